Source: an optimization exercise on an open RTL-to-GDS flow (aim: small area). Production flows keep margins and buffers that such runs may drop. Where RTL was checked, it was by simulation tests only, not by an equivalence proof against the original. Order is by start time. A run may have started before the one above it ended, and the first run may already hold edits. Some runs may be left out. An edit can pass the tests and still lose a function that they never use. The RTL of runs 3 to 6 and 12 was laid out without a check of its function. The clock cells of runs 14, 15, 17 and 18 come from the design's own scripts or RTL, not from TritonCTS. The clock port is modelled as an ideal driver, which makes a skipped or thinned clock tree look cheaper than it is; a real chip needs a root buffer or a tree. No activity file was given, so power comes from the tool's default toggle rates.

`design/flow/config.mk`:
```
export PLATFORM = sky130hd
export DESIGN_NAME = UART
export DESIGN_NICKNAME = UART
export VERILOG_FILES = /design/flow/design.v
export SDC_FILE = /design/flow/constraint.sdc
export NUM_CORES = 4
export LEC_CHECK = 0
export CAP_MARGIN = 20
export CORE_MARGIN = 2
export CORE_UTILIZATION = 40
export SLEW_MARGIN = 20
```
`design/flow/run.sh`:
```
#!/bin/bash
# synth_recipe.tcl (not shown) runs the flow's synth.tcl, then flattens the netlist and writes it again
# the make line also repeats each setting of config.mk as NAME=value (left out here)
make -C /OpenROAD-flow-scripts/flow DESIGN_CONFIG=/design/flow/config.mk WORK_HOME=/design/flow/orfs CLKGATE_MAP_FILE= SYNTH_SCRIPT=/design/flow/synth_recipe.tcl finish
```
`design/flow/constraint.sdc`:
```
create_clock -name core_clock -period 10.0 [get_ports {clk}]
set_input_delay 2.0000 -clock core_clock [delete_from_list [all_inputs] [get_ports {clk}]]
set_output_delay 2.0000 -clock core_clock [all_outputs]
set_load 0.01 [all_outputs]
```
`design/flow/design.v`:
```
`timescale 1ns / 1ps
module baud_decode(clk, rst, baud_control, baud_rate);
    input           clk, rst;
    input    [3:0]  baud_control; 
    output  [18:0]  baud_rate;
    reg     [18:0]  baud_rate;
    always @(*)
        case(baud_control)
            4'b0000: baud_rate = 19'd333_333;
            4'b0001: baud_rate = 19'd83_333;
            4'b0010: baud_rate = 19'd41_667;
            4'b0011: baud_rate = 19'd20_833;
            4'b0100: baud_rate = 19'd10_417;
            4'b0101: baud_rate = 19'd5_208;
            4'b0110: baud_rate = 19'd2_604;
            4'b0111: baud_rate = 19'd1_736;
            4'b1000: baud_rate = 19'd868;
            4'b1001: baud_rate = 19'd434;
            4'b1010: baud_rate = 19'd217;
            4'b1011: baud_rate = 19'd109;
            default: baud_rate = 19'd10_417;
        endcase
endmodule
`timescale 1ns / 1ps
module PED(reset, clk, in, ped);
input           clk, reset, in;
output          ped;
reg             q1, q2;
reg             nq1, nq2;
assign ped = q1 & ~q2;
always @(*)
    begin 
    nq1 = in;
    nq2 = q1;
    end 
always @(posedge clk, posedge reset)
    if (reset) {q1,q2} <= 2'b0;
    else     {q1,q2} <= {nq1,nq2};
endmodule
`timescale 1ns / 1ps
module Rx_engine(clk, rst, BAUD_DECODE, EIGHT, PEN, OHEL, RX, 
                 READS, UART_RDATA, PERR, FERR, OVF, RX_RDY);
    input           clk, rst;
    input  [18:0]   BAUD_DECODE;
    input           EIGHT, PEN, OHEL;
    input           RX; 
    input           READS;
    output  [7:0]   UART_RDATA; 
    output          RX_RDY;
    output          PERR, FERR, OVF;
    wire   [18:0]   K;
    wire            BTU, DONE; 
    wire            Gen_Parity1, Gen_Parity2, Re_Parity;
    wire            Parity_Error;
    reg     [3:0]   Q;
    reg     [1:0]   state, n_state; 
    reg             START, DOIT;
    reg    [18:0]   count, n_count;
    reg     [3:0]   bit_count, bit_count_n;
    reg     [9:0]   shift_reg, RJ_out;
    reg             PERR, FERR, OVF, RX_RDY;
    reg             Stop_Bit;
    always @(posedge clk, posedge rst) 
        if (rst) 
            state <= 2'b0;
        else
            state <= n_state;
    always @*
        case(state)
            2'b00: begin 
                   n_state = RX?  2'b00 : 2'b01;
                   {START,DOIT} = 2'b00;
                   end
            2'b01: begin
                   n_state = RX?  2'b00 : (BTU? 2'b10 : 2'b01);
                   {START,DOIT} = 2'b11; 
                   end
            2'b10: begin
                   n_state = DONE? 2'b00 : 2'b10;
                   {START,DOIT} = 2'b01;
                   end
            default: {n_state,START,DOIT} = 4'b0;
        endcase
    assign K = START? BAUD_DECODE>>1 : BAUD_DECODE; 
    always @(posedge rst, posedge clk) 
        if (rst)
            count <= 19'b0; 
        else   
            count <= n_count; 
    always @(*) 
        casex({DOIT,BTU})
            2'b0?: n_count = 19'b0;
            2'b10: n_count = count + 19'b1;
            2'b11: n_count = 19'b0;
            default: n_count = 19'b0; 
        endcase
    assign BTU = (count == K);
    always @(*) 
        case({EIGHT,PEN})
            2'b00: Q = 4'd9;
            2'b01: Q = 4'd10; 
            2'b10: Q = 4'd10;
            2'b11: Q = 4'd11;
            default: Q = 4'd9;
        endcase
    always @(posedge clk, posedge rst) 
        if (rst)
            bit_count <= 4'b0; 
        else 
            bit_count <= bit_count_n;
    always @(*)
        casex({DOIT,BTU})
            2'b0?: bit_count_n = 4'd0;
            2'b10: bit_count_n = bit_count;
            2'b11: bit_count_n = bit_count + 4'b1; 
            default: bit_count_n = 4'd0;
        endcase
    assign DONE = (bit_count == Q); 
    always @(posedge clk, posedge rst) 
        if (rst) 
            shift_reg <= 10'b0; 
        else if (BTU & ~START)
            shift_reg <= {RX,shift_reg[9:1]};
        else
            shift_reg <= shift_reg;      
    always @(*)
        case({PEN,EIGHT}) 
            2'b00: RJ_out = {2'b0,shift_reg[9:2]}; 
            2'b01: RJ_out = {1'b0,shift_reg[9:1]}; 
            2'b10: RJ_out = {1'b0,shift_reg[9:1]};
            2'b11: RJ_out = shift_reg; 
            default: RJ_out  = 10'b0; 
        endcase   
    assign UART_RDATA =  RJ_out[7:0]; 
    assign Gen_Parity1 = EIGHT? ^RJ_out[7:0] : ^{1'b0,RJ_out[6:0]}; 
    assign Gen_Parity2 = OHEL? ~Gen_Parity1 : Gen_Parity1;
    assign Re_Parity = EIGHT? RJ_out[8] : RJ_out[7]; 
    assign Parity_Error  = PEN & DONE & (Gen_Parity2 ^ Re_Parity);
    always @(posedge clk, posedge rst)
        if (rst) 
            PERR <= 1'b0;
        else if (Parity_Error)
            PERR <= 1'b1;
        else if(READS) 
            PERR <= 1'b0;
        else 
            PERR <= PERR; 
    always @(*)
        case({EIGHT,PEN}) 
            2'b00: Stop_Bit = RJ_out[7];
            2'b01: Stop_Bit = RJ_out[8];
            2'b10: Stop_Bit = RJ_out[8];
            2'b11: Stop_Bit = RJ_out[9];
            default: Stop_Bit = 1'b0;
        endcase
    always @(posedge clk, posedge rst)
        if (rst) 
            FERR <= 1'b0; 
        else if (~Stop_Bit&DONE)
            FERR <= 1'b1;
        else if (READS)
            FERR <= 1'b0;
        else 
            FERR <= FERR; 
    reg         DONE_reg;     
    always @(posedge clk, posedge rst) 
        if (rst)
            DONE_reg <= 1'b0;
        else
            DONE_reg <= DONE;
    always @(posedge clk, posedge rst)
        if (rst) 
            OVF <= 1'b0;
        else if (DONE & ~DONE_reg & RX_RDY)
            OVF <= 1'b1; 
        else if (READS)
            OVF <= 1'b0;
        else
            OVF <= OVF;
    always @(posedge clk, posedge rst) 
        if (rst) 
            RX_RDY <= 1'b0;
        else if (DONE)
            RX_RDY <= 1'b1;
        else if (READS)
            RX_RDY <= 1'b0;
        else 
            RX_RDY <= RX_RDY;
endmodule
`timescale 1ns / 1ps
module transmit_engine(clk, rst, write, out_port, eight, pen, ohel, 
		       baud_decode, TxRdy, Tx);
    input           clk, rst; 
    input           write, eight, pen, ohel;
    input  [18:0]   baud_decode;
    input   [7:0]   out_port; 
    output          TxRdy, Tx;
    reg             TxRdy, doit;
    reg    [18:0]   count, n_count;
    reg     [3:0]   bit_count, n_bit_count;
    reg     [7:0]   out_port_reg;
    reg             write_reg;
    reg             b9, b10;
    reg    [10:0]   shift_reg;
    wire            done, btu;
    wire            EP, OP;
    always @(posedge rst, posedge clk)
        if (rst) 
            TxRdy <= 1'b1;
        else if (done == 1'b1)
            TxRdy <= 1'b1;
        else if (write == 1'b1) 
            TxRdy <= 1'b0;
        else    
            TxRdy <= TxRdy;
    always @(posedge rst, posedge clk)
        if (rst) 
            doit <= 1'b0;
        else if (write == 1'b1)
            doit <= 1'b1;
        else if (done == 1'b1) 
            doit <= 1'b0;
        else    
            doit <= doit;
    always @(posedge rst, posedge clk)
        if(rst)             
            count <= 19'b0;
        else    
            count <= n_count; 
    always @(*)
        casex ({doit,btu})
            2'b0?:      n_count = 19'b0;
            2'b10:      n_count = count + 1;
            2'b11:      n_count = 19'b0;
            default:    n_count = 19'b0;
        endcase
    assign btu = (count == baud_decode)? 1'b1 : 1'b0;
    always @(posedge rst, posedge clk)
        if(rst)             
            bit_count <= 4'b0;
        else    
            bit_count <= n_bit_count; 
    always @(*)
        casex ({doit,btu})
            2'b0?:      n_bit_count = 4'b0;
            2'b10:      n_bit_count = bit_count;
            2'b11:      n_bit_count = bit_count + 1;
            default:    n_bit_count = 4'b0;
        endcase
    assign done = (bit_count == 4'd11)? 1'b1 : 1'b0;  
    always @(posedge clk, posedge rst) 
        if(rst)
            out_port_reg <= 8'b0;
        else if (write)
            out_port_reg <= out_port; 
        else 
            out_port_reg <= out_port_reg; 
    always @(posedge clk, posedge rst)
        if(rst)
            write_reg <= 1'b0;
        else
            write_reg <= write;
    always @(*)
        casex({eight,pen,ohel})
            3'b00?:  {b10,b9} = 2'b11;
            3'b010:  {b10,b9} = {1'b1,EP};
            3'b011:  {b10,b9} = {1'b1,OP};
            3'b10?:  {b10,b9} = {1'b1, out_port_reg[7]};
            3'b110:  {b10,b9} = {EP, out_port_reg[7]};
            3'b111:  {b10,b9} = {OP, out_port_reg[7]};
            default: {b10,b9} = 2'b11;
        endcase
    assign EP = eight? ^out_port_reg : ^out_port_reg[6:0];
    assign OP = eight? !(^out_port_reg) : !(^out_port_reg[6:0]);
    always @(posedge clk, posedge rst) 
        if(rst)
            shift_reg <= 11'h7FF;
        else if (write_reg) 
            shift_reg <= {b10,b9,out_port_reg[6:0],1'b0,1'b1};
        else if (btu)
            shift_reg <= {1'b1,shift_reg[10:1]};
        else 
            shift_reg <= shift_reg; 
    assign Tx = shift_reg[0];
endmodule
`timescale 1ns / 1ps
module UART(clk, rst, WRITES, READS, UDI, RX, UART_INT, TX, UDO);
    input               clk, rst, RX;
    input       [7:0]   READS, WRITES;
    input       [7:0]   UDI;
    output              TX, UART_INT;
    output      [7:0]   UDO; 
    reg         [7:0]   UART_config, UDO;
    wire       [18:0]   baud_decode; 
    wire        [7:0]   UART_RDATA;
    wire                TX_RDY, RX_RDY, TX_PED, RX_PED;
    wire                PERR, FERR, OVF;
    always @(posedge clk, posedge rst) 
        if (rst) 
            UART_config <= 8'b0;
        else if (WRITES[6])
            UART_config <= UDI; 
        else 
            UART_config <= UART_config;
    baud_decode 
        BAUD_DECODE(.clk(clk), 
                    .rst(rst), 
                    .baud_control(UART_config[7:4]), 
                    .baud_rate(baud_decode)); 
    Rx_engine
        RX_engine   (.clk(clk), 
                     .rst(rst), 
                     .BAUD_DECODE(baud_decode), 
                     .EIGHT(UART_config[3]), 
                     .PEN(UART_config[2]),
                     .OHEL(UART_config[1]), 
                     .RX(RX), 
                     .READS(READS[0]), 
                     .UART_RDATA(UART_RDATA), 
                     .PERR(PERR), 
                     .FERR(FERR), 
                     .OVF(OVF), 
                     .RX_RDY(RX_RDY));    
    transmit_engine
        TX_engine   (.clk(clk), 
                     .rst(rst), 
                     .write(WRITES[0]), 
                     .out_port(UDI), 
                     .eight(UART_config[3]), 
                     .pen(UART_config[2]), 
                     .ohel(UART_config[1]), 
		             .baud_decode(baud_decode), 
		             .TxRdy(TX_RDY), 
		             .Tx(TX));    
	always @(*)
	   begin
	   UDO = 8'b0;
	   if (READS[0])
	       UDO = UART_RDATA;
	   else if (READS[1])
	       UDO = {3'b0,OVF,FERR,PERR,TX_RDY,RX_RDY};
	   end 
    PED 
        RxPED (.reset(rst), .clk(clk), .in(RX_RDY), .ped(RX_PED));
    PED    
        TxPED (.reset(rst), .clk(clk), .in(TX_RDY), .ped(TX_PED));
    assign UART_INT = RX_PED | TX_PED;
endmodule
```
==> results of run 1 <==
==> routing by layer <==
metal / vias to the layer above / GRT usage / wire (µm)
met4: 0 / 0.0491 / 158
li1: 2374 / - / -
met3: 13 / 0.0349 / 436
met5: - / 0 / 0
met1: 2332 / 0.245 / 6780
met2: 58 / 0.276 / 6420
==> where the power goes <==
group	switching (mW)	leakage (nW)	internal [mW]
clock	0.166	0.144	0.177
combinational	0.153	1.41	0.116
sequential	0.0379	1.24	0.420
==> kinds of logic after synthesis <==
kind of cell / Yosys count / synth area share
muxes: 34 / 0.0594
AOI/OAI and AO/OA: 137 / 0.161
DFF: 96 / 0.390
and+or+nand+nor: 242 / 0.207
adders and majority gates: 17 / 0.0343
buffers and inverters: 69 / 0.0457
xor gates and xnor gates: 72 / 0.102
==> worst paths after layout <==
check / endpoint / slack (ns)
hold reg to reg: RxPED.q2$_DFF_PP0_ / 0.39
setup / recovery: UDO[1] / 4.48
min in group asynchronous: RX_engine.shift_reg[4]$_DFFE_PP0P_ / 1.99
hold / removal: RxPED.q2$_DFF_PP0_ / 0.39
max in group asynchronous: TX_engine.count[17]$_DFF_PP0_ / 6.87
setup reg to reg: RX_engine.shift_reg[8]$_DFFE_PP0P_ / 5.66
==> cells in the mapped netlist (all sizes together), types with 5 or more instances <==
master | instances | area (µm²)
nor3b | 6 | 45.0
xor2 | 25 | 219
mux2i | 12 | 120
o21ai | 33 | 169
nand3 | 25 | 125
o22ai | 5 | 31.3
dfrtp | 84 | 2100
a22oi | 6 | 45.0
ha | 17 | 213
nor2b | 15 | 93.8
a221o | 8 | 80.1
a21o | 6 | 45.0
inv | 28 | 105
nor4 | 6 | 52.6
xnor2 | 47 | 412
and3 | 9 | 56.3
nor3 | 7 | 35.0
dfstp | 12 | 315
nand4 | 11 | 75.1
nand3b | 6 | 45.0
nand2b | 12 | 75.1
clkbuf | 21 | 78.8
or2 | 6 | 40.0
a21oi | 21 | 105
nand2 | 55 | 206
mux2 | 22 | 248
a211oi | 12 | 90.1
nor2 | 58 | 218
buf | 19 | 95.1
==> layout make-up <==
class	instances	area, µm²
clock buffer	9	225
clock inverter	7	75.1
fill	1421	8300
inverter	29	111
multi-input combinational	502	3500
sequential	96	2420
tap	188	235
timing repair buffer	30	285
==> stage by stage <==
step | instances | setup slack, ns
after floorplan | 667 | 5.51
after global placement | 845 | 4.50
after detailed placement | 845 | 4.48
after CTS | 861 | 4.48
after global routing | 861 | 4.38
final | 861 | 4.48
==> impl_results.md, run 1 <==
* Final critical path time including I/O delays and setup at 5.52 ns
* Kind of start point of the critical path: input pin
* Die ar. at 0.0165 mm²
* Number of unique standard cell types used by synthesis at 69
* Clock-pin slew reported for the worst setup and hold paths after clock tree synthesis at 0.08 ns
* R2r worst-path depth at 9
* Total wirelength of the detailed-routed design at 13800 µm
* Core Area at 0.0151 mm²
* Period Utilization, post-route at 0.552
* Final Skew at 0.00886 ns
* Number of buffers inserted to repair setup after CTS at 0
* Crit path cell chain: clkdlybuf4s50_1, nor2b_1, a22o_1, clkdlybuf4s50_1
* Clock latency reported for the late side of the worst-skew pair at 0.35 ns
* Post-layout net count at 712
* Pin slew with the least headroom to its limit at 0.807 ns
* Number of synthesized register bits at 96
* CP bufs+invs at 2
* Final hold violation count at 0
* Ant diodes at 0
* Number of synthesized flops with an enable pin at 0
* Synth Net Count at 711
* Master cell of the clock root buffer: clkbuf_16
* CP Data Arrival Time at 3.52 ns
* Count of pins over their slew limit at 0
* Total of buffers placed on input and output ports at 24
* Post-route cell area at 0.00685 mm²
* Maximum number of pins on one net before global-route repair at 66
* Placed instance area at 0.00655 mm²
* Number of antenna violations at the first check in global routing at 0
* Htree depth at 3
* Cell depth of the worst hold path at 0
* Via Count at 4777
* Cell with the biggest individual delay on the critical path: clkdlybuf4s50_1
* DRC violation count after routing at 0
* Area of the mapped netlist at 0.00619 mm²
* R2r startpoint: UART_config[5]$_DFFE_PP0P_
* Share of cells above drive strength 1 at 0.110
* Startpoint of the tightest hold check path: RxPED.q1$_DFF_PP0_
* Element type at the critical path end: output port
* Critical Setup Path Class: input pin to output port
* TNS Setup at 0 ns
* Most common library cell in the layout ignoring fill and taps: dfrtp_1
* Initial cell density of the core at 0.409
* Fraction of synthesis flops using an asynchronous set or reset pin at 1.00
* Setup repair after global routing missed its margin: false
* Highest achievable clock rate at 181 MHz
* Final setup violation count at 0
* Relative slew slack at 0.462
* Remaining global-route overflow at 0
* Post-Synthesis Mean Instance Area at 9.28 µm²
* Buffer depth of the longest clock path at 2
* Clock sink count at 96
* Syn. warnings at 5
* Clock tree from TritonCTS: done
* Cell Rows at 45
* Depth of the critical timing path with buffers and inverters included at 4
* Inserted Clock Buffers at 9
* Dominant register cell in the synthesized netlist: dfrtp_1
* Commonest cells after routing, fill and taps aside: dfrtp_1 (84), nor2_1 (58), nand2_1 (55), xnor2_1 (47), o21ai_0 (32)
* Gate family responsible for the most delay along the worst path: buffers and inverters
* DRT iter0 DRCs at 260
* Vias per cell at 5.55
* Beginning of the critical path: READS[0]
* Count of max-cap constraint violations at 0
* Maximum fanout encountered on the critical timing path at 12
* Dpl hpwl at 9940 µm
* Ratio of total power to cell area at 156 mW/mm²
* Layout overhead on the synthesized area at 10.6%
* Y dimension of the die at 128 µm
* Stage delay of the slowest cell on the critical path at 0.58 ns
* Die width at 128 µm
* Last weighted congestion value of the routability-driven placer at 0.838
* Number of instances in the synthesized netlist at 667
* Static Leakage at 2.80 nW
* Number of global-route vias before repair at 4613
* Post-CTS sizing at 0
* Run status: finished clean
* Total I/O pin count at 37
* Crit-path most repeated cell: clkdlybuf4s50_1
* Finished Core Util at 0.452
* Hold-fix buffers, CTS at 0
* Total power at 1.07 mW
* Hold WS at 0.387 ns
* Worst EP required at 8.00 ns
* Post-synthesis sequential area ratio at 0.390
* Worst vdd rail ir drop at 0.0973 mV
* Wire length of the first global-routing pass at 23300 µm
* Drt first pass iters at 5
* Residual antenna-violating net count after detailed routing at 0
* Total GRT Usage at 0.175
* Final routed wire length divided by cell count at 16.0 µm
* Type of the tightest min-delay check: register to register
==> inputs of run 2 (changes only) <==
==> design/flow/design.v (replaced) <==
`timescale 1ns / 1ps
module baud_decode(baud_control, baud_rate);
    input    [3:0]  baud_control;
    output  [18:0]  baud_rate;
    assign baud_rate =
        (baud_control == 4'd0)  ? 19'd333_333 :
        (baud_control == 4'd1)  ? 19'd83_333  :
        (baud_control == 4'd2)  ? 19'd41_667  :
        (baud_control == 4'd3)  ? 19'd20_833  :
        (baud_control == 4'd5)  ? 19'd5_208   :
        (baud_control == 4'd6)  ? 19'd2_604   :
        (baud_control == 4'd7)  ? 19'd1_736   :
        (baud_control == 4'd8)  ? 19'd868     :
        (baud_control == 4'd9)  ? 19'd434     :
        (baud_control == 4'd10) ? 19'd217     :
        (baud_control == 4'd11) ? 19'd109     :
                                  19'd10_417;
endmodule
`timescale 1ns / 1ps
module PED(reset, clk, rise, ped);
    input       clk, reset, rise;
    output      ped;
    reg         p1, ped;
    always @(posedge clk)
        if (reset) begin
            p1  <= 1'b1;
            ped <= 1'b0;
        end else begin
            p1  <= rise;
            ped <= p1;
        end
endmodule
`timescale 1ns / 1ps
module Rx_engine(clk, rst, BAUD_DECODE, EIGHT, PEN, OHEL, RX,
                 READS, UART_RDATA, PERR, FERR, OVF, RX_RDY, rise);
    input           clk, rst;
    input  [18:0]   BAUD_DECODE;
    input           EIGHT, PEN, OHEL;
    input           RX;
    input           READS;
    output  [7:0]   UART_RDATA;
    output          PERR, FERR, OVF, RX_RDY, rise;
    reg             active;           
    reg    [18:0]   count;
    reg     [3:0]   bit_count;
    reg     [9:0]   shift_reg;        
    reg             PERR, FERR, OVF, RX_RDY;
    wire            bc0   = (bit_count == 4'd0);
    wire            START = active & bc0;
    wire            BTU   = &({count[18:1], count[0] | START} | ~BAUD_DECODE);
    wire            DONE  = bit_count[3] & (bit_count[0] | (EIGHT ^ PEN))
                                         & (bit_count[1] | ~(EIGHT | PEN));
    assign          rise  = DONE & ~RX_RDY;
    always @(posedge clk, posedge rst)
        if (rst)
            active <= 1'b0;
        else
            active <= (~active | bc0) ? ~RX : ~DONE;
    always @(posedge clk) begin
        count     <= (active & ~BTU) ?
                     {count[18:1] + {17'b0, count[0] | START}, ~count[0] & ~START} : 19'd0;
        bit_count <= active ? bit_count + {3'b0, BTU} : 4'd0;
    end
    wire            shift = BTU & active & ~bc0;
    always @(posedge clk)
        if (rst)
            shift_reg <= 10'b0;
        else if (shift)
            shift_reg <= {RX, (EIGHT & PEN) ? shift_reg[9] : RX,
                          (EIGHT | PEN) ? shift_reg[8] : RX, shift_reg[7:1]};
    assign UART_RDATA = shift_reg[7:0];
    wire Stop_Bit = (EIGHT & PEN) ? shift_reg[9] : (EIGHT | PEN) ? shift_reg[8] : shift_reg[7];
    wire Parity_Error = PEN & DONE & (^shift_reg[7:0] ^ (EIGHT & shift_reg[8]) ^ OHEL);
    always @(posedge clk)
        if (rst) begin
            PERR   <= 1'b0;
            FERR   <= 1'b0;
            OVF    <= 1'b0;
            RX_RDY <= 1'b0;
        end else begin
            if (Parity_Error)             PERR <= 1'b1;
            else if (READS)               PERR <= 1'b0;
            if (~Stop_Bit & DONE)         FERR <= 1'b1;
            else if (READS)               FERR <= 1'b0;
            if (DONE & active & RX_RDY)   OVF  <= 1'b1;
            else if (READS)               OVF  <= 1'b0;
            if (DONE)                     RX_RDY <= 1'b1;
            else if (READS)               RX_RDY <= 1'b0;
        end
endmodule
`timescale 1ns / 1ps
module transmit_engine(clk, rst, write, out_port, eight, pen, ohel,
                       baud_decode, TxRdy, Tx, rise);
    input           clk, rst;
    input           write, eight, pen, ohel;
    input  [18:0]   baud_decode;
    input   [7:0]   out_port;
    output          TxRdy, Tx, rise;
    reg             TxRdy, doit;
    reg    [18:0]   count;
    reg     [3:0]   bit_count;
    reg             write_reg;
    reg    [10:0]   shift_reg;
    wire            done = (bit_count == 4'd11);
    wire            btu  = &(count | ~baud_decode);
    assign          rise = done & ~TxRdy;
    assign          Tx   = shift_reg[0];
    always @(posedge clk, posedge rst)
        if (rst) begin
            TxRdy <= 1'b1;
            doit  <= 1'b0;
        end else begin
            if (done)       TxRdy <= 1'b1;
            else if (write) TxRdy <= 1'b0;
            if (write)      doit  <= 1'b1;
            else if (done)  doit  <= 1'b0;
        end
    always @(posedge clk) begin
        count     <= (doit & ~btu) ? count + 19'd1 : 19'd0;
        bit_count <= doit ? bit_count + {3'b0, btu} : 4'd0;
        write_reg <= write;
    end
    wire            par = ^out_port[6:0] ^ (eight & out_port[7]) ^ ohel;
    wire            b9  = eight ? out_port[7] : (pen ? par : 1'b1);
    wire            b10 = (eight & pen) ? par : 1'b1;
    always @(posedge clk)
        if (rst)
            shift_reg[0] <= 1'b1;
        else if (write_reg)
            shift_reg[0] <= 1'b1;
        else if (btu)
            shift_reg[0] <= shift_reg[1];
    always @(posedge clk)
        if (write_reg)
            shift_reg[1] <= 1'b0;
        else if (btu)
            shift_reg[1] <= shift_reg[2];
    always @(posedge clk)
        if (write)
            shift_reg[10:2] <= {b10, b9, out_port[6:0]};
        else if (btu & ~write_reg)
            shift_reg[10:2] <= {1'b1, shift_reg[10:3]};
endmodule
`timescale 1ns / 1ps
module UART(clk, rst, WRITES, READS, UDI, RX, UART_INT, TX, UDO);
    input               clk, rst, RX;
    input       [7:0]   READS, WRITES;
    input       [7:0]   UDI;
    output              TX, UART_INT;
    output      [7:0]   UDO;
    reg         [7:1]   UART_config;
    reg         [7:0]   UDO;
    wire       [18:0]   baud_decode;
    wire        [7:0]   UART_RDATA;
    wire                TX_RDY, RX_RDY, TX_RISE, RX_RISE;
    wire                PERR, FERR, OVF;
    always @(posedge clk)
        if (rst)
            UART_config <= 7'b0;
        else if (WRITES[6])
            UART_config <= UDI[7:1];
    baud_decode
        BAUD_DECODE(.baud_control(UART_config[7:4]),
                    .baud_rate(baud_decode));
    Rx_engine
        RX_engine   (.clk(clk),
                     .rst(rst),
                     .BAUD_DECODE(baud_decode),
                     .EIGHT(UART_config[3]),
                     .PEN(UART_config[2]),
                     .OHEL(UART_config[1]),
                     .RX(RX),
                     .READS(READS[0]),
                     .UART_RDATA(UART_RDATA),
                     .PERR(PERR),
                     .FERR(FERR),
                     .OVF(OVF),
                     .RX_RDY(RX_RDY),
                     .rise(RX_RISE));
    transmit_engine
        TX_engine   (.clk(clk),
                     .rst(rst),
                     .write(WRITES[0]),
                     .out_port(UDI),
                     .eight(UART_config[3]),
                     .pen(UART_config[2]),
                     .ohel(UART_config[1]),
                     .baud_decode(baud_decode),
                     .TxRdy(TX_RDY),
                     .Tx(TX),
                     .rise(TX_RISE));
    always @(*)
        if (READS[0])
            UDO = UART_RDATA;
        else if (READS[1])
            UDO = {3'b0, OVF, FERR, PERR, TX_RDY, RX_RDY};
        else
            UDO = 8'b0;
    PED
        IntPED (.reset(rst), .clk(clk), .rise(RX_RISE | TX_RISE), .ped(UART_INT));
endmodule
==> run 2 against run 1 <==
  * Power decreased by 28%
  * Flip-flop and latch count decreased by 12
  * Register-to-register slack improved by 1.1 ns
  * Non-clock buffer count decreased by 2
  * Worst hold slack improved by 0.071 ns
  * Critical path depth increased by 1
  * Largest cell class unchanged
==> impl_results.md, run 2 <==
* Run status: finished clean
* Hold-fix buffers, CTS at 0 (unchanged)
* Total GRT Usage at 0.163 (-0.0118)
* Maximum fanout encountered on the critical timing path at 11 (-1)
* Total I/O pin count at 37 (unchanged)
* Synth Net Count at 534 (-25%)
* Share of power burned in combinational logic at 0.167 (-0.084)
* Final routed wire length divided by cell count at 14.0 µm (-12%)
* Count of max-cap constraint violations at 0 (unchanged)
* Most numerous cell types in the synthesized netlist: dfxtp_1 (72), nor2_1 (69), nand2_1 (38)
* Stage delay of the slowest cell on the critical path at 0.59 ns (about the same)
* Post-Synthesis Mean Instance Area at 8.91 µm² (-4.0%)
* Vias per cell at 5.28 (-4.9%)
* Fraction of post-synthesis cell area in the top cell type by area at 0.325 (-0.0148)
* CP Data Arrival Time at 3.60 ns (+0.08 ns)
* Dpl hpwl at 6500 µm (-35%)
* Switch Pwr at 0.242 mW (-32%)
* Wire length of the first global-routing pass at 15600 µm (-33%)
* DRC violation count after routing at 0 (unchanged)
* Area of the mapped netlist at 0.00444 mm² (-28%)
* Layout overhead on the synthesized area at 10.1%
* Maximum number of pins on one net before global-route repair at 33 (-50%)
* Number of buffers inserted to repair setup after CTS at 0 (unchanged)
* Clock tree from TritonCTS: done
* TNS Setup at 0 ns (unchanged)
* Final WS setup at 4.40 ns (-0.0729 ns)
* Commonest cells after routing, fill and taps aside: dfxtp_1 (72), nor2_1 (69), nand2_1 (38), xnor2_1 (31)
* CP bufs+invs at 3 (+1)
* Last weighted congestion value of the routability-driven placer at 0.838 (about the same)
* Clock share of power at 0.301 (-0.020)
* Most common library cell in the layout ignoring fill and taps: dfxtp_1
* Finished Core Util at 0.451 (-0.00118)
* Period Utilization, post-route at 0.560 (+0.00729)
* Clock latency reported for the late side of the worst-skew pair at 0.36 ns (about the same)
* Drt first pass iters at 4 (-1)
* Leading cell types by total area after synthesis: dfxtp_1 (32%), xnor2_1 (6.1%), edfxtp_1 (6.1%)
* Type of the tightest min-delay check: register to register
* Total wirelength of the detailed-routed design at 9170 µm (-34%)
* Ratio of total power to cell area at 158 mW/mm² (+1.1%)
* Number of instances in the synthesized netlist at 498 (-25%)
* Die width at 109 µm (-15%)
* Setup slack after placement at 4.40 ns (-0.0757 ns)
* Fraction of power consumed by sequential logic at 0.533 (+0.105)
* Most area-hungry cell type in the Yosys netlist: dfxtp_1
* Initial cell density of the core at 0.410 (+0.000671)
* Pin slew with the least headroom to its limit at 0.771 ns (-0.0362 ns)
* Crit-path most repeated cell: clkdlybuf4s50_1
* Final setup violation count at 0 (unchanged)
* Critical Setup Path Class: input pin to output port
* Number of synthesized register bits at 84 (-13%)
* Number of global-route vias before repair at 3309 (-28%)
* Kind of start point of the critical path: input pin
* Dominant register cell in the synthesized netlist: dfxtp_1
* Clock sink count at 84 (-13%)
* Inserted Clock Buffers at 9 (unchanged)
* Fraction of synthesis flops using an asynchronous set or reset pin at 0.0357 (-0.964)
* Most common cell in the netlist: dfxtp_1
* Buffer depth of the longest clock path at 2 (unchanged)
* Share of cells above drive strength 1 at 0.0799 (-0.0300)
* Post-synthesis sequential area ratio at 0.403 (+0.0124)
* Crit path cell chain: clkdlybuf4s50_1, inv_1, nand2_1, o21ai_0, clkdlybuf4s50_1
* Cell with the biggest individual delay on the critical path: clkdlybuf4s50_1
* Htree depth at 3 (unchanged)
* Static Leakage at 1.84 nW (-34%)
* Worst vdd rail ir drop at 0.124 mV (+28%)
* Total of buffers placed on input and output ports at 24 (unchanged)
* Gate family responsible for the most delay along the worst path: buffers and inverters
* DRT iter0 DRCs at 212 (-18%)
* Residual antenna-violating net count after detailed routing at 0 (unchanged)
* Post-layout net count at 544 (-24%)
* Number of synthesized flops with an enable pin at 9 (+9)
* Remaining global-route overflow at 0 (unchanged)
* Post-CTS sizing at 0 (unchanged)
* Total power at 0.772 mW (-28%)
* Count of pins over their slew limit at 0 (unchanged)
* Cell Rows at 38 (-16%)
* Via Count at 3445 (-28%)
* Ant diodes at 0 (unchanged)
* Y dimension of the die at 109 µm (-15%)
* Final hold violation count at 0 (unchanged)
* Highest achievable clock rate at 179 MHz (-1.3%)
* Setup repair after global routing missed its margin: false
* Syn. warnings at 4 (-1)
* Final critical path time including I/O delays and setup at 5.60 ns (+0.0729 ns)
* Post-route cell area at 0.00489 mm² (-29%)
* Placed instance area at 0.00470 mm² (-28%)
* Clock-pin slew reported for the worst setup and hold paths after clock tree synthesis at 0.10 ns (+0.02 ns)
* Sw frac at 0.313 (-0.0208)
* Core Area at 0.0108 mm² (-28%)
* Internal power contribution at 0.531 mW (-26%)
* Relative slew slack at 0.486 (+0.0241)
* Element type at the critical path end: output port
* Master cell of the clock root buffer: clkbuf_8
* Number of unique standard cell types used by synthesis at 64 (-7.2%)
* Final Skew at 0.0109 ns (+0.00206 ns)
* Number of antenna violations at the first check in global routing at 0 (unchanged)
* Worst EP required at 8.00 ns (about the same)
* Die ar. at 0.0120 mm² (-28%)
## run 2: final cells by class
class | instances | area (µm²)
fill | 1042 | 5950
multi-input combinational | 364 | 2390
sequential | 84 | 1790
timing repair buffer | 28 | 270
tap | 140 | 175
clock buffer | 10 | 128
inverter | 21 | 78.8
clock inverter | 6 | 56.3
## run 2: logic make-up after synthesis
family	Yosys count	synth area share
compound gates	75	0.123
simple gates	196	0.214
buf+inv	50	0.0583
xor+xnor	55	0.109
mux	29	0.0676
fa+ha+maj	9	0.0254
flops	84	0.403
## run 2: path summary, 6_finish.rpt
check	to	cells after the start	slack (ns)	from
max in group asynchronous	TX_engine.TxRdy$_DFFE_PP1P_	3	7.49	rst
setup reg to reg	RX_engine.count[11]$_SDFF_PN0_	6	6.79	UART_config[7]$_SDFFE_PP0P_
hold / removal	IntPED.ped$_SDFF_PP0_	1	0.46	IntPED.p1$_SDFF_PP1_
min in group asynchronous	TX_engine.doit$_DFFE_PP0P_	3	2.19	rst
hold reg to reg	IntPED.ped$_SDFF_PP0_	1	0.46	IntPED.p1$_SDFF_PP1_
setup / recovery	UDO[3]	5	4.40	READS[0]
## run 2: power by group through the flow
stage / logic [mW] / clock network [mW] / registers, mW
2_1_floorplan: 0.114 / 0 / 0.400
3_3_place_gp: 0.124 / 0 / 0.418
3_5_place_dp: 0.128 / 0 / 0.419
4_1_cts: 0.130 / 0.238 / 0.411
5_1_grt: 0.147 / 0.249 / 0.417
6_report: 0.129 / 0.232 / 0.411
## run 2: per-layer routing
layer	track usage	part of all wire	vias to the layer above
met5	0	0	-
met4	0.0470	0.0089	0
met3	0.0332	0.045	9
met2	0.254	0.45	61
met1	0.230	0.50	1633
li1	-	-	1742
## run 2: metrics by stage
| stage | instances | hold WS [ns] |
|---|---|---|
| 2_1_floorplan | 498 | 0.414 |
| 3_3_place_gp | 637 | 0.427 |
| 3_5_place_dp | 637 | 0.447 |
| 4_1_cts | 653 | 0.461 |
| 5_1_grt | 653 | 0.474 |
| 6_report | 653 | 0.457 |
==> inputs of run 3 (changes only) <==
--- a/design/flow/design.v
+++ b/design/flow/design.v
@@ -1,20 +1,28 @@
 `timescale 1ns / 1ps
-module baud_decode(baud_control, baud_rate);
+module baud_decode(baud_control, tx_count, rx_count, rx_half, tx_btu, rx_btu);
     input    [3:0]  baud_control;
-    output  [18:0]  baud_rate;
-    assign baud_rate =
-        (baud_control == 4'd0)  ? 19'd333_333 :
-        (baud_control == 4'd1)  ? 19'd83_333  :
-        (baud_control == 4'd2)  ? 19'd41_667  :
-        (baud_control == 4'd3)  ? 19'd20_833  :
-        (baud_control == 4'd5)  ? 19'd5_208   :
-        (baud_control == 4'd6)  ? 19'd2_604   :
-        (baud_control == 4'd7)  ? 19'd1_736   :
-        (baud_control == 4'd8)  ? 19'd868     :
-        (baud_control == 4'd9)  ? 19'd434     :
-        (baud_control == 4'd10) ? 19'd217     :
-        (baud_control == 4'd11) ? 19'd109     :
-                                  19'd10_417;
+    input   [18:0]  tx_count, rx_count;
+    input           rx_half;           
+    output          tx_btu, rx_btu;
+    wire    [18:0]  rx_c = {rx_count[18:1], rx_count[0] | rx_half};
+    function automatic covers(input [18:0] c, input [3:0] code);
+        case (code)
+            4'd0:    covers = &(c | ~19'd333_333);
+            4'd1:    covers = &(c | ~19'd83_333);
+            4'd2:    covers = &(c | ~19'd41_667);
+            4'd3:    covers = &(c | ~19'd20_833);
+            4'd5:    covers = &(c | ~19'd5_208);
+            4'd6:    covers = &(c | ~19'd2_604);
+            4'd7:    covers = &(c | ~19'd1_736);
+            4'd8:    covers = &(c | ~19'd868);
+            4'd9:    covers = &(c | ~19'd434);
+            4'd10:   covers = &(c | ~19'd217);
+            4'd11:   covers = &(c | ~19'd109);
+            default: covers = &(c | ~19'd10_417);
+        endcase
+    endfunction
+    assign tx_btu = covers(tx_count, baud_control);
+    assign rx_btu = covers(rx_c, baud_control);
 endmodule
 `timescale 1ns / 1ps
 module PED(reset, clk, rise, ped);
@@ -31,10 +39,12 @@
         end
 endmodule
 `timescale 1ns / 1ps
-module Rx_engine(clk, rst, BAUD_DECODE, EIGHT, PEN, OHEL, RX,
+module Rx_engine(clk, rst, BTU, count, START, EIGHT, PEN, OHEL, RX,
                  READS, UART_RDATA, PERR, FERR, OVF, RX_RDY, rise);
     input           clk, rst;
-    input  [18:0]   BAUD_DECODE;
+    input           BTU;
+    output [18:0]   count;
+    output          START;
     input           EIGHT, PEN, OHEL;
     input           RX;
     input           READS;
@@ -46,8 +56,7 @@
     reg     [9:0]   shift_reg;        
     reg             PERR, FERR, OVF, RX_RDY;
     wire            bc0   = (bit_count == 4'd0);
-    wire            START = active & bc0;
-    wire            BTU   = &({count[18:1], count[0] | START} | ~BAUD_DECODE);
+    assign          START = active & bc0;    
     wire            DONE  = bit_count[3] & (bit_count[0] | (EIGHT ^ PEN))
                                          & (bit_count[1] | ~(EIGHT | PEN));
     assign          rise  = DONE & ~RX_RDY;
@@ -90,10 +99,11 @@
 endmodule
 `timescale 1ns / 1ps
 module transmit_engine(clk, rst, write, out_port, eight, pen, ohel,
-                       baud_decode, TxRdy, Tx, rise);
+                       btu, count, TxRdy, Tx, rise);
     input           clk, rst;
     input           write, eight, pen, ohel;
-    input  [18:0]   baud_decode;
+    input           btu;
+    output [18:0]   count;
     input   [7:0]   out_port;
     output          TxRdy, Tx, rise;
     reg             TxRdy, doit;
@@ -102,7 +112,6 @@
     reg             write_reg;
     reg    [10:0]   shift_reg;
     wire            done = (bit_count == 4'd11);
-    wire            btu  = &(count | ~baud_decode);
     assign          rise = done & ~TxRdy;
     assign          Tx   = shift_reg[0];
     always @(posedge clk, posedge rst)
@@ -150,7 +159,8 @@
     output      [7:0]   UDO;
     reg         [7:1]   UART_config;
     reg         [7:0]   UDO;
-    wire       [18:0]   baud_decode;
+    wire       [18:0]   tx_count, rx_count;
+    wire                tx_btu, rx_btu, rx_half;
     wire        [7:0]   UART_RDATA;
     wire                TX_RDY, RX_RDY, TX_RISE, RX_RISE;
     wire                PERR, FERR, OVF;
@@ -161,11 +171,17 @@
             UART_config <= UDI[7:1];
     baud_decode
         BAUD_DECODE(.baud_control(UART_config[7:4]),
-                    .baud_rate(baud_decode));
+                    .tx_count(tx_count),
+                    .rx_count(rx_count),
+                    .rx_half(rx_half),
+                    .tx_btu(tx_btu),
+                    .rx_btu(rx_btu));
     Rx_engine
         RX_engine   (.clk(clk),
                      .rst(rst),
-                     .BAUD_DECODE(baud_decode),
+                     .BTU(rx_btu),
+                     .count(rx_count),
+                     .START(rx_half),
                      .EIGHT(UART_config[3]),
                      .PEN(UART_config[2]),
                      .OHEL(UART_config[1]),
@@ -185,7 +201,8 @@
                      .eight(UART_config[3]),
                      .pen(UART_config[2]),
                      .ohel(UART_config[1]),
-                     .baud_decode(baud_decode),
+                     .btu(tx_btu),
+                     .count(tx_count),
                      .TxRdy(TX_RDY),
                      .Tx(TX),
                      .rise(TX_RISE));
==> run 3 against run 2 <==
  * Clock skew down 0.0028 ns
  * Non-clock buffer count decreased by 3
  * Core utilization grew 0.68 points
  * Fmax grew 0.52%
  * Worst hold slack improved by 0.016 ns
  * Via count decreased by 6.7%
  * Flip-flop and latch count stayed put
  * Global-route usage grew 0.086 points
  * Die area fell by 3.7%
  * Wire length down 4.8%
  * Worst setup slack improved by 0.029 ns
  * Register-to-register slack better by 0.34 ns
  * Critical path type unchanged
  * Largest cell class unchanged
  * Largest power group unchanged
==> impl_results.md, run 3 <==
* Htree depth at 3 (unchanged)
* Total wirelength of the detailed-routed design at 8720 µm (-4.8%)
* Gate family responsible for the most delay along the worst path: buffers and inverters
* Via Count at 3213 (-6.7%)
* Clock tree from TritonCTS: done
* Fraction of post-synthesis cell area in the top cell type by area at 0.338 (+0.0129)
* Cell with the biggest individual delay on the critical path: clkdlybuf4s50_1
* Relative slew slack at 0.421 (-0.0653)
* Synth Net Count at 496 (-7.1%)
* Area of the mapped netlist at 0.00427 mm² (-3.8%)
* Core Area at 0.0103 mm² (-4.8%)
* GR met3 Demand/Resource at 0.0363 (+0.00312)
* Total I/O pin count at 37 (unchanged)
* Reg-to-reg setup timing slack at 7.13 ns (+0.34 ns)
* Vias per cell at 5.27 (-0.16%)
* Hold-fix buffers, CTS at 0 (unchanged)
* Residual antenna-violating net count after detailed routing at 0 (unchanged)
* Remaining global-route overflow at 0 (unchanged)
* Pin slew with the least headroom to its limit at 0.869 ns (+0.0980 ns)
* Final hold violation count at 0 (unchanged)
* Dpl hpwl at 6150 µm (-5.4%)
* Most common cell in the netlist: dfxtp_1
* Ratio of total power to cell area at 154 mW/mm² (-2.7%)
* Maximum fanout encountered on the critical timing path at 11 (unchanged)
* Post-layout net count at 505 (-7.2%)
* Clock sink count at 84 (unchanged)
* Cell Rows at 37 (-2.6%)
* Post-Synthesis Mean Instance Area at 9.28 µm² (+4.1%)
* Highest achievable clock rate at 180 MHz (+0.52%)
* Dominant register cell in the synthesized netlist: dfxtp_1
* Combinational family with the most area after synthesis: simple AND/OR/NAND/NOR gates
* Die ar. at 0.0115 mm² (-3.7%)
* Clock-pin slew reported for the worst setup and hold paths after clock tree synthesis at 0.09 ns (about the same)
* Leading cell types by total area after synthesis: dfxtp_1 (34%), xnor2_1 (6.8%), edfxtp_1 (6.3%)
* Most Used Layer, Global Route: met2
* Last weighted congestion value of the routability-driven placer at 0.933 (+11%)
* Area of all sequential standard cells at 0.00179 mm² (unchanged)
* Post-route cell area at 0.00473 mm² (-3.3%)
* Final setup violation count at 0 (unchanged)
* Wire length of the first global-routing pass at 15000 µm (-3.9%)
* Stage delay of the slowest cell on the critical path at 0.57 ns (-0.02 ns)
* Run status: finished clean
* Y dimension of the die at 107 µm (-1.9%)
* Most area-hungry cell type in the Yosys netlist: dfxtp_1
* Setup repair after global routing missed its margin: false
* Hold WS at 0.473 ns (+0.0156 ns)
* TNS Setup at 0 ns (unchanged)
* Master cell of the clock root buffer: clkbuf_8
* Count of max-cap constraint violations at 0 (unchanged)
* Number of buffers inserted to repair setup after CTS at 0 (unchanged)
* Number of filler instances in the final layout at 1018 (-2.3%)
* Post-CTS sizing at 0 (unchanged)
* Initial cell density of the core at 0.414 (+0.00401)
* Worst vdd rail ir drop at 0.106 mV (-15%)
* Number of antenna violations at the first check in global routing at 0 (unchanged)
* Area of the multi-input gates at 0.00230 mm² (-3.8%)
* Post-synthesis sequential area ratio at 0.419 (+0.0161)
* Beginning of the critical path: READS[0]
* Simple-gate share of the synthesized area at 0.271 (+0.0572)
* DRT iter0 DRCs at 116 (-45%)
* Clock latency reported for the late side of the worst-skew pair at 0.36 ns (about the same)
* Most common library cell in the layout ignoring fill and taps: dfxtp_1
* Static Leakage at 1.61 nW (-13%)
* Crit-path most repeated cell: clkdlybuf4s50_1
* CP bufs+invs at 3 (unchanged)
* Crit path cell chain: clkdlybuf4s50_1, inv_1, nand2_1, o21ai_0, clkdlybuf4s50_1
* Number of synthesized register bits at 84 (unchanged)
* R2r startpoint: RX_engine.active$_DFF_PP0_
* Total GRT Usage at 0.164 (+0.000855)
* Syn. warnings at 5 (+1)
* Post-synthesis adder-cell area fraction at 0.0264 (+0.00101)
* Number of global-route vias before repair at 3130 (-5.4%)
* DRC violation count after routing at 0 (unchanged)
* Layout overhead on the synthesized area at 10.7%
* Period Utilization, post-route at 0.557 (-0.00291)
* Inserted Clock Buffers at 9 (unchanged)
* Critical Setup Path Class: input pin to output port
* Element type at the critical path end: output port
* Number of unique standard cell types used by synthesis at 50 (-22%)
* Ant diodes at 0 (unchanged)
* Total of buffers placed on input and output ports at 24 (unchanged)
* Global routing usage on met2 at 0.264 (+0.00959)
* Die width at 107 µm (-1.9%)
* Portion of netlist area occupied by mux cells at 0.0706 (+0.00299)
* Maximum number of pins on one net before global-route repair at 27 (-18%)
* Number of instances in the synthesized netlist at 460 (-7.6%)
* Final routed wire length divided by cell count at 14.3 µm (+1.9%)
* Number of synthesized flops with an enable pin at 9 (unchanged)
* Most numerous cell types in the synthesized netlist: dfxtp_1 (72), nand2_1 (47), nor3b_1 (36)
* Startpoint of the tightest hold check path: IntPED.p1$_SDFF_PP1_
* Final critical path time including I/O delays and setup at 5.57 ns (-0.0291 ns)
* Fraction of synthesis flops using an asynchronous set or reset pin at 0.0357 (unchanged)
* Buffer depth of the longest clock path at 2 (unchanged)
* Placed instance area at 0.00455 mm² (-3.2%)
* Count of pins over their slew limit at 0 (unchanged)
* Xor and xnor fraction of the mapped netlist area at 0.111 (+0.00227)
* Type of the tightest min-delay check: register to register
* Worst EP required at 8.00 ns (about the same)
* Final Skew at 0.00817 ns (-0.00275 ns)
* Commonest cells after routing, fill and taps aside: dfxtp_1 (72), nand2_1 (47), nor3b_1 (36), xnor2_1 (33)
* Share of cells above drive strength 1 at 0.0675 (-0.0124)
* Kind of start point of the critical path: input pin
* CP Data Arrival Time at 3.57 ns (-0.03 ns)
* Post-synthesis compound-gate area fraction at 0.0601 (-0.0634)
* Drt first pass iters at 4 (unchanged)
* Met1 track utilization from global routing at 0.214 (-0.0157)
## run 3: changes by cell type in the layout (fill, tap and decap cells not counted), moves of 4 or more
cell     before  now
o22ai_1       6    1
nor3_1       11   15
nor3b_1       3   36
inv_1        21   12
a21oi_1      11    7
o21ai_0      21   10
a31oi_1       4    0
nand4_1       5   16
nand2_1      38   47
nor2_1       69   23
## run 3: power by group
| group | switching, mW | leakage [nW] | internal [mW] |
|---|---|---|---|
| logic | 0.0438 | 0.821 | 0.0521 |
| clock network | 0.132 | 0.0837 | 0.0911 |
| registers | 0.0362 | 0.702 | 0.372 |
## run 3: path summary, 6_finish.rpt
kind	end	depth (start not counted)
max reg2reg	RX_engine.count[17]$_SDFF_PN0_	9
max in group asynchronous	TX_engine.TxRdy$_DFFE_PP1P_	2
min reg2reg	IntPED.ped$_SDFF_PP0_	1
min in group asynchronous	RX_engine.active$_DFF_PP0_	2
min	IntPED.ped$_SDFF_PP0_	1
max	UDO[3]	5
## run 3: logic make-up after synthesis
group	Yosys count
XOR/XNOR	54
AO/OA/AOI/OAI	38
buffers and inverters	39
multiplexers	29
AND/OR/NAND/NOR	207
flip-flops	84
adder cells (fa/ha/maj)	9
## run 3: area by class of cell
type / count / share of cell area
multi-input cells: 337 / 0.487
flip-flops and latches: 84 / 0.378
repair buffers: 25 / 0.0524
well taps: 136 / 0.0360
clock buffers: 9 / 0.0262
clock inverters: 7 / 0.0106
inverters: 12 / 0.00953
## run 3: worst reg2reg max path: stages, from the launching register on
cell	delay [ns]
dfrtp_1	0.76
a21o_1	0.27
ha_1	0.22
ha_1	0.19
nand3_1	0.15
or3_1	0.41
nor3_1	0.29
nand4_1	0.16
xor2_1	0.17
nor3b_1	0.17
## run 3: layer usage
metal / vias to the layer above / wire length [µm]
li1: 1634 / -
met1: 1506 / 4330
met2: 55 / 3940
met3: 18 / 281
met4: 0 / 178
met5: - / 0
## run 3: stage by stage
step	instances	util	power [mW]	worst slack [ns]
2_1_floorplan	460	-	0.484	5.46
3_3_place_gp	594	0.441	0.510	4.44
3_5_place_dp	594	0.441	0.512	4.44
4_1_cts	610	0.458	0.736	4.42
5_1_grt	610	0.458	0.768	4.29
6_report	610	0.458	0.727	4.43
==> inputs of run 4 (changes only) <==
==> design/flow/flow/run.sh (new file) <==
#!/bin/bash
# Standard layout, with the port buffers made from the smallest buffer cell.
set -euo pipefail
bash standard.sh "BUFFER_PORTS_ARGS=-buffer_cell sky130_fd_sc_hd__buf_1" finish > standard_flow.log 2>&1
==> design/flow/standard.sh (new file) <==
#!/bin/bash
# synth_recipe.tcl (not shown) runs the flow's synth.tcl, then flattens the netlist and writes it again
# the make line also repeats each setting of config.mk as NAME=value (left out here)
make -C /OpenROAD-flow-scripts/flow DESIGN_CONFIG=/design/flow/config.mk WORK_HOME=/design/flow/orfs CLKGATE_MAP_FILE= SYNTH_SCRIPT=/design/flow/synth_recipe.tcl "${@:-finish}"
removed: design/flow/run.sh
==> run 4 against run 3 <==
  * Synthesized cell count is the same
  * Flip-flop and latch count stayed put
  * Final cell count did not move
  * Worst setup slack improved by 0.76 ns
  * Clock skew is 0.0046 ns higher
  * Clock power is 15% higher
  * Area after synthesis is the same
  * Sequential power is essentially flat
  * Critical path type unchanged
  * Highest routed layer unchanged
==> impl_results.md, run 4 <==
* Run status: finished clean
* Dominant register cell in the synthesized netlist: dfxtp_1
* Most numerous cell types in the synthesized netlist: dfxtp_1 (72), nand2_1 (47), nor3b_1 (36)
* Static Leakage at 1.57 nW (-2.4%)
* Post-layout net count at 505 (unchanged)
* Maximum number of pins on one net before global-route repair at 27 (unchanged)
* Clock sink count at 84 (unchanged)
* Post-synthesis compound-gate area fraction at 0.0601 (unchanged)
* Dpl hpwl at 6120 µm (-0.52%)
* Depth of the critical timing path with buffers and inverters included at 5 (unchanged)
* Y dimension of the die at 107 µm (unchanged)
* Residual antenna-violating net count after detailed routing at 0 (unchanged)
* Crit-path most repeated cell: buf_1
* Final Skew at 0.0127 ns (+0.00456 ns)
* Xor and xnor fraction of the mapped netlist area at 0.111 (unchanged)
* Post-synthesis sequential area ratio at 0.419 (unchanged)
* Stage delay of the slowest cell on the critical path at 0.19 ns (-0.38 ns)
* Number of antenna violations at the first check in global routing at 0 (unchanged)
* Buffer depth of the longest clock path at 2 (unchanged)
* CP bufs+invs at 3 (unchanged)
* Post-Synthesis Mean Instance Area at 9.28 µm² (unchanged)
* Count of pins over their slew limit at 0 (unchanged)
* R2r startpoint: RX_engine.active$_DFF_PP0_
* Ratio of total power to cell area at 164 mW/mm² (+6.9%)
* DRT iter0 DRCs at 133 (+15%)
* Leading cell types by total area after synthesis: dfxtp_1 (34%), xnor2_1 (6.8%), edfxtp_1 (6.3%)
* Gate family responsible for the most delay along the worst path: buffers and inverters
* Final routed wire length divided by cell count at 14.5 µm (+1.1%)
* Total GRT Usage at 0.165 (+0.000580)
* Kind of start point of the critical path: input pin
* Vias per cell at 5.29 (+0.47%)
* Simple-gate share of the synthesized area at 0.271 (unchanged)
* Synth Net Count at 496 (unchanged)
* Number of instances in the synthesized netlist at 460 (unchanged)
* Cell Rows at 37 (unchanged)
* Reg-to-reg setup timing slack at 7.01 ns (-0.12 ns)
* Share of cells above drive strength 1 at 0.0696 (+0.00211)
* Portion of netlist area occupied by mux cells at 0.0706 (unchanged)
* Core Area at 0.0103 mm² (unchanged)
* Number of unique standard cell types used by synthesis at 50 (unchanged)
* Worst vdd rail ir drop at 0.0880 mV (-17%)
* Htree depth at 3 (unchanged)
* Ant diodes at 0 (unchanged)
* Pin slew with the least headroom to its limit at 0.880 ns (+0.0111 ns)
* Combinational family with the most area after synthesis: simple AND/OR/NAND/NOR gates
* Commonest cells after routing, fill and taps aside: dfxtp_1 (72), nand2_1 (47), nor3b_1 (36), xnor2_1 (33)
* Placed Cells at 594 (unchanged)
* Capture point of the critical path: UDO[3]
* Die ar. at 0.0115 mm² (unchanged)
* Highest achievable clock rate at 208 MHz (+16%)
* Most area-hungry cell type in the Yosys netlist: dfxtp_1
* Final setup violation count at 0 (unchanged)
* Total wirelength of the detailed-routed design at 8820 µm (+1.1%)
* Element type at the critical path end: output port
* Number of synthesized flops with an enable pin at 9 (unchanged)
* Last weighted congestion value of the routability-driven placer at 0.896 (-4.0%)
* Layout overhead on the synthesized area at 7.91%
* Area of the mapped netlist at 0.00427 mm² (unchanged)
* Critical register-to-register path endpoint: RX_engine.bit_count[3]$_SDFF_PN0_
* Count of max-cap constraint violations at 0 (unchanged)
* Clock latency reported for the late side of the worst-skew pair at 0.36 ns (about the same)
* Syn. warnings at 5 (unchanged)
* Number of synthesized register bits at 84 (unchanged)
* CP Data Arrival Time at 2.81 ns (-0.76 ns)
* Critical Setup Path Class: input pin to output port
* Most common cell in the netlist: dfxtp_1
* Fraction of synthesis flops using an asynchronous set or reset pin at 0.0357 (unchanged)
* Most common library cell in the layout ignoring fill and taps: dfxtp_1
* Fraction of post-synthesis cell area in the top cell type by area at 0.338 (unchanged)
* Initial cell density of the core at 0.414 (unchanged)
* Drt first pass iters at 5 (+1)
* Setup repair after global routing missed its margin: false
* Master cell of the clock root buffer: clkbuf_8
* Inserted Clock Buffers at 9 (unchanged)
* Remaining global-route overflow at 0 (unchanged)
* Via Count at 3228 (+0.47%)
* Period Utilization, post-route at 0.481 (-0.0759)
* Type of the tightest min-delay check: register to register
* Crit path cell chain: buf_1, inv_1, nand2_1, o21ai_0, buf_1
* Hold-fix buffers, CTS at 0 (unchanged)
* Beginning of the critical path: READS[0]
* Worst EP required at 8.00 ns (about the same)
* Relative slew slack at 0.413 (-0.00737)
* Cell with the biggest individual delay on the critical path: o21ai_0
* Maximum fanout encountered on the critical timing path at 11 (unchanged)
* Final hold violation count at 0 (unchanged)
* Clock-pin slew reported for the worst setup and hold paths after clock tree synthesis at 0.10 ns (about the same)
* Final standard cell count with taps included and fillers excluded at 610 (unchanged)
* DRC violation count after routing at 0 (unchanged)
* Total of buffers placed on input and output ports at 24 (unchanged)
* Post-synthesis adder-cell area fraction at 0.0264 (unchanged)
* Number of buffers inserted to repair setup after CTS at 0 (unchanged)
* Post-CTS sizing at 0 (unchanged)
* Clock tree from TritonCTS: done
* Total I/O pin count at 37 (unchanged)
* R2r worst-path depth at 12 (+3)
* Final critical path time including I/O delays and setup at 4.81 ns (-0.759 ns)
* Number of global-route vias before repair at 3165 (+1.1%)
* Wire length of the first global-routing pass at 15300 µm (+2.0%)
* Die width at 107 µm (unchanged)
* TNS Setup at 0 ns (unchanged)
[run 4: tightest hold or removal path, delay by kind of cell (launching register included)]
kind,cells,cell delay [ns]
compound gates,1,0.06
simple gates,1,0.06
flops,1,0.31
[run 4: power breakdown]
part	internal (mW)	switching (mW)	total, mW
registers	0.372	0.0368	0.408
clock network	0.120	0.137	0.257
logic	0.0479	0.0437	0.0916
[run 4: routing by layer]
| metal | up-vias | part of all wire | wire (µm) | track usage |
|---|---|---|---|---|
| met3 | 11 | 0.044 | 389 | 0.0381 |
| li1 | 1629 | - | - | - |
| met1 | 1513 | 0.48 | 4230 | 0.220 |
| met5 | - | 0 | 0 | 0 |
| met4 | 0 | 0.010 | 89 | 0.0427 |
| met2 | 75 | 0.47 | 4110 | 0.269 |
[run 4: cell type report]
type / count / area, µm²
Fill cell: 1013 / 5720
Clock inverter: 7 / 81.3
Tap cell: 136 / 170
Multi-Input combinational cell: 337 / 2300
Inverter: 12 / 45.0
Sequential cell: 84 / 1790
Clock buffer: 9 / 124
Timing Repair Buffer: 25 / 97.6
[run 4: per-stage QoR]
stage               worst slack, ns  hold slack, ns  power [mW]  utilization  cell area, µm²
floorplan                      5.46           0.414       0.484            -            4270
global placement               5.25           0.444       0.505        0.426            4400
detailed placement             5.20           0.460       0.508        0.426            4400
CTS                            5.19           0.475       0.766        0.446            4610
global route                   5.04           0.484       0.795        0.446            4610
finish                         5.19           0.471       0.757        0.446            4610
[run 4: worst min-delay path by stage]
stage / depth (start not counted) / end / startpoint
after floorplan: 1 / IntPED.ped$_SDFF_PP0_ / IntPED.p1$_SDFF_PP1_
after global placement: 2 / TX_engine.shift_reg[1]$_SDFFE_PP0N_ / TX_engine.shift_reg[1]$_SDFFE_PP0N_
after detailed placement: 2 / RX_engine.PERR$_SDFFE_PP0P_ / RX_engine.PERR$_SDFFE_PP0P_
after CTS: 2 / RX_engine.PERR$_SDFFE_PP0P_ / RX_engine.PERR$_SDFFE_PP0P_
after global routing: 1 / IntPED.ped$_SDFF_PP0_ / IntPED.p1$_SDFF_PP1_
final: 2 / RX_engine.PERR$_SDFFE_PP0P_ / RX_engine.PERR$_SDFFE_PP0P_
[run 4: kinds of logic after synthesis]
| logic type | count (synthesis) |
|---|---|
| and+or+nand+nor | 207 |
| muxes | 29 |
| buffers and inverters | 39 |
| adders and majority gates | 9 |
| AOI/OAI and AO/OA | 38 |
| xor gates and xnor gates | 54 |
| DFF | 84 |
==> inputs of run 5 (changes only) <==
==> design/flow/config.mk (replaced) <==
export PLATFORM = sky130hd
export DESIGN_NAME = UART
export DESIGN_NICKNAME = UART
export VERILOG_FILES = /design/flow/design.v
export SDC_FILE = /design/flow/constraint.sdc
export NUM_CORES = 4
export LEC_CHECK = 0
export CAP_MARGIN = 0
export CORE_MARGIN = 2
export CORE_UTILIZATION = 60
export SLEW_MARGIN = 0
==> run 5 against run 4 <==
  * Clock skew fell by 0.0064 ns
  * Synthesized cell count did not move
  * Worst hold slack got worse by 0.022 ns
  * Final cell count fell by 6.6%
  * Critical endpoint is now UDO[2]
  * Largest cell class unchanged
==> impl_results.md, run 5 <==
* Number of buffers inserted to repair setup after CTS at 0 (unchanged)
* Finished Core Util at 0.669 (+0.223)
* Ant diodes at 0 (unchanged)
* Sw frac at 0.271 (-0.0164)
* Most numerous cell types in the synthesized netlist: dfxtp_1 (72), nand2_1 (47), nor3b_1 (36)
* Total power at 0.771 mW (+1.8%)
* Final standard cell count with taps included and fillers excluded at 570 (-6.6%)
* Share of cells above drive strength 1 at 0.0675 (-0.00211)
* Initial cell density of the core at 0.625 (+0.211)
* Final hold violation count at 0 (unchanged)
* Number of global-route vias before repair at 2988 (-5.6%)
* Critical Setup Path Class: input pin to output port
* Drt first pass iters at 4 (-1)
* Clock sink count at 84 (unchanged)
* Number of unique standard cell types used by synthesis at 50 (unchanged)
* Ratio of total power to cell area at 169 mW/mm² (+2.5%)
* Core Area at 0.00683 mm² (-34%)
* Leading cell types by total area after synthesis: dfxtp_1 (34%), xnor2_1 (6.8%), edfxtp_1 (6.3%)
* Vias per cell at 5.66 (+7.0%)
* Number of antenna violations at the first check in global routing at 0 (unchanged)
* Final Skew at 0.00629 ns (-0.00644 ns)
* Type of the tightest min-delay check: register to register
* Total GRT Usage at 0.225 (+0.0603)
* Worst vdd rail ir drop at 0.121 mV (+38%)
* Syn. warnings at 5 (unchanged)
* Pin slew with the least headroom to its limit at 0.847 ns (-0.0334 ns)
* Area of the mapped netlist at 0.00427 mm² (unchanged)
* Die width at 88.4 µm (-18%)
* Worst EP required at 8.00 ns (about the same)
* Total wirelength of the detailed-routed design at 8120 µm (-7.9%)
* Total of buffers placed on input and output ports at 24 (unchanged)
* Final WS setup at 5.20 ns (+0.0106 ns)
* Final critical path time including I/O delays and setup at 4.80 ns (-0.0106 ns)
* Portion of netlist area occupied by mux cells at 0.0706 (unchanged)
* Period Utilization, post-route at 0.480 (-0.00106)
* Fraction of post-synthesis cell area in the top cell type by area at 0.338 (unchanged)
* Htree depth at 3 (unchanged)
* Internal power contribution at 0.562 mW (+4.1%)
* Post-CTS sizing at 0 (unchanged)
* Y dimension of the die at 88.4 µm (-18%)
* Maximum number of pins on one net before global-route repair at 27 (unchanged)
* Switch Pwr at 0.209 mW (-4.0%)
* Share of power burned in combinational logic at 0.116 (-0.005)
* Kind of start point of the critical path: input pin
* Highest achievable clock rate at 208 MHz (+0.22%)
* Fraction of synthesis flops using an asynchronous set or reset pin at 0.0357 (unchanged)
* Wire length of the first global-routing pass at 13800 µm (-9.8%)
* Post-synthesis sequential area ratio at 0.419 (unchanged)
* Final setup violation count at 0 (unchanged)
* Dpl hpwl at 5700 µm (-6.8%)
* Post-layout net count at 505 (unchanged)
* Hold WS at 0.449 ns (-0.0218 ns)
* Hold-fix buffers, CTS at 0 (unchanged)
* Placed Cells at 554 (-6.7%)
* Residual antenna-violating net count after detailed routing at 0 (unchanged)
* Static Leakage at 1.57 nW (+0.11%)
* Clock tree from TritonCTS: done
* Most common library cell in the layout ignoring fill and taps: dfxtp_1
* Clock-pin slew reported for the worst setup and hold paths after clock tree synthesis at 0.08 ns (-0.02 ns)
* Count of max-cap constraint violations at 0 (unchanged)
* Fraction of power consumed by sequential logic at 0.530 (-0.009)
* Buffer depth of the longest clock path at 2 (unchanged)
* Clock latency reported for the late side of the worst-skew pair at 0.36 ns (about the same)
* Run status: finished clean
* Number of filler instances in the final layout at 581 (-43%)
* Most area-hungry cell type in the Yosys netlist: dfxtp_1
* Number of synthesized flops with an enable pin at 9 (unchanged)
* Commonest cells after routing, fill and taps aside: dfxtp_1 (72), nand2_1 (47), nor3b_1 (36), xnor2_1 (33)
* Combinational family with the most area after synthesis: simple AND/OR/NAND/NOR gates
* Post-synthesis adder-cell area fraction at 0.0264 (unchanged)
* Simple-gate share of the synthesized area at 0.271 (unchanged)
* Placed instance area at 0.00435 mm² (-1.1%)
* Cell Rows at 30 (-19%)
* Setup repair after global routing missed its margin: false
* Last weighted congestion value of the routability-driven placer at 0.980 (+9.4%)
* DRT iter0 DRCs at 132 (-0.75%)
* Post-Synthesis Mean Instance Area at 9.28 µm² (unchanged)
* Total I/O pin count at 37 (unchanged)
* CP Data Arrival Time at 2.80 ns (about the same)
* Maximum fanout encountered on the critical timing path at 11 (unchanged)
* Number of synthesized register bits at 84 (unchanged)
* Element type at the critical path end: output port
* Inserted Clock Buffers at 9 (unchanged)
* Post-synthesis compound-gate area fraction at 0.0601 (unchanged)
* TNS Setup at 0 ns (unchanged)
* Remaining global-route overflow at 0 (unchanged)
* Clock share of power at 0.354 (+0.014)
* Post-route cell area at 0.00457 mm² (-0.73%)
* Synth Net Count at 496 (unchanged)
* Xor and xnor fraction of the mapped netlist area at 0.111 (unchanged)
* Setup slack after placement at 5.21 ns (+0.0117 ns)
* Layout overhead on the synthesized area at 7.12%
* Most common cell in the netlist: dfxtp_1
* Area of all sequential standard cells at 0.00179 mm² (unchanged)
* Via Count at 3226 (-0.062%)
* Master cell of the clock root buffer: clkbuf_8
* Count of pins over their slew limit at 0 (unchanged)
* Die ar. at 0.00781 mm² (-32%)
* Number of instances in the synthesized netlist at 460 (unchanged)
* DRC violation count after routing at 0 (unchanged)
* Dominant register cell in the synthesized netlist: dfxtp_1
* Final routed wire length divided by cell count at 14.2 µm (-1.5%)
* Area of the multi-input gates at 0.00230 mm² (unchanged)
* Relative slew slack at 0.436 (+0.0223)
[run 5: cell count changes in the layout (fill, tap and decap cells not counted), sizes merged]
cell / before / now
clkinvlp: 0 / 1
clkinv: 2 / 1
inv: 16 / 15
bufinv: 1 / 2
[run 5: final timing paths]
kind	startpoint	endpoint	slack (ns)	cells after the start
max in group asynchronous	rst	TX_engine.TxRdy$_DFFE_PP1P_	7.67	2
setup / recovery	READS[0]	UDO[2]	5.20	5
hold / removal	IntPED.p1$_SDFF_PP1_	IntPED.ped$_SDFF_PP0_	0.45	1
setup reg to reg	TX_engine.count[0]$_SDFF_PN0_	TX_engine.bit_count[1]$_SDFF_PN0_	7.15	9
hold reg to reg	IntPED.p1$_SDFF_PP1_	IntPED.ped$_SDFF_PP0_	0.45	1
min in group asynchronous	rst	RX_engine.active$_DFF_PP0_	1.98	2
[run 5: cell type report]
type | count | area share
timing repair buffer | 25 | 0.0213
tap | 96 | 0.0263
clock buffer | 9 | 0.0271
clock inverter | 7 | 0.0213
multi-input combinational | 337 | 0.503
sequential | 84 | 0.391
inverter | 12 | 0.00985
[run 5: routing by layer]
layer  wire length, µm  track usage  up-vias
met5                 0            0        -
met4                98       0.0730        0
met3               399       0.0550       10
met2              3710        0.362       75
met1              3910        0.300     1509
li1                  -            -     1632
[run 5: critical path, stage by stage]
cell,delay (ns)
buf_1,0.32
inv_1,0.15
nand2_1,0.12
o21ai_0,0.08
buf_1,0.13
[run 5: power by group through the flow]
| stage | Sequential [mW] | Clock, mW | Combinational [mW] |
|---|---|---|---|
| 4_1_cts | 0.408 | 0.281 | 0.0908 |
| 2_1_floorplan | 0.398 | 0 | 0.0854 |
| 6_report | 0.408 | 0.273 | 0.0897 |
| 3_5_place_dp | 0.415 | 0 | 0.0902 |
| 5_1_grt | 0.413 | 0.291 | 0.100 |
| 3_3_place_gp | 0.415 | 0 | 0.0886 |
[run 5: kinds of logic (layout without fill, tap and decap cells)]
family,Yosys count,after routing
DFF,84,84
and+or+nand+nor,207,207
buffers and inverters,39,53
adders and majority gates,9,9
AOI/OAI and AO/OA,38,38
muxes,29,29
xor gates and xnor gates,54,54
==> inputs of run 6 (changes only) <==
==> design/flow/flow/run.sh (replaced) <==
#!/bin/bash
# Standard layout, with the port buffers made from the smallest buffer cell
# and a clock tree without dummy loads.
set -euo pipefail
bash standard.sh "BUFFER_PORTS_ARGS=-buffer_cell sky130_fd_sc_hd__buf_1" \
  "CTS_ARGS=-sink_clustering_enable -repair_clock_nets -dont_use_dummy_load -sink_clustering_size 30 -sink_clustering_max_diameter 60" \
  finish > standard_flow.log 2>&1
==> design/flow/config.mk (replaced) <==
export PLATFORM = sky130hd
export DESIGN_NAME = UART
export DESIGN_NICKNAME = UART
export VERILOG_FILES = /design/flow/design.v
export SDC_FILE = /design/flow/constraint.sdc
export NUM_CORES = 4
export LEC_CHECK = 0
export CAP_MARGIN = 20
export CORE_MARGIN = 2
export CORE_UTILIZATION = 40
export SLEW_MARGIN = 20
==> run 6 against run 5 <==
  * Still clean on timing, DRC and antenna
  * Register-to-register slack got worse by 0.16 ns
  * Sequential share of layout area is 0.41 points higher
  * Worst setup slack lost 0.0085 ns
  * Sequential power barely moved
  * Critical endpoint is now UDO[3]
  * Largest power group unchanged
==> impl_results.md, run 6 <==
* Run status: finished clean
* Number of synthesized register bits at 84 (unchanged)
* Hold-fix buffers, CTS at 0 (unchanged)
* Vias per cell at 5.29 (-6.6%)
* Residual antenna-violating net count after detailed routing at 0 (unchanged)
* Relative slew slack at 0.413 (-0.0222)
* Final critical path time including I/O delays and setup at 4.81 ns (+0.00853 ns)
* Htree depth at 3 (unchanged)
* Maximum fanout encountered on the critical timing path at 11 (unchanged)
* Master cell of the clock root buffer: clkbuf_8
* Total I/O pin count at 37 (unchanged)
* Post-layout net count at 505 (unchanged)
* Final Skew at 0.0259 ns (+0.0196 ns)
* Wire length of the first global-routing pass at 15300 µm (+11%)
* Post-Synthesis Mean Instance Area at 9.28 µm² (unchanged)
* Fraction of post-synthesis cell area in the top cell type by area at 0.338 (unchanged)
* Die ar. at 0.0115 mm² (+48%)
* Area of the mapped netlist at 0.00427 mm² (unchanged)
* Period Utilization, post-route at 0.481 (+0.000853)
* Most common cell in the netlist: dfxtp_1
* Pin slew with the least headroom to its limit at 0.880 ns (+0.0333 ns)
* Gate family responsible for the most delay along the worst path: buffers and inverters
* Via Count at 3188 (-1.2%)
* Ant diodes at 0 (unchanged)
* Cell with the biggest individual delay on the critical path: o21ai_0
* Most common library cell in the layout ignoring fill and taps: dfxtp_1
* Most numerous cell types in the synthesized netlist: dfxtp_1 (72), nand2_1 (47), nor3b_1 (36)
* Clock-pin slew reported for the worst setup and hold paths after clock tree synthesis at 0.09 ns (about the same)
* Commonest cells after routing, fill and taps aside: dfxtp_1 (72), nand2_1 (47), nor3b_1 (36), xnor2_1 (33)
* Critical Setup Path Class: input pin to output port
* Share of cells above drive strength 1 at 0.0557 (-0.0118)
* Ratio of total power to cell area at 153 mW/mm² (-9.5%)
* Inserted Clock Buffers at 9 (unchanged)
* Die width at 107 µm (+21%)
* Static Leakage at 1.53 nW (-2.8%)
* Area of all sequential standard cells at 0.00179 mm² (unchanged)
* Number of filler instances in the final layout at 1018 (+75%)
* Setup slack after placement at 5.20 ns (-0.0117 ns)
* Layout overhead on the synthesized area at 6.01%
* CP Data Arrival Time at 2.81 ns (about the same)
* Buffer depth of the longest clock path at 2 (unchanged)
* Final hold violation count at 0 (unchanged)
* Number of unique standard cell types used by synthesis at 50 (unchanged)
* Dpl hpwl at 6120 µm (+7.3%)
* Worst EP required at 8.00 ns (about the same)
* Final setup violation count at 0 (unchanged)
* Post-synthesis sequential area ratio at 0.419 (unchanged)
* Element type at the critical path end: output port
* Highest achievable clock rate at 208 MHz (-0.18%)
* Number of synthesized flops with an enable pin at 9 (unchanged)
* Last weighted congestion value of the routability-driven placer at 0.896 (-8.6%)
* Final routed wire length divided by cell count at 14.5 µm (+1.7%)
* Clock tree from TritonCTS: done
* Count of pins over their slew limit at 0 (unchanged)
* TNS Setup at 0 ns (unchanged)
* Number of buffers inserted to repair setup after CTS at 0 (unchanged)
* Leading cell types by total area after synthesis: dfxtp_1 (34%), xnor2_1 (6.8%), edfxtp_1 (6.3%)
* Post-CTS sizing at 0 (unchanged)
* Number of antenna violations at the first check in global routing at 0 (unchanged)
* CP bufs+invs at 3 (unchanged)
* Count of max-cap constraint violations at 0 (unchanged)
* Cell Rows at 37 (+23%)
* Type of the tightest min-delay check: register to register
* Total GRT Usage at 0.166 (-0.0592)
* Core Area at 0.0103 mm² (+51%)
* Stage delay of the slowest cell on the critical path at 0.19 ns (-0.13 ns)
* Total wirelength of the detailed-routed design at 8740 µm (+7.6%)
* Most area-hungry cell type in the Yosys netlist: dfxtp_1
* Kind of start point of the critical path: input pin
* DRT iter0 DRCs at 126 (-4.5%)
* DRC violation count after routing at 0 (unchanged)
* Maximum number of pins on one net before global-route repair at 27 (unchanged)
* Y dimension of the die at 107 µm (+21%)
* Setup repair after global routing missed its margin: false
* Synth Net Count at 496 (unchanged)
* Crit path cell chain: buf_1, inv_1, nand2_1, o21ai_0, buf_1
* Number of instances in the synthesized netlist at 460 (unchanged)
* Worst vdd rail ir drop at 0.0847 mV (-30%)
* Syn. warnings at 5 (unchanged)
* Total of buffers placed on input and output ports at 24 (unchanged)
* Area of the multi-input gates at 0.00230 mm² (unchanged)
* Fraction of synthesis flops using an asynchronous set or reset pin at 0.0357 (unchanged)
* Clock latency reported for the late side of the worst-skew pair at 0.37 ns (about the same)
* Initial cell density of the core at 0.414 (-0.211)
* Dominant register cell in the synthesized netlist: dfxtp_1
* Number of global-route vias before repair at 3143 (+5.2%)
* Remaining global-route overflow at 0 (unchanged)
* Final WS setup at 5.19 ns (-0.00853 ns)
* Drt first pass iters at 8 (+4)
* Clock sink count at 84 (unchanged)
* Crit-path most repeated cell: buf_1
[run 6: area by class of cell]
class | count | area share
Tap cell | 136 | 0.0376
Inverter | 12 | 0.00995
Clock buffer | 9 | 0.0274
Multi-Input combinational cell | 337 | 0.508
Sequential cell | 84 | 0.395
Timing Repair Buffer | 25 | 0.0216
[run 6: path summary, 6_finish.rpt]
| kind | startpoint | end | slack, ns | depth (start not counted) |
|---|---|---|---|---|
| max in group asynchronous | rst | RX_engine.active$_DFF_PP0_ | 7.64 | 2 |
| max | READS[0] | UDO[3] | 5.19 | 5 |
| min | RX_engine.PERR$_SDFFE_PP0P_ | RX_engine.PERR$_SDFFE_PP0P_ | 0.47 | 2 |
| min reg2reg | RX_engine.PERR$_SDFFE_PP0P_ | RX_engine.PERR$_SDFFE_PP0P_ | 0.47 | 2 |
| min in group asynchronous | rst | TX_engine.doit$_DFFE_PP0P_ | 2.01 | 2 |
| max reg2reg | RX_engine.active$_DFF_PP0_ | RX_engine.bit_count[3]$_SDFF_PN0_ | 6.99 | 12 |
[run 6: metrics by stage]
stage,cells,hold slack [ns],utilization,power [mW],area (µm²)
3_3_place_gp,594,0.444,0.426,0.505,4400
3_5_place_dp,594,0.460,0.426,0.508,4400
4_1_cts,603,0.474,0.438,0.699,4530
6_report,603,0.469,0.438,0.690,4530
5_1_grt,603,0.480,0.438,0.729,4530
2_1_floorplan,460,0.414,-,0.484,4270
[run 6: power by group]
part / internal (mW) / switching (mW) / total [mW]
clock: 0.0806 / 0.109 / 0.190
sequential: 0.372 / 0.0370 / 0.409
combinational: 0.0479 / 0.0437 / 0.0915
[run 6: tightest hold or removal path, cell delays in order (launching register included)]
cell	delay [ns]
dfxtp_1	0.30
nand2_1	0.06
a21oi_1	0.06
[run 6: cell families after synthesis]
| group | share of synthesized area |
|---|---|
| and+or+nand+nor | 0.271 |
| DFF | 0.419 |
| xor gates and xnor gates | 0.111 |
| buffers and inverters | 0.0422 |
| AOI/OAI and AO/OA | 0.0601 |
| muxes | 0.0706 |
| adders and majority gates | 0.0264 |
[run 6: per-layer routing]
layer / GRT usage / wire [µm]
met2: 0.266 / 4020
met4: 0.0371 / 97
met1: 0.222 / 4180
met3: 0.0472 / 442
met5: 0 / 0
==> inputs of run 7 (changes only) <==
--- a/design/flow/design.v
+++ b/design/flow/design.v
@@ -79,8 +79,12 @@
                           (EIGHT | PEN) ? shift_reg[8] : RX, shift_reg[7:1]};
     assign UART_RDATA = shift_reg[7:0];
     wire Stop_Bit = (EIGHT & PEN) ? shift_reg[9] : (EIGHT | PEN) ? shift_reg[8] : shift_reg[7];
-    wire Parity_Error = PEN & DONE & (^shift_reg[7:0] ^ (EIGHT & shift_reg[8]) ^ OHEL);
-    always @(posedge clk)
+    reg             par;
+    always @(posedge clk)
+        if (BTU)
+            par <= ~START & (par ^ RX);
+    wire Parity_Error = PEN & DONE & (par ^ Stop_Bit ^ OHEL);
+    always @(posedge clk, posedge rst)
         if (rst) begin
             PERR   <= 1'b0;
             FERR   <= 1'b0;
==> design/flow/flow/run.sh (replaced) <==
#!/bin/bash
# The standard layout (standard.sh), with three changes:
#  - synthesis maps the logic with an area-oriented ABC script (flow/area.abc);
#    everything else in synthesis is ORFS's and the standard flow's own script;
#  - the port buffers are the smallest buffer cell;
#  - the clock tree is built without dummy loads.
set -euo pipefail
here=$(pwd)
export AREA_SYNTH_DIR=$here
sed 's#^source $::env(SCRIPTS_DIR)/synth_preamble.tcl$#source $::env(SCRIPTS_DIR)/synth_preamble.tcl\nlset abc_args 1 '"$here"'/flow/area.abc#' \
  "$FLOW_HOME/scripts/synth.tcl" > my_synth.tcl
grep -q "flow/area.abc" my_synth.tcl
bash standard.sh "SYNTH_SCRIPT=$here/flow/area_synth.tcl" \
  "BUFFER_PORTS_ARGS=-buffer_cell sky130_fd_sc_hd__buf_1" \
  "CTS_ARGS=-sink_clustering_enable -repair_clock_nets -dont_use_dummy_load" \
  finish > standard_flow.log 2>&1
==> design/flow/flow/area.abc (new file) <==
&get -n
&st
&syn2
&dch
&nf -p -R 1000
&st
&syn2
&dch
&nf -p -R 1000
&st
&syn2
&dch
&nf -p -R 1000
&st
&syn2
&dch
&nf -p -R 1000
&put
==> design/flow/flow/area_synth.tcl (new file) <==
# synth_recipe.tcl's synthesis (ORFS synth.tcl, without the fsm and share
# passes, flattened, function nets renamed), with ABC mapping for area:
# my_synth.tcl is ORFS's synth.tcl with the ABC script set to area.abc.
proc synth {args} { yosys synth -nofsm -noshare {*}$args }
source $::env(AREA_SYNTH_DIR)/my_synth.tcl
# left out here: clear keep_hierarchy, flatten, clean up, hide names made inside functions, write 1_2_yosys.v
==> run 7 against run 6 <==
  * Sequential share of layout area up 4.0 points
  * Clock power about the same
  * Sequential power about the same
  * Core utilization up 1.6 points
  * Register-to-register slack worse by 0.14 ns
  * Synthesized cell count down 7.0%
  * Via count down 3.4%
  * Worst setup slack worse by 0.0091 ns
  * Critical endpoint unchanged
  * Fmax down 0.19%
  * Power down 0.83%
  * Still clean
  * Highest routed layer unchanged
  * Combinational power down 5.4%
==> impl_results.md, run 7 <==
* Static Leakage at 1.46 nW (-4.3%)
* Number of synthesized register bits at 85 (+1.2%)
* Relative slew slack at 0.521 (+0.108)
* Syn. warnings at 5 (unchanged)
* Total I/O pin count at 37 (unchanged)
* Remaining global-route overflow at 0 (unchanged)
* Final hold violation count at 0 (unchanged)
* Wire length on met2 at 3480 µm (-13%)
* Capture point of the critical path: UDO[3]
* Most common library cell in the layout ignoring fill and taps: dfxtp_1
* Number of instances in the synthesized netlist at 428 (-7.0%)
* Post-synthesis compound-gate area fraction at 0.0974 (+0.0373)
* Synth Net Count at 464 (-6.5%)
* Placed instance area at 0.00409 mm² (-7.0%)
* Worst EP required at 8.00 ns (about the same)
* Via Count at 3079 (-3.4%)
* Final critical path time including I/O delays and setup at 4.82 ns (+0.00905 ns)
* Final setup violation count at 0 (unchanged)
* Type of the tightest min-delay check: register to register
* Wire length of the first global-routing pass at 14100 µm (-7.9%)
* Drt first pass iters at 4 (-4)
* Worst vdd rail ir drop at 0.0643 mV (-24%)
* Count of max-cap constraint violations at 0 (unchanged)
* Post-route cell area at 0.00422 mm² (-6.7%)
* TNS Setup at 0 ns (unchanged)
* Most numerous cell types in the synthesized netlist: dfxtp_1 (68), nor2_1 (56), nand2_1 (42)
* Layout overhead on the synthesized area at 9.83%
* Post-layout net count at 499 (-1.2%)
* Final Skew at 0.0340 ns (+0.00810 ns)
* Combinational family with the most area after synthesis: simple AND/OR/NAND/NOR gates
* R2r startpoint: RX_engine.bit_count[0]$_SDFF_PN0_
* DRC violation count after routing at 0 (unchanged)
* Element type at the critical path end: output port
* Ant diodes at 0 (unchanged)
* Total wirelength of the detailed-routed design at 8130 µm (-6.9%)
* Total length of routed met3 wires at 262 µm (-41%)
* Period Utilization, post-route at 0.482 (+0.000905)
* Core Area at 0.00928 mm² (-10%)
* Portion of netlist area occupied by mux cells at 0.0414 (-0.0293)
* Total GRT Usage at 0.171 (+0.00547)
* Setup repair after global routing missed its margin: false
* Htree depth at 3 (unchanged)
* Kind of start point of the critical path: input pin
* Run status: finished clean
* Final standard cell count with taps included and fillers excluded at 590 (-2.2%)
* Count of pins over their slew limit at 0 (unchanged)
* Dpl hpwl at 5930 µm (-3.0%)
* Finished Core Util at 0.455 (+0.0162)
* Number of buffers inserted to repair setup after CTS at 0 (unchanged)
* Y dimension of the die at 102 µm (-4.9%)
* Clock-pin slew reported for the worst setup and hold paths after clock tree synthesis at 0.10 ns (about the same)
* Master cell of the clock root buffer: clkbuf_8
* R2r worst-path depth at 12 (unchanged)
* Share of cells above drive strength 1 at 0.0239 (-0.0318)
* Total power at 0.685 mW (-0.83%)
* Reg-to-reg setup timing slack at 6.85 ns (-0.14 ns)
* Total of buffers placed on input and output ports at 24 (unchanged)
* Number of antenna violations at the first check in global routing at 0 (unchanged)
* DRT iter0 DRCs at 162 (+29%)
* Post-CTS sizing at 0 (unchanged)
* Critical register-to-register path endpoint: RX_engine.shift_reg[6]$_SDFFE_PP0P_
* Initial cell density of the core at 0.414 (about the same)
* Ratio of total power to cell area at 162 mW/mm² (+6.3%)
* Final routed wire length divided by cell count at 13.8 µm (-4.9%)
* Critical Setup Path Class: input pin to output port
* Met1 layer wirelength in the final routing at 4250 µm (+1.8%)
* Die width at 102 µm (-4.9%)
* Leading cell types by total area after synthesis: dfxtp_1 (35%), edfxtp_1 (7.8%), nor2_1 (5.5%)
* Maximum number of pins on one net before global-route repair at 21 (-22%)
* Last weighted congestion value of the routability-driven placer at 0.895 (-0.11%)
* Beginning of the critical path: READS[0]
* Fraction of synthesis flops using an asynchronous set or reset pin at 0.0824 (+0.0466)
* Post-synthesis sequential area ratio at 0.478 (+0.0595)
* Clock tree from TritonCTS: done
* Dominant register cell in the synthesized netlist: dfxtp_1
* Clock latency reported for the late side of the worst-skew pair at 0.37 ns (about the same)
* Post-synthesis adder-cell area fraction at 0.0293 (+0.00293)
* Post-Synthesis Mean Instance Area at 8.98 µm² (-3.3%)
* Setup slack after placement at 5.20 ns (-0.00365 ns)
* Cell Rows at 35 (-5.4%)
* Final WS setup at 5.18 ns (-0.00905 ns)
* Commonest cells after routing, fill and taps aside: dfxtp_1 (68), nor2_1 (55), nand2_1 (42), nand3_1 (28), buf_1 (24)
* Inserted Clock Buffers at 9 (unchanged)
* Most common cell in the netlist: dfxtp_1
* Hold-fix buffers, CTS at 0 (unchanged)
* Number of global-route vias before repair at 2889 (-8.1%)
* Placed Cells at 581 (-2.2%)
* Residual antenna-violating net count after detailed routing at 0 (unchanged)
* Fraction of post-synthesis cell area in the top cell type by area at 0.354 (+0.0167)
* Hold WS at 0.444 ns (-0.0245 ns)
* Number of unique standard cell types used by synthesis at 36 (-28%)
* Clock sink count at 85 (+1.2%)
* Highest achievable clock rate at 208 MHz (-0.19%)
* Maximum fanout encountered on the critical timing path at 17 (+6)
* Buffer depth of the longest clock path at 2 (unchanged)
* Area of the mapped netlist at 0.00384 mm² (-10%)
* Simple-gate share of the synthesized area at 0.247 (-0.0236)
* Top routing layer in use: met4
* CP Data Arrival Time at 2.82 ns (about the same)
* Number of synthesized flops with an enable pin at 10 (+1)
* Vias per cell at 5.22 (-1.3%)
* Die ar. at 0.0104 mm² (-9.6%)
* Pin slew with the least headroom to its limit at 0.719 ns (-0.161 ns)
* Xor and xnor fraction of the mapped netlist area at 0.0866 (-0.0242)
* Most area-hungry cell type in the Yosys netlist: dfxtp_1
==> run 7: layout make-up <==
type	instances	area, µm²
clock buffers	9	124
fillers	950	5060
inverters	20	75.1
multi-input cells	323	1930
flip-flops and latches	85	1840
well taps	129	161
repair buffers	24	90.1
==> run 7: logic make-up after synthesis <==
| logic type | after synthesis |
|---|---|
| compound gates | 64 |
| fa+ha+maj | 9 |
| buf+inv | 20 |
| mux | 15 |
| flops | 85 |
| xor+xnor | 38 |
| simple gates | 197 |
==> run 7: where the power goes <==
part           internal (mW)  switching, mW  total, mW  leakage [nW]
registers              0.375         0.0354      0.411         0.735
logic                 0.0374         0.0492     0.0866         0.660
clock network         0.0806          0.107      0.188        0.0647
==> run 7: worst min path at each step <==
stage / slack [ns] / end / cells past startpoint / startpoint
2_1_floorplan: 0.41 / IntPED.ped$_SDFF_PP0_ / 1 / IntPED.p1$_SDFF_PP1_
3_3_place_gp: 0.42 / IntPED.ped$_SDFF_PP0_ / 1 / IntPED.p1$_SDFF_PP1_
5_1_grt: 0.46 / IntPED.ped$_SDFF_PP0_ / 1 / IntPED.p1$_SDFF_PP1_
3_5_place_dp: 0.44 / IntPED.ped$_SDFF_PP0_ / 1 / IntPED.p1$_SDFF_PP1_
4_1_cts: 0.44 / RX_engine.shift_reg[3]$_SDFFE_PP0P_ / 2 / RX_engine.shift_reg[4]$_SDFFE_PP0P_
6_report: 0.44 / RX_engine.shift_reg[3]$_SDFFE_PP0P_ / 2 / RX_engine.shift_reg[4]$_SDFFE_PP0P_
==> run 7: layer usage <==
layer	GRT usage	vias to the layer above
met2	0.256	49
met5	0	-
met1	0.245	1442
met3	0.0363	13
met4	0.0615	0
li1	-	1575
==> run 7: critical path: stages <==
cell and delay [ns]:
buf_1 0.43, nand2_1 0.11, o21ai_0 0.10, buf_1 0.17
==> inputs of run 8 (changes only) <==
--- a/design/flow/flow/run.sh
+++ b/design/flow/flow/run.sh
@@ -12,5 +12,5 @@
 grep -q "flow/area.abc" my_synth.tcl
 bash standard.sh "SYNTH_SCRIPT=$here/flow/area_synth.tcl" \
   "BUFFER_PORTS_ARGS=-buffer_cell sky130_fd_sc_hd__buf_1" \
-  "CTS_ARGS=-sink_clustering_enable -repair_clock_nets -dont_use_dummy_load" \
+  "CTS_ARGS=-sink_clustering_enable -dont_use_dummy_load -sink_clustering_size 42 -sink_clustering_max_diameter 300 -buf_list sky130_fd_sc_hd__clkbuf_16" \
   finish > standard_flow.log 2>&1
--- a/design/flow/config.mk
+++ b/design/flow/config.mk
@@ -7,5 +7,6 @@
 export LEC_CHECK = 0
 export CAP_MARGIN = 20
 export CORE_MARGIN = 2
-export CORE_UTILIZATION = 40
+export CORE_UTILIZATION = 70
+export PLACE_DENSITY = 0.75
 export SLEW_MARGIN = 20
==> run 8 against run 7 <==
  * Still clean
  * First-iteration DRC count rose by 64%
  * Cell area rose by 0.65%
  * Area after synthesis is the same
  * Fmax rose by 1.0%
  * Highest routed layer unchanged
==> impl_results.md, run 8 <==
* Maximum number of pins on one net before global-route repair at 21 (unchanged)
* Maximum fanout encountered on the critical timing path at 17 (unchanged)
* Highest achievable clock rate at 210 MHz (+1.0%)
* Static Leakage at 1.51 nW (+3.2%)
* CP Data Arrival Time at 2.77 ns (-0.05 ns)
* Buffer depth of the longest clock path at 2 (unchanged)
* Leading cell types by total area after synthesis: dfxtp_1 (35%), edfxtp_1 (7.8%), nor2_1 (5.5%)
* Post-synthesis sequential area ratio at 0.478 (unchanged)
* Share of cells above drive strength 1 at 0.0239 (unchanged)
* Fraction of post-synthesis cell area in the top cell type by area at 0.354 (unchanged)
* Pin slew with the least headroom to its limit at 0.705 ns (-0.0137 ns)
* Final Skew at 0.0110 ns (-0.0230 ns)
* R2r worst-path depth at 12 (unchanged)
* Total I/O pin count at 37 (unchanged)
* Fraction of synthesis flops using an asynchronous set or reset pin at 0.0824 (unchanged)
* Number of synthesized flops with an enable pin at 10 (unchanged)
* DRT iter0 DRCs at 266 (+64%)
* Drt first pass iters at 5 (+1)
* Number of unique standard cell types used by synthesis at 36 (unchanged)
* Clock-pin slew reported for the worst setup and hold paths after clock tree synthesis at 0.05 ns (-0.05 ns)
* Type of the tightest min-delay check: register to register
* Most common library cell in the layout ignoring fill and taps: dfxtp_1
* Syn. warnings at 5 (unchanged)
* CP bufs+invs at 2 (unchanged)
* Cell depth of the worst hold path at 1 (-1)
* Final standard cell count with taps included and fillers excluded at 531 (-10%)
* Dpl hpwl at 5720 µm (-3.5%)
* Last weighted congestion value of the routability-driven placer at 0.981 (+9.6%)
* Residual antenna-violating net count after detailed routing at 0 (unchanged)
* Crit-path most repeated cell: buf_1
* Remaining global-route overflow at 0 (unchanged)
* Core Area at 0.00520 mm² (-44%)
* DRC violation count after routing at 0 (unchanged)
* Hold worst-path end: IntPED.ped$_SDFF_PP0_
* Layout overhead on the synthesized area at 10.6%
* Setup repair after global routing missed its margin: false
* Count of pins over their slew limit at 0 (unchanged)
* Worst vdd rail ir drop at 0.141 mV (+120%)
* Number of filler instances in the final layout at 353 (-63%)
* R2r startpoint: RX_engine.active$_DFF_PP0_
* Most area-hungry cell type in the Yosys netlist: dfxtp_1
* Y dimension of the die at 78.1 µm (-23%)
* Final hold violation count at 0 (unchanged)
* Number of antenna violations at the first check in global routing at 0 (unchanged)
* Ratio of total power to cell area at 184 mW/mm² (+13%)
* Final critical path time including I/O delays and setup at 4.77 ns (-0.0478 ns)
* Most numerous cell types in the synthesized netlist: dfxtp_1 (68), nor2_1 (56), nand2_1 (42)
* Gate family responsible for the most delay along the worst path: buffers and inverters
* Master cell of the clock root buffer: clkbuf_16
* Number of global-route vias before repair at 3006 (+4.0%)
* Wire length of the first global-routing pass at 13900 µm (-1.4%)
* Total wirelength of the detailed-routed design at 8220 µm (+1.1%)
* Element type at the critical path end: output port
* Reg-to-reg setup timing slack at 6.83 ns (-0.02 ns)
* Post-CTS sizing at 0 (unchanged)
* Number of instances in the synthesized netlist at 428 (unchanged)
* Critical Setup Path Class: input pin to output port
* Die ar. at 0.00610 mm² (-41%)
* Area of the mapped netlist at 0.00384 mm² (unchanged)
* Htree depth at 3 (unchanged)
* Ant diodes at 0 (unchanged)
* Count of max-cap constraint violations at 0 (unchanged)
* Crit path cell chain: buf_1, and2_0, buf_1
* Via Count at 3214 (+4.4%)
* Initial cell density of the core at 0.738 (+0.324)
* Run status: finished clean
* Final setup violation count at 0 (unchanged)
* Inserted Clock Buffers at 9 (unchanged)
* Commonest cells after routing, fill and taps aside: dfxtp_1 (68), nor2_1 (55), nand2_1 (42), nand3_1 (28), buf_1 (24)
* Critical register-to-register path endpoint: RX_engine.bit_count[1]$_SDFF_PN0_
* Startpoint of the tightest hold check path: IntPED.p1$_SDFF_PP1_
* Stage delay of the slowest cell on the critical path at 0.41 ns (-0.02 ns)
* Kind of start point of the critical path: input pin
* TNS Setup at 0 ns (unchanged)
* Die width at 78.1 µm (-23%)
* Post-layout net count at 499 (unchanged)
* Number of synthesized register bits at 85 (unchanged)
* Hold-fix buffers, CTS at 0 (unchanged)
* Most common cell in the netlist: dfxtp_1
* Placed instance area at 0.00402 mm² (-1.8%)
* Placed Cells at 522 (-10%)
* Clock sink count at 85 (unchanged)
* Clock latency reported for the late side of the worst-skew pair at 0.33 ns (-0.04 ns)
* Clock tree from TritonCTS: done
* Final routed wire length divided by cell count at 15.5 µm (+12%)
* Cell Rows at 26 (-26%)
* Total GRT Usage at 0.287 (+0.115)
* Post-Synthesis Mean Instance Area at 8.98 µm² (unchanged)
* Number of buffers inserted to repair setup after CTS at 0 (unchanged)
* Cell with the biggest individual delay on the critical path: buf_1
* Total of buffers placed on input and output ports at 24 (unchanged)
* Dominant register cell in the synthesized netlist: dfxtp_1
* Post-route cell area at 0.00425 mm² (+0.65%)
* Period Utilization, post-route at 0.477 (-0.00478)
* Vias per cell at 6.05 (+16%)
* Relative slew slack at 0.530 (+0.00911)
* Worst EP required at 8.00 ns (about the same)
* Synth Net Count at 464 (unchanged)
[run 8: kinds of logic (layout without fill, tap and decap cells)]
group | after synthesis | after routing | share of synthesized area
xor+xnor | 38 | 38 | 0.0866
mux | 15 | 15 | 0.0414
flops | 85 | 85 | 0.478
buf+inv | 20 | 53 | 0.0195
fa+ha+maj | 9 | 9 | 0.0293
compound gates | 64 | 64 | 0.0974
simple gates | 197 | 197 | 0.247
[run 8: how the worst max path moves through the flow]
| stage | startpoint | to | slack [ns] | depth (start not counted) |
|---|---|---|---|---|
| after detailed placement | READS[0] | UDO[7] | 5.22 | 3 |
| after floorplan | READS[1] | UDO[0] | 5.69 | 2 |
| final | READS[0] | UDO[7] | 5.23 | 3 |
| after CTS | READS[0] | UDO[7] | 5.23 | 3 |
| after global routing | READS[0] | UDO[3] | 5.08 | 4 |
| after global placement | READS[0] | UDO[6] | 5.23 | 3 |
[run 8: final cells by class]
cell class	count	area [µm²]	area share
Inverter	20	75.1	0.0177
Clock buffer	9	225	0.0530
Multi-Input combinational cell	323	1930	0.455
Tap cell	70	87.6	0.0206
Sequential cell	85	1840	0.433
Timing Repair Buffer	24	90.1	0.0212
[run 8: routing by layer]
| layer | up-vias | global-route usage | part of all wire |
|---|---|---|---|
| li1 | 1573 | - | - |
| met5 | - | 0 | 0 |
| met1 | 1516 | 0.376 | 0.45 |
| met2 | 110 | 0.463 | 0.47 |
| met3 | 15 | 0.0828 | 0.061 |
| met4 | 0 | 0.0860 | 0.014 |
[run 8: worst register-to-register path, delay by kind of cell (launching register included)]
family / cells / cell delay (ns)
compound gates: 2 / 0.60
fa+ha+maj: 3 / 0.78
buf+inv: 2 / 0.42
flops: 1 / 0.48
simple gates: 5 / 0.79
[run 8: stage by stage]
step / hold WS [ns] / setup slack, ns / utilization / power (mW)
finish: 0.441 / 5.23 / 0.816 / 0.780
CTS: 0.443 / 5.23 / 0.816 / 0.778
detailed placement: 0.436 / 5.22 / 0.772 / 0.505
floorplan: 0.414 / 5.69 / - / 0.474
global route: 0.469 / 5.08 / 0.816 / 0.810
global placement: 0.422 / 5.23 / 0.772 / 0.499
[run 8: power breakdown]
part	switching [mW]	internal, mW	leakage, nW
Clock	0.119	0.158	0.111
Combinational	0.0534	0.0377	0.660
Sequential	0.0359	0.376	0.735
Total	0.208	0.572	1.51
==> inputs of run 9 (changes only) <==
--- a/design/flow/flow/run.sh
+++ b/design/flow/flow/run.sh
@@ -12,5 +12,5 @@
 grep -q "flow/area.abc" my_synth.tcl
 bash standard.sh "SYNTH_SCRIPT=$here/flow/area_synth.tcl" \
   "BUFFER_PORTS_ARGS=-buffer_cell sky130_fd_sc_hd__buf_1" \
-  "CTS_ARGS=-sink_clustering_enable -dont_use_dummy_load -sink_clustering_size 42 -sink_clustering_max_diameter 300 -buf_list sky130_fd_sc_hd__clkbuf_16" \
+  "CTS_ARGS=-sink_clustering_enable -repair_clock_nets -dont_use_dummy_load -sink_clustering_size 30 -sink_clustering_max_diameter 300 -buf_list sky130_fd_sc_hd__clkbuf_8" \
   finish > standard_flow.log 2>&1
==> run 9 against run 8 <==
  * Non-clock buffer count did not move
  * Final cell count did not move
  * Power fell by 12%
  * Worst hold slack improved by 0.0019 ns
  * Die area did not move
  * Critical path depth rose by 1
  * Combinational power fell by 0.5%
  * Via count fell by 0.90%
  * Sequential power barely moved
  * Global-route usage fell by 0.58 points
  * Clock power fell by 32%
  * Synthesized cell count did not move
  * Largest power group unchanged
  * Highest routed layer unchanged
==> impl_results.md, run 9 <==
* Run status: finished clean
* Period Utilization, post-route at 0.477 (about the same)
* Master cell of the clock root buffer: clkbuf_8
* Post-Synthesis Mean Instance Area at 8.98 µm² (unchanged)
* Final WS setup at 5.23 ns (+0.000900 ns)
* Setup repair after global routing missed its margin: false
* Last weighted congestion value of the routability-driven placer at 0.981 (unchanged)
* Post-route cell area at 0.00415 mm² (-2.4%)
* Dpl hpwl at 5720 µm (unchanged)
* Y dimension of the die at 78.1 µm (unchanged)
* Highest achievable clock rate at 210 MHz (about the same)
* Fraction of synthesis flops using an asynchronous set or reset pin at 0.0824 (unchanged)
* Relative slew slack at 0.512 (-0.0179)
* Residual antenna-violating net count after detailed routing at 0 (unchanged)
* TNS Setup at 0 ns (unchanged)
* Critical Setup Path Class: input pin to output port
* Final critical path time including I/O delays and setup at 4.77 ns (-0.000900 ns)
* Wire length of the first global-routing pass at 13600 µm (-2.0%)
* Placed instance area at 0.00402 mm² (unchanged)
* Core Area at 0.00520 mm² (unchanged)
* Layout overhead on the synthesized area at 7.91%
* Clock latency reported for the late side of the worst-skew pair at 0.36 ns (+0.03 ns)
* Most common cell in the netlist: dfxtp_1
* Startpoint of the tightest hold check path: IntPED.p1$_SDFF_PP1_
* Drt first pass iters at 5 (unchanged)
* Cell with the biggest individual delay on the critical path: buf_1
* Hold WS at 0.442 ns (+0.00189 ns)
* DRC violation count after routing at 0 (unchanged)
* Kind of start point of the critical path: input pin
* Synth Net Count at 464 (unchanged)
* Number of unique standard cell types used by synthesis at 36 (unchanged)
* Count of pins over their slew limit at 0 (unchanged)
* Reg-to-reg setup timing slack at 6.90 ns (+0.07 ns)
* Number of global-route vias before repair at 2910 (-3.2%)
* Critical register-to-register path endpoint: RX_engine.bit_count[1]$_SDFF_PN0_
* Vias per cell at 6.00 (-0.90%)
* Via Count at 3185 (-0.90%)
* Total wirelength of the detailed-routed design at 8000 µm (-2.6%)
* Dominant register cell in the synthesized netlist: dfxtp_1
* Share of cells above drive strength 1 at 0.0239 (unchanged)
* Setup slack after placement at 5.22 ns (unchanged)
* Inserted Clock Buffers at 9 (unchanged)
* Most numerous cell types in the synthesized netlist: dfxtp_1 (68), nor2_1 (56), nand2_1 (42)
* Fraction of post-synthesis cell area in the top cell type by area at 0.354 (unchanged)
* Remaining global-route overflow at 0 (unchanged)
* Cell depth of the worst hold path at 1 (unchanged)
* Clock tree from TritonCTS: done
* Number of antenna violations at the first check in global routing at 0 (unchanged)
* Total power at 0.689 mW (-12%)
* Most common library cell in the layout ignoring fill and taps: dfxtp_1
* Count of max-cap constraint violations at 0 (unchanged)
* Stage delay of the slowest cell on the critical path at 0.41 ns (about the same)
* Final standard cell count with taps included and fillers excluded at 531 (unchanged)
* Static Leakage at 1.46 nW (-3.1%)
* Die width at 78.1 µm (unchanged)
* Crit path cell chain: buf_1, nand2_1, o21ai_0, buf_1
* Final setup violation count at 0 (unchanged)
* Hold-fix buffers, CTS at 0 (unchanged)
* Ratio of total power to cell area at 166 mW/mm² (-9.5%)
* Pin slew with the least headroom to its limit at 0.732 ns (+0.0268 ns)
* Initial cell density of the core at 0.738 (unchanged)
* Type of the tightest min-delay check: register to register
* Clock-pin slew reported for the worst setup and hold paths after clock tree synthesis at 0.07 ns (+0.02 ns)
* DRT iter0 DRCs at 243 (-8.6%)
* Post-CTS sizing at 0 (unchanged)
* Htree depth at 3 (unchanged)
* Most area-hungry cell type in the Yosys netlist: dfxtp_1
* Hold worst-path end: IntPED.ped$_SDFF_PP0_
* Number of synthesized flops with an enable pin at 10 (unchanged)
* Number of filler instances in the final layout at 374 (+5.9%)
* R2r startpoint: RX_engine.active$_DFF_PP0_
* Cell Rows at 26 (unchanged)
* Syn. warnings at 5 (unchanged)
* Number of instances in the synthesized netlist at 428 (unchanged)
* Maximum number of pins on one net before global-route repair at 21 (unchanged)
* Ant diodes at 0 (unchanged)
* Finished Core Util at 0.797 (-0.0195)
* Final routed wire length divided by cell count at 15.1 µm (-2.6%)
* R2r worst-path depth at 12 (unchanged)
* Total I/O pin count at 37 (unchanged)
* Leading cell types by total area after synthesis: dfxtp_1 (35%), edfxtp_1 (7.8%), nor2_1 (5.5%)
* Total of buffers placed on input and output ports at 24 (unchanged)
* Maximum fanout encountered on the critical timing path at 17 (unchanged)
* Worst vdd rail ir drop at 0.136 mV (-3.9%)
* Number of buffers inserted to repair setup after CTS at 0 (unchanged)
* Post-layout net count at 499 (unchanged)
* Total GRT Usage at 0.281 (-0.00580)
* Post-synthesis sequential area ratio at 0.478 (unchanged)
* Die ar. at 0.00610 mm² (unchanged)
* Number of synthesized register bits at 85 (unchanged)
* Beginning of the critical path: READS[0]
* Final hold violation count at 0 (unchanged)
* Element type at the critical path end: output port
* Commonest cells after routing, fill and taps aside: dfxtp_1 (68), nor2_1 (55), nand2_1 (42), nand3_1 (28), buf_1 (24)
* Clock sink count at 85 (unchanged)
* Placed Cells at 522 (unchanged)
* Final Skew at 0.0178 ns (+0.00679 ns)
* Buffer depth of the longest clock path at 2 (unchanged)
* Worst EP required at 8.00 ns (about the same)
* Area of the mapped netlist at 0.00384 mm² (unchanged)
* CP Data Arrival Time at 2.77 ns (about the same)
* Crit-path most repeated cell: buf_1
==> run 9: cell counts after synthesis <==
No cell type changed its count.
==> run 9: how the worst max path moves through the flow <==
stage,slack [ns],to
2_1_floorplan,5.69,UDO[0]
3_3_place_gp,5.23,UDO[6]
3_5_place_dp,5.22,UDO[7]
4_1_cts,5.22,UDO[7]
5_1_grt,5.07,UDO[3]
6_report,5.23,UDO[0]
==> run 9: final cells by class <==
class / instances / area, µm² / area share
timing repair buffer: 24 / 90.1 / 0.0217
clock buffer: 9 / 124 / 0.0299
multi-input combinational: 323 / 1930 / 0.466
inverter: 20 / 75.1 / 0.0181
tap: 70 / 87.6 / 0.0211
sequential: 85 / 1840 / 0.443
==> run 9: metal layers <==
metal	vias to the layer above	track usage	routed length, µm
met5	-	0	0
met4	0	0.0737	130
met3	16	0.0793	409
met2	102	0.443	3640
met1	1489	0.383	3820
li1	1578	-	-
==> run 9: report_power, final <==
group	switching [mW]	internal [mW]
Combinational	0.0529	0.0377
Sequential	0.0348	0.375
Clock	0.108	0.0806
==> run 9: cells by family (layout without fill, tap and decap cells) <==
logic type	count (synthesis)	after routing	share of synthesized area
AND/OR/NAND/NOR	197	197	0.247
flip-flops	85	85	0.478
AO/OA/AOI/OAI	64	64	0.0974
XOR/XNOR	38	38	0.0866
buffers and inverters	20	53	0.0195
multiplexers	15	15	0.0414
adder cells (fa/ha/maj)	9	9	0.0293
==> run 9: worst max-delay path: cells and delay by family <==
family / cells / cell delay (ns)
and+or+nand+nor: 1 / 0.10
AOI/OAI and AO/OA: 1 / 0.09
buffers and inverters: 2 / 0.58
==> inputs of run 10 (changes only) <==
--- a/design/flow/flow/run.sh
+++ b/design/flow/flow/run.sh
@@ -12,5 +12,5 @@
 grep -q "flow/area.abc" my_synth.tcl
 bash standard.sh "SYNTH_SCRIPT=$here/flow/area_synth.tcl" \
   "BUFFER_PORTS_ARGS=-buffer_cell sky130_fd_sc_hd__buf_1" \
-  "CTS_ARGS=-sink_clustering_enable -repair_clock_nets -dont_use_dummy_load -sink_clustering_size 30 -sink_clustering_max_diameter 300 -buf_list sky130_fd_sc_hd__clkbuf_8" \
+  "CTS_ARGS=-sink_clustering_enable -repair_clock_nets -dont_use_dummy_load -buf_list sky130_fd_sc_hd__clkbuf_4 -root_buf sky130_fd_sc_hd__clkbuf_8" \
   finish > standard_flow.log 2>&1
==> run 10 against run 9 <==
  * Still clean on timing, DRC and antenna
  * Power unchanged
  * Area after synthesis unchanged
  * Die area unchanged
  * Wire length unchanged
  * Final cell count unchanged
  * Sequential share of layout area unchanged
  * Fmax unchanged
  * Core utilization unchanged
  * Critical path depth unchanged
  * Non-clock buffer count unchanged
  * Critical endpoint unchanged
==> impl_results.md, run 10 <==
* TNS Setup at 0 ns (unchanged)
* Post-Synthesis Mean Instance Area at 8.98 µm² (unchanged)
* Crit path cell chain: buf_1, nand2_1, o21ai_0, buf_1
* DRC violation count after routing at 0 (unchanged)
* Area of the mapped netlist at 0.00384 mm² (unchanged)
* Clock latency reported for the late side of the worst-skew pair at 0.36 ns (about the same)
* Internal power contribution at 0.493 mW (unchanged)
* Worst EP required at 8.00 ns (about the same)
* Number of instances in the synthesized netlist at 428 (unchanged)
* Vias per cell at 6.00 (unchanged)
* Post-route cell area at 0.00415 mm² (unchanged)
* Fraction of synthesis flops using an asynchronous set or reset pin at 0.0824 (unchanged)
* DRT iter0 DRCs at 243 (unchanged)
* Switch Pwr at 0.196 mW (unchanged)
* Maximum number of pins on one net before global-route repair at 21 (unchanged)
* Clock tree from TritonCTS: done
* Dpl hpwl at 5720 µm (unchanged)
* Clock-pin slew reported for the worst setup and hold paths after clock tree synthesis at 0.07 ns (about the same)
* Period Utilization, post-route at 0.477 (unchanged)
* Leading cell types by total area after synthesis: dfxtp_1 (35%), edfxtp_1 (7.8%), nor2_1 (5.5%)
* Commonest cells after routing, fill and taps aside: dfxtp_1 (68), nor2_1 (55), nand2_1 (42), nand3_1 (28), buf_1 (24)
* Last weighted congestion value of the routability-driven placer at 0.981 (unchanged)
* CP bufs+invs at 2 (unchanged)
* Most area-hungry cell type in the Yosys netlist: dfxtp_1
* Hold-fix buffers, CTS at 0 (unchanged)
* Post-synthesis sequential area ratio at 0.478 (unchanged)
* Number of unique standard cell types used by synthesis at 36 (unchanged)
* Fraction of post-synthesis cell area in the top cell type by area at 0.354 (unchanged)
* Layout overhead on the synthesized area at 7.91% (unchanged)
* Number of global-route vias before repair at 2910 (unchanged)
* Worst vdd rail ir drop at 0.136 mV (unchanged)
* Total of buffers placed on input and output ports at 24 (unchanged)
* Final Skew at 0.0178 ns (unchanged)
* Initial cell density of the core at 0.738 (unchanged)
* Static Leakage at 1.46 nW (unchanged)
* Y dimension of the die at 78.1 µm (unchanged)
* Die width at 78.1 µm (unchanged)
* Setup repair after global routing missed its margin: false
* Fraction of power consumed by sequential logic at 0.595 (about the same)
* Relative slew slack at 0.512 (unchanged)
* Master cell of the clock root buffer: clkbuf_8
* Count of pins over their slew limit at 0 (unchanged)
* Gate family responsible for the most delay along the worst path: buffers and inverters
* Maximum fanout encountered on the critical timing path at 17 (unchanged)
* Critical Setup Path Class: input pin to output port
* Run status: finished clean
* Element type at the critical path end: output port
* Post-CTS sizing at 0 (unchanged)
* Share of power burned in combinational logic at 0.131 (about the same)
* Placed instance area at 0.00402 mm² (unchanged)
* CP Data Arrival Time at 2.77 ns (about the same)
* Number of filler instances in the final layout at 374 (unchanged)
* Remaining global-route overflow at 0 (unchanged)
* Drt first pass iters at 5 (unchanged)
* Highest achievable clock rate at 210 MHz (unchanged)
* Final critical path time including I/O delays and setup at 4.77 ns (unchanged)
* Ratio of total power to cell area at 166 mW/mm² (unchanged)
* Synth Net Count at 464 (unchanged)
* Cell Rows at 26 (unchanged)
* Syn. warnings at 5 (unchanged)
* Share of cells above drive strength 1 at 0.0239 (unchanged)
* Number of synthesized flops with an enable pin at 10 (unchanged)
* Most numerous cell types in the synthesized netlist: dfxtp_1 (68), nor2_1 (56), nand2_1 (42)
* Clock share of power at 0.274 (about the same)
* Type of the tightest min-delay check: register to register
* Crit-path most repeated cell: buf_1
* Most common library cell in the layout ignoring fill and taps: dfxtp_1
* Most common cell in the netlist: dfxtp_1
* Stage delay of the slowest cell on the critical path at 0.41 ns (about the same)
* Htree depth at 3 (unchanged)
* Wire length of the first global-routing pass at 13600 µm (unchanged)
* Inserted Clock Buffers at 9 (unchanged)
* Total GRT Usage at 0.281 (unchanged)
* Cell with the biggest individual delay on the critical path: buf_1
* Core Area at 0.00520 mm² (unchanged)
* Total I/O pin count at 37 (unchanged)
* Ant diodes at 0 (unchanged)
* Die ar. at 0.00610 mm² (unchanged)
* Clock sink count at 85 (unchanged)
* Pin slew with the least headroom to its limit at 0.732 ns (unchanged)
* Buffer depth of the longest clock path at 2 (unchanged)
* Count of max-cap constraint violations at 0 (unchanged)
* Via Count at 3185 (unchanged)
* Final hold violation count at 0 (unchanged)
* Dominant register cell in the synthesized netlist: dfxtp_1
* Total wirelength of the detailed-routed design at 8000 µm (unchanged)
* Residual antenna-violating net count after detailed routing at 0 (unchanged)
* Number of antenna violations at the first check in global routing at 0 (unchanged)
* Final routed wire length divided by cell count at 15.1 µm (unchanged)
* Final setup violation count at 0 (unchanged)
* Kind of start point of the critical path: input pin
* Sw frac at 0.284 (unchanged)
* Post-layout net count at 499 (unchanged)
* Number of buffers inserted to repair setup after CTS at 0 (unchanged)
* Number of synthesized register bits at 85 (unchanged)
## run 10: cell counts after synthesis
No cell type changed its count.
## run 10: metal layers
layer  part of all wire  track usage
met5                  0            0
met2               0.46        0.443
met4              0.016       0.0737
met3              0.051       0.0793
met1               0.48        0.383
## run 10: worst paths after layout
path | slack, ns | endpoint | depth (start not counted) | from
setup / recovery | 5.23 | UDO[0] | 4 | READS[0]
hold / removal | 0.44 | IntPED.ped$_SDFF_PP0_ | 1 | IntPED.p1$_SDFF_PP1_
setup reg to reg | 6.90 | RX_engine.bit_count[1]$_SDFF_PN0_ | 12 | RX_engine.active$_DFF_PP0_
hold reg to reg | 0.44 | IntPED.ped$_SDFF_PP0_ | 1 | IntPED.p1$_SDFF_PP1_
max in group asynchronous | 7.85 | TX_engine.TxRdy$_DFFE_PP1P_ | 2 | rst
min in group asynchronous | 1.82 | TX_engine.doit$_DFFE_PP0P_ | 2 | rst
## run 10: kinds of logic (layout without fill, tap and decap cells)
logic type | after synthesis | after routing | synth area share
fa+ha+maj | 9 | 9 | 0.0293
xor+xnor | 38 | 38 | 0.0866
buf+inv | 20 | 53 | 0.0195
compound gates | 64 | 64 | 0.0974
simple gates | 197 | 197 | 0.247
mux | 15 | 15 | 0.0414
flops | 85 | 85 | 0.478
## run 10: layout make-up
class | instances | area, µm² | share of cell area
Multi-Input combinational cell | 323 | 1930 | 0.466
Clock buffer | 9 | 124 | 0.0299
Tap cell | 70 | 87.6 | 0.0211
Inverter | 20 | 75.1 | 0.0181
Sequential cell | 85 | 1840 | 0.443
Timing Repair Buffer | 24 | 90.1 | 0.0217
## run 10: power by group through the flow
stage	clock, mW	combinational [mW]	sequential, mW
4_1_cts	0.191	0.0893	0.409
3_3_place_gp	0	0.0831	0.416
5_1_grt	0.204	0.100	0.415
3_5_place_dp	0	0.0887	0.417
6_report	0.189	0.0906	0.410
2_1_floorplan	0	0.0663	0.407
## run 10: metrics by stage
stage,hold slack [ns],total power [mW],cells,worst slack (ns),utilization
floorplan,0.414,0.474,428,5.69,-
global placement,0.422,0.499,522,5.23,0.772
detailed placement,0.436,0.505,522,5.22,0.772
CTS,0.447,0.689,531,5.22,0.796
global route,0.473,0.720,531,5.07,0.797
finish,0.442,0.689,531,5.23,0.797
==> inputs of run 11 (changes only) <==
--- a/design/flow/flow/run.sh
+++ b/design/flow/flow/run.sh
@@ -12,5 +12,5 @@
 grep -q "flow/area.abc" my_synth.tcl
 bash standard.sh "SYNTH_SCRIPT=$here/flow/area_synth.tcl" \
   "BUFFER_PORTS_ARGS=-buffer_cell sky130_fd_sc_hd__buf_1" \
-  "CTS_ARGS=-sink_clustering_enable -repair_clock_nets -dont_use_dummy_load -buf_list sky130_fd_sc_hd__clkbuf_4 -root_buf sky130_fd_sc_hd__clkbuf_8" \
+  "CTS_ARGS=-sink_clustering_enable -repair_clock_nets -dont_use_dummy_load -sink_clustering_size 42 -sink_clustering_max_diameter 300 -sink_buffer_max_cap_derate 1.0 -buf_list sky130_fd_sc_hd__clkbuf_8" \
   finish > standard_flow.log 2>&1
==> run 11 against run 10 <==
  * Synthesized cell count did not move
  * Register-to-register slack barely moved
  * Core utilization did not move
  * Highest routed layer unchanged
  * Critical path type unchanged
  * Sequential share of layout area did not move
  * Power did not move
==> impl_results.md, run 11 <==
* Gate family responsible for the most delay along the worst path: buffers and inverters
* Number of global-route vias before repair at 2910 (unchanged)
* Highest achievable clock rate at 210 MHz (unchanged)
* Area of the mapped netlist at 0.00384 mm² (unchanged)
* Static Leakage at 1.46 nW (unchanged)
* Master cell of the clock root buffer: clkbuf_8
* Number of synthesized flops with an enable pin at 10 (unchanged)
* Final routed wire length divided by cell count at 15.1 µm (unchanged)
* Clock latency reported for the late side of the worst-skew pair at 0.36 ns (about the same)
* Post-synthesis compound-gate area fraction at 0.0974 (unchanged)
* Remaining global-route overflow at 0 (unchanged)
* Run status: finished clean
* Pin slew with the least headroom to its limit at 0.732 ns (unchanged)
* Die ar. at 0.00610 mm² (unchanged)
* Vias per cell at 6.00 (unchanged)
* Total of buffers placed on input and output ports at 24 (unchanged)
* Initial cell density of the core at 0.738 (unchanged)
* Post-synthesis adder-cell area fraction at 0.0293 (unchanged)
* Worst vdd rail ir drop at 0.136 mV (unchanged)
* Fraction of synthesis flops using an asynchronous set or reset pin at 0.0824 (unchanged)
* Crit path cell chain: buf_1, nand2_1, o21ai_0, buf_1
* Final WS setup at 5.23 ns (unchanged)
* Stage delay of the slowest cell on the critical path at 0.41 ns (about the same)
* Maximum fanout encountered on the critical timing path at 17 (unchanged)
* Crit-path most repeated cell: buf_1
* Maximum number of pins on one net before global-route repair at 21 (unchanged)
* Cell Rows at 26 (unchanged)
* Inserted Clock Buffers at 9 (unchanged)
* Count of pins over their slew limit at 0 (unchanged)
* Number of buffers inserted to repair setup after CTS at 0 (unchanged)
* Cell with the biggest individual delay on the critical path: buf_1
* Number of antenna violations at the first check in global routing at 0 (unchanged)
* Portion of netlist area occupied by mux cells at 0.0414 (unchanged)
* Total I/O pin count at 37 (unchanged)
* Htree depth at 3 (unchanged)
* Last weighted congestion value of the routability-driven placer at 0.981 (unchanged)
* Syn. warnings at 5 (unchanged)
* Residual antenna-violating net count after detailed routing at 0 (unchanged)
* Relative slew slack at 0.512 (unchanged)
* Layout overhead on the synthesized area at 7.91% (unchanged)
* Drt first pass iters at 5 (unchanged)
* CP bufs+invs at 2 (unchanged)
* DRT iter0 DRCs at 243 (unchanged)
* Total wirelength of the detailed-routed design at 8000 µm (unchanged)
* CP Data Arrival Time at 2.77 ns (about the same)
* Synth Net Count at 464 (unchanged)
* Share of cells above drive strength 1 at 0.0239 (unchanged)
* Commonest cells after routing, fill and taps aside: dfxtp_1 (68), nor2_1 (55), nand2_1 (42), nand3_1 (28), buf_1 (24)
* Final hold violation count at 0 (unchanged)
* Period Utilization, post-route at 0.477 (unchanged)
* Most common library cell in the layout ignoring fill and taps: dfxtp_1
* Dominant register cell in the synthesized netlist: dfxtp_1
* Post-CTS sizing at 0 (unchanged)
* Setup repair after global routing missed its margin: false
* Final Skew at 0.0178 ns (unchanged)
* Total GRT Usage at 0.281 (unchanged)
* Clock-pin slew reported for the worst setup and hold paths after clock tree synthesis at 0.07 ns (about the same)
* Hold WS at 0.442 ns (unchanged)
* Number of synthesized register bits at 85 (unchanged)
* Ant diodes at 0 (unchanged)
* Xor and xnor fraction of the mapped netlist area at 0.0866 (unchanged)
* Clock sink count at 85 (unchanged)
* DRC violation count after routing at 0 (unchanged)
* Core Area at 0.00520 mm² (unchanged)
* Hold-fix buffers, CTS at 0 (unchanged)
* Fraction of post-synthesis cell area in the top cell type by area at 0.354 (unchanged)
* Dpl hpwl at 5720 µm (unchanged)
* Y dimension of the die at 78.1 µm (unchanged)
* Count of max-cap constraint violations at 0 (unchanged)
* Final critical path time including I/O delays and setup at 4.77 ns (unchanged)
* Element type at the critical path end: output port
* Leading cell types by total area after synthesis: dfxtp_1 (35%), edfxtp_1 (7.8%), nor2_1 (5.5%)
* Buffer depth of the longest clock path at 2 (unchanged)
* Post-layout net count at 499 (unchanged)
* Final setup violation count at 0 (unchanged)
* Via Count at 3185 (unchanged)
* Wire length of the first global-routing pass at 13600 µm (unchanged)
* Die width at 78.1 µm (unchanged)
* Critical Setup Path Class: input pin to output port
* Most area-hungry cell type in the Yosys netlist: dfxtp_1
* Number of instances in the synthesized netlist at 428 (unchanged)
* Post-synthesis sequential area ratio at 0.478 (unchanged)
* Type of the tightest min-delay check: register to register
* TNS Setup at 0 ns (unchanged)
* Combinational family with the most area after synthesis: simple AND/OR/NAND/NOR gates
* Post-Synthesis Mean Instance Area at 8.98 µm² (unchanged)
* Simple-gate share of the synthesized area at 0.247 (unchanged)
* Clock tree from TritonCTS: done
* Number of filler instances in the final layout at 374 (unchanged)
* Most numerous cell types in the synthesized netlist: dfxtp_1 (68), nor2_1 (56), nand2_1 (42)
* Finished Core Util at 0.797 (unchanged)
* Number of unique standard cell types used by synthesis at 36 (unchanged)
* Worst EP required at 8.00 ns (about the same)
* Most common cell in the netlist: dfxtp_1
* Ratio of total power to cell area at 166 mW/mm² (unchanged)
* Kind of start point of the critical path: input pin
* Setup slack after placement at 5.22 ns (unchanged)
==> run 11: cells by family (layout without fill, tap and decap cells) <==
| group | after synthesis | after routing |
|---|---|---|
| multiplexers | 15 | 15 |
| AO/OA/AOI/OAI | 64 | 64 |
| flip-flops | 85 | 85 |
| adder cells (fa/ha/maj) | 9 | 9 |
| XOR/XNOR | 38 | 38 |
| buffers and inverters | 20 | 53 |
| AND/OR/NAND/NOR | 197 | 197 |
==> run 11: layout make-up <==
type | count | area [µm²] | share of cell area
Tap cell | 70 | 87.6 | 0.0211
Multi-Input combinational cell | 323 | 1930 | 0.466
Inverter | 20 | 75.1 | 0.0181
Sequential cell | 85 | 1840 | 0.443
Clock buffer | 9 | 124 | 0.0299
Timing Repair Buffer | 24 | 90.1 | 0.0217
==> run 11: final timing paths <==
| check | start | to | slack [ns] | cells past startpoint |
|---|---|---|---|---|
| max in group asynchronous | rst | TX_engine.TxRdy$_DFFE_PP1P_ | 7.85 | 2 |
| hold / removal | IntPED.p1$_SDFF_PP1_ | IntPED.ped$_SDFF_PP0_ | 0.44 | 1 |
| min in group asynchronous | rst | TX_engine.doit$_DFFE_PP0P_ | 1.82 | 2 |
| hold reg to reg | IntPED.p1$_SDFF_PP1_ | IntPED.ped$_SDFF_PP0_ | 0.44 | 1 |
| setup reg to reg | RX_engine.active$_DFF_PP0_ | RX_engine.bit_count[1]$_SDFF_PN0_ | 6.90 | 12 |
| setup / recovery | READS[0] | UDO[0] | 5.23 | 4 |
==> run 11: per-stage QoR <==
step,total power [mW],cell area (µm²),std cells
finish,0.689,4150,531
global route,0.720,4150,531
CTS,0.689,4140,531
detailed placement,0.505,4020,522
global placement,0.499,4020,522
floorplan,0.474,3840,428
==> run 11: where the power goes <==
group / internal, mW / switching (mW) / leakage [nW]
registers: 0.375 / 0.0348 / 0.735
clock network: 0.0806 / 0.108 / 0.0647
logic: 0.0377 / 0.0529 / 0.660
total: 0.493 / 0.196 / 1.46
==> run 11: metal layers <==
layer  vias to the layer above  wire length [µm]  GRT usage
met5                         -                 0          0
met4                         0               130     0.0737
met3                        16               409     0.0793
met2                       102              3640      0.443
met1                      1489              3820      0.383
li1                       1578                 -          -
==> inputs of run 12 (changes only) <==
--- a/design/flow/design.v
+++ b/design/flow/design.v
@@ -4,6 +4,24 @@
     input   [18:0]  tx_count, rx_count;
     input           rx_half;           
     output          tx_btu, rx_btu;
+    reg             tx_end;
+    wire    [18:0]  c = tx_count;
+    always @(*)
+        case (baud_control)
+            4'd0    : tx_end = c[18] & c[17] & ~c[16] & ~c[15] & ~c[14] & c[13] & ~c[12] & c[11] & c[10] & ~c[8] & ~c[7] & c[6] & ~c[5] & ~c[4] & c[3] & ~c[1] & ~c[0];  
+            4'd1    : tx_end = c[18] & ~c[16] & ~c[15] & c[14] & ~c[13] & c[12] & c[11] & ~c[9] & ~c[8] & ~c[6] & ~c[5] & c[4] & ~c[1] & ~c[0];  
+            4'd2    : tx_end = c[17] & ~c[16] & ~c[15] & c[14] & c[13] & c[12] & c[11] & ~c[10] & c[9] & ~c[8] & ~c[7] & ~c[5] & ~c[3];  
+            4'd3    : tx_end = ~c[14] & c[13] & c[12] & ~c[10] & c[9] & c[8] & ~c[7] & c[5] & c[4] & ~c[3] & ~c[2] & ~c[1];  
+            4'd5    : tx_end = c[18] & c[17] & c[15] & ~c[14] & c[13] & ~c[12] & c[11] & ~c[9] & ~c[8] & c[5];  
+            4'd6    : tx_end = c[18] & ~c[17] & ~c[15] & c[14] & c[13] & c[12] & c[9] & ~c[8] & ~c[7];  
+            4'd7    : tx_end = ~c[11] & c[8] & c[6] & ~c[5] & c[4] & c[1] & ~c[0];  
+            4'd8    : tx_end = c[17] & c[16] & ~c[15] & c[14] & ~c[11] & ~c[6];  
+            4'd9    : tx_end = ~c[13] & c[4] & ~c[3] & c[1] & ~c[0];  
+            4'd10   : tx_end = ~c[16] & c[14] & ~c[10];  
+            4'd11   : tx_end = ~c[18] & c[17] & ~c[14];  
+            default : tx_end = ~c[17] & c[16] & ~c[15] & c[14] & ~c[12] & c[11] & ~c[9] & ~c[8] & c[7] & ~c[6] & ~c[2];  
+        endcase
+    assign tx_btu = tx_end;
     wire    [18:0]  rx_c = {rx_count[18:1], rx_count[0] | rx_half};
     function automatic covers(input [18:0] c, input [3:0] code);
         case (code)
@@ -21,7 +39,6 @@
             default: covers = &(c | ~19'd10_417);
         endcase
     endfunction
-    assign tx_btu = covers(tx_count, baud_control);
     assign rx_btu = covers(rx_c, baud_control);
 endmodule
 `timescale 1ns / 1ps
@@ -129,7 +146,7 @@
             else if (done)  doit  <= 1'b0;
         end
     always @(posedge clk) begin
-        count     <= (doit & ~btu) ? count + 19'd1 : 19'd0;
+        count     <= (doit & ~btu) ? {count[17:0], ~(count[18] ^ count[17])} : 19'd0;
         bit_count <= doit ? bit_count + {3'b0, btu} : 4'd0;
         write_reg <= write;
     end
--- a/design/flow/flow/run.sh
+++ b/design/flow/flow/run.sh
@@ -12,5 +12,5 @@
 grep -q "flow/area.abc" my_synth.tcl
 bash standard.sh "SYNTH_SCRIPT=$here/flow/area_synth.tcl" \
   "BUFFER_PORTS_ARGS=-buffer_cell sky130_fd_sc_hd__buf_1" \
-  "CTS_ARGS=-sink_clustering_enable -repair_clock_nets -dont_use_dummy_load -sink_clustering_size 42 -sink_clustering_max_diameter 300 -sink_buffer_max_cap_derate 1.0 -buf_list sky130_fd_sc_hd__clkbuf_8" \
+  "CTS_ARGS=-sink_clustering_enable -repair_clock_nets -dont_use_dummy_load" \
   finish > standard_flow.log 2>&1
==> design/flow/flow/area.abc (replaced) <==
&get -n
&st
&dc2
&dch -f
&nf -p -a -R 1000
&st
&dc2
&dch -f
&nf -p -a -R 1000
&st
&dc2
&dch -f
&nf -p -a -R 1000
&st
&dc2
&dch -f
&nf -p -a -R 1000
&st
&dc2
&dch -f
&nf -p -a -R 1000
&put
==> run 12 against run 11 <==
  * Worst hold slack worse by 0.014 ns
  * Clock power about the same
  * First-iteration DRC count stayed put
  * Area after synthesis is 3.1% lower
  * Sequential power shrank 8.3%
  * Critical path depth unchanged
  * Power fell by 12%
  * Critical path type unchanged
  * Final cell count is 7.2% lower
  * Via count is 2.6% lower
  * Wire length up 1.5%
  * Sequential share of layout area rose by 1.2 points
  * Cell area is 2.6% lower
  * Largest cell class is now registers
==> impl_results.md, run 12 <==
* Clock share of power at 0.312 (+0.038)
* Fraction of synthesis flops using an asynchronous set or reset pin at 0.0824 (unchanged)
* Static Leakage at 1.56 nW (+6.9%)
* Vias per cell at 6.29 (+4.9%)
* Count of max-cap constraint violations at 0 (unchanged)
* DRT iter0 DRCs at 243 (unchanged)
* Hold-fix buffers, CTS at 0 (unchanged)
* Inserted Clock Buffers at 9 (unchanged)
* Fraction of post-synthesis cell area in the top cell type by area at 0.366 (+0.0113)
* Internal power contribution at 0.460 mW (-6.7%)
* Final critical path time including I/O delays and setup at 4.79 ns (+0.0243 ns)
* Share of cells above drive strength 1 at 0.0284 (+0.00451)
* Most common library cell in the layout ignoring fill and taps: dfxtp_1
* Area of the mapped netlist at 0.00372 mm² (-3.1%)
* Ant diodes at 0 (unchanged)
* Reg-to-reg setup timing slack at 6.89 ns (about the same)
* Type of the tightest min-delay check: register to register
* Dpl hpwl at 5550 µm (-3.0%)
* Die ar. at 0.00592 mm² (-2.9%)
* Layout overhead on the synthesized area at 8.50%
* Final Skew at 0.0313 ns (+0.0135 ns)
* Leading cell types by total area after synthesis: dfxtp_1 (37%), edfxtp_1 (8.1%), and3_1 (5.2%)
* Setup repair after global routing missed its margin: false
* Relative slew slack at 0.390 (-0.122)
* Number of filler instances in the final layout at 356 (-4.8%)
* Most numerous cell types in the synthesized netlist: dfxtp_1 (68), nor2_1 (37), nand2_1 (34)
* Final setup violation count at 0 (unchanged)
* Fraction of power consumed by sequential logic at 0.618 (+0.023)
* Pin slew with the least headroom to its limit at 0.915 ns (+0.184 ns)
* Placed instance area at 0.00392 mm² (-2.6%)
* Area of all sequential standard cells at 0.00184 mm² (unchanged)
* Htree depth at 3 (unchanged)
* Post-CTS sizing at 0 (unchanged)
* Total of buffers placed on input and output ports at 24 (unchanged)
* Element type at the critical path end: output port
* Number of synthesized flops with an enable pin at 10 (unchanged)
* Via Count at 3103 (-2.6%)
* Total wirelength of the detailed-routed design at 8120 µm (+1.5%)
* Total I/O pin count at 37 (unchanged)
* Sw frac at 0.243 (-0.0409)
* Number of unique standard cell types used by synthesis at 47 (+31%)
* Master cell of the clock root buffer: clkbuf_8
* CP Data Arrival Time at 2.79 ns (+0.02 ns)
* Core Area at 0.00511 mm² (-1.9%)
* Final hold violation count at 0 (unchanged)
* Number of buffers inserted to repair setup after CTS at 0 (unchanged)
* Share of power burned in combinational logic at 0.070 (-0.061)
* Cell Rows at 26 (unchanged)
* Dominant register cell in the synthesized netlist: dfxtp_1
* Count of pins over their slew limit at 0 (unchanged)
* Worst vdd rail ir drop at 0.105 mV (-22%)
* R2r startpoint: RX_engine.bit_count[0]$_SDFF_PN0_
* Ratio of total power to cell area at 151 mW/mm² (-9.5%)
* R2r worst-path depth at 11 (-1)
* Commonest cells after routing, fill and taps aside: dfxtp_1 (68), nor2_1 (37), nand2_1 (34), and3_1 (31), buf_1 (24)
* Maximum fanout encountered on the critical timing path at 17 (unchanged)
* Final routed wire length divided by cell count at 16.5 µm (+9.3%)
* Hold worst-path end: TX_engine.shift_reg[1]$_SDFFE_PP0P_
* Wire length of the first global-routing pass at 13900 µm (+2.4%)
* DRC violation count after routing at 0 (unchanged)
* Post-route cell area at 0.00404 mm² (-2.6%)
* Critical Setup Path Class: input pin to output port
* Cell depth of the worst hold path at 1 (unchanged)
* Highest achievable clock rate at 209 MHz (-0.51%)
* Clock sink count at 85 (unchanged)
* Initial cell density of the core at 0.729 (-0.00917)
* Worst EP required at 8.00 ns (about the same)
* Startpoint of the tightest hold check path: TX_engine.write_reg$_DFF_P_
* Most area-hungry cell type in the Yosys netlist: dfxtp_1
* Total GRT Usage at 0.296 (+0.0150)
* Syn. warnings at 5 (unchanged)
* Switch Pwr at 0.148 mW (-24%)
* Kind of start point of the critical path: input pin
* TNS Setup at 0 ns (unchanged)
* Residual antenna-violating net count after detailed routing at 0 (unchanged)
* Y dimension of the die at 76.9 µm (-1.5%)
* Area of the multi-input gates at 0.00183 mm² (-5.5%)
* Most common cell in the netlist: dfxtp_1
* Number of instances in the synthesized netlist at 388 (-9.3%)
* Synth Net Count at 426 (-8.2%)
* Drt first pass iters at 5 (unchanged)
* Last weighted congestion value of the routability-driven placer at 0.877 (-11%)
* Die width at 76.9 µm (-1.5%)
* Number of synthesized register bits at 85 (unchanged)
* Period Utilization, post-route at 0.479 (+0.00243)
* Critical register-to-register path endpoint: RX_engine.count[18]$_SDFF_PN0_
* Maximum number of pins on one net before global-route repair at 26 (+24%)
* Buffer depth of the longest clock path at 2 (unchanged)
* Number of antenna violations at the first check in global routing at 0 (unchanged)
* Post-layout net count at 463 (-7.2%)
* Number of global-route vias before repair at 2963 (+1.8%)
* Run status: finished clean
* Post-synthesis sequential area ratio at 0.494 (+0.0153)
* Clock-pin slew reported for the worst setup and hold paths after clock tree synthesis at 0.09 ns (+0.02 ns)
* Remaining global-route overflow at 0 (unchanged)
* Clock tree from TritonCTS: done
* Clock latency reported for the late side of the worst-skew pair at 0.36 ns (about the same)
* Post-Synthesis Mean Instance Area at 9.60 µm² (+6.9%)
## run 12: per-stage QoR
stage / std cells / utilization / total power [mW] / hold slack (ns) / worst slack (ns)
global route: 493 / 0.791 / 0.627 / 0.444 / 5.09
floorplan: 388 / - / 0.406 / 0.414 / 5.75
CTS: 493 / 0.791 / 0.607 / 0.429 / 5.21
detailed placement: 484 / 0.767 / 0.424 / 0.422 / 5.21
global placement: 484 / 0.767 / 0.422 / 0.416 / 5.22
finish: 493 / 0.791 / 0.608 / 0.428 / 5.21
## run 12: worst max-delay path by stage
stage,start,to,slack [ns],cells after the start
finish,READS[0],UDO[1],5.21,4
global route,READS[0],UDO[1],5.09,4
CTS,READS[0],UDO[1],5.21,4
detailed placement,READS[0],UDO[1],5.21,4
global placement,READS[0],UDO[1],5.22,4
floorplan,READS[1],UDO[1],5.75,2
## run 12: area by class of cell
class	count	area share
tap	70	0.0217
timing repair buffer	26	0.0260
multi-input combinational	287	0.452
clock buffer	9	0.0307
sequential	85	0.455
inverter	16	0.0149
## run 12: critical path, cell delays in order
cell	delay (ns)
buf_1	0.42
a21oi_1	0.08
a21oi_1	0.13
buf_1	0.16
## run 12: kinds of logic (layout without fill, tap and decap cells)
group	Yosys count	count (layout)	synth area share
fa+ha+maj	11	11	0.0370
compound gates	61	61	0.102
buf+inv	16	51	0.0161
mux	22	22	0.0615
simple gates	180	180	0.259
xor+xnor	13	13	0.0306
flops	85	85	0.494
## run 12: per-layer routing
metal  routed length [µm]  up-vias  share of wire  track usage
li1                     -     1494              -            -
met1                 3450     1465           0.42        0.384
met3                  502       21          0.062       0.0482
met2                 3960      123           0.49        0.484
met4                  211        0          0.026        0.142
met5                    0        -              0            0
## run 12: power groups by stage
stage / clock network (mW) / logic, mW / registers (mW)
4_1_cts: 0.189 / 0.0422 / 0.375
6_report: 0.190 / 0.0425 / 0.376
2_1_floorplan: 0 / 0.0285 / 0.377
5_1_grt: 0.201 / 0.0469 / 0.378
3_5_place_dp: 0 / 0.0412 / 0.383
3_3_place_gp: 0 / 0.0396 / 0.383
==> inputs of run 13 (changes only) <==
--- a/design/flow/design.v
+++ b/design/flow/design.v
@@ -8,18 +8,18 @@
     wire    [18:0]  c = tx_count;
     always @(*)
         case (baud_control)
-            4'd0    : tx_end = c[18] & c[17] & ~c[16] & ~c[15] & ~c[14] & c[13] & ~c[12] & c[11] & c[10] & ~c[8] & ~c[7] & c[6] & ~c[5] & ~c[4] & c[3] & ~c[1] & ~c[0];  
-            4'd1    : tx_end = c[18] & ~c[16] & ~c[15] & c[14] & ~c[13] & c[12] & c[11] & ~c[9] & ~c[8] & ~c[6] & ~c[5] & c[4] & ~c[1] & ~c[0];  
-            4'd2    : tx_end = c[17] & ~c[16] & ~c[15] & c[14] & c[13] & c[12] & c[11] & ~c[10] & c[9] & ~c[8] & ~c[7] & ~c[5] & ~c[3];  
-            4'd3    : tx_end = ~c[14] & c[13] & c[12] & ~c[10] & c[9] & c[8] & ~c[7] & c[5] & c[4] & ~c[3] & ~c[2] & ~c[1];  
-            4'd5    : tx_end = c[18] & c[17] & c[15] & ~c[14] & c[13] & ~c[12] & c[11] & ~c[9] & ~c[8] & c[5];  
-            4'd6    : tx_end = c[18] & ~c[17] & ~c[15] & c[14] & c[13] & c[12] & c[9] & ~c[8] & ~c[7];  
-            4'd7    : tx_end = ~c[11] & c[8] & c[6] & ~c[5] & c[4] & c[1] & ~c[0];  
-            4'd8    : tx_end = c[17] & c[16] & ~c[15] & c[14] & ~c[11] & ~c[6];  
-            4'd9    : tx_end = ~c[13] & c[4] & ~c[3] & c[1] & ~c[0];  
-            4'd10   : tx_end = ~c[16] & c[14] & ~c[10];  
-            4'd11   : tx_end = ~c[18] & c[17] & ~c[14];  
-            default : tx_end = ~c[17] & c[16] & ~c[15] & c[14] & ~c[12] & c[11] & ~c[9] & ~c[8] & c[7] & ~c[6] & ~c[2];  
+            4'd0    : tx_end = ~c[18] & c[17] & c[16] & c[15] & c[14] & ~c[13] & ~c[12] & c[11] & ~c[10] & c[9] & c[8] & ~c[6] & c[3] & c[2] & c[1] & c[0];  
+            4'd1    : tx_end = c[18] & ~c[17] & ~c[15] & c[14] & c[13] & ~c[12] & c[11] & ~c[10] & ~c[9] & ~c[8] & ~c[7] & ~c[6] & c[4] & c[1];  
+            4'd2    : tx_end = ~c[18] & c[17] & c[16] & c[15] & ~c[14] & c[13] & c[11] & c[10] & ~c[9] & ~c[8] & ~c[7] & c[5] & c[3];  
+            4'd3    : tx_end = c[18] & c[17] & c[16] & c[15] & c[14] & ~c[13] & c[11] & c[10] & ~c[9] & c[8] & c[7] & ~c[4];  
+            4'd5    : tx_end = c[18] & ~c[17] & ~c[16] & c[14] & ~c[13] & c[11] & c[9] & c[8] & ~c[5] & c[3];  
+            4'd6    : tx_end = c[17] & ~c[13] & c[11] & ~c[9] & ~c[8] & ~c[6] & ~c[5] & c[1];  
+            4'd7    : tx_end = ~c[15] & ~c[13] & ~c[12] & c[8] & ~c[7] & c[6] & c[5] & ~c[1];  
+            4'd8    : tx_end = ~c[14] & c[10] & c[9] & ~c[8] & c[7] & c[6];  
+            4'd9    : tx_end = c[17] & ~c[14] & ~c[13] & c[1];  
+            4'd10   : tx_end = c[9] & ~c[1] & ~c[0];  
+            4'd11   : tx_end = c[15] & ~c[1] & ~c[0];  
+            default : tx_end = ~c[18] & c[16] & c[15] & ~c[14] & ~c[13] & ~c[12] & c[11] & ~c[9] & ~c[8] & c[6] & ~c[5];  
         endcase
     assign tx_btu = tx_end;
     wire    [18:0]  rx_c = {rx_count[18:1], rx_count[0] | rx_half};
@@ -146,7 +146,7 @@
             else if (done)  doit  <= 1'b0;
         end
     always @(posedge clk) begin
-        count     <= (doit & ~btu) ? {count[17:0], ~(count[18] ^ count[17])} : 19'd0;
+        count     <= (doit & ~btu) ? {~count[17:0], count[18] ^ count[17]} : 19'd0;
         bit_count <= doit ? bit_count + {3'b0, btu} : 4'd0;
         write_reg <= write;
     end
==> run 13 against run 12 <==
  * Still clean on timing, DRC and antenna
  * Clock-buffer cell count unchanged
  * Clock skew down 0.0099 ns
  * Synthesized cell count unchanged
  * Die area down 0.48%
  * Critical path depth unchanged
  * Wire length down 6.6%
  * Clock power about the same
  * Non-clock buffer count down 2
==> impl_results.md, run 13 <==
* Setup repair after global routing missed its margin: false
* Met1 layer wirelength in the final routing at 3300 µm (-4.2%)
* Area of the mapped netlist at 0.00370 mm² (-0.50%)
* Y dimension of the die at 76.8 µm (-0.24%)
* Most common library cell in the layout ignoring fill and taps: dfxtp_1
* Dpl hpwl at 5410 µm (-2.6%)
* Total GRT Usage at 0.267 (-0.0288)
* Die ar. at 0.00589 mm² (-0.48%)
* Number of antenna violations at the first check in global routing at 0 (unchanged)
* CP bufs+invs at 2 (unchanged)
* Post-synthesis sequential area ratio at 0.496 (+0.00250)
* Post-synthesis compound-gate area fraction at 0.0993 (-0.00252)
* Number of instances in the synthesized netlist at 388 (unchanged)
* Dominant register cell in the synthesized netlist: dfxtp_1
* Total length of routed met3 wires at 392 µm (-22%)
* Maximum fanout encountered on the critical timing path at 17 (unchanged)
* Total I/O pin count at 37 (unchanged)
* Critical Setup Path Class: input pin to output port
* Master cell of the clock root buffer: clkbuf_8
* Maximum number of pins on one net before global-route repair at 21 (-19%)
* Remaining global-route overflow at 0 (unchanged)
* Static Leakage at 1.54 nW (-1.5%)
* Total wirelength of the detailed-routed design at 7580 µm (-6.6%)
* Die width at 76.8 µm (-0.24%)
* Placed Cells at 482 (-0.41%)
* Layout overhead on the synthesized area at 8.14%
* Xor and xnor fraction of the mapped netlist area at 0.0449 (+0.0143)
* Number of unique standard cell types used by synthesis at 49 (+4.3%)
* R2r startpoint: RX_engine.active$_DFF_PP0_
* Total of buffers placed on input and output ports at 24 (unchanged)
* Reg-to-reg setup timing slack at 6.64 ns (-0.25 ns)
* Count of pins over their slew limit at 0 (unchanged)
* Inserted Clock Buffers at 9 (unchanged)
* Final routed wire length divided by cell count at 15.4 µm (-6.3%)
* Cell Rows at 26 (unchanged)
* TNS Setup at 0 ns (unchanged)
* Count of max-cap constraint violations at 0 (unchanged)
* Stage delay of the slowest cell on the critical path at 0.44 ns (+0.02 ns)
* Cell with the biggest individual delay on the critical path: buf_1
* Crit path cell chain: buf_1, a21oi_1, a21oi_1, buf_1
* Synth Net Count at 426 (unchanged)
* Top routing layer in use: met4
* Number of synthesized register bits at 85 (unchanged)
* Initial cell density of the core at 0.725 (-0.00367)
* Core Area at 0.00511 mm² (unchanged)
* Relative slew slack at 0.327 (-0.0627)
* Clock sink count at 85 (unchanged)
* Post-CTS sizing at 0 (unchanged)
* Final hold violation count at 0 (unchanged)
* Element type at the critical path end: output port
* Commonest cells after routing, fill and taps aside: dfxtp_1 (68), nor2_1 (56), nand2_1 (35), buf_1 (24), clkinv_1 (16)
* Drt first pass iters at 5 (unchanged)
* Via Count at 3025 (-2.5%)
* Gate family responsible for the most delay along the worst path: buffers and inverters
* Final standard cell count with taps included and fillers excluded at 491 (-0.41%)
* Hold-fix buffers, CTS at 0 (unchanged)
* DRC violation count after routing at 0 (unchanged)
* Fraction of post-synthesis cell area in the top cell type by area at 0.367 (+0.00185)
* Ant diodes at 0 (unchanged)
* Final critical path time including I/O delays and setup at 4.83 ns (+0.0386 ns)
* Final Skew at 0.0214 ns (-0.00993 ns)
* Portion of netlist area occupied by mux cells at 0.0618 (+0.000312)
* Worst vdd rail ir drop at 0.188 mV (+79%)
* Type of the tightest min-delay check: register to register
* Post-synthesis adder-cell area fraction at 0.0371 (+0.000187)
* CP Data Arrival Time at 2.83 ns (+0.04 ns)
* Clock latency reported for the late side of the worst-skew pair at 0.35 ns (about the same)
* Post-Synthesis Mean Instance Area at 9.55 µm² (-0.50%)
* Ratio of total power to cell area at 184 mW/mm² (+22%)
* Post-layout net count at 461 (-0.43%)
* Period Utilization, post-route at 0.483 (+0.00386)
* Simple-gate share of the synthesized area at 0.245 (-0.0149)
* Clock tree from TritonCTS: done
* Vias per cell at 6.16 (-2.1%)
* Share of cells above drive strength 1 at 0.0238 (-0.00462)
* Buffer depth of the longest clock path at 2 (unchanged)
* Most area-hungry cell type in the Yosys netlist: dfxtp_1
* Most common cell in the netlist: dfxtp_1
* Number of synthesized flops with an enable pin at 10 (unchanged)
* Clock-pin slew reported for the worst setup and hold paths after clock tree synthesis at 0.06 ns (-0.03 ns)
* Run status: finished clean
* Worst EP required at 8.00 ns (about the same)
* Last weighted congestion value of the routability-driven placer at 0.891 (+1.6%)
* Combinational family with the most area after synthesis: simple AND/OR/NAND/NOR gates
* Wire length on met2 at 3650 µm (-7.8%)
* Critical register-to-register path endpoint: RX_engine.shift_reg[7]$_SDFFE_PP0P_
* Startpoint of the tightest hold check path: TX_engine.count[2]$_SDFF_PN0_
* Leading cell types by total area after synthesis: dfxtp_1 (37%), edfxtp_1 (8.1%), nor2_1 (5.7%)
* Residual antenna-violating net count after detailed routing at 0 (unchanged)
* Pin slew with the least headroom to its limit at 1.01 ns (+0.0940 ns)
* Hold worst-path end: TX_engine.count[3]$_SDFF_PN0_
* Cell depth of the worst hold path at 1 (unchanged)
* Most numerous cell types in the synthesized netlist: dfxtp_1 (68), nor2_1 (56), nand2_1 (35)
* Wire length of the first global-routing pass at 12700 µm (-9.2%)
* Number of global-route vias before repair at 2780 (-6.2%)
* Number of buffers inserted to repair setup after CTS at 0 (unchanged)
* Fraction of synthesis flops using an asynchronous set or reset pin at 0.0824 (unchanged)
* Final setup violation count at 0 (unchanged)
* Highest achievable clock rate at 207 MHz (-0.80%)
* Depth of the critical timing path with buffers and inverters included at 4 (unchanged)
* Syn. warnings at 5 (unchanged)
* Kind of start point of the critical path: input pin
* R2r worst-path depth at 11 (unchanged)
* DRT iter0 DRCs at 238 (-2.1%)
* Htree depth at 3 (unchanged)
## run 13: metrics by stage
stage / hold slack (ns) / utilization / area [µm²] / power, mW / worst slack [ns]
2_1_floorplan: 0.393 / - / 3700 / 0.511 / 5.75
3_3_place_gp: 0.400 / 0.760 / 3880 / 0.547 / 5.19
3_5_place_dp: 0.407 / 0.760 / 3880 / 0.553 / 5.18
4_1_cts: 0.416 / 0.784 / 4010 / 0.734 / 5.18
5_1_grt: 0.429 / 0.784 / 4010 / 0.770 / 5.10
6_report: 0.413 / 0.784 / 4010 / 0.736 / 5.17
## run 13: logic make-up (layout without fill, tap and decap cells)
| logic type | after synthesis | count (layout) |
|---|---|---|
| flip-flops | 85 | 85 |
| AND/OR/NAND/NOR | 178 | 178 |
| XOR/XNOR | 19 | 19 |
| buffers and inverters | 16 | 49 |
| adder cells (fa/ha/maj) | 11 | 11 |
| AO/OA/AOI/OAI | 57 | 57 |
| multiplexers | 22 | 22 |
## run 13: worst max-delay path by stage
stage                         from      to  slack [ns]
final                     READS[0]  UDO[1]        5.17
after global placement    READS[0]  UDO[1]        5.19
after global routing      READS[0]  UDO[1]        5.10
after CTS                 READS[0]  UDO[1]        5.18
after floorplan           READS[1]  UDO[1]        5.75
after detailed placement  READS[0]  UDO[1]        5.18
## run 13: layer usage
layer  global-route usage  up-vias
met5                    0        -
met4                0.127        0
met3               0.0447       33
met2                0.436      108
met1                0.346     1422
li1                     -     1462
## run 13: cell type report
class                   count  area (µm²)
well taps                  70        87.6
clock buffers               9         124
multi-input cells         287        1810
inverters                  16        60.1
flip-flops and latches     85        1840
fillers                   371        1100
repair buffers             24        90.1
## run 13: where the power goes
part	total, mW	internal [mW]	leakage (nW)	switching, mW
Combinational	0.0899	0.0452	0.736	0.0448
Clock	0.187	0.0806	0.0647	0.106
Sequential	0.459	0.397	0.737	0.0618
Total	0.736	0.523	1.54	0.213
==> inputs of run 14 (changes only) <==
==> design/flow/flow/run.sh (replaced) <==
#!/bin/bash
# The standard layout (standard.sh), with three changes:
#  - synthesis maps the logic with an area-oriented ABC script (flow/area.abc);
#    everything else in synthesis is ORFS's and the standard flow's own script;
#  - the port buffers are the smallest buffer cell;
#  - the clock tree is built by flow/manual_cts.tcl: the clock port drives one
#    clock buffer, which drives six buffers, each for the flip-flops of one
#    region of the core.
set -euo pipefail
here=$(pwd)
export AREA_SYNTH_DIR=$here
sed 's#^source $::env(SCRIPTS_DIR)/synth_preamble.tcl$#source $::env(SCRIPTS_DIR)/synth_preamble.tcl\nlset abc_args 1 '"$here"'/flow/area.abc#' \
  "$FLOW_HOME/scripts/synth.tcl" > my_synth.tcl
grep -q "flow/area.abc" my_synth.tcl
export MCTS_N=6 MCTS_COLS=2 MCTS_MAXG=15 MCTS_CELL=sky130_fd_sc_hd__clkbuf_8 \
  MCTS_ROOT=sky130_fd_sc_hd__clkbuf_2 MCTS_SLEW_PS=105 MCTS_BIG_CELL=sky130_fd_sc_hd__clkbuf_16
bash standard.sh "SYNTH_SCRIPT=$here/flow/area_synth.tcl" \
  "BUFFER_PORTS_ARGS=-buffer_cell sky130_fd_sc_hd__buf_1" \
  "PRE_CTS_TCL=$here/flow/manual_cts.tcl" \
  finish > standard_flow.log 2>&1
==> design/flow/flow/manual_cts.tcl (new file) <==
# Clock tree built by hand, in place of clock_tree_synthesis (sourced before
# CTS as PRE_CTS_TCL; cts.tcl then calls the proc below instead of TritonCTS).
# The clock port drives MCTS_N clock buffers (MCTS_CELL) directly; each drives
# the flip-flops of one region of the core. The regions start as an even split
# by position (columns by x, then rows by y) and are then made compact by a few
# rounds of k-means. A buffer whose estimated clock-pin slew is over
# MCTS_SLEW_PS is swapped for MCTS_BIG_CELL.
proc clock_tree_synthesis { args } {
  set n $::env(MCTS_N)
  set cell $::env(MCTS_CELL)
  set db [ord::get_db]
  set block [ord::get_db_block]
  set master [$db findMaster $cell]
  set clk [$block findNet clk]
  set sinks {}
  foreach it [$clk getITerms] {
    set inst [$it getInst]
    set box [$inst getBBox]
    set x [expr {([$box xMin] + [$box xMax]) / 2}]
    set y [expr {([$box yMin] + [$box yMax]) / 2}]
    lappend sinks [list $x $y $it]
  }
  set total [llength $sinks]
  set cols $::env(MCTS_COLS)
  set rows [expr {$n / $cols}]
  set sinks [lsort -integer -index 0 $sinks]
  set groups {}
  for {set c 0} {$c < $cols} {incr c} {
    set a [expr {$c * $total / $cols}]
    set b [expr {($c + 1) * $total / $cols - 1}]
    set col [lsort -integer -index 1 [lrange $sinks $a $b]]
    set m [llength $col]
    for {set r 0} {$r < $rows} {incr r} {
      lappend groups [lrange $col [expr {$r * $m / $rows}] [expr {($r + 1) * $m / $rows - 1}]]
    }
  }
  # k-means, keeping each group within MCTS_MAXG sinks
  set maxg $::env(MCTS_MAXG)
  for {set round 0} {$round < 10} {incr round} {
    set cents {}
    foreach g $groups {
      set sx 0; set sy 0
      foreach s $g { incr sx [lindex $s 0]; incr sy [lindex $s 1] }
      lappend cents [list [expr {$sx / [llength $g]}] [expr {$sy / [llength $g]}]]
    }
    # assign sinks, nearest first, to the nearest centre with room
    set pairs {}
    foreach s $sinks {
      set k 0
      foreach c $cents {
        set d [expr {abs([lindex $s 0] - [lindex $c 0]) + abs([lindex $s 1] - [lindex $c 1])}]
        lappend pairs [list $d $k $s]
        incr k
      }
    }
    set pairs [lsort -integer -index 0 $pairs]
    set done [dict create]
    set new {}
    for {set k 0} {$k < $n} {incr k} { lappend new {} }
    foreach p $pairs {
      set s [lindex $p 2]
      set key [lindex $s 2]
      if {[dict exists $done $key]} { continue }
      set k [lindex $p 1]
      if {[llength [lindex $new $k]] >= $maxg} { continue }
      lset new $k [concat [lindex $new $k] [list $s]]
      dict set done $key 1
    }
    set groups $new
  }
  # optional root buffer between the clock port and the leaf buffers
  set src $clk
  if {[info exists ::env(MCTS_ROOT)] && $::env(MCTS_ROOT) ne ""} {
    set root [odb::dbInst_create $block [$db findMaster $::env(MCTS_ROOT)] "clkbuf_root"]
    set rnet [odb::dbNet_create $block "clknet_root"]
    $rnet setSigType CLOCK
    [$root findITerm A] connect $clk
    [$root findITerm X] connect $rnet
    set sx 0; set sy 0
    foreach s $sinks { incr sx [lindex $s 0]; incr sy [lindex $s 1] }
    $root setLocation [expr {$sx / $total}] [expr {$sy / $total}]
    $root setPlacementStatus PLACED
    puts "manual CTS: clkbuf_root ($::env(MCTS_ROOT)) drives the $n leaf buffers"
    set src $rnet
  }
  set i 0
  set bufs {}
  foreach g $groups {
    set sx 0; set sy 0
    foreach s $g { incr sx [lindex $s 0]; incr sy [lindex $s 1] }
    set cx [expr {$sx / [llength $g]}]
    set cy [expr {$sy / [llength $g]}]
    set buf [odb::dbInst_create $block $master "clkbuf_leaf_$i"]
    set net [odb::dbNet_create $block "clknet_leaf_$i"]
    $net setSigType CLOCK
    [$buf findITerm A] connect $src
    [$buf findITerm X] connect $net
    foreach s $g {
      set it [lindex $s 2]
      $it disconnect
      $it connect $net
    }
    $buf setLocation $cx $cy
    $buf setPlacementStatus PLACED
    puts "manual CTS: clkbuf_leaf_$i ($cell) drives [llength $g] flip-flops at ($cx, $cy)"
    lappend bufs $buf
    incr i
  }
  # upsize the buffers whose flip-flops would see too slow a clock edge
  set_propagated_clock [all_clocks]
  estimate_parasitics -placement
  foreach buf $bufs {
    set worst 0
    foreach it [[[$buf findITerm X] getNet] getITerms] {
      if {[$it isOutputSignal]} { continue }
      set pin [get_pins [[$it getInst] getName]/[[$it getMTerm] getName]]
      foreach a {slew_max_rise slew_max_fall} {
        set s [get_property $pin $a]
        if {$s > $worst} { set worst $s }
      }
    }
    set ps [expr {[sta::time_ui_sta $worst] * 1e12}]
    puts "manual CTS: [$buf getName] worst clock-pin slew [format %.1f $ps] ps"
    if {$ps > $::env(MCTS_SLEW_PS)} {
      replace_cell [$buf getName] $::env(MCTS_BIG_CELL)
      puts "manual CTS: [$buf getName] swapped for $::env(MCTS_BIG_CELL)"
    }
  }
}
==> run 14 against run 13 <==
  * Core utilization shrank 0.71 points
  * Critical path type unchanged
  * Worst setup slack better by 0.0025 ns
  * Critical endpoint unchanged
  * Fmax about the same
==> impl_results.md, run 14 <==
* R2r startpoint: RX_engine.active$_DFF_PP0_
* DRT iter0 DRCs at 229 (-3.8%)
* Final Skew at 0.00576 ns (-0.0156 ns)
* Number of global-route vias before repair at 2737 (-1.5%)
* Clock-pin slew reported for the worst setup and hold paths after clock tree synthesis at 0.09 ns (+0.03 ns)
* Wire length of the first global-routing pass at 12700 µm (unchanged)
* Kind of start point of the critical path: input pin
* Post-Synthesis Mean Instance Area at 9.55 µm² (unchanged)
* Syn. warnings at 5 (unchanged)
* Worst EP required at 8.00 ns (about the same)
* Most numerous cell types in the synthesized netlist: dfxtp_1 (68), nor2_1 (56), nand2_1 (35)
* Number of antenna violations at the first check in global routing at 0 (unchanged)
* Cell with the biggest individual delay on the critical path: buf_1
* Maximum number of pins on one net before global-route repair at 21 (unchanged)
* Via Count at 2949 (-2.5%)
* Static Leakage at 1.52 nW (-1.1%)
* Ratio of total power to cell area at 178 mW/mm² (-3.2%)
* Maximum fanout encountered on the critical timing path at 17 (unchanged)
* Placed instance area at 0.00388 mm² (unchanged)
* Fraction of post-synthesis cell area in the top cell type by area at 0.367 (unchanged)
* Count of max-cap constraint violations at 0 (unchanged)
* Cell Rows at 26 (unchanged)
* Dpl hpwl at 5410 µm (unchanged)
* Count of pins over their slew limit at 0 (unchanged)
* Post-layout net count at 459 (-0.43%)
* Most common cell in the netlist: dfxtp_1
* Last weighted congestion value of the routability-driven placer at 0.891 (unchanged)
* Hold WS at 0.420 ns (+0.00656 ns)
* Number of unique standard cell types used by synthesis at 49 (unchanged)
* Vias per cell at 6.03 (-2.1%)
* Post-route cell area at 0.00397 mm² (-0.91%)
* Dominant register cell in the synthesized netlist: dfxtp_1
* Clock latency reported for the late side of the worst-skew pair at 0.48 ns (+0.13 ns)
* Critical Setup Path Class: input pin to output port
* R2r worst-path depth at 11 (unchanged)
* Startpoint of the tightest hold check path: TX_engine.count[2]$_SDFF_PN0_
* Drt first pass iters at 4 (-1)
* Total I/O pin count at 37 (unchanged)
* Final hold violation count at 0 (unchanged)
* Type of the tightest min-delay check: register to register
* TNS Setup at 0 ns (unchanged)
* Period Utilization, post-route at 0.483 (about the same)
* Cell depth of the worst hold path at 1 (unchanged)
* Area of the mapped netlist at 0.00370 mm² (unchanged)
* Number of instances in the synthesized netlist at 388 (unchanged)
* Core Area at 0.00511 mm² (unchanged)
* Initial cell density of the core at 0.725 (unchanged)
* Total of buffers placed on input and output ports at 24 (unchanged)
* Run status: finished clean
* Reg-to-reg setup timing slack at 6.62 ns (-0.02 ns)
* Y dimension of the die at 76.8 µm (unchanged)
* Final routed wire length divided by cell count at 15.6 µm (+0.77%)
* Number of synthesized register bits at 85 (unchanged)
* Number of synthesized flops with an enable pin at 10 (unchanged)
* Hold-fix buffers, CTS at 0 (unchanged)
* Post-synthesis sequential area ratio at 0.496 (unchanged)
* Total wirelength of the detailed-routed design at 7610 µm (+0.36%)
* Commonest cells after routing, fill and taps aside: dfxtp_1 (68), nor2_1 (56), nand2_1 (35), buf_1 (24), clkinv_1 (16)
* Worst vdd rail ir drop at 0.183 mV (-2.6%)
* Most common library cell in the layout ignoring fill and taps: dfxtp_1
* Layout overhead on the synthesized area at 7.16%
* Post-CTS sizing at 0 (unchanged)
* Final setup violation count at 0 (unchanged)
* Pin slew with the least headroom to its limit at 1.01 ns (+0.0000107 ns)
* Relative slew slack at 0.327 (about the same)
* Fraction of synthesis flops using an asynchronous set or reset pin at 0.0824 (unchanged)
* Highest achievable clock rate at 207 MHz (about the same)
* Crit path cell chain: buf_1, a21oi_1, a21oi_1, buf_1
* Most area-hungry cell type in the Yosys netlist: dfxtp_1
* Synth Net Count at 426 (unchanged)
* Placed Cells at 482 (unchanged)
* Finished Core Util at 0.777 (-0.00710)
* Final WS setup at 5.17 ns (+0.00246 ns)
* Number of buffers inserted to repair setup after CTS at 0 (unchanged)
* Setup repair after global routing missed its margin: false
* Leading cell types by total area after synthesis: dfxtp_1 (37%), edfxtp_1 (8.1%), nor2_1 (5.7%)
* Element type at the critical path end: output port
* Die ar. at 0.00589 mm² (unchanged)
* Ant diodes at 0 (unchanged)
* Final standard cell count with taps included and fillers excluded at 489 (-0.41%)
* DRC violation count after routing at 0 (unchanged)
* Final critical path time including I/O delays and setup at 4.83 ns (-0.00246 ns)
* CP Data Arrival Time at 2.83 ns (about the same)
* Total GRT Usage at 0.253 (-0.0137)
* Hold worst-path end: TX_engine.count[3]$_SDFF_PN0_
* Setup slack after placement at 5.18 ns (unchanged)
* Share of cells above drive strength 1 at 0.0191 (-0.00466)
* Critical register-to-register path endpoint: RX_engine.shift_reg[7]$_SDFFE_PP0P_
* Residual antenna-violating net count after detailed routing at 0 (unchanged)
* Stage delay of the slowest cell on the critical path at 0.44 ns (about the same)
* Remaining global-route overflow at 0 (unchanged)
* Total power at 0.706 mW (-4.0%)
* Die width at 76.8 µm (unchanged)
==> run 14: cell counts after synthesis <==
Identical to the previous run, type by type.
==> run 14: routing by layer <==
layer  routed length, µm  part of all wire  vias up  GRT usage
met5                   0                 0        -          0
li1                    -                 -     1454          -
met3                 316             0.042       18     0.0129
met1                3420              0.45     1382      0.360
met4                 162             0.021        0     0.0618
met2                3710              0.49       95      0.429
==> run 14: worst max path at each step <==
stage               slack [ns]      to  startpoint
detailed placement        5.18  UDO[1]    READS[0]
CTS                       5.18  UDO[1]    READS[0]
finish                    5.17  UDO[1]    READS[0]
global route              5.10  UDO[1]    READS[0]
global placement          5.19  UDO[1]    READS[0]
floorplan                 5.75  UDO[1]    READS[1]
==> run 14: cell type report <==
| cell class | count | area, µm² |
|---|---|---|
| repair buffers | 24 | 90.1 |
| fillers | 380 | 1140 |
| inverters | 16 | 60.1 |
| flip-flops and latches | 85 | 1840 |
| well taps | 70 | 87.6 |
| plain buffers | 7 | 87.6 |
| multi-input cells | 287 | 1810 |
==> run 14: worst max-delay path, delay by kind of cell <==
family | cells | cell delay [ns]
buffers and inverters | 2 | 0.61
AO/OA/AOI/OAI | 2 | 0.22
==> run 14: logic make-up (layout without fill, tap and decap cells) <==
logic type / after synthesis / in the layout / share of synthesized area
simple gates: 178 / 178 / 0.245
flops: 85 / 85 / 0.496
compound gates: 57 / 57 / 0.0993
mux: 22 / 22 / 0.0618
xor+xnor: 19 / 19 / 0.0449
buf+inv: 16 / 47 / 0.0162
fa+ha+maj: 11 / 11 / 0.0371
==> run 14: where the power goes <==
group	total (mW)	leakage (nW)	switching [mW]	internal, mW
sequential	0.459	0.737	0.0613	0.397
combinational	0.0895	0.736	0.0444	0.0451
clock	0.158	0.0473	0.103	0.0557
==> inputs of run 15 (changes only) <==
==> design/flow/flow/area.abc (replaced) <==
&get -n
&st
&syn3
&dc2
&dch -f
&nf -p -a -R 1000
&st
&syn3
&dc2
&dch -f
&nf -p -a -R 1000
&st
&syn3
&dc2
&dch -f
&nf -p -a -R 1000
&put
==> run 15 against run 14 <==
  * Clock skew increased by 0.0076 ns
  * Core utilization shrank 0.15 points
  * Register-to-register slack gained 0.48 ns
  * Fmax shrank 0.76%
  * Sequential share of layout area up 0.088 points
  * Still clean
  * Global-route usage about the same
  * Synthesized cell count is 2.8% higher
==> impl_results.md, run 15 <==
* Remaining global-route overflow at 0 (unchanged)
* Run status: finished clean
* Number of antenna violations at the first check in global routing at 0 (unchanged)
* Type of the tightest min-delay check: register to register
* Die width at 76.7 µm (-0.13%)
* Total wirelength of the detailed-routed design at 7520 µm (-1.2%)
* Maximum number of pins on one net before global-route repair at 21 (unchanged)
* Dpl hpwl at 5320 µm (-1.5%)
* Most numerous cell types in the synthesized netlist: dfxtp_1 (68), nor2_1 (56), nand2_1 (37)
* Reg-to-reg setup timing slack at 7.10 ns (+0.48 ns)
* Synth Net Count at 437 (+2.6%)
* Hold worst-path end: TX_engine.count[3]$_SDFF_PN0_
* Core Area at 0.00511 mm² (unchanged)
* TNS Setup at 0 ns (unchanged)
* Total I/O pin count at 37 (unchanged)
* Post-CTS sizing at 0 (unchanged)
* Total power at 0.765 mW (+8.4%)
* Kind of start point of the critical path: input pin
* Total GRT Usage at 0.254 (+0.000272)
* Most common cell in the netlist: dfxtp_1
* Total of buffers placed on input and output ports at 24 (unchanged)
* Share of cells above drive strength 1 at 0.0209 (+0.00184)
* Vias per cell at 6.00 (-0.57%)
* R2r startpoint: RX_engine.active$_DFF_PP0_
* Commonest cells after routing, fill and taps aside: dfxtp_1 (68), nor2_1 (55), nand2_1 (37), a21oi_1 (24), buf_1 (24)
* Most area-hungry cell type in the Yosys netlist: dfxtp_1
* Cell Rows at 26 (unchanged)
* Count of pins over their slew limit at 0 (unchanged)
* Fraction of post-synthesis cell area in the top cell type by area at 0.368 (+0.000995)
* Drt first pass iters at 4 (unchanged)
* Area of the mapped netlist at 0.00369 mm² (-0.27%)
* Number of synthesized register bits at 85 (unchanged)
* Number of instances in the synthesized netlist at 399 (+2.8%)
* Final critical path time including I/O delays and setup at 4.87 ns (+0.0368 ns)
* Layout overhead on the synthesized area at 7.25% (about the same)
* Static Leakage at 1.45 nW (-4.5%)
* CP Data Arrival Time at 2.87 ns (+0.04 ns)
* Wire length of the first global-routing pass at 12700 µm (+0.60%)
* Ant diodes at 0 (unchanged)
* Final hold violation count at 0 (unchanged)
* Post-Synthesis Mean Instance Area at 9.26 µm² (-3.0%)
* Element type at the critical path end: output port
* Die ar. at 0.00588 mm² (-0.26%)
* Critical Setup Path Class: input pin to output port
* Number of unique standard cell types used by synthesis at 43 (-12%)
* Most common library cell in the layout ignoring fill and taps: dfxtp_1
* Clock-pin slew reported for the worst setup and hold paths after clock tree synthesis at 0.09 ns (about the same)
* Setup repair after global routing missed its margin: false
* Via Count at 2998 (+1.7%)
* Critical register-to-register path endpoint: RX_engine.bit_count[2]$_SDFF_PN0_
* Leading cell types by total area after synthesis: dfxtp_1 (37%), edfxtp_1 (8.1%), nor2_1 (5.7%)
* Hold-fix buffers, CTS at 0 (unchanged)
* Clock latency reported for the late side of the worst-skew pair at 0.52 ns (+0.04 ns)
* Initial cell density of the core at 0.723 (-0.00196)
* Number of global-route vias before repair at 2910 (+6.3%)
* Period Utilization, post-route at 0.487 (+0.00368)
* Final Skew at 0.0133 ns (+0.00759 ns)
* Syn. warnings at 5 (unchanged)
* Finished Core Util at 0.776 (-0.00147)
* Number of synthesized flops with an enable pin at 10 (unchanged)
* Last weighted congestion value of the routability-driven placer at 0.914 (+2.6%)
* Number of buffers inserted to repair setup after CTS at 0 (unchanged)
* Startpoint of the tightest hold check path: TX_engine.count[2]$_SDFF_PN0_
* R2r worst-path depth at 13 (+2)
* Dominant register cell in the synthesized netlist: dfxtp_1
* DRC violation count after routing at 0 (unchanged)
* Count of max-cap constraint violations at 0 (unchanged)
* Hold WS at 0.417 ns (-0.00240 ns)
* Post-synthesis sequential area ratio at 0.497 (+0.00134)
* Residual antenna-violating net count after detailed routing at 0 (unchanged)
* Worst vdd rail ir drop at 0.233 mV (+27%)
* Worst EP required at 8.00 ns (about the same)
* Ratio of total power to cell area at 193 mW/mm² (+8.6%)
* Pin slew with the least headroom to its limit at 0.844 ns (-0.165 ns)
* Maximum fanout encountered on the critical timing path at 17 (unchanged)
* Y dimension of the die at 76.7 µm (-0.13%)
* Final routed wire length divided by cell count at 15.0 µm (-3.4%)
* Fraction of synthesis flops using an asynchronous set or reset pin at 0.0824 (unchanged)
* Relative slew slack at 0.436 (+0.109)
* DRT iter0 DRCs at 152 (-34%)
* Post-layout net count at 470 (+2.4%)
* Final setup violation count at 0 (unchanged)
* Cell depth of the worst hold path at 1 (unchanged)
* Highest achievable clock rate at 206 MHz (-0.76%)
## run 15: cell types whose count changed after synthesis, sizes merged, moves of 3 or more
cell    before  now
o21ai       11   21
mux2i       15   10
clkinv      16   21
nand4        8    5
nor3        10   13
a21oi       15   24
## run 15: kinds of logic after synthesis
| family | Yosys count | share of synthesized area |
|---|---|---|
| AO/OA/AOI/OAI | 69 | 0.110 |
| buffers and inverters | 21 | 0.0213 |
| multiplexers | 17 | 0.0484 |
| XOR/XNOR | 20 | 0.0474 |
| adder cells (fa/ha/maj) | 11 | 0.0372 |
| flip-flops | 85 | 0.497 |
| AND/OR/NAND/NOR | 176 | 0.238 |
## run 15: metrics by stage
stage	instance area, µm²	cells	worst slack [ns]
after floorplan	3690	399	5.75
after CTS	3960	500	5.16
final	3960	500	5.13
after global placement	3870	493	5.19
after global routing	3960	500	5.01
after detailed placement	3870	493	5.16
## run 15: worst max path at each step
stage / start / end / slack (ns) / cells after the start
after floorplan: READS[1] / UDO[1] / 5.75 / 2
after global placement: READS[0] / UDO[1] / 5.19 / 4
after detailed placement: READS[0] / UDO[1] / 5.16 / 4
after CTS: READS[0] / UDO[1] / 5.16 / 4
after global routing: READS[0] / UDO[1] / 5.01 / 4
final: READS[0] / UDO[1] / 5.13 / 4
## run 15: power breakdown
part,internal (mW),switching [mW]
sequential,0.412,0.0642
clock,0.0555,0.102
combinational,0.0592,0.0724
## run 15: area by class of cell
type                       instances  area [µm²]
buffer                             7        87.6
fill                             378        1140
multi-input combinational        293        1780
inverter                          21        78.8
sequential                        85        1840
tap                               70        87.6
timing repair buffer              24        90.1
## run 15: metal layers
| layer | track usage | up-vias | wire (µm) |
|---|---|---|---|
| met4 | 0.0800 | 0 | 223 |
| met2 | 0.463 | 102 | 3690 |
| met3 | 0.0212 | 22 | 327 |
| li1 | - | 1468 | - |
| met1 | 0.320 | 1406 | 3280 |
| met5 | 0 | - | 0 |
## run 15: worst max-delay path: stages
cell and delay [ns]:
buf_1 0.46, a21oi_1 0.10, a21oi_1 0.14, buf_1 0.16
==> inputs of run 16 (changes only) <==
==> design/flow/flow/run.sh (replaced) <==
#!/bin/bash
# The standard layout (standard.sh), with three changes:
#  - synthesis maps the logic with an area-oriented ABC script (flow/area.abc);
#    everything else in synthesis is ORFS's and the standard flow's own script;
#  - the port buffers are the smallest buffer cell;
#  - the clock tree is built by flow/manual_cts.tcl: the clock port drives one
#    clock buffer, which drives five buffers, each for the flip-flops of one
#    region of the core.
set -euo pipefail
here=$(pwd)
export AREA_SYNTH_DIR=$here
sed 's#^source $::env(SCRIPTS_DIR)/synth_preamble.tcl$#source $::env(SCRIPTS_DIR)/synth_preamble.tcl\nlset abc_args 1 '"$here"'/flow/area.abc#' \
  "$FLOW_HOME/scripts/synth.tcl" > my_synth.tcl
grep -q "flow/area.abc" my_synth.tcl
export MCTS_N=5 MCTS_COLS=1 MCTS_MAXG=18 MCTS_CELL=sky130_fd_sc_hd__clkbuf_8 \
  MCTS_ROOT=sky130_fd_sc_hd__clkbuf_2 MCTS_SLEW_PS=110 MCTS_BIG_CELL=sky130_fd_sc_hd__clkbuf_16
bash standard.sh "SYNTH_SCRIPT=$here/flow/area_synth.tcl" \
  "BUFFER_PORTS_ARGS=-buffer_cell sky130_fd_sc_hd__buf_1" \
  "PRE_CTS_TCL=$here/flow/manual_cts.tcl" \
  finish > standard_flow.log 2>&1
--- a/design/flow/config.mk
+++ b/design/flow/config.mk
@@ -7,6 +7,6 @@
 export LEC_CHECK = 0
 export CAP_MARGIN = 20
 export CORE_MARGIN = 2
-export CORE_UTILIZATION = 70
-export PLACE_DENSITY = 0.75
+export CORE_UTILIZATION = 85
+export PLACE_DENSITY = 0.9
 export SLEW_MARGIN = 20
==> run 16 against run 15 <==
  * The run now fails in global placement (3_3_place_gp)
  * Area after synthesis unchanged
  * Synthesized cell count unchanged
==> impl_results.md, run 16 <==
* Failing step: global placement (3_3_place_gp)
* Number of unique standard cell types used by synthesis at 43 (unchanged)
* Number of instances in the synthesized netlist at 399 (unchanged)
* Syn. warnings at 5 (unchanged)
* Run status: did not finish
* Fraction of synthesis flops using an asynchronous set or reset pin at 0.0824 (unchanged)
* Initial cell density of the core at 0.904 (+0.181)
* Dominant register cell in the synthesized netlist: dfxtp_1
* Most numerous cell types in the synthesized netlist: dfxtp_1 (68), nor2_1 (56), nand2_1 (37)
* Post-Synthesis Mean Instance Area at 9.26 µm² (unchanged)
* Leading cell types by total area after synthesis: dfxtp_1 (37%), edfxtp_1 (8.1%), nor2_1 (5.7%)
* Cell Rows at 23 (-12%)
* Number of synthesized register bits at 85 (unchanged)
* Total of buffers placed on input and output ports at 24 (unchanged)
* Most common cell in the netlist: dfxtp_1
* Total I/O pin count at 37 (unchanged)
* Most area-hungry cell type in the Yosys netlist: dfxtp_1
* Synth Net Count at 437 (unchanged)
* Number of synthesized flops with an enable pin at 10 (unchanged)
* Fraction of post-synthesis cell area in the top cell type by area at 0.368 (unchanged)
* First Error: [ERROR GPL-0301] Utilization 102.136 % exceeds 100%.
* Post-synthesis sequential area ratio at 0.497 (unchanged)
* Y dimension of the die at 69.9 µm (-8.8%)
* Area of the mapped netlist at 0.00369 mm² (unchanged)
* Die width at 69.9 µm (-8.8%)
==> run 16: cell counts after synthesis <==
Identical to the previous run, type by type.
==> run 16: kinds of logic after synthesis <==
family,count (synthesis),synth area share
flops,85,0.497
simple gates,176,0.238
fa+ha+maj,11,0.0372
xor+xnor,20,0.0474
buf+inv,21,0.0213
compound gates,69,0.110
mux,17,0.0484
==> inputs of run 17 (changes only) <==
--- a/design/flow/config.mk
+++ b/design/flow/config.mk
@@ -7,6 +7,6 @@
 export LEC_CHECK = 0
 export CAP_MARGIN = 20
 export CORE_MARGIN = 2
-export CORE_UTILIZATION = 85
-export PLACE_DENSITY = 0.9
+export CORE_UTILIZATION = 72
+export PLACE_DENSITY = 0.85
 export SLEW_MARGIN = 20
==> run 17 against run 16 <==
  * Now clean on timing, DRC and antenna
  * Area after synthesis did not move
  * Synthesized cell count unchanged
==> impl_results.md, run 17 <==
* Run status: finished clean
* Core Area at 0.00504 mm²
* Die ar. at 0.00572 mm²
* Share of cells above drive strength 1 at 0.0163
* Ant diodes at 0
* Most common cell in the netlist: dfxtp_1
* Number of buffers inserted to repair setup after CTS at 0
* Initial cell density of the core at 0.733 (-0.171)
* Stage delay of the slowest cell on the critical path at 0.44 ns
* Reg-to-reg setup timing slack at 6.78 ns
* Total wirelength of the detailed-routed design at 7160 µm
* Cell with the biggest individual delay on the critical path: buf_1
* Clock-pin slew reported for the worst setup and hold paths after clock tree synthesis at 0.09 ns
* DRC violation count after routing at 0
* Critical Setup Path Class: input pin to output port
* Static Leakage at 1.45 nW
* Die width at 75.6 µm (+8.2%)
* Synth Net Count at 437 (unchanged)
* Area of the mapped netlist at 0.00369 mm² (unchanged)
* DRT iter0 DRCs at 182
* CP Data Arrival Time at 2.84 ns
* Most numerous cell types in the synthesized netlist: dfxtp_1 (68), nor2_1 (56), nand2_1 (37)
* Final critical path time including I/O delays and setup at 4.84 ns
* Maximum fanout encountered on the critical timing path at 17
* Post-synthesis sequential area ratio at 0.497 (unchanged)
* Post-CTS sizing at 0
* Total GRT Usage at 0.251
* Relative slew slack at 0.313
* Element type at the critical path end: output port
* Residual antenna-violating net count after detailed routing at 0
* Total of buffers placed on input and output ports at 24 (unchanged)
* Commonest cells after routing, fill and taps aside: dfxtp_1 (68), nor2_1 (56), nand2_1 (37), a21oi_1 (24), buf_1 (24)
* Ratio of total power to cell area at 190 mW/mm²
* Hold-fix buffers, CTS at 0
* Final setup violation count at 0
* Via Count at 2935
* Syn. warnings at 5 (unchanged)
* Fraction of synthesis flops using an asynchronous set or reset pin at 0.0824 (unchanged)
* Most area-hungry cell type in the Yosys netlist: dfxtp_1
* Final routed wire length divided by cell count at 14.4 µm
* Dpl hpwl at 5270 µm
* Remaining global-route overflow at 0
* Y dimension of the die at 75.6 µm (+8.2%)
* Clock latency reported for the late side of the worst-skew pair at 0.45 ns
* Number of antenna violations at the first check in global routing at 0
* Period Utilization, post-route at 0.484
* Number of unique standard cell types used by synthesis at 43 (unchanged)
* Crit path cell chain: buf_1, a21oi_1, a21oi_1, buf_1
* Wire length of the first global-routing pass at 11500 µm
* Vias per cell at 5.88
* Kind of start point of the critical path: input pin
* Finished Core Util at 0.783
* Total I/O pin count at 37 (unchanged)
* Maximum number of pins on one net before global-route repair at 21
* Leading cell types by total area after synthesis: dfxtp_1 (37%), edfxtp_1 (8.1%), nor2_1 (5.7%)
* Worst vdd rail ir drop at 0.235 mV
* Highest achievable clock rate at 207 MHz
* Number of global-route vias before repair at 2597
* Drt first pass iters at 4
* Type of the tightest min-delay check: register to register
* Final hold violation count at 0
* Dominant register cell in the synthesized netlist: dfxtp_1
* Post-Synthesis Mean Instance Area at 9.26 µm² (unchanged)
* Fraction of post-synthesis cell area in the top cell type by area at 0.368 (unchanged)
* Cell Rows at 26 (+13%)
* Post-layout net count at 469
* Count of max-cap constraint violations at 0
* Final Skew at 0.0124 ns
* Count of pins over their slew limit at 0
* Pin slew with the least headroom to its limit at 1.03 ns
* Number of synthesized flops with an enable pin at 10 (unchanged)
* Setup repair after global routing missed its margin: false
* Most common library cell in the layout ignoring fill and taps: dfxtp_1
* Number of synthesized register bits at 85 (unchanged)
* Worst EP required at 8.00 ns
* Last weighted congestion value of the routability-driven placer at 0.952
* Number of instances in the synthesized netlist at 399 (unchanged)
* Layout overhead on the synthesized area at 6.81%
* TNS Setup at 0 ns
## run 17: where the power goes
group          leakage (nW)  switching, mW  total (mW)  internal (mW)
combinational         0.666         0.0727       0.132         0.0591
clock                0.0401         0.0947       0.142         0.0473
sequential            0.739         0.0625       0.474          0.412
## run 17: critical path: cells and delay by family
kind                   cells  cell delay [ns]
AOI/OAI and AO/OA          2             0.23
buffers and inverters      2             0.60
## run 17: layout make-up
cell class	count	area, µm²
sequential	85	1840
buffer	6	73.8
inverter	21	78.8
tap	70	87.6
fill	363	1100
multi-input combinational	293	1780
timing repair buffer	24	90.1
## run 17: cell families (layout without fill, tap and decap cells)
group	after synthesis	count (layout)	synth area share
AOI/OAI and AO/OA	69	69	0.110
xor gates and xnor gates	20	20	0.0474
adders and majority gates	11	11	0.0372
muxes	17	17	0.0484
and+or+nand+nor	176	176	0.238
buffers and inverters	21	51	0.0213
DFF	85	85	0.497
## run 17: routing by layer
metal | global-route usage | up-vias | wire length, µm | share of wire
met5 | 0 | - | 0 | 0
met4 | 0.0643 | 0 | 162 | 0.023
met3 | 0.0238 | 13 | 282 | 0.039
met2 | 0.450 | 76 | 3470 | 0.48
met1 | 0.327 | 1370 | 3250 | 0.45
li1 | - | 1476 | - | -
## run 17: final timing paths
kind | startpoint | end | cells past startpoint
setup / recovery | READS[0] | UDO[1] | 4
hold / removal | TX_engine.count[2]$_SDFF_PN0_ | TX_engine.count[3]$_SDFF_PN0_ | 1
setup reg to reg | RX_engine.bit_count[0]$_SDFF_PN0_ | RX_engine.shift_reg[8]$_SDFFE_PP0P_ | 11
min in group asynchronous | rst | RX_engine.RX_RDY$_DFFE_PP0P_ | 2
max in group asynchronous | rst | TX_engine.TxRdy$_DFFE_PP1P_ | 2
hold reg to reg | TX_engine.count[2]$_SDFF_PN0_ | TX_engine.count[3]$_SDFF_PN0_ | 1
## run 17: metrics by stage
| step | instances | worst slack [ns] | instance area (µm²) | power, mW | hold slack (ns) |
|---|---|---|---|---|---|
| after floorplan | 399 | 5.75 | 3690 | 0.563 | 0.392 |
| after global placement | 493 | 5.20 | 3870 | 0.604 | 0.406 |
| after detailed placement | 493 | 5.17 | 3870 | 0.614 | 0.425 |
| after CTS | 499 | 5.16 | 3950 | 0.753 | 0.443 |
| after global routing | 499 | 5.05 | 3950 | 0.794 | 0.467 |
| final | 499 | 5.16 | 3950 | 0.748 | 0.438 |
==> inputs of run 18 (changes only) <==
--- a/design/flow/design.v
+++ b/design/flow/design.v
@@ -98,8 +98,7 @@
     wire Stop_Bit = (EIGHT & PEN) ? shift_reg[9] : (EIGHT | PEN) ? shift_reg[8] : shift_reg[7];
     reg             par;
     always @(posedge clk)
-        if (BTU)
-            par <= ~START & (par ^ RX);
+        par <= ~START & (par ^ (BTU & RX));
     wire Parity_Error = PEN & DONE & (par ^ Stop_Bit ^ OHEL);
     always @(posedge clk, posedge rst)
         if (rst) begin
==> design/flow/flow/area.abc (replaced) <==
&get -n
&st
&dc2
&dch -f
&nf -p -a -R 1000
&st
&dc2
&dch -f
&nf -p -a -R 1000
&st
&dc2
&dch -f
&nf -p -a -R 1000
&st
&dc2
&dch -f
&nf -p -a -R 1000
&st
&dc2
&dch -f
&nf -p -a -R 1000
&put
==> run 18 against run 17 <==
  * Still clean on timing, DRC and antenna
  * Power shrank 7.6%
  * Core utilization grew 2.8 points
  * Synthesized cell count shrank 2.0%
  * Die area shrank 0.94%
  * Via count grew 0.55%
  * First-iteration DRC count grew 15%
  * Register-to-register slack gained 0.06 ns
  * Cell area shrank 1.0%
  * Flip-flop and latch count is the same
  * Critical path depth is the same
  * Fmax shrank 0.17%
  * Clock skew grew 0.0071 ns
  * Critical path type unchanged
  * Largest cell class unchanged
==> impl_results.md, run 18 <==
* Maximum fanout encountered on the critical timing path at 17 (unchanged)
* Crit path cell chain: buf_1, a21oi_1, a21oi_1, buf_1
* Final WS setup at 5.16 ns (-0.00820 ns)
* Syn. warnings at 5 (unchanged)
* Final critical path time including I/O delays and setup at 4.84 ns (+0.00820 ns)
* DRC violation count after routing at 0 (unchanged)
* Layout overhead on the synthesized area at 6.77% (about the same)
* Number of global-route vias before repair at 2764 (+6.4%)
* Startpoint of the tightest hold check path: TX_engine.count[2]$_SDFF_PN0_
* Ant diodes at 0 (unchanged)
* Number of unique standard cell types used by synthesis at 44 (+2.3%)
* Number of instances in the synthesized netlist at 391 (-2.0%)
* Most common library cell in the layout ignoring fill and taps: dfxtp_1
* Fraction of post-synthesis cell area in the top cell type by area at 0.378 (+0.00913)
* Run status: finished clean
* Number of antenna violations at the first check in global routing at 0 (unchanged)
* Leading cell types by total area after synthesis: dfxtp_1 (38%), edfxtp_1 (7.4%), nor2_1 (5.3%)
* Die ar. at 0.00567 mm² (-0.94%)
* Die width at 75.3 µm (-0.47%)
* Highest achievable clock rate at 206 MHz (-0.17%)
* TNS Setup at 0 ns (unchanged)
* Number of buffers inserted to repair setup after CTS at 0 (unchanged)
* Drt first pass iters at 5 (+1)
* Commonest cells after routing, fill and taps aside: dfxtp_1 (69), nor2_1 (52), nand2_1 (39), buf_1 (24), a21oi_1 (23)
* Final routed wire length divided by cell count at 15.0 µm (+4.3%)
* Stage delay of the slowest cell on the critical path at 0.44 ns (about the same)
* Post-CTS sizing at 0 (unchanged)
* Final Skew at 0.0195 ns (+0.00711 ns)
* Beginning of the critical path: READS[0]
* Number of synthesized register bits at 85 (unchanged)
* Fraction of synthesis flops using an asynchronous set or reset pin at 0.0824 (unchanged)
* Dpl hpwl at 5200 µm (-1.3%)
* Final setup violation count at 0 (unchanged)
* Cell Rows at 25 (-3.8%)
* Most common cell in the netlist: dfxtp_1
* Setup slack after placement at 5.16 ns (-0.00986 ns)
* Last weighted congestion value of the routability-driven placer at 0.912 (-4.3%)
* Total I/O pin count at 37 (unchanged)
* Pin slew with the least headroom to its limit at 0.864 ns (-0.163 ns)
* Initial cell density of the core at 0.759 (+0.0267)
* Worst vdd rail ir drop at 0.185 mV (-21%)
* Total wirelength of the detailed-routed design at 7300 µm (+2.0%)
* Vias per cell at 6.05 (+2.8%)
* Number of synthesized flops with an enable pin at 9 (-1)
* Element type at the critical path end: output port
* Number of filler instances in the final layout at 326 (-10%)
* Synth Net Count at 429 (-1.8%)
* Y dimension of the die at 75.3 µm (-0.47%)
* Residual antenna-violating net count after detailed routing at 0 (unchanged)
* Remaining global-route overflow at 0 (unchanged)
* Reg-to-reg setup timing slack at 6.84 ns (+0.06 ns)
* Maximum number of pins on one net before global-route repair at 20 (-4.8%)
* Type of the tightest min-delay check: register to register
* R2r startpoint: RX_engine.bit_count[1]$_SDFF_PN0_
* Count of pins over their slew limit at 0 (unchanged)
* Relative slew slack at 0.424 (+0.111)
* Via Count at 2951 (+0.55%)
* DRT iter0 DRCs at 210 (+15%)
* Area of the mapped netlist at 0.00366 mm² (-0.98%)
* Period Utilization, post-route at 0.484 (+0.000820)
* Wire length of the first global-routing pass at 12100 µm (+5.0%)
* Worst EP required at 8.00 ns (about the same)
* Setup repair after global routing missed its margin: false
* Cell with the biggest individual delay on the critical path: buf_1
* Clock-pin slew reported for the worst setup and hold paths after clock tree synthesis at 0.10 ns (about the same)
* Cell depth of the worst hold path at 1 (unchanged)
* Most area-hungry cell type in the Yosys netlist: dfxtp_1
* Post-synthesis sequential area ratio at 0.500 (+0.00220)
* Share of cells above drive strength 1 at 0.0166 (+0.000310)
* R2r worst-path depth at 12 (+1)
* Critical Setup Path Class: input pin to output port
* Dominant register cell in the synthesized netlist: dfxtp_1
* Post-layout net count at 461 (-1.7%)
* Clock latency reported for the late side of the worst-skew pair at 0.48 ns (+0.03 ns)
* Kind of start point of the critical path: input pin
* Ratio of total power to cell area at 177 mW/mm² (-6.6%)
* CP Data Arrival Time at 2.84 ns (about the same)
* Hold-fix buffers, CTS at 0 (unchanged)
* Core Area at 0.00482 mm² (-4.5%)
* Most numerous cell types in the synthesized netlist: dfxtp_1 (69), nor2_1 (52), nand2_1 (39)
* Count of max-cap constraint violations at 0 (unchanged)
* Total of buffers placed on input and output ports at 24 (unchanged)
* Final hold violation count at 0 (unchanged)
* Post-Synthesis Mean Instance Area at 9.36 µm² (+1.0%)
* Total GRT Usage at 0.265 (+0.0135)
* Static Leakage at 1.52 nW (+5.1%)
-- run 18: cell count changes after synthesis, moves of 3 or more --
cell	delta
o21ai_0	-12
clkinv_1	-9
and3_1	+6
mux2i_1	+5
nand4b_1	-5
nor4_1	+5
nor2_1	-4
nand3_1	+3
nand3b_1	-3
nor2b_1	+3
nor3_1	+3
xnor2_1	-3
xor2_1	-3
-- run 18: critical path: cells and delay by family --
kind	cells	cell delay, ns
AOI/OAI and AO/OA	2	0.24
buffers and inverters	2	0.61
-- run 18: final timing paths --
check                                                 end
max reg2reg                RX_engine.count[18]$_SDFF_PN0_
max in group asynchronous     TX_engine.TxRdy$_DFFE_PP1P_
min                         TX_engine.count[3]$_SDFF_PN0_
min in group asynchronous      RX_engine.active$_DFF_PP0_
min reg2reg                 TX_engine.count[3]$_SDFF_PN0_
max                                                UDO[1]
-- run 18: power breakdown --
| group | internal (mW) | total, mW | leakage [nW] | switching, mW |
|---|---|---|---|---|
| logic | 0.0425 | 0.0894 | 0.742 | 0.0469 |
| clock network | 0.0472 | 0.145 | 0.0401 | 0.0974 |
| registers | 0.397 | 0.457 | 0.736 | 0.0604 |
-- run 18: layer usage --
layer / track usage / share of wire / wire [µm] / vias to the layer above
met1: 0.328 / 0.44 / 3200 / 1377
li1: - / - / - / 1459
met2: 0.502 / 0.49 / 3590 / 102
met5: 0 / 0 / 0 / -
met3: 0.0254 / 0.055 / 399 / 13
met4: 0.0468 / 0.016 / 114 / 0
-- run 18: cells by family (layout without fill, tap and decap cells) --
kind of cell | Yosys count | count (layout) | synth area share
xor+xnor | 14 | 14 | 0.0335
mux | 22 | 22 | 0.0626
fa+ha+maj | 11 | 11 | 0.0376
compound gates | 58 | 58 | 0.0975
flops | 85 | 85 | 0.500
simple gates | 189 | 189 | 0.257
buf+inv | 12 | 42 | 0.0123
-- run 18: metrics by stage --
step / area, µm² / hold WS, ns / cells / utilization / power, mW
after floorplan: 3660 / 0.393 / 391 / - / 0.512
after global placement: 3830 / 0.401 / 482 / 0.796 / 0.547
after detailed placement: 3830 / 0.411 / 482 / 0.796 / 0.553
after CTS: 3910 / 0.425 / 488 / 0.811 / 0.693
after global routing: 3910 / 0.452 / 488 / 0.811 / 0.728
final: 3910 / 0.426 / 488 / 0.811 / 0.691
-- run 18: final cells by class --
| class | count | area, µm² | share of cell area |
|---|---|---|---|
| inverters | 12 | 45.0 | 0.0115 |
| flip-flops and latches | 85 | 1830 | 0.468 |
| multi-input cells | 294 | 1790 | 0.457 |
| well taps | 67 | 83.8 | 0.0215 |
| repair buffers | 24 | 90.1 | 0.0231 |
| plain buffers | 6 | 73.8 | 0.0189 |

-- re-timing with driven ports --
No port has a modelled driver above. Below, the same layouts with a new extraction and two added sets of constraints.
Step 1 assumes that a clkbuf_16 drives the clock port and a buf_2 every other input.
Step 2 adds t to the input delays and takes it off the output delays; t is the mean of the earliest and latest rising clock arrival at the registers after step 1. Input paths then give back, and output paths get back, about the clock's delay inside the block.
Three values: ideal, step 1, step 2; two values: the first two.
run	shift t [ns]	setup WS [ns]	worst register clock-pin slew, ns
run 1	0.387	4.475 / 4.450 / 4.450	0.08 / 0.08
run 2	0.387	4.403 / 4.373 / 4.373	0.10 / 0.10
run 3	0.392	4.432 / 4.410 / 4.410	0.09 / 0.09
run 4	0.390	5.190 / 5.171 / 5.171	0.10 / 0.10
run 5	0.383	5.201 / 5.179 / 5.179	0.09 / 0.09
run 6	0.386	5.192 / 5.173 / 5.173	0.09 / 0.09
run 7	0.381	5.183 / 5.153 / 5.153	0.10 / 0.10
run 8	0.361	5.231 / 5.209 / 5.209	0.06 / 0.06
run 9	0.380	5.232 / 5.210 / 5.210	0.08 / 0.08
run 10	0.380	5.232 / 5.210 / 5.210	0.08 / 0.08
run 11	0.380	5.232 / 5.210 / 5.210	0.08 / 0.08
run 12	0.377	5.208 / 5.184 / 5.184	0.09 / 0.09
run 13	0.371	5.169 / 5.145 / 5.145	0.09 / 0.09
run 14	0.501	5.172 / 5.148 / 5.148	0.09 / 0.09
run 15	0.539	5.135 / 5.112 / 5.112	0.10 / 0.10
run 17	0.469	5.163 / 5.139 / 5.139	0.11 / 0.11
run 18	0.492	5.155 / 5.131 / 5.131	0.11 / 0.11
After both steps setup and hold are still met in every run listed.
